Background: an optimization exercise with open tools, aiming at small area. Do not read the settings as production practice.
The RTL was checked by simulation tests, not by an equivalence proof against the original design.
Runs are listed by start time; runs that overlapped did not see each other's results, and the first one shown may already differ from the original design.
Not every run is shown, and edits may drop behaviour that the tests do not exercise.
The clock port is modelled as an ideal driver; clocking choices that lean on that would not hold on a real chip.
Power figures rest on the tool's default switching activity, not on a simulated workload.

==> flow/design.v <==
module boron_gate (x3, x2, x1, x0, y3, y2, y1, y0);
input x3, x2, x1, x0;
output y3, y2, y1, y0;
reg [3:0] y;
always @(*)
  case ({x3, x2, x1, x0})
    4'h0: y = 4'he; 4'h1: y = 4'h4; 4'h2: y = 4'hb; 4'h3: y = 4'h1;
    4'h4: y = 4'h7; 4'h5: y = 4'h9; 4'h6: y = 4'hc; 4'h7: y = 4'ha;
    4'h8: y = 4'hd; 4'h9: y = 4'h2; 4'ha: y = 4'h0; 4'hb: y = 4'hf;
    4'hc: y = 4'h8; 4'hd: y = 4'h5; 4'he: y = 4'h3; default: y = 4'h6;
  endcase
assign {y3, y2, y1, y0} = y;
endmodule
module block_shuffle (so, bso);
input [15:0] so;
output [15:0] bso;
assign bso[3:0] = so[11:8];
assign bso[7:4] = so[15:12];
assign bso[11:8] = so[3:0];
assign bso[15:12] = so[7:4];
endmodule
module round_p (bso, rpo);
input [63:0] bso;
output [63:0] rpo;
wire [15:0] a,b,c,d;
assign d ={bso[54:48],bso[63:55]};
assign c ={bso[40:32],bso[47:41]};
assign b ={bso[27:16],bso[31:28]};
assign a ={bso[14:0],bso[15]};
assign rpo = {d, c, b, a};
endmodule
module boron_xor (rpo, xor_op);
input [63:0] rpo;
output [63:0] xor_op;
wire [15:0] t1 = rpo[47:32] ^ rpo[15:0];
wire [15:0] t2 = rpo[63:48] ^ rpo[31:16];
assign xor_op[63:48] = rpo[63:48] ^ t1;
assign xor_op[47:32] = t1;
assign xor_op[31:16] = t2;
assign xor_op[15:0] = t2 ^ rpo[15:0];
endmodule
module counter (clk,reset,count);
  input clk;
  input reset;
  output reg [4:0]count;
  always @(posedge clk)
    begin
      if(reset)
        count<=5'b00000;
      else
        count<=count+5'b00001;
    end
endmodule
module key_boron (key_in, count, clk, select, RKi);
  input [127:0] key_in;
  input clk, select;
  input [4:0] count;
  output [63:0] RKi;
  reg [127:0] key;
  wire [127:0] s = {key[114:0], key[127:115]};
  wire [3:0] n1, n2;
  boron_gate sbox1 (s[3], s[2], s[1], s[0], n1[3], n1[2], n1[1], n1[0]);
  boron_gate sbox2 (s[7], s[6], s[5], s[4], n2[3], n2[2], n2[1], n2[0]);
  wire [127:0] next_key = {s[127:64], s[63:59] ^ count, s[58:8], n2, n1};
  always @(posedge clk)
    key <= select ? key_in : next_key;
  assign RKi = key[63:0];
endmodule
module boron_top (clk, plain_txt, key_in, cipher_txt, select, count1, reset);
input [63:0] plain_txt;
input [127:0] key_in;
input clk, select, reset;
output [63:0] cipher_txt;
output [4:0] count1;
wire [63:0] so, xor_op, rpo, bso, si, RKi;
wire [4:0] count;
reg [63:0] state;
assign count1 = count;
always @(posedge clk)
  state <= select ? plain_txt : xor_op;
assign si = state ^ RKi;
assign cipher_txt = si;
counter c2 (clk, reset, count);
key_boron k1 (key_in, count, clk, select, RKi);
genvar i;
generate for (i = 0; i < 16; i = i + 1) begin : sb
  boron_gate s (si[4*i+3], si[4*i+2], si[4*i+1], si[4*i], so[4*i+3], so[4*i+2], so[4*i+1], so[4*i]);
end endgenerate
block_shuffle b1 (so[15:0], bso[15:0]);
block_shuffle b2 (so[31:16], bso[31:16]);
block_shuffle b3 (so[47:32], bso[47:32]);
block_shuffle b4 (so[63:48], bso[63:48]);
round_p r1 (bso, rpo);
boron_xor r2 (rpo, xor_op);
endmodule
==> flow/run.sh <==
#!/bin/bash
# synth_recipe.tcl (not shown) runs the flow's synth.tcl, then flattens the netlist and writes it again
# the make line also repeats each setting of config.mk as NAME=value (left out here)
make -C /OpenROAD-flow-scripts/flow DESIGN_CONFIG=/design/flow/config.mk WORK_HOME=/design/flow/orfs CLKGATE_MAP_FILE= SYNTH_SCRIPT=/design/flow/synth_recipe.tcl finish
==> flow/config.mk <==
export PLATFORM = sky130hd
export DESIGN_NAME = boron_top
export DESIGN_NICKNAME = boron_top
export VERILOG_FILES = /design/flow/design.v
export SDC_FILE = /design/flow/constraint.sdc
export NUM_CORES = 4
export LEC_CHECK = 0
export ABC_AREA = 1
export CAP_MARGIN = 20
export CORE_MARGIN = 2
export CORE_UTILIZATION = 40
export SLEW_MARGIN = 20
==> flow/constraint.sdc <==
create_clock -name core_clock -period 5.0 [get_ports {clk}]
set_input_delay 1.0000 -clock core_clock [delete_from_list [all_inputs] [get_ports {clk}]]
set_output_delay 1.0000 -clock core_clock [all_outputs]
set_load 0.01 [all_outputs]
==> flow_summary.json, run 1 <==
{
  "avgSynthCellArea_sq_um": 6.04,
  "hold_buffers": 0,
  "cts_tree": "done",
  "synth_ff_type": "dfxtp_1",
  "fillers": 2967,
  "die_y_microns": 175,
  "synth_edf_count": 0,
  "num_rows": 62,
  "setup_violations": 0,
  "clk_latency_ns": 0.45,
  "vias": 12100,
  "finalHoldViolCount": 0,
  "antenna_found_initial": 1,
  "grt_max_degree": 110,
  "cp-start-kind": "input pin",
  "drt_iter0_drc": 700,
  "power.total_mw": 9.18,
  "cts.sinks": 197,
  "syn_area_sq_um": 11700,
  "cts_root_buffer": "clkbuf_16",
  "crit_path_frequent_cell": "inv_1",
  "clockBufferDepth": 2,
  "drive_gt1_share_pct": 3.23,
  "grt_pass1_vias": 11200,
  "wl_mm": 39.1,
  "maxCapViolCount": 0,
  "ir_drop_mv": 0.270,
  "timing.slew.headroom_pct": 46.8,
  "synth_seq_cells": 197,
  "finalNetCount": 2340,
  "yosysTopAreaCell": "dfxtp_1",
  "ctsResizeCount": 0,
  "grtUsageTotal_pct": 25.1,
  "clk_pin_slew_worst_paths_ns": 0.07,
  "finalCritPeriodShare_pct": 60.9,
  "power_density_nw_per_um2": 620,
  "fin_skew_ns": 0.0207,
  "grt_pass1_wl_mm": 59.4,
  "path_class": "input pin to register",
  "synth_top_area_share_pct": 33.6,
  "tightest_slew_ns": 0.799,
  "synth_most_common_cell": "nand2_1",
  "synth_commonest_cells": "nand2_1, inv_1, dfxtp_1",
  "async_reset_ff_share_pct": 0,
  "rsz0062_at_grt": "false",
  "cp_max_fo": 109,
  "dp_hpwl_mm": 31.8,
  "antenna_left": 0,
  "fin_area_sq_um": 14800,
  "min_period_ns": 3.04,
  "worstSetupEndpointType": "register",
  "synthTopCellsByArea": "dfxtp_1, nand2_1, nand3_1",
  "yosysSeqAreaShare_pct": 33.6,
  "routedWlPerCell_microns": 15.5,
  "final.setup.tns_ns": 0,
  "die_area_sq_um": 30800,
  "port-buffer-count": 263,
  "status": "timing/DRC/antenna clean",
  "postCtsSetupBuffers": 0,
  "p_leak_nw": 7.87,
  "area_growth_pct": 26.0,
  "slowest_delay_ns": 0.55,
  "synth.distinct_cells": 33,
  "gp_congestion": 0.878,
  "initial_core_util_pct": 40.8,
  "drc_errors": 0,
  "worstPathCellList": "buf_6 > inv_4 > or2_2 > o21a_1 > inv_1 > ha_1 > inv_1 > nand2_1 > a21oi_1 > a21o_1",
  "core_sq_um": 28800,
  "cp.required_ns": 5.38,
  "syn_inst": 1946,
  "path_delay_family": "buffers and inverters",
  "clock.fmax_mhz": 329,
  "viasPerCell": 4.78,
  "worst_path_max_delay_cell": "buf_6",
  "h-tree-depth": 4,
  "path_buf_inv": 4,
  "arrival_ns": 3.42,
  "hp-class": "register to register",
  "diodes": 0,
  "drtPass1Iterations": 5,
  "yosys_warnings": 4,
  "io_pins": 264,
  "die_width_microns": 175,
  "grt-ovfl-total": 0,
  "dpl_cell_area_sq_um": 14200,
  "cts_made_buffers": 17,
  "finalMaxSlewViolations": 0
}
==> worst paths after layout <==
path	start	to	slack [ns]	depth (start not counted)
max	select	k1.n1[3]	1.96	10
min	k1.key[114]	k1.key[127]	0.42	2
max reg2reg	k1.key[49]	state[4]	2.84	13
min reg2reg	k1.key[114]	k1.key[127]	0.42	2
==> cell families after synthesis <==
| kind of cell | count (synthesis) | share of synthesized area, % |
|---|---|---|
| DFF | 197 | 33.6 |
| xor gates and xnor gates | 30 | 2.94 |
| adders and majority gates | 21 | 2.24 |
| AOI/OAI and AO/OA | 123 | 5.69 |
| and+or+nand+nor | 1264 | 43.2 |
| buffers and inverters | 311 | 12.4 |
==> layout by cell type, fill, tap and decap left out, types with 5 or more instances in the layout <==
| cell | synthesis | final |
|---|---|---|
| nand2_1 | 1016 | 1016 |
| clkdlybuf4s50_1 | 0 | 262 |
| inv_1 | 200 | 200 |
| dfxtp_1 | 197 | 197 |
| nand3_1 | 191 | 191 |
| o21ai_0 | 80 | 80 |
| nor2_1 | 26 | 26 |
| ha_1 | 21 | 21 |
| xnor2_1 | 17 | 17 |
| clkbuf_16 | 0 | 17 |
| a31oi_1 | 16 | 16 |
| a21oi_1 | 13 | 13 |
| nand2_2 | 10 | 10 |
| xor2_2 | 10 | 10 |
| nand4_1 | 8 | 8 |
| clkinv_8 | 0 | 5 |
| inv_8 | 0 | 5 |
==> where the power goes <==
group | switching [mW] | internal (mW) | leakage (nW)
clock | 0.740 | 0.679 | 0.287
sequential | 0.349 | 1.97 | 1.66
combinational | 3.46 | 1.98 | 5.92
total | 4.55 | 4.63 | 7.87
==> flip-flops by register name, indices dropped and copies added (netlist names) <==
signal and cells:
k1.key 120, c2.count 5, state 64, k1.n1 4, k1.n2 4
==> area by class of cell <==
cell class | count | area (sq um) | share of cell area, %
Timing Repair Buffer | 266 | 2660 | 17.9
Clock inverter | 15 | 179 | 1.21
Inverter | 204 | 768 | 5.19
Multi-Input combinational cell | 1438 | 6350 | 42.9
Clock buffer | 17 | 425 | 2.87
Tap cell | 384 | 480 | 3.25
Sequential cell | 197 | 3940 | 26.6
==> stage by stage <==
step	hold WS, ns	setup WS (ns)	std cells	util [%]
after floorplan	0.396	2.57	1946	-
after global placement	0.403	1.59	2489	49.3
after detailed placement	0.406	1.50	2489	49.3
after CTS	0.423	1.95	2521	51.4
after global routing	0.433	1.75	2521	51.4
final	0.422	1.96	2521	51.4
==> metal layers <==
layer / global-route usage, % / part of all wire (%) / up-vias
met5: 0 / 0.041 / -
met4: 5.94 / 1.9 / 2
met2: 43.6 / 47 / 349
met3: 4.72 / 6.5 / 32
met1: 32.2 / 44 / 5387
li1: - / - / 6282
==> worst register-to-register path, stage by stage, from the launching register on <==
cell and delay, ns:
dfxtp_1 0.49, inv_1 0.10, nand2_1 0.07, nand2_1 0.09, ha_1 0.31, inv_1 0.06
nand2_1 0.10, nand3_1 0.08, nand2_1 0.15, nand3_1 0.11, nand2_1 0.15, nand2_1 0.13
nand3_1 0.15, nand2_1 0.07
==> run 2: changes to the inputs <==
--- a/flow/config.mk
+++ b/flow/config.mk
@@ -7,3 +7,2 @@
 export LEC_CHECK = 0
-export ABC_AREA = 1
 export CAP_MARGIN = 20
==> run 2 against run 1 <==
Compared with the run above: setup slack lost 0.16 ns; highest routed layer unchanged; synthesized area shrank 12%; routed wire length shrank 30%; still clean on timing, DRC and antenna; largest cell class unchanged.
==> flow_summary.json, run 2 <==
{
  "wl_mm": 27.4,
  "synth_xor_area_share_pct": 17.0,
  "port-buffer-count": 263,
  "core_sq_um": 25300,
  "cts_made_buffers": 17,
  "cp.required_ns": 4.00,
  "dp_hpwl_mm": 22.0,
  "rrSetupSlack_ns": 2.49,
  "syn_inst": 986,
  "path_class": "register to primary output",
  "die_area_sq_um": 27300,
  "cts_tree": "done",
  "hold_buffers": 0,
  "regMostFlops": "k1.key",
  "grt_max_degree": 94,
  "finalCritPeriodShare_pct": 64.0,
  "rsz0062_at_grt": "false",
  "yosysSeqAreaShare_pct": 38.0,
  "cp-start-kind": "register",
  "min_from": "k1.key[99]",
  "final.setup.tns_ns": 0,
  "postCtsSetupBuffers": 0,
  "synthSimpleGateAreaFrac_pct": 4.81,
  "min_period_ns": 3.20,
  "die_width_microns": 165,
  "synth_top_family_by_area": "multiplexers",
  "drt_iter0_drc": 415,
  "grtUsageTotal_pct": 20.1,
  "worst_path_max_delay_cell": "xor2_1",
  "antenna_left": 0,
  "synth.distinct_cells": 43,
  "area_growth_pct": 29.8,
  "setup_violations": 0,
  "hold_path_depth": 1,
  "largestRegisters": "k1.key: 120 flops, state: 64 flops, c2.count: 5 flops",
  "tightest_slew_ns": 1.04,
  "diodes": 0,
  "finalMaxSlewViolations": 0,
  "holdPathEnd": "k1.key[112]",
  "path_buf_inv": 1,
  "drive_gt1_share_pct": 17.6,
  "r2r-end": "state[2]",
  "arrival_ns": 2.20,
  "synth_commonest_cells": "dfxtp_1, mux2_2, xnor2_1",
  "synthAdderAreaFrac_pct": 2.53,
  "maxCapViolCount": 0,
  "grt_pass1_vias": 7081,
  "drc_errors": 0,
  "path_delay_family": "XOR/XNOR gates",
  "h-tree-depth": 4,
  "grt-ovfl-total": 0,
  "final_cell_mix": "clkdlybuf4s50_1, dfxtp_1, mux2_2",
  "gp_congestion": 0.828,
  "reg2reg_from": "k1.key[49]",
  "synth_top_area_share_pct": 38.0,
  "synth_most_common_cell": "dfxtp_1",
  "timing.slew.headroom_pct": 30.7,
  "viasPerCell": 4.73,
  "drtPass1Iterations": 4,
  "post-route-util_pct": 53.2,
  "num_rows": 58,
  "avgSynthCellArea_sq_um": 10.5,
  "slowest_delay_ns": 0.71,
  "initial_core_util_pct": 41.0,
  "io_pins": 264,
  "synth_edf_count": 0,
  "finalNetCount": 1393,
  "hp-class": "register to register",
  "syn_area_sq_um": 10400,
  "status": "timing/DRC/antenna clean",
  "routedWlPerCell_microns": 18.1,
  "vias": 7189,
  "synthTopCellsByArea": "dfxtp_1, mux2_2, xnor2_1",
  "clockBufferDepth": 2,
  "finalHoldViolCount": 0,
  "yosys_warnings": 4,
  "synth_ff_type": "dfxtp_1",
  "clk_pin_slew_worst_paths_ns": 0.08,
  "largest_reg_flops": 120,
  "r2r_cells": 6,
  "final_common_cell": "clkdlybuf4s50_1",
  "yosysTopAreaCell": "dfxtp_1",
  "cts.sinks": 197,
  "cp_max_fo": 11,
  "grt_pass1_wl_mm": 40.3,
  "antenna_found_initial": 3,
  "worstSetupEndpointType": "primary output",
  "fin_skew_ns": 0.0117,
  "clock.fmax_mhz": 312,
  "clk_latency_ns": 0.44,
  "async_reset_ff_share_pct": 0,
  "die_y_microns": 165,
  "synth_seq_cells": 197,
  "synth_compound_area_share_pct": 6.48,
  "ctsResizeCount": 0,
  "synthMuxAreaShare_pct": 22.8,
  "worstPathCellList": "xor2_1 > clkdlybuf4s50_1",
  "cts_root_buffer": "clkbuf_16"
}
-- run 2: cell count changes after synthesis, sizes merged, moves of 13 or more --
cell	delta
mux2i	+74
nand2	-963
a211oi	+21
nor3	+13
buf	-24
nand3	-187
mux2	+125
a31oi	-14
xor2	+22
o21ai	-30
xnor2	+120
inv	-130
-- run 2: stage by stage --
| step | std cells | instance area (sq um) | setup WS (ns) | hold WS (ns) |
|---|---|---|---|---|
| final | 1520 | 13500 | 1.80 | 0.458 |
| after global routing | 1520 | 13500 | 1.70 | 0.471 |
| after CTS | 1520 | 13500 | 1.80 | 0.463 |
| after detailed placement | 1488 | 12900 | 2.12 | 0.443 |
| after global placement | 1488 | 12900 | 2.12 | 0.436 |
| after floorplan | 986 | 10400 | 2.36 | 0.434 |
-- run 2: how the worst max path moves through the flow --
stage,from,to,cells after the start
finish,k1.key[2],cipher_txt[2],2
global route,k1.key[6],cipher_txt[6],2
CTS,k1.key[6],cipher_txt[6],2
detailed placement,select,state[6],3
global placement,select,state[6],3
floorplan,select,k1.n1[3],6
-- run 2: cell type report --
| cell class | instances | area [sq um] |
|---|---|---|
| Sequential cell | 197 | 3940 |
| Multi-Input combinational cell | 623 | 5580 |
| Fill cell | 2270 | 11800 |
| Clock buffer | 18 | 439 |
| Tap cell | 330 | 413 |
| Timing Repair Buffer | 265 | 2650 |
| Clock inverter | 14 | 180 |
| Inverter | 73 | 274 |
-- run 2: cells by family (layout without fill, tap and decap cells) --
| group | count (synthesis) | after routing |
|---|---|---|
| AO/OA/AOI/OAI | 105 | 105 |
| XOR/XNOR | 173 | 173 |
| adder cells (fa/ha/maj) | 21 | 21 |
| buffers and inverters | 166 | 370 |
| flip-flops | 197 | 197 |
| multiplexers | 209 | 209 |
| AND/OR/NAND/NOR | 115 | 115 |
-- run 2: routing by layer --
| metal | global-route usage [%] | vias up | routed length, microns |
|---|---|---|---|
| met3 | 6.89 | 13 | 2220 |
| met4 | 3.83 | 4 | 187 |
| met2 | 32.3 | 196 | 12500 |
| met1 | 26.4 | 3333 | 12500 |
| met5 | 0 | - | 24 |
| li1 | - | 3643 | - |
Power of run 2 is not shown: the default activity estimate is doubtful for this run.
==> run 3: changes to the inputs <==
==> flow/flow/run.sh (new file) <==
#!/bin/bash
# Own layout flow: the standard synthesis, then the standard ORFS steps with
# smaller port buffers, synthesis buffers removed, every cell first downsized to
# its smallest drive strength, and power (area) recovery after global routing.
set -euo pipefail
cd "$(dirname "$0")/.."
F=$PWD/flow
bash standard.sh synth > synth.log 2>&1
bash standard.sh \
  REMOVE_ABC_BUFFERS=1 \
  POST_FLOORPLAN_TCL=$F/post_floorplan.tcl \
  BUFFER_PORTS_ARGS="-buffer_cell sky130_fd_sc_hd__buf_1" \
  RECOVER_POWER=100 \
  finish > layout.log 2>&1
==> flow/flow/downsize.tcl (new file) <==
proc my_downsize_all {} {
  set dont_use {}
  if { [info exists ::env(DONT_USE_CELLS)] } { set dont_use $::env(DONT_USE_CELLS) }
  set best [dict create]
  set n 0
  set saved 0.0
  foreach inst [get_cells *] {
    set lc [get_lib_cells -of_objects $inst]
    set name [get_name $lc]
    if { ![regexp {^(sky130_fd_sc_hd__[a-z0-9]+)_[0-9]+$} $name -> fam] } { continue }
    if { [string match "*df*" $fam] || [string match "*tap*" $fam] || [string match "*conb*" $fam] } { continue }
    if { ![dict exists $best $fam] } {
      set bc ""
      set ba 1e9
      foreach c [get_lib_cells ${fam}_*] {
        set cn [get_name $c]
        if { ![regexp "^${fam}_\[0-9\]+\$" $cn] } { continue }
        if { [lsearch -exact $dont_use $cn] >= 0 } { continue }
        set a [get_property $c area]
        if { $a < $ba } { set ba $a; set bc $cn }
      }
      dict set best $fam [list $bc $ba]
    }
    lassign [dict get $best $fam] bc ba
    if { $bc ne "" && $bc ne $name } {
      set a0 [get_property $lc area]
      if { $ba < $a0 } {
        replace_cell $inst $bc
        incr n
        set saved [expr { $saved + $a0 - $ba }]
      }
    }
  }
  puts "my_downsize_all: resized $n cells, saved $saved um^2"
}
my_downsize_all
==> flow/flow/post_floorplan.tcl (new file) <==
source [file join [file dirname [info script]] downsize.tcl]
==> flow/standard.sh (new file) <==
#!/bin/bash
# synth_recipe.tcl (not shown) runs the flow's synth.tcl, then flattens the netlist and writes it again
# the make line also repeats each setting of config.mk as NAME=value (left out here)
make -C /OpenROAD-flow-scripts/flow DESIGN_CONFIG=/design/flow/config.mk WORK_HOME=/design/flow/orfs CLKGATE_MAP_FILE= SYNTH_SCRIPT=/design/flow/synth_recipe.tcl "${@:-finish}"
removed: flow/run.sh
==> run 3 against run 2 <==
Compared with the run above: the layout now fails its checks (max-capacitance violations, max-slew violations); routed wire length decreased by 4.5%; clock skew is 0.0015 ns higher; sequential share of layout area increased by 4.9 points; die area stayed put; synthesized area unchanged; global-route usage shrank 0.87 points; register-to-register slack got worse by 0.02 ns; sequential cell count stayed put; critical endpoint is now k1.key[85].
==> flow_summary.json, run 3 <==
{
  "drt_iter0_drc": 261,
  "cts_tree": "done",
  "min_period_ns": 3.70,
  "clk_pin_slew_worst_paths_ns": 0.08,
  "initial_core_util_pct": 41.0,
  "area_growth_pct": 11.1,
  "synth_ff_type": "dfxtp_1",
  "worstPathCellList": "clkbuf_1 > clkbuf_2 > mux2_2",
  "rsz0062_at_grt": "false",
  "grtUsageTotal_pct": 19.3,
  "syn_area_sq_um": 10400,
  "yosys_warnings": 4,
  "postCtsSetupBuffers": 0,
  "dp_hpwl_mm": 21.0,
  "largestRegisters": "k1.key: 120 flops, state: 64 flops, c2.count: 5 flops",
  "worst_path_max_delay_cell": "clkbuf_1",
  "antenna_left": 0,
  "hp-class": "register to register",
  "finalMaxSlewViolations": 34,
  "hold_path_depth": 1,
  "finalCritPeriodShare_pct": 74.0,
  "wl_met1_mm": 11.7,
  "die_width_microns": 165,
  "synth_edf_count": 0,
  "cp-start-kind": "input pin",
  "clock.fmax_mhz": 270,
  "tightest_slew_ns": 2.14,
  "finalHoldViolCount": 0,
  "antenna_found_initial": 1,
  "cp_max_fo": 51,
  "grt_max_degree": 117,
  "post-route-util_pct": 45.6,
  "syn_inst": 986,
  "core_sq_um": 25300,
  "so_faults": "max-capacitance violations, max-slew violations",
  "drc_errors": 0,
  "grt_pass1_wl_mm": 38.7,
  "min_from": "k1.key[85]",
  "die_area_sq_um": 27300,
  "port-buffer-count": 263,
  "vias": 7182,
  "final_cell_mix": "buf_1, dfxtp_1, xnor2_1",
  "worstSetupEndpointType": "register",
  "reg2reg_from": "k1.key[31]",
  "final_common_cell": "buf_1",
  "timing.slew.headroom_pct": -42.4,
  "regMostFlops": "k1.key",
  "largest_reg_flops": 120,
  "synth_commonest_cells": "dfxtp_1, mux2_2, xnor2_1",
  "io_pins": 264,
  "yosysSeqAreaShare_pct": 38.0,
  "synth_top_area_share_pct": 38.0,
  "drive_gt1_share_pct": 14.1,
  "synth.distinct_cells": 43,
  "r2r_cells": 7,
  "top_layer_used": "met4",
  "synth_seq_cells": 197,
  "num_rows": 58,
  "startpoint": "select",
  "grt_pass1_vias": 7100,
  "yosysTopAreaCell": "dfxtp_1",
  "viasPerCell": 4.72,
  "final.setup.tns_ns": 0,
  "holdPathEnd": "k1.key[98]",
  "grt-ovfl-total": 0,
  "synthTopCellsByArea": "dfxtp_1, mux2_2, xnor2_1",
  "die_y_microns": 165,
  "avgSynthCellArea_sq_um": 10.5,
  "setup_violations": 0,
  "slowest_delay_ns": 1.49,
  "async_reset_ff_share_pct": 0,
  "dr_wl_met3_mm": 2.01,
  "arrival_ns": 4.02,
  "finalNetCount": 1394,
  "gp_congestion": 0.855,
  "h-tree-depth": 4,
  "cp.required_ns": 5.32,
  "r2r-end": "state[10]",
  "ctsResizeCount": 0,
  "path_class": "input pin to register",
  "synth_most_common_cell": "dfxtp_1",
  "clk_latency_ns": 0.44,
  "wl_mm": 26.2,
  "fin_skew_ns": 0.0133,
  "cts.sinks": 197,
  "rrSetupSlack_ns": 2.47,
  "clockBufferDepth": 2,
  "status": "failed layout checks",
  "cts_root_buffer": "clkbuf_16",
  "drtPass1Iterations": 4,
  "cts_made_buffers": 17,
  "hold_buffers": 0,
  "maxCapViolCount": 1,
  "dr_wl_met2_mm": 12.1,
  "routedWlPerCell_microns": 17.2
}
[run 3: cell types whose count changed in the layout (fill, tap and decap cells not counted), sizes merged]
| cell | before | now |
|---|---|---|
| clkdlybuf4s50 | 262 | 0 |
| buf | 3 | 263 |
| clkbuf | 18 | 22 |
| clkinv | 8 | 6 |
| clkinvlp | 0 | 2 |
| diode | 0 | 2 |
| inv | 79 | 77 |
| bufinv | 0 | 1 |
[run 3: how the worst max path moves through the flow]
stage	end	slack [ns]	cells after the start
2_1_floorplan	k1.n2[3]	2.85	2
3_3_place_gp	k1.n2[3]	2.23	3
3_5_place_dp	k1.n2[3]	2.17	5
4_1_cts	cipher_txt[2]	2.12	2
5_1_grt	state[4]	1.02	3
6_report	k1.key[85]	1.30	3
[run 3: worst max-delay path: cells and delay by family]
kind                   cells  cell delay, ns
buffers and inverters      2            2.54
muxes                      1            0.42
[run 3: cell families (layout without fill, tap and decap cells)]
kind of cell / Yosys count / in the layout / synth area share [%]
multiplexers: 209 / 209 / 22.8
flip-flops: 197 / 197 / 38.0
XOR/XNOR: 173 / 173 / 17.0
buffers and inverters: 166 / 371 / 8.35
AND/OR/NAND/NOR: 115 / 115 / 4.81
AO/OA/AOI/OAI: 105 / 105 / 6.48
adder cells (fa/ha/maj): 21 / 21 / 2.53
other: 0 / 2 / 0
[run 3: layout make-up]
class	instances	area [sq um]
Antenna cell	2	5.00
Clock buffer	19	443
Clock inverter	13	140
Fill cell	2534	13800
Inverter	73	274
Multi-Input combinational cell	623	5310
Sequential cell	197	3940
Tap cell	330	413
Timing Repair Buffer	266	1020
[run 3: through the flow]
step	instances	area, sq um	hold WS (ns)	setup slack (ns)
2_1_floorplan	893	9800	0.434	2.85
3_3_place_gp	1489	11000	0.436	2.23
3_5_place_dp	1489	11000	0.442	2.17
4_1_cts	1521	11500	0.455	2.12
5_1_grt	1521	11500	0.454	1.02
6_report	1523	11500	0.454	1.30
[run 3: metal layers]
layer	global-route usage [%]	up-vias
li1	-	3663
met1	24.6	3305
met4	5.10	0
met2	31.9	194
met3	5.52	20
met5	0	-
Power of run 3 is not shown: the default activity estimate is doubtful for this run.
==> run 4: changes to the inputs <==
--- a/flow/flow/run.sh
+++ b/flow/flow/run.sh
@@ -3,3 +3,3 @@
 # smaller port buffers, synthesis buffers removed, every cell first downsized to
-# its smallest drive strength, and power (area) recovery after global routing.
+# its smallest drive strength, and a clock tree of small buffers.
 set -euo pipefail
@@ -12,3 +12,3 @@
   BUFFER_PORTS_ARGS="-buffer_cell sky130_fd_sc_hd__buf_1" \
-  RECOVER_POWER=100 \
+  CTS_ARGS="-sink_clustering_enable -repair_clock_nets -dont_use_dummy_load -buf_list sky130_fd_sc_hd__clkbuf_8" \
   finish > layout.log 2>&1
==> run 4 against run 3 <==
Compared with the run above: now clean on timing, DRC and antenna; worst hold slack worse by 0.016 ns; sequential share of layout area up 1.1 points; clock skew up 0.029 ns; setup slack better by 0.80 ns; synthesized cell count unchanged; fmax up 28%; final cell count down 1.1%; synthesized area unchanged; sequential cell count unchanged; critical path type is now register to primary output; critical endpoint is now cipher_txt[2].
==> flow_summary.json, run 4 <==
{
  "status": "timing/DRC/antenna clean",
  "antenna_found_initial": 1,
  "core_sq_um": 25300,
  "finalNetCount": 1394,
  "drtPass1Iterations": 4,
  "clk_pin_slew_worst_paths_ns": 0.10,
  "drc_errors": 0,
  "rrSetupSlack_ns": 2.47,
  "wl_mm": 26.0,
  "cts_made_buffers": 17,
  "r2r_cells": 7,
  "dp_cells": 1489,
  "synth_ff_type": "dfxtp_1",
  "gp_congestion": 0.855,
  "final.setup.tns_ns": 0,
  "regMostFlops": "k1.key",
  "setup_violations": 0,
  "syn_area_sq_um": 10400,
  "largest_reg_flops": 120,
  "worstSetupEndpointType": "primary output",
  "die_area_sq_um": 27300,
  "hold_buffers": 0,
  "synth.distinct_cells": 43,
  "postCtsSetupBuffers": 0,
  "timing.slew.headroom_pct": 38.1,
  "maxCapViolCount": 0,
  "initial_core_util_pct": 41.0,
  "path_class": "register to primary output",
  "startpoint": "k1.key[2]",
  "holdWs_ns": 0.438,
  "crit_end": "cipher_txt[2]",
  "synth_top_area_share_pct": 38.0,
  "vias": 7125,
  "die_y_microns": 165,
  "cts.sinks": 197,
  "cp-start-kind": "register",
  "yosysSeqAreaShare_pct": 38.0,
  "num_rows": 58,
  "final_cell_mix": "buf_1, dfxtp_1, xnor2_1",
  "synth_seq_cells": 197,
  "cp_max_fo": 11,
  "antenna_left": 0,
  "clockBufferDepth": 2,
  "diodes": 0,
  "finalMaxSlewViolations": 0,
  "tightest_slew_ns": 0.925,
  "r2r-end": "state[10]",
  "busiest_layer": "met2",
  "drt_iter0_drc": 265,
  "cts_tree": "done",
  "grt_pass1_vias": 7059,
  "avgSynthCellArea_sq_um": 10.5,
  "fin_skew_ns": 0.0425,
  "routedWlPerCell_microns": 17.3,
  "dpl_cell_area_sq_um": 11000,
  "largestRegisters": "k1.key: 120 flops, state: 64 flops, c2.count: 5 flops",
  "min_period_ns": 2.90,
  "grt-ovfl-total": 0,
  "io_pins": 264,
  "die_width_microns": 165,
  "reg2reg_from": "k1.key[31]",
  "synth_most_common_cell": "dfxtp_1",
  "grt_pass1_wl_mm": 38.4,
  "hp-class": "register to register",
  "cp.required_ns": 4.00,
  "synth_commonest_cells": "dfxtp_1, mux2_2, xnor2_1",
  "port-buffer-count": 263,
  "rsz0062_at_grt": "false",
  "final_common_cell": "buf_1",
  "clock.fmax_mhz": 345,
  "yosys_warnings": 4,
  "syn_inst": 986,
  "fillers": 2551,
  "async_reset_ff_share_pct": 0,
  "grt_max_degree": 117,
  "grt_use_met2_pct": 31.3,
  "synth_edf_count": 0,
  "grt_use_met3_pct": 5.49,
  "h-tree-depth": 4,
  "fin_area_sq_um": 11200,
  "clk_latency_ns": 0.47,
  "dp_hpwl_mm": 21.0,
  "yosysTopAreaCell": "dfxtp_1",
  "finalCritPeriodShare_pct": 57.9,
  "cts_root_buffer": "clkbuf_8",
  "grtUsageTotal_pct": 19.0,
  "drive_gt1_share_pct": 13.7,
  "area_growth_pct": 7.77,
  "fin_cells": 1506,
  "synthTopCellsByArea": "dfxtp_1, mux2_2, xnor2_1",
  "viasPerCell": 4.73,
  "finalHoldViolCount": 0,
  "arrival_ns": 1.90,
  "ctsResizeCount": 0,
  "use_met1_pct": 24.4
}
## run 4: cell counts after synthesis
No cell type changed its count.
## run 4: per-layer routing
metal	vias up	share of wire [%]
met3	20	7.0
met5	-	0
met1	3287	45
met2	185	46
met4	0	1.6
li1	3633	-
## run 4: cells by family (layout without fill, tap and decap cells)
logic type                 after synthesis  count (layout)  share of synthesized area [%]
muxes                                  209             209                           22.8
xor gates and xnor gates               173             173                           17.0
adders and majority gates               21              21                           2.53
buffers and inverters                  166             356                           8.35
and+or+nand+nor                        115             115                           4.81
AOI/OAI and AO/OA                      105             105                           6.48
DFF                                    197             197                           38.0
## run 4: final cells by class
| class | count | area (sq um) | area share, % |
|---|---|---|---|
| repair buffers | 266 | 1030 | 9.16 |
| multi-input cells | 623 | 5310 | 47.4 |
| well taps | 330 | 413 | 3.69 |
| flip-flops and latches | 197 | 3940 | 35.2 |
| inverters | 73 | 274 | 2.45 |
| clock buffers | 17 | 234 | 2.09 |
## run 4: per-stage QoR
stage                     setup slack (ns)  util, %
after global placement                2.23     43.3
after detailed placement              2.17     43.3
after CTS                             2.07     44.2
after global routing                  1.94     44.2
after floorplan                       2.85        -
final                                 2.10     44.2
## run 4: worst min path at each step
stage                             to  cells past startpoint  slack (ns)        start
final                      k1.key[9]                      1        0.44  k1.key[124]
after global routing       k1.key[9]                      1        0.44  k1.key[124]
after CTS                  k1.key[9]                      1        0.43  k1.key[124]
after detailed placement   k1.key[9]                      1        0.44  k1.key[124]
after global placement    k1.key[85]                      1        0.44   k1.key[72]
after floorplan            k1.key[0]                      1        0.43     k1.n1[0]
## run 4: critical path: stages (launching register included)
cell and delay (ns):
dfxtp_1 0.44, xor2_1 0.74, buf_1 0.26
Power of run 4 is not shown: the default activity estimate is doubtful for this run.
==> run 5: changes to the inputs <==
==> flow/design.v (replaced) <==
module sbox_s (x, y);
  input [3:0] x;
  output [3:0] y;
  wire n10, n11, n12, n13, n14, n15, n16, n17, n18, n19, n20, n21, n22, n23, n24, n25, n6, n7, n8, n9;
  c_clkinv g0 (.A(x[1]), .Y(n10));
  c_clkinv g1 (.A(x[2]), .Y(n11));
  c_clkinv g2 (.A(x[3]), .Y(n12));
  c_nand2 g3 (.A(x[0]), .B(x[3]), .Y(n13));
  c_nor2 g4 (.A(x[2]), .B(n13), .Y(n14));
  c_nor2 g5 (.A(x[1]), .B(x[2]), .Y(n15));
  c_nand2b g6 (.A_N(x[0]), .B(n12), .Y(n16));
  c_o21ai g7 (.A1(n11), .A2(n16), .B1(n13), .Y(n17));
  c_nor2 g8 (.A(n15), .B(n17), .Y(n18));
  c_a21oi g9 (.A1(n10), .A2(n14), .B1(n18), .Y(n8));
  c_nor2 g10 (.A(n10), .B(n11), .Y(n19));
  c_o21ai g11 (.A1(n14), .A2(n19), .B1(n16), .Y(n20));
  c_o21ai g12 (.A1(n16), .A2(n19), .B1(n20), .Y(n7));
  c_nor2 g13 (.A(x[0]), .B(n12), .Y(n21));
  c_nor2 g14 (.A(n15), .B(n19), .Y(n22));
  c_nor2 g15 (.A(n21), .B(n22), .Y(n23));
  c_a21oi g16 (.A1(n21), .A2(n22), .B1(n23), .Y(n6));
  c_a22oi g17 (.A1(n11), .A2(x[0]), .B1(x[1]), .B2(x[3]), .Y(n24));
  c_nor2 g18 (.A(n14), .B(n24), .Y(n25));
  c_a21oi g19 (.A1(n10), .A2(n17), .B1(n25), .Y(n9));
  assign y[0] = n6;
  assign y[1] = n7;
  assign y[2] = n8;
  assign y[3] = n9;
endmodule
module sbox_k (x, y);
  input [3:0] x;
  output [3:0] y;
  wire n10, n11, n12, n13, n14, n15, n16, n17, n18, n19, n20, n21, n22, n23, n24, n25, n6, n7, n8, n9;
  c_clkinv g0 (.A(x[1]), .Y(n10));
  c_clkinv g1 (.A(x[2]), .Y(n11));
  c_clkinv g2 (.A(x[3]), .Y(n12));
  c_nand2 g3 (.A(x[0]), .B(x[3]), .Y(n13));
  c_nor2 g4 (.A(x[2]), .B(n13), .Y(n14));
  c_nor2 g5 (.A(x[1]), .B(x[2]), .Y(n15));
  c_nand2b g6 (.A_N(x[0]), .B(n12), .Y(n16));
  c_o21ai g7 (.A1(n11), .A2(n16), .B1(n13), .Y(n17));
  c_nor2 g8 (.A(n15), .B(n17), .Y(n18));
  c_a21oi g9 (.A1(n10), .A2(n14), .B1(n18), .Y(n8));
  c_nor2 g10 (.A(n10), .B(n11), .Y(n19));
  c_o21ai g11 (.A1(n14), .A2(n19), .B1(n16), .Y(n20));
  c_o21ai g12 (.A1(n16), .A2(n19), .B1(n20), .Y(n7));
  c_nor2 g13 (.A(x[0]), .B(n12), .Y(n21));
  c_nor2 g14 (.A(n15), .B(n19), .Y(n22));
  c_nor2 g15 (.A(n21), .B(n22), .Y(n23));
  c_a21oi g16 (.A1(n21), .A2(n22), .B1(n23), .Y(n6));
  c_a22oi g17 (.A1(n11), .A2(x[0]), .B1(x[1]), .B2(x[3]), .Y(n24));
  c_nor2 g18 (.A(n14), .B(n24), .Y(n25));
  c_a21oi g19 (.A1(n10), .A2(n17), .B1(n25), .Y(n9));
  assign y[0] = n6;
  assign y[1] = n7;
  assign y[2] = n8;
  assign y[3] = n9;
endmodule
module c_a21oi (A1, A2, B1, Y);
input A1;
input A2;
input B1;
output Y;
assign Y = (~A1&~B1) | (~A2&~B1);
endmodule
module c_a22oi (A1, A2, B1, B2, Y);
input A1;
input A2;
input B1;
input B2;
output Y;
assign Y = (~A1&~B1) | (~A1&~B2) | (~A2&~B1) | (~A2&~B2);
endmodule
module c_clkinv (A, Y);
input A;
output Y;
assign Y = (~A);
endmodule
module c_nand2 (A, B, Y);
input A;
input B;
output Y;
assign Y = (~A) | (~B);
endmodule
module c_nand2b (A_N, B, Y);
input A_N;
input B;
output Y;
assign Y = (A_N) | (~B);
endmodule
module c_nor2 (A, B, Y);
input A;
input B;
output Y;
assign Y = (~A&~B);
endmodule
module c_o21ai (A1, A2, B1, Y);
input A1;
input A2;
input B1;
output Y;
assign Y = (~A1&~A2) | (~B1);
endmodule
module c_o22a (A1, A2, B1, B2, X);
input A1;
input A2;
input B1;
input B2;
output X;
assign X = (A1&B1) | (A2&B1) | (A1&B2) | (A2&B2);
endmodule
module c_o22ai (A1, A2, B1, B2, Y);
input A1;
input A2;
input B1;
input B2;
output Y;
assign Y = (~B1&~B2) | (~A1&~A2);
endmodule
module c_xnor2 (A, B, Y);
input A;
input B;
output Y;
assign Y = (~A&~B) | (A&B);
endmodule
module c_xor2 (A, B, X);
input A;
input B;
output X;
assign X = (A&~B) | (~A&B);
endmodule
module counter (clk,reset,count);
  input clk;
  input reset;
  output reg [4:0]count;
  always @(posedge clk)
    begin
      if(reset)
        count<=5'b00000;
      else
        count<=count+5'b00001;
    end
endmodule
module boron_top (clk, plain_txt, key_in, cipher_txt, select, count1, reset);
input [63:0] plain_txt;
input [127:0] key_in;
input clk, select, reset;
output [63:0] cipher_txt;
output [4:0] count1;
reg [63:0] state_n;
reg [127:0] key;
wire [4:0] count;
wire ns;
wire [63:0] si, so, x;
wire [63:0] nstate_n;
wire [127:0] s, nkey;
wire [15:0] t1, t2;
assign count1 = count;
counter c2 (clk, reset, count);
c_clkinv u_ns (.A(select), .Y(ns));
always @(posedge clk) begin
  state_n <= nstate_n;
  key <= nkey;
end
c_xnor2 u_si0 (.A(state_n[0]), .B(key[0]), .Y(si[0]));
c_xnor2 u_si1 (.A(state_n[1]), .B(key[1]), .Y(si[1]));
c_xnor2 u_si2 (.A(state_n[2]), .B(key[2]), .Y(si[2]));
c_xnor2 u_si3 (.A(state_n[3]), .B(key[3]), .Y(si[3]));
c_xnor2 u_si4 (.A(state_n[4]), .B(key[4]), .Y(si[4]));
c_xnor2 u_si5 (.A(state_n[5]), .B(key[5]), .Y(si[5]));
c_xnor2 u_si6 (.A(state_n[6]), .B(key[6]), .Y(si[6]));
c_xnor2 u_si7 (.A(state_n[7]), .B(key[7]), .Y(si[7]));
c_xnor2 u_si8 (.A(state_n[8]), .B(key[8]), .Y(si[8]));
c_xnor2 u_si9 (.A(state_n[9]), .B(key[9]), .Y(si[9]));
c_xnor2 u_si10 (.A(state_n[10]), .B(key[10]), .Y(si[10]));
c_xnor2 u_si11 (.A(state_n[11]), .B(key[11]), .Y(si[11]));
c_xnor2 u_si12 (.A(state_n[12]), .B(key[12]), .Y(si[12]));
c_xnor2 u_si13 (.A(state_n[13]), .B(key[13]), .Y(si[13]));
c_xnor2 u_si14 (.A(state_n[14]), .B(key[14]), .Y(si[14]));
c_xnor2 u_si15 (.A(state_n[15]), .B(key[15]), .Y(si[15]));
c_xnor2 u_si16 (.A(state_n[16]), .B(key[16]), .Y(si[16]));
c_xnor2 u_si17 (.A(state_n[17]), .B(key[17]), .Y(si[17]));
c_xnor2 u_si18 (.A(state_n[18]), .B(key[18]), .Y(si[18]));
c_xnor2 u_si19 (.A(state_n[19]), .B(key[19]), .Y(si[19]));
c_xnor2 u_si20 (.A(state_n[20]), .B(key[20]), .Y(si[20]));
c_xnor2 u_si21 (.A(state_n[21]), .B(key[21]), .Y(si[21]));
c_xnor2 u_si22 (.A(state_n[22]), .B(key[22]), .Y(si[22]));
c_xnor2 u_si23 (.A(state_n[23]), .B(key[23]), .Y(si[23]));
c_xnor2 u_si24 (.A(state_n[24]), .B(key[24]), .Y(si[24]));
c_xnor2 u_si25 (.A(state_n[25]), .B(key[25]), .Y(si[25]));
c_xnor2 u_si26 (.A(state_n[26]), .B(key[26]), .Y(si[26]));
c_xnor2 u_si27 (.A(state_n[27]), .B(key[27]), .Y(si[27]));
c_xnor2 u_si28 (.A(state_n[28]), .B(key[28]), .Y(si[28]));
c_xnor2 u_si29 (.A(state_n[29]), .B(key[29]), .Y(si[29]));
c_xnor2 u_si30 (.A(state_n[30]), .B(key[30]), .Y(si[30]));
c_xnor2 u_si31 (.A(state_n[31]), .B(key[31]), .Y(si[31]));
c_xnor2 u_si32 (.A(state_n[32]), .B(key[32]), .Y(si[32]));
c_xnor2 u_si33 (.A(state_n[33]), .B(key[33]), .Y(si[33]));
c_xnor2 u_si34 (.A(state_n[34]), .B(key[34]), .Y(si[34]));
c_xnor2 u_si35 (.A(state_n[35]), .B(key[35]), .Y(si[35]));
c_xnor2 u_si36 (.A(state_n[36]), .B(key[36]), .Y(si[36]));
c_xnor2 u_si37 (.A(state_n[37]), .B(key[37]), .Y(si[37]));
c_xnor2 u_si38 (.A(state_n[38]), .B(key[38]), .Y(si[38]));
c_xnor2 u_si39 (.A(state_n[39]), .B(key[39]), .Y(si[39]));
c_xnor2 u_si40 (.A(state_n[40]), .B(key[40]), .Y(si[40]));
c_xnor2 u_si41 (.A(state_n[41]), .B(key[41]), .Y(si[41]));
c_xnor2 u_si42 (.A(state_n[42]), .B(key[42]), .Y(si[42]));
c_xnor2 u_si43 (.A(state_n[43]), .B(key[43]), .Y(si[43]));
c_xnor2 u_si44 (.A(state_n[44]), .B(key[44]), .Y(si[44]));
c_xnor2 u_si45 (.A(state_n[45]), .B(key[45]), .Y(si[45]));
c_xnor2 u_si46 (.A(state_n[46]), .B(key[46]), .Y(si[46]));
c_xnor2 u_si47 (.A(state_n[47]), .B(key[47]), .Y(si[47]));
c_xnor2 u_si48 (.A(state_n[48]), .B(key[48]), .Y(si[48]));
c_xnor2 u_si49 (.A(state_n[49]), .B(key[49]), .Y(si[49]));
c_xnor2 u_si50 (.A(state_n[50]), .B(key[50]), .Y(si[50]));
c_xnor2 u_si51 (.A(state_n[51]), .B(key[51]), .Y(si[51]));
c_xnor2 u_si52 (.A(state_n[52]), .B(key[52]), .Y(si[52]));
c_xnor2 u_si53 (.A(state_n[53]), .B(key[53]), .Y(si[53]));
c_xnor2 u_si54 (.A(state_n[54]), .B(key[54]), .Y(si[54]));
c_xnor2 u_si55 (.A(state_n[55]), .B(key[55]), .Y(si[55]));
c_xnor2 u_si56 (.A(state_n[56]), .B(key[56]), .Y(si[56]));
c_xnor2 u_si57 (.A(state_n[57]), .B(key[57]), .Y(si[57]));
c_xnor2 u_si58 (.A(state_n[58]), .B(key[58]), .Y(si[58]));
c_xnor2 u_si59 (.A(state_n[59]), .B(key[59]), .Y(si[59]));
c_xnor2 u_si60 (.A(state_n[60]), .B(key[60]), .Y(si[60]));
c_xnor2 u_si61 (.A(state_n[61]), .B(key[61]), .Y(si[61]));
c_xnor2 u_si62 (.A(state_n[62]), .B(key[62]), .Y(si[62]));
c_xnor2 u_si63 (.A(state_n[63]), .B(key[63]), .Y(si[63]));
assign cipher_txt = si;
sbox_s u_sb0 (.x(si[3:0]), .y(so[3:0]));
sbox_s u_sb1 (.x(si[7:4]), .y(so[7:4]));
sbox_s u_sb2 (.x(si[11:8]), .y(so[11:8]));
sbox_s u_sb3 (.x(si[15:12]), .y(so[15:12]));
sbox_s u_sb4 (.x(si[19:16]), .y(so[19:16]));
sbox_s u_sb5 (.x(si[23:20]), .y(so[23:20]));
sbox_s u_sb6 (.x(si[27:24]), .y(so[27:24]));
sbox_s u_sb7 (.x(si[31:28]), .y(so[31:28]));
sbox_s u_sb8 (.x(si[35:32]), .y(so[35:32]));
sbox_s u_sb9 (.x(si[39:36]), .y(so[39:36]));
sbox_s u_sb10 (.x(si[43:40]), .y(so[43:40]));
sbox_s u_sb11 (.x(si[47:44]), .y(so[47:44]));
sbox_s u_sb12 (.x(si[51:48]), .y(so[51:48]));
sbox_s u_sb13 (.x(si[55:52]), .y(so[55:52]));
sbox_s u_sb14 (.x(si[59:56]), .y(so[59:56]));
sbox_s u_sb15 (.x(si[63:60]), .y(so[63:60]));
c_xor2 u_t1_0 (.A(so[33]), .B(so[7]), .X(t1[0]));
c_xor2 u_t2_0 (.A(so[63]), .B(so[20]), .X(t2[0]));
c_xor2 u_x63_0 (.A(so[63]), .B(t1[0]), .X(x[48]));
assign x[32] = t1[0];
assign x[16] = t2[0];
c_xor2 u_x15_0 (.A(t2[0]), .B(so[7]), .X(x[0]));
c_xor2 u_t1_1 (.A(so[34]), .B(so[8]), .X(t1[1]));
c_xor2 u_t2_1 (.A(so[48]), .B(so[21]), .X(t2[1]));
c_xor2 u_x63_1 (.A(so[48]), .B(t1[1]), .X(x[49]));
assign x[33] = t1[1];
assign x[17] = t2[1];
c_xor2 u_x15_1 (.A(t2[1]), .B(so[8]), .X(x[1]));
c_xor2 u_t1_2 (.A(so[35]), .B(so[9]), .X(t1[2]));
c_xor2 u_t2_2 (.A(so[49]), .B(so[22]), .X(t2[2]));
c_xor2 u_x63_2 (.A(so[49]), .B(t1[2]), .X(x[50]));
assign x[34] = t1[2];
assign x[18] = t2[2];
c_xor2 u_x15_2 (.A(t2[2]), .B(so[9]), .X(x[2]));
c_xor2 u_t1_3 (.A(so[36]), .B(so[10]), .X(t1[3]));
c_xor2 u_t2_3 (.A(so[50]), .B(so[23]), .X(t2[3]));
c_xor2 u_x63_3 (.A(so[50]), .B(t1[3]), .X(x[51]));
assign x[35] = t1[3];
assign x[19] = t2[3];
c_xor2 u_x15_3 (.A(t2[3]), .B(so[10]), .X(x[3]));
c_xor2 u_t1_4 (.A(so[37]), .B(so[11]), .X(t1[4]));
c_xor2 u_t2_4 (.A(so[51]), .B(so[24]), .X(t2[4]));
c_xor2 u_x63_4 (.A(so[51]), .B(t1[4]), .X(x[52]));
assign x[36] = t1[4];
assign x[20] = t2[4];
c_xor2 u_x15_4 (.A(t2[4]), .B(so[11]), .X(x[4]));
c_xor2 u_t1_5 (.A(so[38]), .B(so[12]), .X(t1[5]));
c_xor2 u_t2_5 (.A(so[52]), .B(so[25]), .X(t2[5]));
c_xor2 u_x63_5 (.A(so[52]), .B(t1[5]), .X(x[53]));
assign x[37] = t1[5];
assign x[21] = t2[5];
c_xor2 u_x15_5 (.A(t2[5]), .B(so[12]), .X(x[5]));
c_xor2 u_t1_6 (.A(so[39]), .B(so[13]), .X(t1[6]));
c_xor2 u_t2_6 (.A(so[53]), .B(so[26]), .X(t2[6]));
c_xor2 u_x63_6 (.A(so[53]), .B(t1[6]), .X(x[54]));
assign x[38] = t1[6];
assign x[22] = t2[6];
c_xor2 u_x15_6 (.A(t2[6]), .B(so[13]), .X(x[6]));
c_xor2 u_t1_7 (.A(so[40]), .B(so[14]), .X(t1[7]));
c_xor2 u_t2_7 (.A(so[54]), .B(so[27]), .X(t2[7]));
c_xor2 u_x63_7 (.A(so[54]), .B(t1[7]), .X(x[55]));
assign x[39] = t1[7];
assign x[23] = t2[7];
c_xor2 u_x15_7 (.A(t2[7]), .B(so[14]), .X(x[7]));
c_xor2 u_t1_8 (.A(so[41]), .B(so[15]), .X(t1[8]));
c_xor2 u_t2_8 (.A(so[55]), .B(so[28]), .X(t2[8]));
c_xor2 u_x63_8 (.A(so[55]), .B(t1[8]), .X(x[56]));
assign x[40] = t1[8];
assign x[24] = t2[8];
c_xor2 u_x15_8 (.A(t2[8]), .B(so[15]), .X(x[8]));
c_xor2 u_t1_9 (.A(so[42]), .B(so[0]), .X(t1[9]));
c_xor2 u_t2_9 (.A(so[56]), .B(so[29]), .X(t2[9]));
c_xor2 u_x63_9 (.A(so[56]), .B(t1[9]), .X(x[57]));
assign x[41] = t1[9];
assign x[25] = t2[9];
c_xor2 u_x15_9 (.A(t2[9]), .B(so[0]), .X(x[9]));
c_xor2 u_t1_10 (.A(so[43]), .B(so[1]), .X(t1[10]));
c_xor2 u_t2_10 (.A(so[57]), .B(so[30]), .X(t2[10]));
c_xor2 u_x63_10 (.A(so[57]), .B(t1[10]), .X(x[58]));
assign x[42] = t1[10];
assign x[26] = t2[10];
c_xor2 u_x15_10 (.A(t2[10]), .B(so[1]), .X(x[10]));
c_xor2 u_t1_11 (.A(so[44]), .B(so[2]), .X(t1[11]));
c_xor2 u_t2_11 (.A(so[58]), .B(so[31]), .X(t2[11]));
c_xor2 u_x63_11 (.A(so[58]), .B(t1[11]), .X(x[59]));
assign x[43] = t1[11];
assign x[27] = t2[11];
c_xor2 u_x15_11 (.A(t2[11]), .B(so[2]), .X(x[11]));
c_xor2 u_t1_12 (.A(so[45]), .B(so[3]), .X(t1[12]));
c_xor2 u_t2_12 (.A(so[59]), .B(so[16]), .X(t2[12]));
c_xor2 u_x63_12 (.A(so[59]), .B(t1[12]), .X(x[60]));
assign x[44] = t1[12];
assign x[28] = t2[12];
c_xor2 u_x15_12 (.A(t2[12]), .B(so[3]), .X(x[12]));
c_xor2 u_t1_13 (.A(so[46]), .B(so[4]), .X(t1[13]));
c_xor2 u_t2_13 (.A(so[60]), .B(so[17]), .X(t2[13]));
c_xor2 u_x63_13 (.A(so[60]), .B(t1[13]), .X(x[61]));
assign x[45] = t1[13];
assign x[29] = t2[13];
c_xor2 u_x15_13 (.A(t2[13]), .B(so[4]), .X(x[13]));
c_xor2 u_t1_14 (.A(so[47]), .B(so[5]), .X(t1[14]));
c_xor2 u_t2_14 (.A(so[61]), .B(so[18]), .X(t2[14]));
c_xor2 u_x63_14 (.A(so[61]), .B(t1[14]), .X(x[62]));
assign x[46] = t1[14];
assign x[30] = t2[14];
c_xor2 u_x15_14 (.A(t2[14]), .B(so[5]), .X(x[14]));
c_xor2 u_t1_15 (.A(so[32]), .B(so[6]), .X(t1[15]));
c_xor2 u_t2_15 (.A(so[62]), .B(so[19]), .X(t2[15]));
c_xor2 u_x63_15 (.A(so[62]), .B(t1[15]), .X(x[63]));
assign x[47] = t1[15];
assign x[31] = t2[15];
c_xor2 u_x15_15 (.A(t2[15]), .B(so[6]), .X(x[15]));
c_o22ai u_ms0 (.A1(select), .A2(x[0]), .B1(ns), .B2(plain_txt[0]), .Y(nstate_n[0]));
c_o22ai u_ms1 (.A1(select), .A2(x[1]), .B1(ns), .B2(plain_txt[1]), .Y(nstate_n[1]));
c_o22ai u_ms2 (.A1(select), .A2(x[2]), .B1(ns), .B2(plain_txt[2]), .Y(nstate_n[2]));
c_o22ai u_ms3 (.A1(select), .A2(x[3]), .B1(ns), .B2(plain_txt[3]), .Y(nstate_n[3]));
c_o22ai u_ms4 (.A1(select), .A2(x[4]), .B1(ns), .B2(plain_txt[4]), .Y(nstate_n[4]));
c_o22ai u_ms5 (.A1(select), .A2(x[5]), .B1(ns), .B2(plain_txt[5]), .Y(nstate_n[5]));
c_o22ai u_ms6 (.A1(select), .A2(x[6]), .B1(ns), .B2(plain_txt[6]), .Y(nstate_n[6]));
c_o22ai u_ms7 (.A1(select), .A2(x[7]), .B1(ns), .B2(plain_txt[7]), .Y(nstate_n[7]));
c_o22ai u_ms8 (.A1(select), .A2(x[8]), .B1(ns), .B2(plain_txt[8]), .Y(nstate_n[8]));
c_o22ai u_ms9 (.A1(select), .A2(x[9]), .B1(ns), .B2(plain_txt[9]), .Y(nstate_n[9]));
c_o22ai u_ms10 (.A1(select), .A2(x[10]), .B1(ns), .B2(plain_txt[10]), .Y(nstate_n[10]));
c_o22ai u_ms11 (.A1(select), .A2(x[11]), .B1(ns), .B2(plain_txt[11]), .Y(nstate_n[11]));
c_o22ai u_ms12 (.A1(select), .A2(x[12]), .B1(ns), .B2(plain_txt[12]), .Y(nstate_n[12]));
c_o22ai u_ms13 (.A1(select), .A2(x[13]), .B1(ns), .B2(plain_txt[13]), .Y(nstate_n[13]));
c_o22ai u_ms14 (.A1(select), .A2(x[14]), .B1(ns), .B2(plain_txt[14]), .Y(nstate_n[14]));
c_o22ai u_ms15 (.A1(select), .A2(x[15]), .B1(ns), .B2(plain_txt[15]), .Y(nstate_n[15]));
c_o22ai u_ms16 (.A1(select), .A2(x[16]), .B1(ns), .B2(plain_txt[16]), .Y(nstate_n[16]));
c_o22ai u_ms17 (.A1(select), .A2(x[17]), .B1(ns), .B2(plain_txt[17]), .Y(nstate_n[17]));
c_o22ai u_ms18 (.A1(select), .A2(x[18]), .B1(ns), .B2(plain_txt[18]), .Y(nstate_n[18]));
c_o22ai u_ms19 (.A1(select), .A2(x[19]), .B1(ns), .B2(plain_txt[19]), .Y(nstate_n[19]));
c_o22ai u_ms20 (.A1(select), .A2(x[20]), .B1(ns), .B2(plain_txt[20]), .Y(nstate_n[20]));
c_o22ai u_ms21 (.A1(select), .A2(x[21]), .B1(ns), .B2(plain_txt[21]), .Y(nstate_n[21]));
c_o22ai u_ms22 (.A1(select), .A2(x[22]), .B1(ns), .B2(plain_txt[22]), .Y(nstate_n[22]));
c_o22ai u_ms23 (.A1(select), .A2(x[23]), .B1(ns), .B2(plain_txt[23]), .Y(nstate_n[23]));
c_o22ai u_ms24 (.A1(select), .A2(x[24]), .B1(ns), .B2(plain_txt[24]), .Y(nstate_n[24]));
c_o22ai u_ms25 (.A1(select), .A2(x[25]), .B1(ns), .B2(plain_txt[25]), .Y(nstate_n[25]));
c_o22ai u_ms26 (.A1(select), .A2(x[26]), .B1(ns), .B2(plain_txt[26]), .Y(nstate_n[26]));
c_o22ai u_ms27 (.A1(select), .A2(x[27]), .B1(ns), .B2(plain_txt[27]), .Y(nstate_n[27]));
c_o22ai u_ms28 (.A1(select), .A2(x[28]), .B1(ns), .B2(plain_txt[28]), .Y(nstate_n[28]));
c_o22ai u_ms29 (.A1(select), .A2(x[29]), .B1(ns), .B2(plain_txt[29]), .Y(nstate_n[29]));
c_o22ai u_ms30 (.A1(select), .A2(x[30]), .B1(ns), .B2(plain_txt[30]), .Y(nstate_n[30]));
c_o22ai u_ms31 (.A1(select), .A2(x[31]), .B1(ns), .B2(plain_txt[31]), .Y(nstate_n[31]));
c_o22ai u_ms32 (.A1(select), .A2(x[32]), .B1(ns), .B2(plain_txt[32]), .Y(nstate_n[32]));
c_o22ai u_ms33 (.A1(select), .A2(x[33]), .B1(ns), .B2(plain_txt[33]), .Y(nstate_n[33]));
c_o22ai u_ms34 (.A1(select), .A2(x[34]), .B1(ns), .B2(plain_txt[34]), .Y(nstate_n[34]));
c_o22ai u_ms35 (.A1(select), .A2(x[35]), .B1(ns), .B2(plain_txt[35]), .Y(nstate_n[35]));
c_o22ai u_ms36 (.A1(select), .A2(x[36]), .B1(ns), .B2(plain_txt[36]), .Y(nstate_n[36]));
c_o22ai u_ms37 (.A1(select), .A2(x[37]), .B1(ns), .B2(plain_txt[37]), .Y(nstate_n[37]));
c_o22ai u_ms38 (.A1(select), .A2(x[38]), .B1(ns), .B2(plain_txt[38]), .Y(nstate_n[38]));
c_o22ai u_ms39 (.A1(select), .A2(x[39]), .B1(ns), .B2(plain_txt[39]), .Y(nstate_n[39]));
c_o22ai u_ms40 (.A1(select), .A2(x[40]), .B1(ns), .B2(plain_txt[40]), .Y(nstate_n[40]));
c_o22ai u_ms41 (.A1(select), .A2(x[41]), .B1(ns), .B2(plain_txt[41]), .Y(nstate_n[41]));
c_o22ai u_ms42 (.A1(select), .A2(x[42]), .B1(ns), .B2(plain_txt[42]), .Y(nstate_n[42]));
c_o22ai u_ms43 (.A1(select), .A2(x[43]), .B1(ns), .B2(plain_txt[43]), .Y(nstate_n[43]));
c_o22ai u_ms44 (.A1(select), .A2(x[44]), .B1(ns), .B2(plain_txt[44]), .Y(nstate_n[44]));
c_o22ai u_ms45 (.A1(select), .A2(x[45]), .B1(ns), .B2(plain_txt[45]), .Y(nstate_n[45]));
c_o22ai u_ms46 (.A1(select), .A2(x[46]), .B1(ns), .B2(plain_txt[46]), .Y(nstate_n[46]));
c_o22ai u_ms47 (.A1(select), .A2(x[47]), .B1(ns), .B2(plain_txt[47]), .Y(nstate_n[47]));
c_o22ai u_ms48 (.A1(select), .A2(x[48]), .B1(ns), .B2(plain_txt[48]), .Y(nstate_n[48]));
c_o22ai u_ms49 (.A1(select), .A2(x[49]), .B1(ns), .B2(plain_txt[49]), .Y(nstate_n[49]));
c_o22ai u_ms50 (.A1(select), .A2(x[50]), .B1(ns), .B2(plain_txt[50]), .Y(nstate_n[50]));
c_o22ai u_ms51 (.A1(select), .A2(x[51]), .B1(ns), .B2(plain_txt[51]), .Y(nstate_n[51]));
c_o22ai u_ms52 (.A1(select), .A2(x[52]), .B1(ns), .B2(plain_txt[52]), .Y(nstate_n[52]));
c_o22ai u_ms53 (.A1(select), .A2(x[53]), .B1(ns), .B2(plain_txt[53]), .Y(nstate_n[53]));
c_o22ai u_ms54 (.A1(select), .A2(x[54]), .B1(ns), .B2(plain_txt[54]), .Y(nstate_n[54]));
c_o22ai u_ms55 (.A1(select), .A2(x[55]), .B1(ns), .B2(plain_txt[55]), .Y(nstate_n[55]));
c_o22ai u_ms56 (.A1(select), .A2(x[56]), .B1(ns), .B2(plain_txt[56]), .Y(nstate_n[56]));
c_o22ai u_ms57 (.A1(select), .A2(x[57]), .B1(ns), .B2(plain_txt[57]), .Y(nstate_n[57]));
c_o22ai u_ms58 (.A1(select), .A2(x[58]), .B1(ns), .B2(plain_txt[58]), .Y(nstate_n[58]));
c_o22ai u_ms59 (.A1(select), .A2(x[59]), .B1(ns), .B2(plain_txt[59]), .Y(nstate_n[59]));
c_o22ai u_ms60 (.A1(select), .A2(x[60]), .B1(ns), .B2(plain_txt[60]), .Y(nstate_n[60]));
c_o22ai u_ms61 (.A1(select), .A2(x[61]), .B1(ns), .B2(plain_txt[61]), .Y(nstate_n[61]));
c_o22ai u_ms62 (.A1(select), .A2(x[62]), .B1(ns), .B2(plain_txt[62]), .Y(nstate_n[62]));
c_o22ai u_ms63 (.A1(select), .A2(x[63]), .B1(ns), .B2(plain_txt[63]), .Y(nstate_n[63]));
assign s = {key[114:0], key[127:115]};
wire [127:0] ks;
sbox_k u_ks0 (.x(s[3:0]), .y(ks[3:0]));
sbox_k u_ks1 (.x(s[7:4]), .y(ks[7:4]));
assign ks[58:8] = s[58:8];
c_xor2 u_kc0 (.A(s[59]), .B(count[0]), .X(ks[59]));
c_xor2 u_kc1 (.A(s[60]), .B(count[1]), .X(ks[60]));
c_xor2 u_kc2 (.A(s[61]), .B(count[2]), .X(ks[61]));
c_xor2 u_kc3 (.A(s[62]), .B(count[3]), .X(ks[62]));
c_xor2 u_kc4 (.A(s[63]), .B(count[4]), .X(ks[63]));
assign ks[127:64] = s[127:64];
c_o22a u_mk0 (.A1(select), .A2(ks[0]), .B1(ns), .B2(key_in[0]), .X(nkey[0]));
c_o22a u_mk1 (.A1(select), .A2(ks[1]), .B1(ns), .B2(key_in[1]), .X(nkey[1]));
c_o22a u_mk2 (.A1(select), .A2(ks[2]), .B1(ns), .B2(key_in[2]), .X(nkey[2]));
c_o22a u_mk3 (.A1(select), .A2(ks[3]), .B1(ns), .B2(key_in[3]), .X(nkey[3]));
c_o22a u_mk4 (.A1(select), .A2(ks[4]), .B1(ns), .B2(key_in[4]), .X(nkey[4]));
c_o22a u_mk5 (.A1(select), .A2(ks[5]), .B1(ns), .B2(key_in[5]), .X(nkey[5]));
c_o22a u_mk6 (.A1(select), .A2(ks[6]), .B1(ns), .B2(key_in[6]), .X(nkey[6]));
c_o22a u_mk7 (.A1(select), .A2(ks[7]), .B1(ns), .B2(key_in[7]), .X(nkey[7]));
c_o22a u_mk8 (.A1(select), .A2(ks[8]), .B1(ns), .B2(key_in[8]), .X(nkey[8]));
c_o22a u_mk9 (.A1(select), .A2(ks[9]), .B1(ns), .B2(key_in[9]), .X(nkey[9]));
c_o22a u_mk10 (.A1(select), .A2(ks[10]), .B1(ns), .B2(key_in[10]), .X(nkey[10]));
c_o22a u_mk11 (.A1(select), .A2(ks[11]), .B1(ns), .B2(key_in[11]), .X(nkey[11]));
c_o22a u_mk12 (.A1(select), .A2(ks[12]), .B1(ns), .B2(key_in[12]), .X(nkey[12]));
c_o22a u_mk13 (.A1(select), .A2(ks[13]), .B1(ns), .B2(key_in[13]), .X(nkey[13]));
c_o22a u_mk14 (.A1(select), .A2(ks[14]), .B1(ns), .B2(key_in[14]), .X(nkey[14]));
c_o22a u_mk15 (.A1(select), .A2(ks[15]), .B1(ns), .B2(key_in[15]), .X(nkey[15]));
c_o22a u_mk16 (.A1(select), .A2(ks[16]), .B1(ns), .B2(key_in[16]), .X(nkey[16]));
c_o22a u_mk17 (.A1(select), .A2(ks[17]), .B1(ns), .B2(key_in[17]), .X(nkey[17]));
c_o22a u_mk18 (.A1(select), .A2(ks[18]), .B1(ns), .B2(key_in[18]), .X(nkey[18]));
c_o22a u_mk19 (.A1(select), .A2(ks[19]), .B1(ns), .B2(key_in[19]), .X(nkey[19]));
c_o22a u_mk20 (.A1(select), .A2(ks[20]), .B1(ns), .B2(key_in[20]), .X(nkey[20]));
c_o22a u_mk21 (.A1(select), .A2(ks[21]), .B1(ns), .B2(key_in[21]), .X(nkey[21]));
c_o22a u_mk22 (.A1(select), .A2(ks[22]), .B1(ns), .B2(key_in[22]), .X(nkey[22]));
c_o22a u_mk23 (.A1(select), .A2(ks[23]), .B1(ns), .B2(key_in[23]), .X(nkey[23]));
c_o22a u_mk24 (.A1(select), .A2(ks[24]), .B1(ns), .B2(key_in[24]), .X(nkey[24]));
c_o22a u_mk25 (.A1(select), .A2(ks[25]), .B1(ns), .B2(key_in[25]), .X(nkey[25]));
c_o22a u_mk26 (.A1(select), .A2(ks[26]), .B1(ns), .B2(key_in[26]), .X(nkey[26]));
c_o22a u_mk27 (.A1(select), .A2(ks[27]), .B1(ns), .B2(key_in[27]), .X(nkey[27]));
c_o22a u_mk28 (.A1(select), .A2(ks[28]), .B1(ns), .B2(key_in[28]), .X(nkey[28]));
c_o22a u_mk29 (.A1(select), .A2(ks[29]), .B1(ns), .B2(key_in[29]), .X(nkey[29]));
c_o22a u_mk30 (.A1(select), .A2(ks[30]), .B1(ns), .B2(key_in[30]), .X(nkey[30]));
c_o22a u_mk31 (.A1(select), .A2(ks[31]), .B1(ns), .B2(key_in[31]), .X(nkey[31]));
c_o22a u_mk32 (.A1(select), .A2(ks[32]), .B1(ns), .B2(key_in[32]), .X(nkey[32]));
c_o22a u_mk33 (.A1(select), .A2(ks[33]), .B1(ns), .B2(key_in[33]), .X(nkey[33]));
c_o22a u_mk34 (.A1(select), .A2(ks[34]), .B1(ns), .B2(key_in[34]), .X(nkey[34]));
c_o22a u_mk35 (.A1(select), .A2(ks[35]), .B1(ns), .B2(key_in[35]), .X(nkey[35]));
c_o22a u_mk36 (.A1(select), .A2(ks[36]), .B1(ns), .B2(key_in[36]), .X(nkey[36]));
c_o22a u_mk37 (.A1(select), .A2(ks[37]), .B1(ns), .B2(key_in[37]), .X(nkey[37]));
c_o22a u_mk38 (.A1(select), .A2(ks[38]), .B1(ns), .B2(key_in[38]), .X(nkey[38]));
c_o22a u_mk39 (.A1(select), .A2(ks[39]), .B1(ns), .B2(key_in[39]), .X(nkey[39]));
c_o22a u_mk40 (.A1(select), .A2(ks[40]), .B1(ns), .B2(key_in[40]), .X(nkey[40]));
c_o22a u_mk41 (.A1(select), .A2(ks[41]), .B1(ns), .B2(key_in[41]), .X(nkey[41]));
c_o22a u_mk42 (.A1(select), .A2(ks[42]), .B1(ns), .B2(key_in[42]), .X(nkey[42]));
c_o22a u_mk43 (.A1(select), .A2(ks[43]), .B1(ns), .B2(key_in[43]), .X(nkey[43]));
c_o22a u_mk44 (.A1(select), .A2(ks[44]), .B1(ns), .B2(key_in[44]), .X(nkey[44]));
c_o22a u_mk45 (.A1(select), .A2(ks[45]), .B1(ns), .B2(key_in[45]), .X(nkey[45]));
c_o22a u_mk46 (.A1(select), .A2(ks[46]), .B1(ns), .B2(key_in[46]), .X(nkey[46]));
c_o22a u_mk47 (.A1(select), .A2(ks[47]), .B1(ns), .B2(key_in[47]), .X(nkey[47]));
c_o22a u_mk48 (.A1(select), .A2(ks[48]), .B1(ns), .B2(key_in[48]), .X(nkey[48]));
c_o22a u_mk49 (.A1(select), .A2(ks[49]), .B1(ns), .B2(key_in[49]), .X(nkey[49]));
c_o22a u_mk50 (.A1(select), .A2(ks[50]), .B1(ns), .B2(key_in[50]), .X(nkey[50]));
c_o22a u_mk51 (.A1(select), .A2(ks[51]), .B1(ns), .B2(key_in[51]), .X(nkey[51]));
c_o22a u_mk52 (.A1(select), .A2(ks[52]), .B1(ns), .B2(key_in[52]), .X(nkey[52]));
c_o22a u_mk53 (.A1(select), .A2(ks[53]), .B1(ns), .B2(key_in[53]), .X(nkey[53]));
c_o22a u_mk54 (.A1(select), .A2(ks[54]), .B1(ns), .B2(key_in[54]), .X(nkey[54]));
c_o22a u_mk55 (.A1(select), .A2(ks[55]), .B1(ns), .B2(key_in[55]), .X(nkey[55]));
c_o22a u_mk56 (.A1(select), .A2(ks[56]), .B1(ns), .B2(key_in[56]), .X(nkey[56]));
c_o22a u_mk57 (.A1(select), .A2(ks[57]), .B1(ns), .B2(key_in[57]), .X(nkey[57]));
c_o22a u_mk58 (.A1(select), .A2(ks[58]), .B1(ns), .B2(key_in[58]), .X(nkey[58]));
c_o22a u_mk59 (.A1(select), .A2(ks[59]), .B1(ns), .B2(key_in[59]), .X(nkey[59]));
c_o22a u_mk60 (.A1(select), .A2(ks[60]), .B1(ns), .B2(key_in[60]), .X(nkey[60]));
c_o22a u_mk61 (.A1(select), .A2(ks[61]), .B1(ns), .B2(key_in[61]), .X(nkey[61]));
c_o22a u_mk62 (.A1(select), .A2(ks[62]), .B1(ns), .B2(key_in[62]), .X(nkey[62]));
c_o22a u_mk63 (.A1(select), .A2(ks[63]), .B1(ns), .B2(key_in[63]), .X(nkey[63]));
c_o22a u_mk64 (.A1(select), .A2(ks[64]), .B1(ns), .B2(key_in[64]), .X(nkey[64]));
c_o22a u_mk65 (.A1(select), .A2(ks[65]), .B1(ns), .B2(key_in[65]), .X(nkey[65]));
c_o22a u_mk66 (.A1(select), .A2(ks[66]), .B1(ns), .B2(key_in[66]), .X(nkey[66]));
c_o22a u_mk67 (.A1(select), .A2(ks[67]), .B1(ns), .B2(key_in[67]), .X(nkey[67]));
c_o22a u_mk68 (.A1(select), .A2(ks[68]), .B1(ns), .B2(key_in[68]), .X(nkey[68]));
c_o22a u_mk69 (.A1(select), .A2(ks[69]), .B1(ns), .B2(key_in[69]), .X(nkey[69]));
c_o22a u_mk70 (.A1(select), .A2(ks[70]), .B1(ns), .B2(key_in[70]), .X(nkey[70]));
c_o22a u_mk71 (.A1(select), .A2(ks[71]), .B1(ns), .B2(key_in[71]), .X(nkey[71]));
c_o22a u_mk72 (.A1(select), .A2(ks[72]), .B1(ns), .B2(key_in[72]), .X(nkey[72]));
c_o22a u_mk73 (.A1(select), .A2(ks[73]), .B1(ns), .B2(key_in[73]), .X(nkey[73]));
c_o22a u_mk74 (.A1(select), .A2(ks[74]), .B1(ns), .B2(key_in[74]), .X(nkey[74]));
c_o22a u_mk75 (.A1(select), .A2(ks[75]), .B1(ns), .B2(key_in[75]), .X(nkey[75]));
c_o22a u_mk76 (.A1(select), .A2(ks[76]), .B1(ns), .B2(key_in[76]), .X(nkey[76]));
c_o22a u_mk77 (.A1(select), .A2(ks[77]), .B1(ns), .B2(key_in[77]), .X(nkey[77]));
c_o22a u_mk78 (.A1(select), .A2(ks[78]), .B1(ns), .B2(key_in[78]), .X(nkey[78]));
c_o22a u_mk79 (.A1(select), .A2(ks[79]), .B1(ns), .B2(key_in[79]), .X(nkey[79]));
c_o22a u_mk80 (.A1(select), .A2(ks[80]), .B1(ns), .B2(key_in[80]), .X(nkey[80]));
c_o22a u_mk81 (.A1(select), .A2(ks[81]), .B1(ns), .B2(key_in[81]), .X(nkey[81]));
c_o22a u_mk82 (.A1(select), .A2(ks[82]), .B1(ns), .B2(key_in[82]), .X(nkey[82]));
c_o22a u_mk83 (.A1(select), .A2(ks[83]), .B1(ns), .B2(key_in[83]), .X(nkey[83]));
c_o22a u_mk84 (.A1(select), .A2(ks[84]), .B1(ns), .B2(key_in[84]), .X(nkey[84]));
c_o22a u_mk85 (.A1(select), .A2(ks[85]), .B1(ns), .B2(key_in[85]), .X(nkey[85]));
c_o22a u_mk86 (.A1(select), .A2(ks[86]), .B1(ns), .B2(key_in[86]), .X(nkey[86]));
c_o22a u_mk87 (.A1(select), .A2(ks[87]), .B1(ns), .B2(key_in[87]), .X(nkey[87]));
c_o22a u_mk88 (.A1(select), .A2(ks[88]), .B1(ns), .B2(key_in[88]), .X(nkey[88]));
c_o22a u_mk89 (.A1(select), .A2(ks[89]), .B1(ns), .B2(key_in[89]), .X(nkey[89]));
c_o22a u_mk90 (.A1(select), .A2(ks[90]), .B1(ns), .B2(key_in[90]), .X(nkey[90]));
c_o22a u_mk91 (.A1(select), .A2(ks[91]), .B1(ns), .B2(key_in[91]), .X(nkey[91]));
c_o22a u_mk92 (.A1(select), .A2(ks[92]), .B1(ns), .B2(key_in[92]), .X(nkey[92]));
c_o22a u_mk93 (.A1(select), .A2(ks[93]), .B1(ns), .B2(key_in[93]), .X(nkey[93]));
c_o22a u_mk94 (.A1(select), .A2(ks[94]), .B1(ns), .B2(key_in[94]), .X(nkey[94]));
c_o22a u_mk95 (.A1(select), .A2(ks[95]), .B1(ns), .B2(key_in[95]), .X(nkey[95]));
c_o22a u_mk96 (.A1(select), .A2(ks[96]), .B1(ns), .B2(key_in[96]), .X(nkey[96]));
c_o22a u_mk97 (.A1(select), .A2(ks[97]), .B1(ns), .B2(key_in[97]), .X(nkey[97]));
c_o22a u_mk98 (.A1(select), .A2(ks[98]), .B1(ns), .B2(key_in[98]), .X(nkey[98]));
c_o22a u_mk99 (.A1(select), .A2(ks[99]), .B1(ns), .B2(key_in[99]), .X(nkey[99]));
c_o22a u_mk100 (.A1(select), .A2(ks[100]), .B1(ns), .B2(key_in[100]), .X(nkey[100]));
c_o22a u_mk101 (.A1(select), .A2(ks[101]), .B1(ns), .B2(key_in[101]), .X(nkey[101]));
c_o22a u_mk102 (.A1(select), .A2(ks[102]), .B1(ns), .B2(key_in[102]), .X(nkey[102]));
c_o22a u_mk103 (.A1(select), .A2(ks[103]), .B1(ns), .B2(key_in[103]), .X(nkey[103]));
c_o22a u_mk104 (.A1(select), .A2(ks[104]), .B1(ns), .B2(key_in[104]), .X(nkey[104]));
c_o22a u_mk105 (.A1(select), .A2(ks[105]), .B1(ns), .B2(key_in[105]), .X(nkey[105]));
c_o22a u_mk106 (.A1(select), .A2(ks[106]), .B1(ns), .B2(key_in[106]), .X(nkey[106]));
c_o22a u_mk107 (.A1(select), .A2(ks[107]), .B1(ns), .B2(key_in[107]), .X(nkey[107]));
c_o22a u_mk108 (.A1(select), .A2(ks[108]), .B1(ns), .B2(key_in[108]), .X(nkey[108]));
c_o22a u_mk109 (.A1(select), .A2(ks[109]), .B1(ns), .B2(key_in[109]), .X(nkey[109]));
c_o22a u_mk110 (.A1(select), .A2(ks[110]), .B1(ns), .B2(key_in[110]), .X(nkey[110]));
c_o22a u_mk111 (.A1(select), .A2(ks[111]), .B1(ns), .B2(key_in[111]), .X(nkey[111]));
c_o22a u_mk112 (.A1(select), .A2(ks[112]), .B1(ns), .B2(key_in[112]), .X(nkey[112]));
c_o22a u_mk113 (.A1(select), .A2(ks[113]), .B1(ns), .B2(key_in[113]), .X(nkey[113]));
c_o22a u_mk114 (.A1(select), .A2(ks[114]), .B1(ns), .B2(key_in[114]), .X(nkey[114]));
c_o22a u_mk115 (.A1(select), .A2(ks[115]), .B1(ns), .B2(key_in[115]), .X(nkey[115]));
c_o22a u_mk116 (.A1(select), .A2(ks[116]), .B1(ns), .B2(key_in[116]), .X(nkey[116]));
c_o22a u_mk117 (.A1(select), .A2(ks[117]), .B1(ns), .B2(key_in[117]), .X(nkey[117]));
c_o22a u_mk118 (.A1(select), .A2(ks[118]), .B1(ns), .B2(key_in[118]), .X(nkey[118]));
c_o22a u_mk119 (.A1(select), .A2(ks[119]), .B1(ns), .B2(key_in[119]), .X(nkey[119]));
c_o22a u_mk120 (.A1(select), .A2(ks[120]), .B1(ns), .B2(key_in[120]), .X(nkey[120]));
c_o22a u_mk121 (.A1(select), .A2(ks[121]), .B1(ns), .B2(key_in[121]), .X(nkey[121]));
c_o22a u_mk122 (.A1(select), .A2(ks[122]), .B1(ns), .B2(key_in[122]), .X(nkey[122]));
c_o22a u_mk123 (.A1(select), .A2(ks[123]), .B1(ns), .B2(key_in[123]), .X(nkey[123]));
c_o22a u_mk124 (.A1(select), .A2(ks[124]), .B1(ns), .B2(key_in[124]), .X(nkey[124]));
c_o22a u_mk125 (.A1(select), .A2(ks[125]), .B1(ns), .B2(key_in[125]), .X(nkey[125]));
c_o22a u_mk126 (.A1(select), .A2(ks[126]), .B1(ns), .B2(key_in[126]), .X(nkey[126]));
c_o22a u_mk127 (.A1(select), .A2(ks[127]), .B1(ns), .B2(key_in[127]), .X(nkey[127]));
endmodule
--- a/flow/config.mk
+++ b/flow/config.mk
@@ -9,3 +9,4 @@
 export CORE_MARGIN = 2
-export CORE_UTILIZATION = 40
+export CORE_UTILIZATION = 70
 export SLEW_MARGIN = 20
+export SYNTH_HIERARCHICAL = 1
==> run 5 against run 4 <==
Compared with the run above: final cell count is 10% lower; sequential cell count stayed put; clock skew is 0.012 ns lower; synthesized cell count is 1.8% lower; critical path depth stayed put; register-to-register slack better by 0.14 ns; die area is 49% lower; count of clock-buffer cells in the layout stayed put; critical endpoint is now cipher_txt[32]; sequential share of layout area is 5.0 points higher; still clean; synthesized area is 12% lower; design area is 12% lower.
==> flow_summary.json, run 5 <==
{
  "status": "timing/DRC/antenna clean",
  "io_pins": 264,
  "cp_max_fo": 5,
  "final_common_cell": "buf_1",
  "min_period_ns": 2.46,
  "grt_pass1_wl_mm": 34.7,
  "finalHoldViolCount": 0,
  "clk_pin_slew_worst_paths_ns": 0.09,
  "hp-class": "register to register",
  "regMostFlops": "key",
  "grt-ovfl-total": 0,
  "grt_max_degree": 163,
  "routedWlPerCell_microns": 16.7,
  "timing.slew.headroom_pct": 39.4,
  "setup_violations": 0,
  "cts_made_buffers": 17,
  "rrSetupSlack_ns": 2.61,
  "die_width_microns": 118,
  "min_from": "key[77]",
  "core_sq_um": 12700,
  "area_growth_pct": 6.95,
  "cts_root_buffer": "clkbuf_8",
  "port-buffer-count": 263,
  "r2r_cells": 8,
  "largestRegisters": "key: 128 flops, state_n: 64 flops, c2.count: 5 flops",
  "die_y_microns": 118,
  "final.setup.tns_ns": 0,
  "synth_top_area_share_pct": 43.0,
  "dr_wl_met3_mm": 2.05,
  "cts_tree": "done",
  "diodes": 0,
  "maxCapViolCount": 0,
  "viasPerCell": 5.61,
  "h-tree-depth": 4,
  "yosysSeqAreaShare_pct": 43.0,
  "dpl_cell_area_sq_um": 9560,
  "rsz0062_at_grt": "false",
  "holdWs_ns": 0.452,
  "finalMaxSlewViolations": 0,
  "startpoint": "key[32]",
  "final_cell_mix": "buf_1, dfxtp_1, nor2_1",
  "synthTopCellsByArea": "dfxtp_1, o22a_1, xor2_1",
  "dr_wl_met2_mm": 10.4,
  "top_layer_used": "met4",
  "syn_area_sq_um": 9160,
  "synth_seq_cells": 197,
  "fin_area_sq_um": 9800,
  "synth.distinct_cells": 17,
  "antenna_left": 0,
  "antenna_found_initial": 0,
  "holdPathEnd": "key[90]",
  "fin_skew_ns": 0.0309,
  "arrival_ns": 1.46,
  "worstSetupEndpointType": "primary output",
  "syn_inst": 968,
  "grtUsageTotal_pct": 31.6,
  "postCtsSetupBuffers": 0,
  "r2r-end": "state_n[11]",
  "synth_edf_count": 0,
  "die_area_sq_um": 14000,
  "drt_iter0_drc": 620,
  "finalNetCount": 1378,
  "async_reset_ff_share_pct": 0,
  "clk_latency_ns": 0.46,
  "ctsResizeCount": 0,
  "synth_commonest_cells": "dfxtp_1, nor2_1, o22a_1",
  "largest_reg_flops": 128,
  "hold_path_depth": 1,
  "synth_most_common_cell": "dfxtp_1",
  "path_class": "register to primary output",
  "tightest_slew_ns": 0.908,
  "drive_gt1_share_pct": 1.95,
  "finalCritPeriodShare_pct": 49.1,
  "clockBufferDepth": 2,
  "hold_buffers": 0,
  "dp_hpwl_mm": 17.0,
  "drc_errors": 0,
  "cp.required_ns": 4.00,
  "wl_mm": 22.6,
  "yosysTopAreaCell": "dfxtp_1",
  "num_rows": 41,
  "cts.sinks": 197,
  "drtPass1Iterations": 5,
  "yosys_warnings": 8,
  "cp-start-kind": "register",
  "grt_pass1_vias": 7064,
  "initial_core_util_pct": 72.0,
  "vias": 7585,
  "gp_congestion": 0.969,
  "synth_ff_type": "dfxtp_1",
  "clock.fmax_mhz": 407,
  "wl_met1_mm": 9.36,
  "avgSynthCellArea_sq_um": 9.46,
  "reg2reg_from": "key[58]"
}
==> run 5: cell count changes in the layout (fill, tap and decap cells not counted), sizes merged, moves of 20 or more <==
| cell | delta |
|---|---|
| xor2 | +35 |
| o22a | +128 |
| mux2 | -123 |
| nor2 | +128 |
| ha | -20 |
| a21oi | +46 |
| xnor2 | -73 |
| mux2i | -74 |
| a211oi | -21 |
| o22ai | +64 |
| nand2 | -45 |
==> run 5: how the worst max path moves through the flow <==
stage                          end  cells after the start
floorplan                   key[0]                      2
global placement       state_n[57]                      4
detailed placement     state_n[57]                      4
CTS                    state_n[43]                      4
global route        cipher_txt[36]                      2
finish              cipher_txt[32]                      2
==> run 5: layout make-up <==
class,count,area (sq um)
Tap cell,172,215
Multi-Input combinational cell,644,4170
Sequential cell,197,3940
Fill cell,1038,2920
Inverter,55,214
Timing Repair Buffer,267,1020
Clock buffer,17,234
==> run 5: modules after synthesis, one instance, submodules excluded, a selection <==
module / times used / cell area (sq um) / cells inside
sbox_k: 2 / 30.0 / 4
sbox_s: 16 / 30.0 / 4
boron_top: 1 / 3840 / 192
c_clkinv: 55 / 3.75 / 1
c_xnor2: 64 / 8.76 / 1
c_o22a: 128 / 8.76 / 1
==> run 5: cell families (layout without fill, tap and decap cells) <==
| group | count (synthesis) | count (layout) | synth area share, % |
|---|---|---|---|
| compound gates | 318 | 318 | 27.2 |
| buf+inv | 127 | 339 | 8.15 |
| mux | 2 | 2 | 0.328 |
| xor+xnor | 134 | 134 | 12.8 |
| simple gates | 189 | 189 | 8.34 |
| flops | 197 | 197 | 43.0 |
| fa+ha+maj | 1 | 1 | 0.137 |
==> run 5: critical path: stages (launching register included) <==
cell and delay (ns):
dfxtp_1 0.33, xnor2_1 0.47, buf_1 0.21
==> run 5: through the flow <==
step	setup WS (ns)	utilization [%]	cells
2_1_floorplan	0.806	-	896
3_3_place_gp	1.96	75.2	1335
3_5_place_dp	1.97	75.2	1335
4_1_cts	2.45	77.0	1352
5_1_grt	2.46	77.0	1352
6_report	2.54	77.0	1352
==> run 5: per-layer routing <==
| layer | global-route usage [%] | vias to the layer above |
|---|---|---|
| met2 | 51.6 | 326 |
| met3 | 9.46 | 47 |
| met5 | 0 | - |
| met1 | 38.9 | 3441 |
| met4 | 13.5 | 0 |
| li1 | - | 3771 |
Power of run 5 is not shown: the default activity estimate is doubtful for this run.
==> run 6: changes to the inputs <==
--- a/flow/config.mk
+++ b/flow/config.mk
@@ -9,3 +9,3 @@
 export CORE_MARGIN = 2
-export CORE_UTILIZATION = 70
+export CORE_UTILIZATION = 55
 export SLEW_MARGIN = 20
==> run 6 against run 5 <==
Compared with the run above: setup slack worse by 0.17 ns; global-route usage down 5.4 points; core utilization down 17 points; worst hold slack worse by 0.0068 ns; clock skew up 0.0011 ns; count of clock-buffer cells in the layout unchanged; fmax down 6.6%; critical path type is now input pin to register; sequential cell count unchanged; critical endpoint is now state_n[6].
==> flow_summary.json, run 6 <==
{
  "p_leak_nw": 3.84,
  "timing.final.ws_setup_ns": 2.37,
  "area_growth_pct": 7.58,
  "async_reset_ff_share_pct": 0,
  "clk_pin_slew_worst_paths_ns": 0.09,
  "rsz0062_at_grt": "false",
  "diodes": 0,
  "dp_hpwl_mm": 18.0,
  "antenna_left": 0,
  "h-tree-depth": 4,
  "port-buffer-count": 263,
  "synth_ff_type": "dfxtp_1",
  "synthTopCellsByArea": "dfxtp_1, o22a_1, xor2_1",
  "final_cell_mix": "buf_1, dfxtp_1, nor2_1",
  "antenna_found_initial": 0,
  "path_class": "input pin to register",
  "cts_made_buffers": 17,
  "clockBufferDepth": 2,
  "io_pins": 264,
  "tightest_slew_ns": 0.883,
  "yosysTopAreaCell": "dfxtp_1",
  "die_area_sq_um": 17700,
  "timing.slew.headroom_pct": 41.1,
  "drc_errors": 0,
  "grt_pass1_wl_mm": 35.8,
  "final_common_cell": "buf_1",
  "cts_root_buffer": "clkbuf_8",
  "initial_core_util_pct": 55.8,
  "gp_congestion": 0.918,
  "postCtsSetupBuffers": 0,
  "drive_gt1_share_pct": 1.95,
  "synth_seq_cells": 197,
  "cts_tree": "done",
  "finalCritPeriodShare_pct": 52.6,
  "vias": 7361,
  "hold_buffers": 0,
  "dp_slack_ns": 1.93,
  "synth_top_area_share_pct": 43.0,
  "finalHoldViolCount": 0,
  "ir_drop_mv": 0.356,
  "finalMaxSlewViolations": 0,
  "clock.fmax_mhz": 380,
  "arrival_ns": 2.92,
  "cp-start-kind": "input pin",
  "cp.required_ns": 5.29,
  "synth_commonest_cells": "dfxtp_1, nor2_1, o22a_1",
  "die_y_microns": 133,
  "synth_most_common_cell": "dfxtp_1",
  "r2r-end": "state_n[5]",
  "final.setup.tns_ns": 0,
  "power_density_nw_per_um2": 794,
  "num_rows": 47,
  "largestRegisters": "key: 128 flops, state_n: 64 flops, c2.count: 5 flops",
  "crit_end": "state_n[6]",
  "synth_edf_count": 0,
  "grtUsageTotal_pct": 26.3,
  "syn_area_sq_um": 9160,
  "ctsResizeCount": 0,
  "reg2reg_from": "key[53]",
  "grt_max_degree": 116,
  "hp-class": "register to register",
  "routedWlPerCell_microns": 17.0,
  "avgSynthCellArea_sq_um": 9.46,
  "status": "timing/DRC/antenna clean",
  "fin_skew_ns": 0.0319,
  "wl_mm": 23.8,
  "cp_max_fo": 115,
  "startpoint": "select",
  "min_period_ns": 2.63,
  "finalNetCount": 1378,
  "grt-ovfl-total": 0,
  "yosysSeqAreaShare_pct": 43.0,
  "die_width_microns": 133,
  "drtPass1Iterations": 6,
  "largest_reg_flops": 128,
  "cts.sinks": 197,
  "regMostFlops": "key",
  "core_sq_um": 16400,
  "syn_inst": 968,
  "r2r_cells": 8,
  "worstSetupEndpointType": "register",
  "yosys_warnings": 8,
  "drt_iter0_drc": 441,
  "grt_pass1_vias": 6873,
  "clk_latency_ns": 0.46,
  "setup_violations": 0,
  "rrSetupSlack_ns": 2.67,
  "synth.distinct_cells": 17,
  "viasPerCell": 5.26,
  "maxCapViolCount": 0
}
## run 6: cell types whose count changed in the layout (fill, tap and decap cells not counted)
cell   previous run  this run
inv_8             1         0
inv_6             0         1
## run 6: layout make-up
type	instances	area, sq um
flip-flops and latches	197	3940
repair buffers	267	1020
well taps	220	275
clock buffers	17	234
fillers	1556	6550
inverters	55	211
multi-input cells	644	4170
## run 6: worst max-delay path, cell delays in order
cell and delay (ns):
clkbuf_4 0.40, inv_6 0.76, buf_4 0.54, o22ai_1 0.15
## run 6: worst min-delay path by stage
stage	startpoint	end	depth (start not counted)	slack [ns]
4_1_cts	key[101]	key[114]	1	0.44
3_5_place_dp	key[125]	key[10]	1	0.43
3_3_place_gp	key[96]	key[109]	1	0.43
2_1_floorplan	key[87]	key[100]	1	0.43
6_report	key[101]	key[114]	1	0.44
5_1_grt	key[102]	key[115]	1	0.46
## run 6: per-module statistics from Yosys, one instance, submodules excluded, a selection
module	copies in the design	cell area [sq um]
boron_top	1	3840
sbox_s	16	30.0
sbox_k	2	30.0
c_a22oi	18	12.5
c_a21oi	54	8.76
c_xor2	69	8.76
c_xnor2	64	8.76
c_o22a	128	8.76
c_nand2b	18	6.26
c_o22ai	64	6.26
c_o21ai	54	5.00
c_nand2	18	3.75
c_nor2	144	3.75
c_clkinv	55	3.75
## run 6: logic make-up after synthesis
logic type / share of synthesized area, %
buffers and inverters: 8.15
AO/OA/AOI/OAI: 27.2
AND/OR/NAND/NOR: 8.34
multiplexers: 0.328
XOR/XNOR: 12.8
adder cells (fa/ha/maj): 0.137
flip-flops: 43.0
## run 6: stage by stage
stage | hold WS [ns] | cell area [sq um] | cells | util, % | power, mW
after floorplan | 0.426 | 8620 | 896 | - | 6.13
after global placement | 0.429 | 9620 | 1383 | 58.6 | 7.01
after detailed placement | 0.433 | 9620 | 1383 | 58.6 | 7.01
after CTS | 0.441 | 9860 | 1400 | 60.1 | 7.82
after global routing | 0.464 | 9860 | 1400 | 60.1 | 8.46
final | 0.445 | 9860 | 1400 | 60.1 | 7.82
## run 6: layer usage
layer	vias to the layer above	GRT usage, %	share of wire [%]
li1	3763	-	-
met1	3339	34.1	44
met2	226	43.1	47
met3	33	6.02	6.4
met4	0	9.14	2.4
met5	-	0	0
## run 6: power breakdown
part	internal [mW]	switching (mW)
combinational	1.84	3.01
clock	0.302	0.475
sequential	1.99	0.203
==> run 7: changes to the inputs <==
--- a/flow/flow/run.sh
+++ b/flow/flow/run.sh
@@ -12,3 +12,3 @@
   BUFFER_PORTS_ARGS="-buffer_cell sky130_fd_sc_hd__buf_1" \
-  CTS_ARGS="-sink_clustering_enable -repair_clock_nets -dont_use_dummy_load -buf_list sky130_fd_sc_hd__clkbuf_8" \
+  CTS_ARGS="-sink_clustering_enable -repair_clock_nets -dont_use_dummy_load -buf_list {sky130_fd_sc_hd__clkbuf_4 sky130_fd_sc_hd__clkbuf_8}" \
   finish > layout.log 2>&1
--- a/flow/config.mk
+++ b/flow/config.mk
@@ -9,3 +9,3 @@
 export CORE_MARGIN = 2
-export CORE_UTILIZATION = 55
+export CORE_UTILIZATION = 70
 export SLEW_MARGIN = 20
==> run 7 against run 6 <==
Compared with the run above: routed wire length shrank 5.0%; final cell count fell by 3.4%; global-route usage rose by 5.4 points; design area fell by 0.58%; non-clock buffer count stayed put; sequential share of layout area is 0.24 points higher; first-iteration DRC count grew 41%; setup slack better by 0.17 ns; critical path type is now register to primary output; sequential cell count unchanged; fmax is 7.0% higher; still clean on timing, DRC and antenna; die area fell by 21%; register-to-register slack lost 0.06 ns.
==> flow_summary.json, run 7 <==
{
  "status": "timing/DRC/antenna clean",
  "grt_max_degree": 163,
  "cts.sinks": 197,
  "postCtsSetupBuffers": 0,
  "finalCritPeriodShare_pct": 49.1,
  "startpoint": "key[32]",
  "cts_tree": "done",
  "final_cell_mix": "buf_1, dfxtp_1, nor2_1",
  "rsz0062_at_grt": "false",
  "largestRegisters": "key: 128 flops, state_n: 64 flops, c2.count: 5 flops",
  "diodes": 0,
  "arrival_ns": 1.46,
  "finalMaxSlewViolations": 0,
  "drt_iter0_drc": 620,
  "regMostFlops": "key",
  "clk_pin_slew_worst_paths_ns": 0.09,
  "routedWlPerCell_microns": 16.7,
  "worstPathCellList": "xnor2_1 > buf_1",
  "cp_max_fo": 5,
  "yosysTopAreaCell": "dfxtp_1",
  "async_reset_ff_share_pct": 0,
  "hp-class": "register to register",
  "synth_seq_cells": 197,
  "port-buffer-count": 263,
  "grt_pass1_vias": 7064,
  "dp_hpwl_mm": 17.0,
  "final_common_cell": "buf_1",
  "final.setup.tns_ns": 0,
  "tightest_slew_ns": 0.908,
  "antenna_found_initial": 0,
  "synth_ff_type": "dfxtp_1",
  "worstSetupEndpointType": "primary output",
  "fin_skew_ns": 0.0309,
  "antenna_left": 0,
  "grt_use_met2_pct": 51.6,
  "h-tree-depth": 4,
  "finalNetCount": 1378,
  "viasPerCell": 5.61,
  "r2r_cells": 8,
  "drc_errors": 0,
  "maxCapViolCount": 0,
  "num_rows": 41,
  "io_pins": 264,
  "use_met1_pct": 38.9,
  "gp_congestion": 0.969,
  "cp-start-kind": "register",
  "cp.required_ns": 4.00,
  "drtPass1Iterations": 5,
  "hold_path_depth": 1,
  "finalHoldViolCount": 0,
  "cts_root_buffer": "clkbuf_8",
  "synth.distinct_cells": 17,
  "area_growth_pct": 6.95,
  "slowest_delay_ns": 0.47,
  "grtUsageTotal_pct": 31.6,
  "vias": 7585,
  "cts_made_buffers": 17,
  "wl_mm": 22.6,
  "die_width_microns": 118,
  "synth_commonest_cells": "dfxtp_1, nor2_1, o22a_1",
  "min_from": "key[77]",
  "clk_latency_ns": 0.46,
  "syn_area_sq_um": 9160,
  "fillers": 1038,
  "core_sq_um": 12700,
  "multi_input_area_sq_um": 4170,
  "ctsResizeCount": 0,
  "yosys_warnings": 8,
  "busiest_layer": "met2",
  "initial_core_util_pct": 72.0,
  "clockBufferDepth": 2,
  "synth_edf_count": 0,
  "reg2reg_from": "key[58]",
  "path_class": "register to primary output",
  "drive_gt1_share_pct": 1.95,
  "largest_reg_flops": 128,
  "die_area_sq_um": 14000,
  "yosysSeqAreaShare_pct": 43.0,
  "grt_use_met3_pct": 9.46,
  "seqCellArea_sq_um": 3940,
  "setup_violations": 0,
  "synthTopCellsByArea": "dfxtp_1, o22a_1, xor2_1",
  "r2r-end": "state_n[11]",
  "syn_inst": 968,
  "timing.slew.headroom_pct": 39.4,
  "worst_path_max_delay_cell": "xnor2_1",
  "avgSynthCellArea_sq_um": 9.46,
  "grt-ovfl-total": 0,
  "min_period_ns": 2.46,
  "synth_most_common_cell": "dfxtp_1",
  "hold_buffers": 0,
  "die_y_microns": 118,
  "rrSetupSlack_ns": 2.61,
  "synth_top_area_share_pct": 43.0,
  "clock.fmax_mhz": 407,
  "holdPathEnd": "key[90]",
  "grt_pass1_wl_mm": 34.7
}
==> run 7: cell counts after synthesis <==
Identical to the previous run, type by type.
==> run 7: critical path, delay by kind of cell (launching register included) <==
kind	cells	cell delay [ns]
xor gates and xnor gates	1	0.47
DFF	1	0.33
buffers and inverters	1	0.21
==> run 7: area by class of cell <==
type                       count  area share, %
clock buffer                  17           2.39
inverter                      55           2.18
multi-input combinational    644           42.6
sequential                   197           40.3
tap                          172           2.20
timing repair buffer         267           10.4
==> run 7: cells by family (layout without fill, tap and decap cells) <==
kind of cell    count (synthesis)  in the layout  share of synthesized area (%)
compound gates                318            318                           27.2
simple gates                  189            189                           8.34
buf+inv                       127            339                           8.15
xor+xnor                      134            134                           12.8
fa+ha+maj                       1              1                          0.137
mux                             2              2                          0.328
flops                         197            197                           43.0
==> run 7: per-stage QoR <==
| step | worst slack, ns | std cells | area (sq um) | utilization (%) | hold WS, ns |
|---|---|---|---|---|---|
| floorplan | 0.806 | 896 | 8620 | - | 0.426 |
| global placement | 1.96 | 1335 | 9560 | 75.2 | 0.427 |
| detailed placement | 1.97 | 1335 | 9560 | 75.2 | 0.433 |
| CTS | 2.45 | 1352 | 9800 | 77.0 | 0.455 |
| global route | 2.46 | 1352 | 9800 | 77.0 | 0.461 |
| finish | 2.54 | 1352 | 9800 | 77.0 | 0.452 |
==> run 7: how the worst max path moves through the flow <==
stage	cells after the start	slack, ns	to
6_report	2	2.54	cipher_txt[32]
3_3_place_gp	4	1.96	state_n[57]
5_1_grt	2	2.46	cipher_txt[36]
2_1_floorplan	2	0.81	key[0]
4_1_cts	4	2.45	state_n[43]
3_5_place_dp	4	1.97	state_n[57]
==> run 7: modules after synthesis, one instance, submodules excluded, a selection <==
module	cells inside	flops+latches	cell area (sq um)	copies in the design
c_nand2	1	0	3.75	18
c_nor2	1	0	3.75	144
c_o22a	1	0	8.76	128
c_o21ai	1	0	5.00	54
c_o22ai	1	0	6.26	64
boron_top	192	192	3840	1
c_a21oi	1	0	8.76	54
sbox_s	4	0	30.0	16
c_xor2	1	0	8.76	69
==> run 7: layer usage <==
layer  part of all wire, %  wire length [microns]  vias to the layer above
li1                      -                      -                     3771
met1                    41                   9360                     3441
met5                     0                      0                        -
met4                   3.5                    799                        0
met2                    46                  10400                      326
met3                   9.1                   2050                       47
Power of run 7 is not shown: the default activity estimate is doubtful for this run.
==> run 8: changes to the inputs <==
--- a/flow/design.v
+++ b/flow/design.v
@@ -3,23 +3,20 @@
   output [3:0] y;
-  wire n10, n11, n12, n13, n14, n15, n16, n17, n18, n19, n20, n21, n22, n23, n24, n25, n6, n7, n8, n9;
-  c_clkinv g0 (.A(x[1]), .Y(n10));
-  c_clkinv g1 (.A(x[2]), .Y(n11));
-  c_clkinv g2 (.A(x[3]), .Y(n12));
-  c_nand2 g3 (.A(x[0]), .B(x[3]), .Y(n13));
-  c_nor2 g4 (.A(x[2]), .B(n13), .Y(n14));
-  c_nor2 g5 (.A(x[1]), .B(x[2]), .Y(n15));
-  c_nand2b g6 (.A_N(x[0]), .B(n12), .Y(n16));
-  c_o21ai g7 (.A1(n11), .A2(n16), .B1(n13), .Y(n17));
-  c_nor2 g8 (.A(n15), .B(n17), .Y(n18));
-  c_a21oi g9 (.A1(n10), .A2(n14), .B1(n18), .Y(n8));
-  c_nor2 g10 (.A(n10), .B(n11), .Y(n19));
-  c_o21ai g11 (.A1(n14), .A2(n19), .B1(n16), .Y(n20));
-  c_o21ai g12 (.A1(n16), .A2(n19), .B1(n20), .Y(n7));
-  c_nor2 g13 (.A(x[0]), .B(n12), .Y(n21));
-  c_nor2 g14 (.A(n15), .B(n19), .Y(n22));
-  c_nor2 g15 (.A(n21), .B(n22), .Y(n23));
-  c_a21oi g16 (.A1(n21), .A2(n22), .B1(n23), .Y(n6));
-  c_a22oi g17 (.A1(n11), .A2(x[0]), .B1(x[1]), .B2(x[3]), .Y(n24));
-  c_nor2 g18 (.A(n14), .B(n24), .Y(n25));
-  c_a21oi g19 (.A1(n10), .A2(n17), .B1(n25), .Y(n9));
+  wire n10, n11, n12, n13, n14, n15, n16, n17, n18, n19, n20, n21, n22, n6, n7, n8, n9;
+  c_clkinv g0 (.A(x[2]), .Y(n10));
+  c_nor2 g1 (.A(x[1]), .B(x[2]), .Y(n11));
+  c_nand2b g2 (.A_N(x[0]), .B(x[3]), .Y(n12));
+  c_nor2 g3 (.A(n10), .B(x[0]), .Y(n13));
+  c_o21ai g4 (.A1(x[3]), .A2(n13), .B1(n12), .Y(n14));
+  c_and3 g5 (.A(n10), .B(x[0]), .C(x[3]), .X(n15));
+  c_nand2 g6 (.A(n11), .B(n14), .Y(n16));
+  c_o21ai g7 (.A1(n11), .A2(n14), .B1(n16), .Y(n8));
+  c_nor2 g8 (.A(x[0]), .B(x[3]), .Y(n17));
+  c_nor2b g9 (.A(n10), .B_N(x[1]), .Y(n18));
+  c_nor3 g10 (.A(n17), .B(n18), .C(n15), .Y(n19));
+  c_a21oi g11 (.A1(n17), .A2(n18), .B1(n19), .Y(n7));
+  c_nor2 g12 (.A(n11), .B(n18), .Y(n20));
+  c_nor2 g13 (.A(n12), .B(n20), .Y(n21));
+  c_a21oi g14 (.A1(n12), .A2(n20), .B1(n21), .Y(n6));
+  c_a22oi g15 (.A1(n10), .A2(x[0]), .B1(x[1]), .B2(x[3]), .Y(n22));
+  c_o22ai g16 (.A1(x[1]), .A2(n14), .B1(n15), .B2(n22), .Y(n9));
   assign y[0] = n6;
@@ -73,2 +70,9 @@
 endmodule
+module c_and3 (A, B, C, X);
+input A;
+input B;
+input C;
+output X;
+assign X = (A&B&C);
+endmodule
 module c_clkinv (A, Y);
@@ -96,2 +100,15 @@
 endmodule
+module c_nor2b (A, B_N, Y);
+input A;
+input B_N;
+output Y;
+assign Y = (~A&B_N);
+endmodule
+module c_nor3 (A, B, C, Y);
+input A;
+input B;
+input C;
+output Y;
+assign Y = (~A&~B&~C);
+endmodule
 module c_o21ai (A1, A2, B1, Y);
@@ -245,15 +262,15 @@
 sbox_s u_sb15 (.x(si[63:60]), .y(so[63:60]));
-c_xor2 u_t1_0 (.A(so[33]), .B(so[7]), .X(t1[0]));
+c_xnor2 u_t1_0 (.A(so[33]), .B(so[7]), .Y(t1[0]));
 c_xor2 u_t2_0 (.A(so[63]), .B(so[20]), .X(t2[0]));
-c_xor2 u_x63_0 (.A(so[63]), .B(t1[0]), .X(x[48]));
+c_xnor2 u_x63_0 (.A(so[63]), .B(t1[0]), .Y(x[48]));
 assign x[32] = t1[0];
 assign x[16] = t2[0];
-c_xor2 u_x15_0 (.A(t2[0]), .B(so[7]), .X(x[0]));
-c_xor2 u_t1_1 (.A(so[34]), .B(so[8]), .X(t1[1]));
-c_xor2 u_t2_1 (.A(so[48]), .B(so[21]), .X(t2[1]));
-c_xor2 u_x63_1 (.A(so[48]), .B(t1[1]), .X(x[49]));
+c_xnor2 u_x15_0 (.A(t2[0]), .B(so[7]), .Y(x[0]));
+c_xnor2 u_t1_1 (.A(so[34]), .B(so[8]), .Y(t1[1]));
+c_xnor2 u_t2_1 (.A(so[48]), .B(so[21]), .Y(t2[1]));
+c_xnor2 u_x63_1 (.A(so[48]), .B(t1[1]), .Y(x[49]));
 assign x[33] = t1[1];
 assign x[17] = t2[1];
-c_xor2 u_x15_1 (.A(t2[1]), .B(so[8]), .X(x[1]));
-c_xor2 u_t1_2 (.A(so[35]), .B(so[9]), .X(t1[2]));
+c_xnor2 u_x15_1 (.A(t2[1]), .B(so[8]), .Y(x[1]));
+c_xnor2 u_t1_2 (.A(so[35]), .B(so[9]), .Y(t1[2]));
 c_xor2 u_t2_2 (.A(so[49]), .B(so[22]), .X(t2[2]));
@@ -263,4 +280,4 @@
 c_xor2 u_x15_2 (.A(t2[2]), .B(so[9]), .X(x[2]));
-c_xor2 u_t1_3 (.A(so[36]), .B(so[10]), .X(t1[3]));
-c_xor2 u_t2_3 (.A(so[50]), .B(so[23]), .X(t2[3]));
+c_xnor2 u_t1_3 (.A(so[36]), .B(so[10]), .Y(t1[3]));
+c_xnor2 u_t2_3 (.A(so[50]), .B(so[23]), .Y(t2[3]));
 c_xor2 u_x63_3 (.A(so[50]), .B(t1[3]), .X(x[51]));
@@ -269,15 +286,15 @@
 c_xor2 u_x15_3 (.A(t2[3]), .B(so[10]), .X(x[3]));
-c_xor2 u_t1_4 (.A(so[37]), .B(so[11]), .X(t1[4]));
+c_xnor2 u_t1_4 (.A(so[37]), .B(so[11]), .Y(t1[4]));
 c_xor2 u_t2_4 (.A(so[51]), .B(so[24]), .X(t2[4]));
-c_xor2 u_x63_4 (.A(so[51]), .B(t1[4]), .X(x[52]));
+c_xnor2 u_x63_4 (.A(so[51]), .B(t1[4]), .Y(x[52]));
 assign x[36] = t1[4];
 assign x[20] = t2[4];
-c_xor2 u_x15_4 (.A(t2[4]), .B(so[11]), .X(x[4]));
-c_xor2 u_t1_5 (.A(so[38]), .B(so[12]), .X(t1[5]));
-c_xor2 u_t2_5 (.A(so[52]), .B(so[25]), .X(t2[5]));
-c_xor2 u_x63_5 (.A(so[52]), .B(t1[5]), .X(x[53]));
+c_xnor2 u_x15_4 (.A(t2[4]), .B(so[11]), .Y(x[4]));
+c_xnor2 u_t1_5 (.A(so[38]), .B(so[12]), .Y(t1[5]));
+c_xnor2 u_t2_5 (.A(so[52]), .B(so[25]), .Y(t2[5]));
+c_xnor2 u_x63_5 (.A(so[52]), .B(t1[5]), .Y(x[53]));
 assign x[37] = t1[5];
 assign x[21] = t2[5];
-c_xor2 u_x15_5 (.A(t2[5]), .B(so[12]), .X(x[5]));
-c_xor2 u_t1_6 (.A(so[39]), .B(so[13]), .X(t1[6]));
+c_xnor2 u_x15_5 (.A(t2[5]), .B(so[12]), .Y(x[5]));
+c_xnor2 u_t1_6 (.A(so[39]), .B(so[13]), .Y(t1[6]));
 c_xor2 u_t2_6 (.A(so[53]), .B(so[26]), .X(t2[6]));
@@ -287,4 +304,4 @@
 c_xor2 u_x15_6 (.A(t2[6]), .B(so[13]), .X(x[6]));
-c_xor2 u_t1_7 (.A(so[40]), .B(so[14]), .X(t1[7]));
-c_xor2 u_t2_7 (.A(so[54]), .B(so[27]), .X(t2[7]));
+c_xnor2 u_t1_7 (.A(so[40]), .B(so[14]), .Y(t1[7]));
+c_xnor2 u_t2_7 (.A(so[54]), .B(so[27]), .Y(t2[7]));
 c_xor2 u_x63_7 (.A(so[54]), .B(t1[7]), .X(x[55]));
@@ -293,15 +310,15 @@
 c_xor2 u_x15_7 (.A(t2[7]), .B(so[14]), .X(x[7]));
-c_xor2 u_t1_8 (.A(so[41]), .B(so[15]), .X(t1[8]));
+c_xnor2 u_t1_8 (.A(so[41]), .B(so[15]), .Y(t1[8]));
 c_xor2 u_t2_8 (.A(so[55]), .B(so[28]), .X(t2[8]));
-c_xor2 u_x63_8 (.A(so[55]), .B(t1[8]), .X(x[56]));
+c_xnor2 u_x63_8 (.A(so[55]), .B(t1[8]), .Y(x[56]));
 assign x[40] = t1[8];
 assign x[24] = t2[8];
-c_xor2 u_x15_8 (.A(t2[8]), .B(so[15]), .X(x[8]));
-c_xor2 u_t1_9 (.A(so[42]), .B(so[0]), .X(t1[9]));
-c_xor2 u_t2_9 (.A(so[56]), .B(so[29]), .X(t2[9]));
-c_xor2 u_x63_9 (.A(so[56]), .B(t1[9]), .X(x[57]));
+c_xnor2 u_x15_8 (.A(t2[8]), .B(so[15]), .Y(x[8]));
+c_xnor2 u_t1_9 (.A(so[42]), .B(so[0]), .Y(t1[9]));
+c_xnor2 u_t2_9 (.A(so[56]), .B(so[29]), .Y(t2[9]));
+c_xnor2 u_x63_9 (.A(so[56]), .B(t1[9]), .Y(x[57]));
 assign x[41] = t1[9];
 assign x[25] = t2[9];
-c_xor2 u_x15_9 (.A(t2[9]), .B(so[0]), .X(x[9]));
-c_xor2 u_t1_10 (.A(so[43]), .B(so[1]), .X(t1[10]));
+c_xnor2 u_x15_9 (.A(t2[9]), .B(so[0]), .Y(x[9]));
+c_xnor2 u_t1_10 (.A(so[43]), .B(so[1]), .Y(t1[10]));
 c_xor2 u_t2_10 (.A(so[57]), .B(so[30]), .X(t2[10]));
@@ -311,4 +328,4 @@
 c_xor2 u_x15_10 (.A(t2[10]), .B(so[1]), .X(x[10]));
-c_xor2 u_t1_11 (.A(so[44]), .B(so[2]), .X(t1[11]));
-c_xor2 u_t2_11 (.A(so[58]), .B(so[31]), .X(t2[11]));
+c_xnor2 u_t1_11 (.A(so[44]), .B(so[2]), .Y(t1[11]));
+c_xnor2 u_t2_11 (.A(so[58]), .B(so[31]), .Y(t2[11]));
 c_xor2 u_x63_11 (.A(so[58]), .B(t1[11]), .X(x[59]));
@@ -317,15 +334,15 @@
 c_xor2 u_x15_11 (.A(t2[11]), .B(so[2]), .X(x[11]));
-c_xor2 u_t1_12 (.A(so[45]), .B(so[3]), .X(t1[12]));
+c_xnor2 u_t1_12 (.A(so[45]), .B(so[3]), .Y(t1[12]));
 c_xor2 u_t2_12 (.A(so[59]), .B(so[16]), .X(t2[12]));
-c_xor2 u_x63_12 (.A(so[59]), .B(t1[12]), .X(x[60]));
+c_xnor2 u_x63_12 (.A(so[59]), .B(t1[12]), .Y(x[60]));
 assign x[44] = t1[12];
 assign x[28] = t2[12];
-c_xor2 u_x15_12 (.A(t2[12]), .B(so[3]), .X(x[12]));
-c_xor2 u_t1_13 (.A(so[46]), .B(so[4]), .X(t1[13]));
-c_xor2 u_t2_13 (.A(so[60]), .B(so[17]), .X(t2[13]));
-c_xor2 u_x63_13 (.A(so[60]), .B(t1[13]), .X(x[61]));
+c_xnor2 u_x15_12 (.A(t2[12]), .B(so[3]), .Y(x[12]));
+c_xnor2 u_t1_13 (.A(so[46]), .B(so[4]), .Y(t1[13]));
+c_xnor2 u_t2_13 (.A(so[60]), .B(so[17]), .Y(t2[13]));
+c_xnor2 u_x63_13 (.A(so[60]), .B(t1[13]), .Y(x[61]));
 assign x[45] = t1[13];
 assign x[29] = t2[13];
-c_xor2 u_x15_13 (.A(t2[13]), .B(so[4]), .X(x[13]));
-c_xor2 u_t1_14 (.A(so[47]), .B(so[5]), .X(t1[14]));
+c_xnor2 u_x15_13 (.A(t2[13]), .B(so[4]), .Y(x[13]));
+c_xnor2 u_t1_14 (.A(so[47]), .B(so[5]), .Y(t1[14]));
 c_xor2 u_t2_14 (.A(so[61]), .B(so[18]), .X(t2[14]));
@@ -335,4 +352,4 @@
 c_xor2 u_x15_14 (.A(t2[14]), .B(so[5]), .X(x[14]));
-c_xor2 u_t1_15 (.A(so[32]), .B(so[6]), .X(t1[15]));
-c_xor2 u_t2_15 (.A(so[62]), .B(so[19]), .X(t2[15]));
+c_xnor2 u_t1_15 (.A(so[32]), .B(so[6]), .Y(t1[15]));
+c_xnor2 u_t2_15 (.A(so[62]), .B(so[19]), .Y(t2[15]));
 c_xor2 u_x63_15 (.A(so[62]), .B(t1[15]), .X(x[63]));
==> flow/flow/run.sh (replaced) <==
#!/bin/bash
# Own layout flow: the standard synthesis, then the standard ORFS steps with
# smaller port buffers, synthesis buffers removed, every cell first downsized to
# its smallest drive strength, and a clock tree of small buffers,
# shrunk after CTS while the flip-flop clock slew stays low.
set -euo pipefail
cd "$(dirname "$0")/.."
F=$PWD/flow
bash standard.sh synth > synth.log 2>&1
bash standard.sh \
  REMOVE_ABC_BUFFERS=1 \
  POST_FLOORPLAN_TCL=$F/post_floorplan.tcl \
  POST_CTS_TCL=$F/post_cts.tcl \
  BUFFER_PORTS_ARGS="-buffer_cell sky130_fd_sc_hd__buf_1" \
  CTS_ARGS="-sink_clustering_enable -repair_clock_nets -dont_use_dummy_load -buf_list sky130_fd_sc_hd__clkbuf_8" \
  finish > layout.log 2>&1
==> flow/flow/post_cts.tcl (new file) <==
proc my_max_clk_slew {} {
  set m 0.0
  foreach p [get_pins -hierarchical */CLK] {
    set s [get_property $p slew_max]
    if { $s > $m } { set m $s }
  }
  return $m
}
proc my_shrink_clock_buffers { limit } {
  estimate_parasitics -placement
  puts "my_shrink_clock_buffers: start max clk slew [my_max_clk_slew]"
  foreach to {sky130_fd_sc_hd__clkbuf_4 sky130_fd_sc_hd__clkbuf_2} {
    foreach inst [get_cells *] {
      set from [get_name [get_lib_cells -of_objects $inst]]
      if { ![string match sky130_fd_sc_hd__clkbuf_* $from] } { continue }
      if { $from eq $to } { continue }
      if { [get_property [get_lib_cells */$from] area] <= [get_property [get_lib_cells */$to] area] } { continue }
      replace_cell $inst $to
      estimate_parasitics -placement
      if { [my_max_clk_slew] > $limit } {
        replace_cell $inst $from
        estimate_parasitics -placement
      } else {
        puts "my_shrink_clock_buffers: [get_name $inst] $from -> $to"
      }
    }
  }
  puts "my_shrink_clock_buffers: end max clk slew [my_max_clk_slew]"
}
my_shrink_clock_buffers 0.105
==> run 8 against run 7 <==
Compared with the run above: synthesized area grew 0.66%; synthesized cell count shrank 5.0%; the run now fails in clock tree synthesis (4_1_cts).
==> flow_summary.json, run 8 <==
{
  "synth_seq_cells": 197,
  "yosysSeqAreaShare_pct": 42.8,
  "initial_core_util_pct": 72.5,
  "synthTopCellsByArea": "dfxtp_1, o22a_1, xnor2_1",
  "dp_slack_ns": 2.03,
  "synth_commonest_cells": "dfxtp_1, o22a_1, xnor2_1",
  "synth_edf_count": 0,
  "io_pins": 264,
  "firstError": "[ERROR STA-2204] get_property NULL is not an object.",
  "port-buffer-count": 263,
  "die_width_microns": 119,
  "synth_ff_type": "dfxtp_1",
  "dp_hpwl_mm": 16.7,
  "die_y_microns": 119,
  "yosys_warnings": 8,
  "gp_congestion": 0.924,
  "async_reset_ff_share_pct": 0,
  "syn_area_sq_um": 9220,
  "synth.distinct_cells": 20,
  "syn_inst": 920,
  "stop_stage": "clock tree synthesis (4_1_cts)",
  "synth_most_common_cell": "dfxtp_1",
  "num_rows": 41,
  "avgSynthCellArea_sq_um": 10.0,
  "yosysTopAreaCell": "dfxtp_1",
  "synth_top_area_share_pct": 42.8,
  "status": "stopped before the end",
  "cts.sinks": 197
}
==> run 8: how the worst min path moves through the flow <==
| stage | end | slack [ns] | depth (start not counted) |
|---|---|---|---|
| 3_5_place_dp | key[113] | 0.43 | 1 |
| 3_3_place_gp | key[8] | 0.43 | 1 |
| 2_1_floorplan | key[100] | 0.43 | 1 |
==> run 8: kinds of logic after synthesis <==
logic type                 after synthesis  share of synthesized area (%)
buffers and inverters                   95                           6.80
and+or+nand+nor                        189                           11.5
xor gates and xnor gates               134                           12.7
adders and majority gates                1                          0.136
DFF                                    197                           42.8
muxes                                    2                          0.326
AOI/OAI and AO/OA                      302                           25.7
==> run 8: Yosys stat by module (local to each module, per instance), excerpt <==
module | copies in the design | cells inside
c_xor2 | 29 | 1
counter | 1 | 18
c_nor3 | 16 | 1
c_nor2 | 96 | 1
c_clkinv | 23 | 1
c_o21ai | 38 | 1
c_and3 | 16 | 1
sbox_k | 2 | 4
c_a22oi | 18 | 1
==> run 8: stage by stage <==
step,instance area [sq um],std cells,util [%]
after floorplan,8680,848,-
after detailed placement,9480,1287,74.5
after global placement,9480,1287,74.5
==> run 9: changes to the inputs <==
--- a/flow/flow/run.sh
+++ b/flow/flow/run.sh
@@ -3,4 +3,3 @@
 # smaller port buffers, synthesis buffers removed, every cell first downsized to
-# its smallest drive strength, and a clock tree of small buffers,
-# shrunk after CTS while the flip-flop clock slew stays low.
+# its smallest drive strength, and a clock tree of small buffers.
 set -euo pipefail
@@ -12,3 +11,2 @@
   POST_FLOORPLAN_TCL=$F/post_floorplan.tcl \
-  POST_CTS_TCL=$F/post_cts.tcl \
   BUFFER_PORTS_ARGS="-buffer_cell sky130_fd_sc_hd__buf_1" \
removed: flow/flow/post_cts.tcl
==> run 9 against run 8 <==
Compared with the run above: now clean on timing, DRC and antenna; synthesized cell count is the same; synthesized area is the same.
==> flow_summary.json, run 9 <==
{
  "cp_max_fo": 135,
  "maxCapViolCount": 0,
  "yosysTopAreaCell": "dfxtp_1",
  "largest_reg_flops": 128,
  "initial_core_util_pct": 72.5,
  "synth_most_common_cell": "dfxtp_1",
  "path_class": "input pin to register",
  "hold_path_depth": 1,
  "synth_compound_area_share_pct": 25.7,
  "reg2reg_from": "key[2]",
  "wl_mm": 22.6,
  "arrival_ns": 2.90,
  "port-buffer-count": 263,
  "cp.required_ns": 5.30,
  "grt-ovfl-total": 0,
  "die_width_microns": 119,
  "grtUsageTotal_pct": 31.4,
  "syn_inst": 920,
  "synthTopCellsByArea": "dfxtp_1, o22a_1, xnor2_1",
  "grt_pass1_wl_mm": 34.2,
  "regMostFlops": "key",
  "hold_buffers": 0,
  "diodes": 0,
  "die_area_sq_um": 14100,
  "finalHoldViolCount": 0,
  "multi_input_area_sq_um": 4210,
  "synth_edf_count": 0,
  "synth_commonest_cells": "dfxtp_1, o22a_1, xnor2_1",
  "drt_iter0_drc": 677,
  "clockBufferDepth": 2,
  "antenna_left": 0,
  "fin_skew_ns": 0.0315,
  "timing.slew.headroom_pct": 33.2,
  "postCtsSetupBuffers": 0,
  "grt_pass1_vias": 6818,
  "final_cell_mix": "buf_1, dfxtp_1, o22a_1",
  "die_y_microns": 119,
  "dp_hpwl_mm": 16.7,
  "largestRegisters": "key: 128 flops, state_n: 64 flops, c2.count: 5 flops",
  "synthSimpleGateAreaFrac_pct": 11.5,
  "worstSetupEndpointType": "register",
  "min_from": "key[100]",
  "yosysSeqAreaShare_pct": 42.8,
  "viasPerCell": 5.77,
  "finalMaxSlewViolations": 0,
  "antenna_found_initial": 0,
  "avgSynthCellArea_sq_um": 10.0,
  "ctsResizeCount": 0,
  "cts_root_buffer": "clkbuf_8",
  "seqCellArea_sq_um": 3940,
  "grt_max_degree": 136,
  "core_sq_um": 12700,
  "gp_congestion": 0.924,
  "synth_xor_area_share_pct": 12.7,
  "finalCritPeriodShare_pct": 51.9,
  "area_growth_pct": 5.36,
  "min_period_ns": 2.59,
  "cts.sinks": 197,
  "holdPathEnd": "key[113]",
  "async_reset_ff_share_pct": 0,
  "routedWlPerCell_microns": 17.3,
  "synth_top_area_share_pct": 42.8,
  "final_common_cell": "buf_1",
  "syn_area_sq_um": 9220,
  "rrSetupSlack_ns": 2.74,
  "vias": 7530,
  "synth_ff_type": "dfxtp_1",
  "cts_made_buffers": 17,
  "clk_latency_ns": 0.47,
  "r2r-end": "state_n[60]",
  "synthMuxAreaShare_pct": 0.326,
  "drive_gt1_share_pct": 2.03,
  "drtPass1Iterations": 8,
  "rsz0062_at_grt": "false",
  "h-tree-depth": 4,
  "cts_tree": "done",
  "drc_errors": 0,
  "hp-class": "register to register",
  "yosys_warnings": 8,
  "final.setup.tns_ns": 0,
  "num_rows": 41,
  "synth_seq_cells": 197,
  "cp-start-kind": "input pin",
  "r2r_cells": 8,
  "status": "timing/DRC/antenna clean",
  "fillers": 1000,
  "clock.fmax_mhz": 386,
  "setup_violations": 0,
  "io_pins": 264,
  "synth_top_family_by_area": "compound AO/OA/AOI/OAI gates",
  "clk_pin_slew_worst_paths_ns": 0.08,
  "tightest_slew_ns": 1.00,
  "finalNetCount": 1330,
  "synth.distinct_cells": 20,
  "synthAdderAreaFrac_pct": 0.136
}
-- run 9: cell counts after synthesis --
No cell type changed its count.
-- run 9: cells by family (layout without fill, tap and decap cells) --
group,after synthesis,in the layout
buf+inv,95,307
flops,197,197
simple gates,189,189
mux,2,2
xor+xnor,134,134
compound gates,302,302
fa+ha+maj,1,1
-- run 9: cell type report --
class	instances	area share, %
clock buffers	17	2.41
repair buffers	267	10.5
multi-input cells	628	43.3
inverters	23	0.940
well taps	172	2.22
flip-flops and latches	197	40.6
-- run 9: worst max path at each step --
stage	start	end	slack [ns]	cells past startpoint
3_3_place_gp	select	state_n[39]	2.05	4
3_5_place_dp	select	state_n[54]	2.03	4
6_report	select	state_n[53]	2.41	4
2_1_floorplan	select	key[0]	0.81	2
4_1_cts	key[47]	cipher_txt[47]	2.47	2
5_1_grt	select	state_n[53]	2.28	4
-- run 9: modules after synthesis, one instance, submodules excluded, a selection --
module     times used  flops+latches
boron_top           1            192
c_a21oi            38              0
c_a22oi            18              0
c_and3             16              0
c_clkinv           23              0
c_nand2            18              0
c_nor2             96              0
c_nor3             16              0
c_o21ai            38              0
c_o22a            128              0
c_o22ai            80              0
c_xnor2           104              0
c_xor2             29              0
counter             1              5
-- run 9: critical path, stage by stage --
cell      delay [ns]
clkbuf_4        0.36
inv_6           0.78
buf_4           0.48
o22ai_1         0.14
-- run 9: metal layers --
metal	part of all wire (%)	track usage, %	vias up	routed length [microns]
li1	-	-	3696	-
met1	42	40.0	3430	9400
met2	47	51.0	372	10600
met3	9.2	8.78	32	2080
met4	2.3	10.9	0	525
met5	0	0	-	0
-- run 9: through the flow --
stage | cell area [sq um] | hold slack [ns] | setup WS, ns | utilization (%) | std cells
3_3_place_gp | 9480 | 0.428 | 2.05 | 74.5 | 1287
2_1_floorplan | 8680 | 0.426 | 0.806 | - | 848
6_report | 9720 | 0.452 | 2.41 | 76.4 | 1304
5_1_grt | 9720 | 0.458 | 2.28 | 76.4 | 1304
3_5_place_dp | 9480 | 0.433 | 2.03 | 74.5 | 1287
4_1_cts | 9720 | 0.450 | 2.47 | 76.4 | 1304
Power of run 9 is not shown: the default activity estimate is doubtful for this run.
==> run 10: changes to the inputs <==
--- a/flow/flow/run.sh
+++ b/flow/flow/run.sh
@@ -3,3 +3,4 @@
 # smaller port buffers, synthesis buffers removed, every cell first downsized to
-# its smallest drive strength, and a clock tree of small buffers.
+# its smallest drive strength, and a clock tree of small buffers,
+# shrunk after CTS while the flip-flop clock slew stays low.
 set -euo pipefail
@@ -11,2 +12,3 @@
   POST_FLOORPLAN_TCL=$F/post_floorplan.tcl \
+  POST_CTS_TCL=$F/post_cts.tcl \
   BUFFER_PORTS_ARGS="-buffer_cell sky130_fd_sc_hd__buf_1" \
==> flow/flow/post_cts.tcl (new file) <==
proc my_max_clk_slew {} {
  set m 0.0
  foreach p [get_pins -hierarchical */CLK] {
    set s [get_property $p slew_max]
    if { $s > $m } { set m $s }
  }
  return $m
}
proc my_shrink_clock_buffers { limit } {
  estimate_parasitics -placement
  puts "my_shrink_clock_buffers: start max clk slew [my_max_clk_slew]"
  foreach to {sky130_fd_sc_hd__clkbuf_4 sky130_fd_sc_hd__clkbuf_2} {
    foreach inst [get_cells *] {
      set from [get_name [get_lib_cells -of_objects $inst]]
      if { ![string match sky130_fd_sc_hd__clkbuf_* $from] } { continue }
      if { $from eq $to } { continue }
      if { [get_property [get_lib_cells $from] area] <= [get_property [get_lib_cells $to] area] } { continue }
      replace_cell $inst $to
      estimate_parasitics -placement
      if { [my_max_clk_slew] > $limit } {
        replace_cell $inst $from
        estimate_parasitics -placement
      } else {
        puts "my_shrink_clock_buffers: [get_name $inst] $from -> $to"
      }
    }
  }
  puts "my_shrink_clock_buffers: end max clk slew [my_max_clk_slew]"
}
my_shrink_clock_buffers 0.105
==> run 10 against run 9 <==
Compared with the run above: synthesized area is the same; synthesized cell count is the same; the flow now stops in clock tree synthesis (4_1_cts).
==> flow_summary.json, run 10 <==
{
  "initial_core_util_pct": 72.5,
  "syn_area_sq_um": 9220,
  "port-buffer-count": 263,
  "syn_inst": 920,
  "synth_seq_cells": 197,
  "avgSynthCellArea_sq_um": 10.0,
  "status": "stopped before the end",
  "synth_ff_type": "dfxtp_1",
  "cts.sinks": 197,
  "synthTopCellsByArea": "dfxtp_1, o22a_1, xnor2_1",
  "yosysSeqAreaShare_pct": 42.8,
  "io_pins": 264,
  "synth_commonest_cells": "dfxtp_1, o22a_1, xnor2_1",
  "die_width_microns": 119,
  "firstError": "[ERROR STA-2204] get_property NULL is not an object.",
  "gp_congestion": 0.924,
  "synth_top_area_share_pct": 42.8,
  "stop_stage": "clock tree synthesis (4_1_cts)",
  "dp_hpwl_mm": 16.7,
  "yosys_warnings": 8,
  "synth_edf_count": 0,
  "async_reset_ff_share_pct": 0,
  "synth_most_common_cell": "dfxtp_1",
  "yosysTopAreaCell": "dfxtp_1",
  "die_y_microns": 119,
  "num_rows": 41,
  "synth.distinct_cells": 20
}
run 10: cell counts after synthesis:
Identical to the previous run, type by type.
run 10: kinds of logic after synthesis:
logic type      Yosys count  share of synthesized area (%)
flops                   197                           42.8
buf+inv                  95                           6.80
fa+ha+maj                 1                          0.136
xor+xnor                134                           12.7
simple gates            189                           11.5
compound gates          302                           25.7
mux                       2                          0.326
run 10: worst max-delay path by stage:
stage                              to  slack (ns)  depth (start not counted)
after floorplan                key[0]        0.81                          2
after global placement    state_n[39]        2.05                          4
after detailed placement  state_n[54]        2.03                          4
run 10: modules after synthesis (local to each module, per instance), a selection:
module     area (sq um)  flops+latches  cells inside
boron_top          3840            192           192
counter             195              5            18
sbox_k             30.0              0             4
sbox_s             30.0              0             4
c_nor2b            13.8              0             1
c_a22oi            12.5              0             1
c_xor2             8.76              0             1
c_a21oi            8.76              0             1
c_o22a             8.76              0             1
c_xnor2            8.76              0             1
c_nand2b           6.26              0             1
c_and3             6.26              0             1
c_o21ai            5.00              0             1
c_clkinv           3.75              0             1
c_nand2            3.75              0             1
run 10: metrics by stage:
stage	hold slack (ns)	cells	setup WS, ns	area, sq um
3_5_place_dp	0.433	1287	2.03	9480
3_3_place_gp	0.428	1287	2.05	9480
2_1_floorplan	0.426	848	0.806	8680
==> run 11: changes to the inputs <==
--- a/flow/flow/post_cts.tcl
+++ b/flow/flow/post_cts.tcl
@@ -13,3 +13,5 @@
     foreach inst [get_cells *] {
-      set from [get_name [get_lib_cells -of_objects $inst]]
+      # only the buffers CTS made (named clkbuf_*), not port or repair buffers
+      if { ![string match clkbuf_* [get_name $inst]] } { continue }
+      set from [get_property $inst ref_name]
       if { ![string match sky130_fd_sc_hd__clkbuf_* $from] } { continue }
@@ -29,2 +31,2 @@
 }
-my_shrink_clock_buffers 0.105
+my_shrink_clock_buffers 0.118
==> run 11 against run 10 <==
Compared with the run above: the run now finishes clean; synthesized cell count unchanged; synthesized area is the same.
==> flow_summary.json, run 11 <==
{
  "initial_core_util_pct": 72.5,
  "timing.slew.headroom_pct": 34.7,
  "rsz0062_at_grt": "false",
  "worstSetupEndpointType": "primary output",
  "path_class": "register to primary output",
  "antenna_left": 0,
  "finalNetCount": 1330,
  "drtPass1Iterations": 5,
  "syn_inst": 920,
  "wl_mm": 22.5,
  "cp.required_ns": 4.00,
  "final_cell_mix": "buf_1, dfxtp_1, o22a_1",
  "yosysSeqAreaShare_pct": 42.8,
  "drc_errors": 0,
  "port-buffer-count": 263,
  "gp_congestion": 0.924,
  "synthTopCellsByArea": "dfxtp_1, o22a_1, xnor2_1",
  "largest_reg_flops": 128,
  "busiest_layer": "met2",
  "routedWlPerCell_microns": 17.3,
  "grt-ovfl-total": 0,
  "synth_top_area_share_pct": 42.8,
  "cts_tree": "done",
  "finalMaxSlewViolations": 0,
  "final_common_cell": "buf_1",
  "async_reset_ff_share_pct": 0,
  "cts.sinks": 197,
  "status": "timing/DRC/antenna clean",
  "die_area_sq_um": 14100,
  "grt_max_degree": 136,
  "cp_max_fo": 6,
  "num_rows": 41,
  "tightest_slew_ns": 0.980,
  "drt_iter0_drc": 639,
  "largestRegisters": "key: 128 flops, state_n: 64 flops, c2.count: 5 flops",
  "die_y_microns": 119,
  "multi_input_area_sq_um": 4210,
  "grt_use_met2_pct": 51.1,
  "finalHoldViolCount": 0,
  "maxCapViolCount": 0,
  "fillers": 1005,
  "core_sq_um": 12700,
  "synth_commonest_cells": "dfxtp_1, o22a_1, xnor2_1",
  "setup_violations": 0,
  "syn_area_sq_um": 9220,
  "synth.distinct_cells": 20,
  "avgSynthCellArea_sq_um": 10.0,
  "io_pins": 264,
  "yosysTopAreaCell": "dfxtp_1",
  "final.setup.tns_ns": 0,
  "finalCritPeriodShare_pct": 54.4,
  "viasPerCell": 5.76,
  "diodes": 0,
  "arrival_ns": 1.72,
  "seqCellArea_sq_um": 3940,
  "min_period_ns": 2.72,
  "post-route-util_pct": 76.0,
  "clk_pin_slew_worst_paths_ns": 0.11,
  "regMostFlops": "key",
  "synth_edf_count": 0,
  "fin_area_sq_um": 9670,
  "yosys_warnings": 8,
  "clk_latency_ns": 0.61,
  "grt_pass1_wl_mm": 34.2,
  "grt_pass1_vias": 6809,
  "synth_ff_type": "dfxtp_1",
  "synth_seq_cells": 197,
  "clock.fmax_mhz": 368,
  "dp_hpwl_mm": 16.7,
  "drive_gt1_share_pct": 2.03,
  "synth_most_common_cell": "dfxtp_1",
  "area_growth_pct": 4.88,
  "cp-start-kind": "register",
  "grt_use_met3_pct": 9.36,
  "fin_skew_ns": 0.0391,
  "vias": 7513,
  "holdWs_ns": 0.430,
  "use_met1_pct": 39.9,
  "dpl_cell_area_sq_um": 9480,
  "die_width_microns": 119,
  "antenna_found_initial": 0,
  "hp-class": "register to register",
  "grtUsageTotal_pct": 31.4
}
-- run 11: cell counts after synthesis --
Identical to the previous run, type by type.
-- run 11: routing by layer --
layer	wire length, microns	share of wire [%]
met5	0	0
met4	535	2.4
met3	2010	8.9
met2	10500	47
met1	9430	42
-- run 11: path summary, 6_finish.rpt --
kind / start / to / slack (ns) / cells past startpoint
min reg2reg: key[87] / key[100] / 0.43 / 1
max: key[31] / cipher_txt[31] / 2.28 / 2
min: key[87] / key[100] / 0.43 / 1
max reg2reg: key[31] / state_n[11] / 2.66 / 7
-- run 11: through the flow --
stage,cells,setup slack [ns]
finish,1304,2.28
global route,1304,2.21
detailed placement,1287,2.03
global placement,1287,2.05
floorplan,848,0.806
-- run 11: per-module statistics from Yosys (local to each module, per instance), a selection --
module,copies in the design,flip-flops and latches,cells inside
c_nand2,18,0,1
c_xnor2,104,0,1
c_nand2b,18,0,1
sbox_k,2,0,4
c_nor2b,16,0,1
boron_top,1,192,192
-- run 11: logic make-up (layout without fill, tap and decap cells) --
logic type / count (synthesis) / after routing / share of synthesized area [%]
AOI/OAI and AO/OA: 302 / 302 / 25.7
xor gates and xnor gates: 134 / 134 / 12.7
adders and majority gates: 1 / 1 / 0.136
buffers and inverters: 95 / 307 / 6.80
DFF: 197 / 197 / 42.8
muxes: 2 / 2 / 0.326
and+or+nand+nor: 189 / 189 / 11.5
-- run 11: final cells by class --
class	count	area share, %
clock buffers	17	1.97
inverters	23	0.944
multi-input cells	628	43.5
flip-flops and latches	197	40.8
well taps	172	2.23
repair buffers	267	10.6
-- run 11: worst max-delay path, stage by stage (launching register included) --
cell and delay [ns]:
dfxtp_1 0.35, xnor2_1 0.55, buf_1 0.21
Power of run 11 is not shown: the default activity estimate is doubtful for this run.
==> run 12: changes to the inputs <==
--- a/flow/design.v
+++ b/flow/design.v
@@ -94,2 +94,17 @@
 endmodule
+module c_nand3 (A, B, C, Y);
+input A;
+input B;
+input C;
+output Y;
+assign Y = (~A) | (~B) | (~C);
+endmodule
+module c_nand4 (A, B, C, D, Y);
+input A;
+input B;
+input C;
+input D;
+output Y;
+assign Y = (~A) | (~B) | (~C) | (~D);
+endmodule
 module c_nor2 (A, B, Y);
@@ -148,13 +163,22 @@
 endmodule
-module counter (clk,reset,count);
+module counter (clk, reset, count);
   input clk;
   input reset;
-  output reg [4:0]count;
+  output reg [4:0] count;
+  wire [4:0] n;
+  wire e1, a2, e2, a3, e3, a4, e4;
+  c_nor2 u_n0 (.A(reset), .B(count[0]), .Y(n[0]));
+  c_xnor2 u_e1 (.A(count[1]), .B(count[0]), .Y(e1));
+  c_nor2 u_n1 (.A(reset), .B(e1), .Y(n[1]));
+  c_nand2 u_a2 (.A(count[1]), .B(count[0]), .Y(a2));
+  c_xor2 u_e2 (.A(count[2]), .B(a2), .X(e2));
+  c_nor2 u_n2 (.A(reset), .B(e2), .Y(n[2]));
+  c_nand3 u_a3 (.A(count[2]), .B(count[1]), .C(count[0]), .Y(a3));
+  c_xor2 u_e3 (.A(count[3]), .B(a3), .X(e3));
+  c_nor2 u_n3 (.A(reset), .B(e3), .Y(n[3]));
+  c_nand4 u_a4 (.A(count[3]), .B(count[2]), .C(count[1]), .D(count[0]), .Y(a4));
+  c_xor2 u_e4 (.A(count[4]), .B(a4), .X(e4));
+  c_nor2 u_n4 (.A(reset), .B(e4), .Y(n[4]));
   always @(posedge clk)
-    begin
-      if(reset)
-        count<=5'b00000;
-      else
-        count<=count+5'b00001;
-    end
+    count <= n;
 endmodule
==> run 12 against run 11 <==
Compared with the run above: still clean on timing, DRC and antenna; design area down 0.12%; setup slack better by 0.041 ns; fmax up 1.5%; register-to-register slack better by 0.03 ns; die area down 0.28%; count of clock-buffer cells in the layout unchanged; final cell count up 0.15%; global-route usage down 0.37 points; highest routed layer unchanged.
==> flow_summary.json, run 12 <==
{
  "core_sq_um": 12700,
  "die_area_sq_um": 14100,
  "fin_cells": 1306,
  "final.setup.tns_ns": 0,
  "num_rows": 41,
  "min_period_ns": 2.68,
  "worstPathCellList": "xnor2_1 > buf_1",
  "antenna_found_initial": 1,
  "synthTopCellsByArea": "dfxtp_1, o22a_1, xnor2_1",
  "grt_max_degree": 103,
  "drive_gt1_share_pct": 2.03,
  "synth_most_common_cell": "dfxtp_1",
  "largestRegisters": "key: 128 flops, state_n: 64 flops, c2.count: 5 flops",
  "finalMaxSlewViolations": 0,
  "synth.distinct_cells": 18,
  "yosysSeqAreaShare_pct": 42.9,
  "timing.slew.headroom_pct": 44.4,
  "synth_seq_cells": 197,
  "die_width_microns": 119,
  "grtUsageTotal_pct": 31.1,
  "drtPass1Iterations": 7,
  "area_growth_pct": 5.06,
  "routedWlPerCell_microns": 17.0,
  "yosys_warnings": 8,
  "worstSetupEndpointType": "primary output",
  "finalCritPeriodShare_pct": 53.6,
  "maxCapViolCount": 0,
  "regMostFlops": "key",
  "async_reset_ff_share_pct": 0,
  "worst_path_max_delay_cell": "xnor2_1",
  "dp_cells": 1286,
  "drc_errors": 0,
  "antenna_left": 0,
  "fillers": 1026,
  "grt_pass1_vias": 6703,
  "synth_edf_count": 0,
  "die_y_microns": 119,
  "yosysTopAreaCell": "dfxtp_1",
  "fin_skew_ns": 0.0328,
  "arrival_ns": 1.68,
  "tightest_slew_ns": 0.833,
  "avgSynthCellArea_sq_um": 10.0,
  "clock.fmax_mhz": 373,
  "drt_iter0_drc": 765,
  "wl_mm": 22.2,
  "multi_input_area_sq_um": 4190,
  "cp.required_ns": 4.00,
  "cts_tree": "done",
  "largest_reg_flops": 128,
  "grt_pass1_wl_mm": 33.9,
  "io_pins": 264,
  "status": "timing/DRC/antenna clean",
  "cp-start-kind": "register",
  "path_class": "register to primary output",
  "synth_commonest_cells": "dfxtp_1, o22a_1, xnor2_1",
  "hp-class": "register to register",
  "rsz0062_at_grt": "false",
  "gp_congestion": 0.938,
  "grt-ovfl-total": 0,
  "timing.final.ws_setup_ns": 2.32,
  "dp_slack_ns": 2.04,
  "synth_ff_type": "dfxtp_1",
  "clk_pin_slew_worst_paths_ns": 0.10,
  "initial_core_util_pct": 72.3,
  "seqCellArea_sq_um": 3940,
  "setup_violations": 0,
  "clk_latency_ns": 0.61,
  "port-buffer-count": 263,
  "viasPerCell": 5.76,
  "dp_hpwl_mm": 16.7,
  "finalNetCount": 1328,
  "slowest_delay_ns": 0.45,
  "final_cell_mix": "buf_1, dfxtp_1, o22a_1",
  "cts.sinks": 197,
  "vias": 7524,
  "finalHoldViolCount": 0,
  "final_common_cell": "buf_1",
  "synth_top_area_share_pct": 42.9,
  "cp_max_fo": 6,
  "syn_area_sq_um": 9200,
  "syn_inst": 919
}
==> run 12: cell families (layout without fill, tap and decap cells) <==
family	Yosys count	after routing	share of synthesized area (%)
compound gates	302	302	25.8
flops	197	197	42.9
xor+xnor	137	137	13.0
simple gates	188	188	11.5
other cells	0	3	0
buf+inv	95	307	6.82
==> run 12: metal layers <==
layer	share of wire (%)	GRT usage, %	up-vias	wire [microns]
met5	0	0	-	0
met4	2.0	10.3	0	435
met3	9.1	8.11	37	2030
met2	47	49.8	352	10500
met1	42	40.8	3453	9300
li1	-	-	3682	-
==> run 12: area by class of cell <==
class,count,area share [%]
antenna,3,0.0777
tap,172,2.23
clock buffer,17,1.97
multi-input combinational,627,43.4
sequential,197,40.8
inverter,23,0.945
timing repair buffer,267,10.6
==> run 12: modules after synthesis (local to each module, per instance), excerpt <==
| module | copies in the design | flip-flops and latches |
|---|---|---|
| boron_top | 1 | 192 |
| c_a21oi | 38 | 0 |
| c_clkinv | 23 | 0 |
| c_nand4 | 1 | 0 |
| c_nor2b | 16 | 0 |
| c_o21ai | 38 | 0 |
| c_xnor2 | 105 | 0 |
| c_xor2 | 32 | 0 |
| counter | 1 | 5 |
| sbox_s | 16 | 0 |
==> run 12: worst max-delay path, delay by kind of cell, from the launching register on <==
kind / cells / cell delay [ns]
XOR/XNOR: 1 / 0.45
buffers and inverters: 1 / 0.23
flip-flops: 1 / 0.40
==> run 12: final timing paths <==
path / depth (start not counted) / slack (ns) / startpoint / to
hold reg to reg: 1 / 0.45 / key[100] / key[113]
setup reg to reg: 7 / 2.69 / key[53] / state_n[6]
hold / removal: 1 / 0.45 / key[100] / key[113]
setup / recovery: 2 / 2.32 / key[7] / cipher_txt[7]
==> run 12: per-stage QoR <==
step	hold WS, ns	area [sq um]	util (%)
2_1_floorplan	0.426	8650	-
3_3_place_gp	0.428	9460	74.4
3_5_place_dp	0.433	9460	74.4
5_1_grt	0.453	9660	75.9
6_report	0.446	9660	75.9
Power of run 12 is not shown: the default activity estimate is doubtful for this run.
==> run 13: changes to the inputs <==
--- a/flow/design.v
+++ b/flow/design.v
@@ -3,24 +3,18 @@
   output [3:0] y;
-  wire n10, n11, n12, n13, n14, n15, n16, n17, n18, n19, n20, n21, n22, n6, n7, n8, n9;
-  c_clkinv g0 (.A(x[2]), .Y(n10));
-  c_nor2 g1 (.A(x[1]), .B(x[2]), .Y(n11));
-  c_nand2b g2 (.A_N(x[0]), .B(x[3]), .Y(n12));
-  c_nor2 g3 (.A(n10), .B(x[0]), .Y(n13));
-  c_o21ai g4 (.A1(x[3]), .A2(n13), .B1(n12), .Y(n14));
-  c_and3 g5 (.A(n10), .B(x[0]), .C(x[3]), .X(n15));
-  c_nand2 g6 (.A(n11), .B(n14), .Y(n16));
-  c_o21ai g7 (.A1(n11), .A2(n14), .B1(n16), .Y(n8));
-  c_nor2 g8 (.A(x[0]), .B(x[3]), .Y(n17));
-  c_nor2b g9 (.A(n10), .B_N(x[1]), .Y(n18));
-  c_nor3 g10 (.A(n17), .B(n18), .C(n15), .Y(n19));
-  c_a21oi g11 (.A1(n17), .A2(n18), .B1(n19), .Y(n7));
-  c_nor2 g12 (.A(n11), .B(n18), .Y(n20));
-  c_nor2 g13 (.A(n12), .B(n20), .Y(n21));
-  c_a21oi g14 (.A1(n12), .A2(n20), .B1(n21), .Y(n6));
-  c_a22oi g15 (.A1(n10), .A2(x[0]), .B1(x[1]), .B2(x[3]), .Y(n22));
-  c_o22ai g16 (.A1(x[1]), .A2(n14), .B1(n15), .B2(n22), .Y(n9));
-  assign y[0] = n6;
-  assign y[1] = n7;
-  assign y[2] = n8;
-  assign y[3] = n9;
+  wire n4, n5, n7, n9, n13, n17, n19, n24, n29, n31, n33;
+  c_nor2 g4 (.A(x[3]), .B(x[0]), .Y(n4));
+  c_a21oi g5 (.A1(x[3]), .A2(x[0]), .B1(n4), .Y(n5));
+  c_o22ai g7 (.A1(n5), .A2(n5), .B1(x[1]), .B2(x[2]), .Y(n7));
+  c_xnor2 g9 (.A(x[1]), .B(x[2]), .Y(n9));
+  c_nand2 g13 (.A(x[3]), .B(n5), .Y(n13));
+  c_xor2 g17 (.A(n9), .B(n13), .X(n17));
+  c_a2bb2oi g19 (.A1_N(n9), .A2_N(x[1]), .B1(x[0]), .B2(n9), .Y(n19));
+  c_xor2 g24 (.A(n4), .B(x[1]), .X(n24));
+  c_o31ai g29 (.A1(x[2]), .A2(n5), .A3(n24), .B1(n7), .Y(n29));
+  c_o22ai g31 (.A1(n29), .A2(n24), .B1(n9), .B2(n7), .Y(n31));
+  c_xor2 g33 (.A(n19), .B(n7), .X(n33));
+  assign y[0] = n17;
+  assign y[1] = n31;
+  assign y[2] = n29;
+  assign y[3] = n33;
 endmodule
@@ -70,8 +64,9 @@
 endmodule
-module c_and3 (A, B, C, X);
-input A;
-input B;
-input C;
-output X;
-assign X = (A&B&C);
+module c_a2bb2oi (A1_N, A2_N, B1, B2, Y);
+input A1_N;
+input A2_N;
+input B1;
+input B2;
+output Y;
+assign Y = (A1_N&~B1) | (A1_N&~B2) | (A2_N&~B1) | (A2_N&~B2);
 endmodule
@@ -115,15 +110,2 @@
 endmodule
-module c_nor2b (A, B_N, Y);
-input A;
-input B_N;
-output Y;
-assign Y = (~A&B_N);
-endmodule
-module c_nor3 (A, B, C, Y);
-input A;
-input B;
-input C;
-output Y;
-assign Y = (~A&~B&~C);
-endmodule
 module c_o21ai (A1, A2, B1, Y);
@@ -151,2 +133,10 @@
 endmodule
+module c_o31ai (A1, A2, A3, B1, Y);
+input A1;
+input A2;
+input A3;
+input B1;
+output Y;
+assign Y = (~A1&~A2&~A3) | (~B1);
+endmodule
 module c_xnor2 (A, B, Y);
@@ -286,4 +276,4 @@
 sbox_s u_sb15 (.x(si[63:60]), .y(so[63:60]));
-c_xnor2 u_t1_0 (.A(so[33]), .B(so[7]), .Y(t1[0]));
-c_xor2 u_t2_0 (.A(so[63]), .B(so[20]), .X(t2[0]));
+c_xor2 u_t1_0 (.A(so[33]), .B(so[7]), .X(t1[0]));
+c_xnor2 u_t2_0 (.A(so[63]), .B(so[20]), .Y(t2[0]));
 c_xnor2 u_x63_0 (.A(so[63]), .B(t1[0]), .Y(x[48]));
@@ -294,20 +284,20 @@
 c_xnor2 u_t2_1 (.A(so[48]), .B(so[21]), .Y(t2[1]));
-c_xnor2 u_x63_1 (.A(so[48]), .B(t1[1]), .Y(x[49]));
+c_xor2 u_x63_1 (.A(so[48]), .B(t1[1]), .X(x[49]));
 assign x[33] = t1[1];
 assign x[17] = t2[1];
-c_xnor2 u_x15_1 (.A(t2[1]), .B(so[8]), .Y(x[1]));
-c_xnor2 u_t1_2 (.A(so[35]), .B(so[9]), .Y(t1[2]));
+c_xor2 u_x15_1 (.A(t2[1]), .B(so[8]), .X(x[1]));
+c_xor2 u_t1_2 (.A(so[35]), .B(so[9]), .X(t1[2]));
 c_xor2 u_t2_2 (.A(so[49]), .B(so[22]), .X(t2[2]));
-c_xor2 u_x63_2 (.A(so[49]), .B(t1[2]), .X(x[50]));
+c_xnor2 u_x63_2 (.A(so[49]), .B(t1[2]), .Y(x[50]));
 assign x[34] = t1[2];
 assign x[18] = t2[2];
-c_xor2 u_x15_2 (.A(t2[2]), .B(so[9]), .X(x[2]));
+c_xnor2 u_x15_2 (.A(t2[2]), .B(so[9]), .Y(x[2]));
 c_xnor2 u_t1_3 (.A(so[36]), .B(so[10]), .Y(t1[3]));
-c_xnor2 u_t2_3 (.A(so[50]), .B(so[23]), .Y(t2[3]));
-c_xor2 u_x63_3 (.A(so[50]), .B(t1[3]), .X(x[51]));
+c_xor2 u_t2_3 (.A(so[50]), .B(so[23]), .X(t2[3]));
+c_xnor2 u_x63_3 (.A(so[50]), .B(t1[3]), .Y(x[51]));
 assign x[35] = t1[3];
 assign x[19] = t2[3];
-c_xor2 u_x15_3 (.A(t2[3]), .B(so[10]), .X(x[3]));
-c_xnor2 u_t1_4 (.A(so[37]), .B(so[11]), .Y(t1[4]));
-c_xor2 u_t2_4 (.A(so[51]), .B(so[24]), .X(t2[4]));
+c_xnor2 u_x15_3 (.A(t2[3]), .B(so[10]), .Y(x[3]));
+c_xor2 u_t1_4 (.A(so[37]), .B(so[11]), .X(t1[4]));
+c_xnor2 u_t2_4 (.A(so[51]), .B(so[24]), .Y(t2[4]));
 c_xnor2 u_x63_4 (.A(so[51]), .B(t1[4]), .Y(x[52]));
@@ -318,20 +308,20 @@
 c_xnor2 u_t2_5 (.A(so[52]), .B(so[25]), .Y(t2[5]));
-c_xnor2 u_x63_5 (.A(so[52]), .B(t1[5]), .Y(x[53]));
+c_xor2 u_x63_5 (.A(so[52]), .B(t1[5]), .X(x[53]));
 assign x[37] = t1[5];
 assign x[21] = t2[5];
-c_xnor2 u_x15_5 (.A(t2[5]), .B(so[12]), .Y(x[5]));
-c_xnor2 u_t1_6 (.A(so[39]), .B(so[13]), .Y(t1[6]));
+c_xor2 u_x15_5 (.A(t2[5]), .B(so[12]), .X(x[5]));
+c_xor2 u_t1_6 (.A(so[39]), .B(so[13]), .X(t1[6]));
 c_xor2 u_t2_6 (.A(so[53]), .B(so[26]), .X(t2[6]));
-c_xor2 u_x63_6 (.A(so[53]), .B(t1[6]), .X(x[54]));
+c_xnor2 u_x63_6 (.A(so[53]), .B(t1[6]), .Y(x[54]));
 assign x[38] = t1[6];
 assign x[22] = t2[6];
-c_xor2 u_x15_6 (.A(t2[6]), .B(so[13]), .X(x[6]));
+c_xnor2 u_x15_6 (.A(t2[6]), .B(so[13]), .Y(x[6]));
 c_xnor2 u_t1_7 (.A(so[40]), .B(so[14]), .Y(t1[7]));
-c_xnor2 u_t2_7 (.A(so[54]), .B(so[27]), .Y(t2[7]));
-c_xor2 u_x63_7 (.A(so[54]), .B(t1[7]), .X(x[55]));
+c_xor2 u_t2_7 (.A(so[54]), .B(so[27]), .X(t2[7]));
+c_xnor2 u_x63_7 (.A(so[54]), .B(t1[7]), .Y(x[55]));
 assign x[39] = t1[7];
 assign x[23] = t2[7];
-c_xor2 u_x15_7 (.A(t2[7]), .B(so[14]), .X(x[7]));
-c_xnor2 u_t1_8 (.A(so[41]), .B(so[15]), .Y(t1[8]));
-c_xor2 u_t2_8 (.A(so[55]), .B(so[28]), .X(t2[8]));
+c_xnor2 u_x15_7 (.A(t2[7]), .B(so[14]), .Y(x[7]));
+c_xor2 u_t1_8 (.A(so[41]), .B(so[15]), .X(t1[8]));
+c_xnor2 u_t2_8 (.A(so[55]), .B(so[28]), .Y(t2[8]));
 c_xnor2 u_x63_8 (.A(so[55]), .B(t1[8]), .Y(x[56]));
@@ -342,20 +332,20 @@
 c_xnor2 u_t2_9 (.A(so[56]), .B(so[29]), .Y(t2[9]));
-c_xnor2 u_x63_9 (.A(so[56]), .B(t1[9]), .Y(x[57]));
+c_xor2 u_x63_9 (.A(so[56]), .B(t1[9]), .X(x[57]));
 assign x[41] = t1[9];
 assign x[25] = t2[9];
-c_xnor2 u_x15_9 (.A(t2[9]), .B(so[0]), .Y(x[9]));
-c_xnor2 u_t1_10 (.A(so[43]), .B(so[1]), .Y(t1[10]));
+c_xor2 u_x15_9 (.A(t2[9]), .B(so[0]), .X(x[9]));
+c_xor2 u_t1_10 (.A(so[43]), .B(so[1]), .X(t1[10]));
 c_xor2 u_t2_10 (.A(so[57]), .B(so[30]), .X(t2[10]));
-c_xor2 u_x63_10 (.A(so[57]), .B(t1[10]), .X(x[58]));
+c_xnor2 u_x63_10 (.A(so[57]), .B(t1[10]), .Y(x[58]));
 assign x[42] = t1[10];
 assign x[26] = t2[10];
-c_xor2 u_x15_10 (.A(t2[10]), .B(so[1]), .X(x[10]));
+c_xnor2 u_x15_10 (.A(t2[10]), .B(so[1]), .Y(x[10]));
 c_xnor2 u_t1_11 (.A(so[44]), .B(so[2]), .Y(t1[11]));
-c_xnor2 u_t2_11 (.A(so[58]), .B(so[31]), .Y(t2[11]));
-c_xor2 u_x63_11 (.A(so[58]), .B(t1[11]), .X(x[59]));
+c_xor2 u_t2_11 (.A(so[58]), .B(so[31]), .X(t2[11]));
+c_xnor2 u_x63_11 (.A(so[58]), .B(t1[11]), .Y(x[59]));
 assign x[43] = t1[11];
 assign x[27] = t2[11];
-c_xor2 u_x15_11 (.A(t2[11]), .B(so[2]), .X(x[11]));
-c_xnor2 u_t1_12 (.A(so[45]), .B(so[3]), .Y(t1[12]));
-c_xor2 u_t2_12 (.A(so[59]), .B(so[16]), .X(t2[12]));
+c_xnor2 u_x15_11 (.A(t2[11]), .B(so[2]), .Y(x[11]));
+c_xor2 u_t1_12 (.A(so[45]), .B(so[3]), .X(t1[12]));
+c_xnor2 u_t2_12 (.A(so[59]), .B(so[16]), .Y(t2[12]));
 c_xnor2 u_x63_12 (.A(so[59]), .B(t1[12]), .Y(x[60]));
@@ -366,18 +356,18 @@
 c_xnor2 u_t2_13 (.A(so[60]), .B(so[17]), .Y(t2[13]));
-c_xnor2 u_x63_13 (.A(so[60]), .B(t1[13]), .Y(x[61]));
+c_xor2 u_x63_13 (.A(so[60]), .B(t1[13]), .X(x[61]));
 assign x[45] = t1[13];
 assign x[29] = t2[13];
-c_xnor2 u_x15_13 (.A(t2[13]), .B(so[4]), .Y(x[13]));
-c_xnor2 u_t1_14 (.A(so[47]), .B(so[5]), .Y(t1[14]));
+c_xor2 u_x15_13 (.A(t2[13]), .B(so[4]), .X(x[13]));
+c_xor2 u_t1_14 (.A(so[47]), .B(so[5]), .X(t1[14]));
 c_xor2 u_t2_14 (.A(so[61]), .B(so[18]), .X(t2[14]));
-c_xor2 u_x63_14 (.A(so[61]), .B(t1[14]), .X(x[62]));
+c_xnor2 u_x63_14 (.A(so[61]), .B(t1[14]), .Y(x[62]));
 assign x[46] = t1[14];
 assign x[30] = t2[14];
-c_xor2 u_x15_14 (.A(t2[14]), .B(so[5]), .X(x[14]));
+c_xnor2 u_x15_14 (.A(t2[14]), .B(so[5]), .Y(x[14]));
 c_xnor2 u_t1_15 (.A(so[32]), .B(so[6]), .Y(t1[15]));
-c_xnor2 u_t2_15 (.A(so[62]), .B(so[19]), .Y(t2[15]));
-c_xor2 u_x63_15 (.A(so[62]), .B(t1[15]), .X(x[63]));
+c_xor2 u_t2_15 (.A(so[62]), .B(so[19]), .X(t2[15]));
+c_xnor2 u_x63_15 (.A(so[62]), .B(t1[15]), .Y(x[63]));
 assign x[47] = t1[15];
 assign x[31] = t2[15];
-c_xor2 u_x15_15 (.A(t2[15]), .B(so[6]), .X(x[15]));
+c_xnor2 u_x15_15 (.A(t2[15]), .B(so[6]), .Y(x[15]));
 c_o22ai u_ms0 (.A1(select), .A2(x[0]), .B1(ns), .B2(plain_txt[0]), .Y(nstate_n[0]));
==> run 13 against run 12 <==
Compared with the run above: still clean; design area decreased by 1.3%; global-route usage decreased by 0.69 points; clock skew increased by 0.0055 ns; routed wire length decreased by 3.2%; worst hold slack lost 0.016 ns; core utilization increased by 0.28 points; first-iteration DRC count is 27% lower; final cell count shrank 7.6%; via count fell by 7.7%; critical path type is now register to register.
==> flow_summary.json, run 13 <==
{
  "drt_iter0_drc": 557,
  "vias": 6948,
  "drive_gt1_share_pct": 2.22,
  "avgSynthCellArea_sq_um": 10.8,
  "syn_inst": 823,
  "finalCritPeriodShare_pct": 52.7,
  "rsz0062_at_grt": "false",
  "path_buf_inv": 0,
  "worst_path_max_delay_cell": "o31ai_1",
  "hp-class": "register to register",
  "cp_max_fo": 4,
  "io_pins": 264,
  "largest_reg_flops": 128,
  "initial_core_util_pct": 71.2,
  "synth.distinct_cells": 17,
  "grt_pass1_vias": 6217,
  "drc_errors": 0,
  "largestRegisters": "key: 128 flops, state_n: 64 flops, c2.count: 5 flops",
  "fillers": 985,
  "worstPathCellList": "xnor2_1 > nor2_1 > xor2_1 > o31ai_1 > o22ai_1 > xor2_1 > xnor2_1 > o22ai_1",
  "die_y_microns": 117,
  "fin_skew_ns": 0.0383,
  "die_width_microns": 117,
  "grt_max_degree": 104,
  "grtUsageTotal_pct": 30.4,
  "min_period_ns": 2.64,
  "num_rows": 41,
  "path_class": "register to register",
  "yosysSeqAreaShare_pct": 44.2,
  "regMostFlops": "key",
  "cts_tree": "done",
  "arrival_ns": 3.08,
  "async_reset_ff_share_pct": 0,
  "dp_hpwl_mm": 16.3,
  "cts.sinks": 197,
  "routedWlPerCell_microns": 17.8,
  "clk_pin_slew_worst_paths_ns": 0.11,
  "synth_seq_cells": 197,
  "finalNetCount": 1232,
  "status": "timing/DRC/antenna clean",
  "synth_top_area_share_pct": 44.2,
  "synth_most_common_cell": "dfxtp_1",
  "synth_commonest_cells": "dfxtp_1, o22a_1, xnor2_1",
  "grt-ovfl-total": 0,
  "cp.required_ns": 5.44,
  "worstSetupEndpointType": "register",
  "cp-start-kind": "register",
  "final_common_cell": "buf_1",
  "grt_pass1_wl_mm": 31.0,
  "synth_edf_count": 0,
  "path_delay_family": "XOR/XNOR gates",
  "antenna_found_initial": 0,
  "gp_congestion": 0.905,
  "core_sq_um": 12500,
  "timing.final.ws_setup_ns": 2.36,
  "yosys_warnings": 8,
  "synthTopCellsByArea": "dfxtp_1, o22a_1, xnor2_1",
  "final.setup.tns_ns": 0,
  "viasPerCell": 5.76,
  "synth_ff_type": "dfxtp_1",
  "slowest_delay_ns": 0.51,
  "dp_slack_ns": 2.38,
  "syn_area_sq_um": 8910,
  "die_area_sq_um": 13700,
  "clk_latency_ns": 0.60,
  "finalMaxSlewViolations": 0,
  "wl_mm": 21.5,
  "diodes": 0,
  "clock.fmax_mhz": 379,
  "setup_violations": 0,
  "drtPass1Iterations": 4,
  "antenna_left": 0,
  "tightest_slew_ns": 1.02,
  "maxCapViolCount": 0,
  "port-buffer-count": 263,
  "final_cell_mix": "buf_1, dfxtp_1, o22a_1",
  "area_growth_pct": 7.00,
  "yosysTopAreaCell": "dfxtp_1",
  "finalHoldViolCount": 0,
  "timing.slew.headroom_pct": 31.7
}
## run 13: worst register-to-register path, cell delays in order, from the launching register on
cell and delay [ns]:
dfxtp_1 0.35, xnor2_1 0.43, nor2_1 0.14, xor2_1 0.19, o31ai_1 0.51, o22ai_1 0.25, xor2_1 0.35, xnor2_1 0.16
o22ai_1 0.09
## run 13: final timing paths
| check | startpoint | to | slack, ns | cells past startpoint |
|---|---|---|---|---|
| max | key[15] | state_n[54] | 2.36 | 8 |
| min | key[76] | key[89] | 0.43 | 1 |
| max reg2reg | key[15] | state_n[54] | 2.36 | 8 |
| min reg2reg | key[76] | key[89] | 0.43 | 1 |
## run 13: per-stage QoR
step	utilization, %	area [sq um]	std cells	hold WS (ns)
6_report	76.2	9540	1207	0.430
5_1_grt	76.2	9540	1207	0.439
3_5_place_dp	74.6	9340	1190	0.433
3_3_place_gp	74.6	9340	1190	0.430
2_1_floorplan	-	8370	751	0.426
## run 13: area by class of cell
| type | count | area (sq um) | area share [%] |
|---|---|---|---|
| Clock buffer | 17 | 196 | 2.06 |
| Inverter | 7 | 31.3 | 0.328 |
| Multi-Input combinational cell | 547 | 4130 | 43.3 |
| Sequential cell | 197 | 3940 | 41.3 |
| Tap cell | 172 | 215 | 2.26 |
| Timing Repair Buffer | 267 | 1020 | 10.7 |
## run 13: modules after synthesis, one instance, submodules excluded, a selection
module | cells | cell area [sq um] | copies in the design
c_nor2 | 1 | 3.75 | 37
c_xor2 | 1 | 8.76 | 80
c_clkinv | 1 | 3.75 | 7
counter | 5 | 100 | 1
c_nand2b | 1 | 6.26 | 2
boron_top | 192 | 3840 | 1
c_a2bb2oi | 1 | 15.0 | 16
c_o21ai | 1 | 5.00 | 6
c_xnor2 | 1 | 8.76 | 121
sbox_s | 4 | 30.0 | 16
sbox_k | 4 | 30.0 | 2
## run 13: layer usage
| metal | global-route usage (%) | part of all wire [%] | vias to the layer above | wire length [microns] |
|---|---|---|---|---|
| met5 | 0 | 0 | - | 0 |
| met4 | 14.1 | 3.5 | 0 | 745 |
| met3 | 8.34 | 7.9 | 49 | 1710 |
| met2 | 49.6 | 47 | 268 | 10200 |
| met1 | 37.5 | 41 | 3234 | 8880 |
| li1 | - | - | 3397 | - |
## run 13: kinds of logic (layout without fill, tap and decap cells)
family,count (synthesis),in the layout,share of synthesized area (%)
flip-flops,197,197,44.2
AO/OA/AOI/OAI,286,286,27.0
buffers and inverters,79,291,6.36
AND/OR/NAND/NOR,60,60,2.62
XOR/XNOR,201,201,19.7
Power of run 13 is not shown: the default activity estimate is doubtful for this run.
==> run 14: changes to the inputs <==
--- a/flow/design.v
+++ b/flow/design.v
@@ -3,18 +3,18 @@
   output [3:0] y;
-  wire n4, n5, n7, n9, n13, n17, n19, n24, n29, n31, n33;
-  c_nor2 g4 (.A(x[3]), .B(x[0]), .Y(n4));
-  c_a21oi g5 (.A1(x[3]), .A2(x[0]), .B1(n4), .Y(n5));
-  c_o22ai g7 (.A1(n5), .A2(n5), .B1(x[1]), .B2(x[2]), .Y(n7));
-  c_xnor2 g9 (.A(x[1]), .B(x[2]), .Y(n9));
-  c_nand2 g13 (.A(x[3]), .B(n5), .Y(n13));
-  c_xor2 g17 (.A(n9), .B(n13), .X(n17));
-  c_a2bb2oi g19 (.A1_N(n9), .A2_N(x[1]), .B1(x[0]), .B2(n9), .Y(n19));
-  c_xor2 g24 (.A(n4), .B(x[1]), .X(n24));
-  c_o31ai g29 (.A1(x[2]), .A2(n5), .A3(n24), .B1(n7), .Y(n29));
-  c_o22ai g31 (.A1(n29), .A2(n24), .B1(n9), .B2(n7), .Y(n31));
-  c_xor2 g33 (.A(n19), .B(n7), .X(n33));
+  wire n4, n5, n7, n15, n17, n23, n24, n25, n29, n32, n33;
+  c_xnor2 g4 (.A(x[0]), .B(x[2]), .Y(n4));
+  c_o2bb2ai g5 (.A1_N(x[0]), .A2_N(n4), .B1(x[1]), .B2(n4), .Y(n5));
+  c_nor2 g7 (.A(x[3]), .B(x[0]), .Y(n7));
+  c_xor2 g15 (.A(n7), .B(x[1]), .X(n15));
+  c_xnor2 g17 (.A(n4), .B(n15), .Y(n17));
+  c_a21oi g23 (.A1(x[3]), .A2(x[0]), .B1(n7), .Y(n23));
+  c_nand2 g24 (.A(x[2]), .B(n15), .Y(n24));
+  c_o21ai g25 (.A1(n15), .A2(x[2]), .B1(n23), .Y(n25));
+  c_xnor2 g29 (.A(n25), .B(n5), .Y(n29));
+  c_o31ai g32 (.A1(x[2]), .A2(n15), .A3(n23), .B1(n25), .Y(n32));
+  c_o21ai g33 (.A1(n23), .A2(x[2]), .B1(n24), .Y(n33));
   assign y[0] = n17;
-  assign y[1] = n31;
-  assign y[2] = n29;
-  assign y[3] = n33;
+  assign y[1] = n33;
+  assign y[2] = n32;
+  assign y[3] = n29;
 endmodule
@@ -23,27 +23,19 @@
   output [3:0] y;
-  wire n10, n11, n12, n13, n14, n15, n16, n17, n18, n19, n20, n21, n22, n23, n24, n25, n6, n7, n8, n9;
-  c_clkinv g0 (.A(x[1]), .Y(n10));
-  c_clkinv g1 (.A(x[2]), .Y(n11));
-  c_clkinv g2 (.A(x[3]), .Y(n12));
-  c_nand2 g3 (.A(x[0]), .B(x[3]), .Y(n13));
-  c_nor2 g4 (.A(x[2]), .B(n13), .Y(n14));
-  c_nor2 g5 (.A(x[1]), .B(x[2]), .Y(n15));
-  c_nand2b g6 (.A_N(x[0]), .B(n12), .Y(n16));
-  c_o21ai g7 (.A1(n11), .A2(n16), .B1(n13), .Y(n17));
-  c_nor2 g8 (.A(n15), .B(n17), .Y(n18));
-  c_a21oi g9 (.A1(n10), .A2(n14), .B1(n18), .Y(n8));
-  c_nor2 g10 (.A(n10), .B(n11), .Y(n19));
-  c_o21ai g11 (.A1(n14), .A2(n19), .B1(n16), .Y(n20));
-  c_o21ai g12 (.A1(n16), .A2(n19), .B1(n20), .Y(n7));
-  c_nor2 g13 (.A(x[0]), .B(n12), .Y(n21));
-  c_nor2 g14 (.A(n15), .B(n19), .Y(n22));
-  c_nor2 g15 (.A(n21), .B(n22), .Y(n23));
-  c_a21oi g16 (.A1(n21), .A2(n22), .B1(n23), .Y(n6));
-  c_a22oi g17 (.A1(n11), .A2(x[0]), .B1(x[1]), .B2(x[3]), .Y(n24));
-  c_nor2 g18 (.A(n14), .B(n24), .Y(n25));
-  c_a21oi g19 (.A1(n10), .A2(n17), .B1(n25), .Y(n9));
-  assign y[0] = n6;
-  assign y[1] = n7;
-  assign y[2] = n8;
-  assign y[3] = n9;
+  wire n4, n5, n6, n7, n8, n12, n13, n14, n16, n19, n22, n30;
+  c_xor2 g4 (.A(x[0]), .B(x[3]), .X(n4));
+  c_nand2 g5 (.A(x[3]), .B(n4), .Y(n5));
+  c_xnor2 g6 (.A(n5), .B(x[2]), .Y(n6));
+  c_o21a g7 (.A1(x[0]), .A2(x[1]), .B1(x[2]), .X(n7));
+  c_xor2 g8 (.A(x[1]), .B(n6), .X(n8));
+  c_a21oi g12 (.A1(x[3]), .A2(n8), .B1(n7), .Y(n12));
+  c_a22o g13 (.A1(n4), .A2(x[2]), .B1(x[3]), .B2(n5), .X(n13));
+  c_o21a g14 (.A1(n6), .A2(x[0]), .B1(n12), .X(n14));
+  c_nand2 g16 (.A(x[1]), .B(n13), .Y(n16));
+  c_o21ai g19 (.A1(n7), .A2(n4), .B1(n16), .Y(n19));
+  c_o22ai g22 (.A1(x[3]), .A2(n12), .B1(n7), .B2(n14), .Y(n22));
+  c_o22ai g30 (.A1(n13), .A2(x[1]), .B1(n12), .B2(n4), .Y(n30));
+  assign y[0] = n8;
+  assign y[1] = n19;
+  assign y[2] = n30;
+  assign y[3] = n22;
 endmodule
@@ -56,3 +48,3 @@
 endmodule
-module c_a22oi (A1, A2, B1, B2, Y);
+module c_a22o (A1, A2, B1, B2, X);
 input A1;
@@ -61,12 +53,4 @@
 input B2;
-output Y;
-assign Y = (~A1&~B1) | (~A1&~B2) | (~A2&~B1) | (~A2&~B2);
-endmodule
-module c_a2bb2oi (A1_N, A2_N, B1, B2, Y);
-input A1_N;
-input A2_N;
-input B1;
-input B2;
-output Y;
-assign Y = (A1_N&~B1) | (A1_N&~B2) | (A2_N&~B1) | (A2_N&~B2);
+output X;
+assign X = (B1&B2) | (A1&A2);
 endmodule
@@ -83,8 +67,2 @@
 endmodule
-module c_nand2b (A_N, B, Y);
-input A_N;
-input B;
-output Y;
-assign Y = (A_N) | (~B);
-endmodule
 module c_nand3 (A, B, C, Y);
@@ -110,2 +88,9 @@
 endmodule
+module c_o21a (A1, A2, B1, X);
+input A1;
+input A2;
+input B1;
+output X;
+assign X = (A1&B1) | (A2&B1);
+endmodule
 module c_o21ai (A1, A2, B1, Y);
@@ -133,2 +118,10 @@
 endmodule
+module c_o2bb2ai (A1_N, A2_N, B1, B2, Y);
+input A1_N;
+input A2_N;
+input B1;
+input B2;
+output Y;
+assign Y = (~B1&~B2) | (A1_N&A2_N);
+endmodule
 module c_o31ai (A1, A2, A3, B1, Y);
@@ -276,4 +269,4 @@
 sbox_s u_sb15 (.x(si[63:60]), .y(so[63:60]));
-c_xor2 u_t1_0 (.A(so[33]), .B(so[7]), .X(t1[0]));
-c_xnor2 u_t2_0 (.A(so[63]), .B(so[20]), .Y(t2[0]));
+c_xnor2 u_t1_0 (.A(so[33]), .B(so[7]), .Y(t1[0]));
+c_xor2 u_t2_0 (.A(so[63]), .B(so[20]), .X(t2[0]));
 c_xnor2 u_x63_0 (.A(so[63]), .B(t1[0]), .Y(x[48]));
@@ -282,15 +275,15 @@
 c_xnor2 u_x15_0 (.A(t2[0]), .B(so[7]), .Y(x[0]));
-c_xnor2 u_t1_1 (.A(so[34]), .B(so[8]), .Y(t1[1]));
+c_xor2 u_t1_1 (.A(so[34]), .B(so[8]), .X(t1[1]));
 c_xnor2 u_t2_1 (.A(so[48]), .B(so[21]), .Y(t2[1]));
-c_xor2 u_x63_1 (.A(so[48]), .B(t1[1]), .X(x[49]));
+c_xnor2 u_x63_1 (.A(so[48]), .B(t1[1]), .Y(x[49]));
 assign x[33] = t1[1];
 assign x[17] = t2[1];
-c_xor2 u_x15_1 (.A(t2[1]), .B(so[8]), .X(x[1]));
-c_xor2 u_t1_2 (.A(so[35]), .B(so[9]), .X(t1[2]));
-c_xor2 u_t2_2 (.A(so[49]), .B(so[22]), .X(t2[2]));
-c_xnor2 u_x63_2 (.A(so[49]), .B(t1[2]), .Y(x[50]));
+c_xnor2 u_x15_1 (.A(t2[1]), .B(so[8]), .Y(x[1]));
+c_xnor2 u_t1_2 (.A(so[35]), .B(so[9]), .Y(t1[2]));
+c_xnor2 u_t2_2 (.A(so[49]), .B(so[22]), .Y(t2[2]));
+c_xor2 u_x63_2 (.A(so[49]), .B(t1[2]), .X(x[50]));
 assign x[34] = t1[2];
 assign x[18] = t2[2];
-c_xnor2 u_x15_2 (.A(t2[2]), .B(so[9]), .Y(x[2]));
-c_xnor2 u_t1_3 (.A(so[36]), .B(so[10]), .Y(t1[3]));
+c_xor2 u_x15_2 (.A(t2[2]), .B(so[9]), .X(x[2]));
+c_xor2 u_t1_3 (.A(so[36]), .B(so[10]), .X(t1[3]));
 c_xor2 u_t2_3 (.A(so[50]), .B(so[23]), .X(t2[3]));
@@ -300,4 +293,4 @@
 c_xnor2 u_x15_3 (.A(t2[3]), .B(so[10]), .Y(x[3]));
-c_xor2 u_t1_4 (.A(so[37]), .B(so[11]), .X(t1[4]));
-c_xnor2 u_t2_4 (.A(so[51]), .B(so[24]), .Y(t2[4]));
+c_xnor2 u_t1_4 (.A(so[37]), .B(so[11]), .Y(t1[4]));
+c_xor2 u_t2_4 (.A(so[51]), .B(so[24]), .X(t2[4]));
 c_xnor2 u_x63_4 (.A(so[51]), .B(t1[4]), .Y(x[52]));
@@ -306,15 +299,15 @@
 c_xnor2 u_x15_4 (.A(t2[4]), .B(so[11]), .Y(x[4]));
-c_xnor2 u_t1_5 (.A(so[38]), .B(so[12]), .Y(t1[5]));
+c_xor2 u_t1_5 (.A(so[38]), .B(so[12]), .X(t1[5]));
 c_xnor2 u_t2_5 (.A(so[52]), .B(so[25]), .Y(t2[5]));
-c_xor2 u_x63_5 (.A(so[52]), .B(t1[5]), .X(x[53]));
+c_xnor2 u_x63_5 (.A(so[52]), .B(t1[5]), .Y(x[53]));
 assign x[37] = t1[5];
 assign x[21] = t2[5];
-c_xor2 u_x15_5 (.A(t2[5]), .B(so[12]), .X(x[5]));
-c_xor2 u_t1_6 (.A(so[39]), .B(so[13]), .X(t1[6]));
-c_xor2 u_t2_6 (.A(so[53]), .B(so[26]), .X(t2[6]));
-c_xnor2 u_x63_6 (.A(so[53]), .B(t1[6]), .Y(x[54]));
+c_xnor2 u_x15_5 (.A(t2[5]), .B(so[12]), .Y(x[5]));
+c_xnor2 u_t1_6 (.A(so[39]), .B(so[13]), .Y(t1[6]));
+c_xnor2 u_t2_6 (.A(so[53]), .B(so[26]), .Y(t2[6]));
+c_xor2 u_x63_6 (.A(so[53]), .B(t1[6]), .X(x[54]));
 assign x[38] = t1[6];
 assign x[22] = t2[6];
-c_xnor2 u_x15_6 (.A(t2[6]), .B(so[13]), .Y(x[6]));
-c_xnor2 u_t1_7 (.A(so[40]), .B(so[14]), .Y(t1[7]));
+c_xor2 u_x15_6 (.A(t2[6]), .B(so[13]), .X(x[6]));
+c_xor2 u_t1_7 (.A(so[40]), .B(so[14]), .X(t1[7]));
 c_xor2 u_t2_7 (.A(so[54]), .B(so[27]), .X(t2[7]));
@@ -324,4 +317,4 @@
 c_xnor2 u_x15_7 (.A(t2[7]), .B(so[14]), .Y(x[7]));
-c_xor2 u_t1_8 (.A(so[41]), .B(so[15]), .X(t1[8]));
-c_xnor2 u_t2_8 (.A(so[55]), .B(so[28]), .Y(t2[8]));
+c_xnor2 u_t1_8 (.A(so[41]), .B(so[15]), .Y(t1[8]));
+c_xor2 u_t2_8 (.A(so[55]), .B(so[28]), .X(t2[8]));
 c_xnor2 u_x63_8 (.A(so[55]), .B(t1[8]), .Y(x[56]));
@@ -330,15 +323,15 @@
 c_xnor2 u_x15_8 (.A(t2[8]), .B(so[15]), .Y(x[8]));
-c_xnor2 u_t1_9 (.A(so[42]), .B(so[0]), .Y(t1[9]));
+c_xor2 u_t1_9 (.A(so[42]), .B(so[0]), .X(t1[9]));
 c_xnor2 u_t2_9 (.A(so[56]), .B(so[29]), .Y(t2[9]));
-c_xor2 u_x63_9 (.A(so[56]), .B(t1[9]), .X(x[57]));
+c_xnor2 u_x63_9 (.A(so[56]), .B(t1[9]), .Y(x[57]));
 assign x[41] = t1[9];
 assign x[25] = t2[9];
-c_xor2 u_x15_9 (.A(t2[9]), .B(so[0]), .X(x[9]));
-c_xor2 u_t1_10 (.A(so[43]), .B(so[1]), .X(t1[10]));
-c_xor2 u_t2_10 (.A(so[57]), .B(so[30]), .X(t2[10]));
-c_xnor2 u_x63_10 (.A(so[57]), .B(t1[10]), .Y(x[58]));
+c_xnor2 u_x15_9 (.A(t2[9]), .B(so[0]), .Y(x[9]));
+c_xnor2 u_t1_10 (.A(so[43]), .B(so[1]), .Y(t1[10]));
+c_xnor2 u_t2_10 (.A(so[57]), .B(so[30]), .Y(t2[10]));
+c_xor2 u_x63_10 (.A(so[57]), .B(t1[10]), .X(x[58]));
 assign x[42] = t1[10];
 assign x[26] = t2[10];
-c_xnor2 u_x15_10 (.A(t2[10]), .B(so[1]), .Y(x[10]));
-c_xnor2 u_t1_11 (.A(so[44]), .B(so[2]), .Y(t1[11]));
+c_xor2 u_x15_10 (.A(t2[10]), .B(so[1]), .X(x[10]));
+c_xor2 u_t1_11 (.A(so[44]), .B(so[2]), .X(t1[11]));
 c_xor2 u_t2_11 (.A(so[58]), .B(so[31]), .X(t2[11]));
@@ -348,4 +341,4 @@
 c_xnor2 u_x15_11 (.A(t2[11]), .B(so[2]), .Y(x[11]));
-c_xor2 u_t1_12 (.A(so[45]), .B(so[3]), .X(t1[12]));
-c_xnor2 u_t2_12 (.A(so[59]), .B(so[16]), .Y(t2[12]));
+c_xnor2 u_t1_12 (.A(so[45]), .B(so[3]), .Y(t1[12]));
+c_xor2 u_t2_12 (.A(so[59]), .B(so[16]), .X(t2[12]));
 c_xnor2 u_x63_12 (.A(so[59]), .B(t1[12]), .Y(x[60]));
@@ -354,15 +347,15 @@
 c_xnor2 u_x15_12 (.A(t2[12]), .B(so[3]), .Y(x[12]));
-c_xnor2 u_t1_13 (.A(so[46]), .B(so[4]), .Y(t1[13]));
+c_xor2 u_t1_13 (.A(so[46]), .B(so[4]), .X(t1[13]));
 c_xnor2 u_t2_13 (.A(so[60]), .B(so[17]), .Y(t2[13]));
-c_xor2 u_x63_13 (.A(so[60]), .B(t1[13]), .X(x[61]));
+c_xnor2 u_x63_13 (.A(so[60]), .B(t1[13]), .Y(x[61]));
 assign x[45] = t1[13];
 assign x[29] = t2[13];
-c_xor2 u_x15_13 (.A(t2[13]), .B(so[4]), .X(x[13]));
-c_xor2 u_t1_14 (.A(so[47]), .B(so[5]), .X(t1[14]));
-c_xor2 u_t2_14 (.A(so[61]), .B(so[18]), .X(t2[14]));
-c_xnor2 u_x63_14 (.A(so[61]), .B(t1[14]), .Y(x[62]));
+c_xnor2 u_x15_13 (.A(t2[13]), .B(so[4]), .Y(x[13]));
+c_xnor2 u_t1_14 (.A(so[47]), .B(so[5]), .Y(t1[14]));
+c_xnor2 u_t2_14 (.A(so[61]), .B(so[18]), .Y(t2[14]));
+c_xor2 u_x63_14 (.A(so[61]), .B(t1[14]), .X(x[62]));
 assign x[46] = t1[14];
 assign x[30] = t2[14];
-c_xnor2 u_x15_14 (.A(t2[14]), .B(so[5]), .Y(x[14]));
-c_xnor2 u_t1_15 (.A(so[32]), .B(so[6]), .Y(t1[15]));
+c_xor2 u_x15_14 (.A(t2[14]), .B(so[5]), .X(x[14]));
+c_xor2 u_t1_15 (.A(so[32]), .B(so[6]), .X(t1[15]));
 c_xor2 u_t2_15 (.A(so[62]), .B(so[19]), .X(t2[15]));
==> run 14 against run 13 <==
Compared with the run above: critical endpoint is now cipher_txt[58]; critical path depth decreased by 6; final cell count fell by 1.2%; synthesized area fell by 0.93%; worst hold slack got worse by 0.064 ns; clock skew hardly changed; synthesized cell count decreased by 1.9%; largest cell class unchanged; register-to-register slack gained 0.097 ns; still clean; fmax fell by 8.8%; sequential cell count is the same.
==> flow_summary.json, run 14 <==
{
  "cts_tree": "done",
  "die_width_microns": 116,
  "min_from": "plain_txt[28]",
  "hp-class": "input pin to register",
  "setup_violations": 0,
  "routedWlPerCell_microns": 17.7,
  "fin_skew_ns": 0.0388,
  "path_class": "register to primary output",
  "path_delay_family": "XOR/XNOR gates",
  "syn_area_sq_um": 8830,
  "final.setup.tns_ns": 0,
  "rrSetupSlack_ns": 2.46,
  "seqCellArea_sq_um": 3940,
  "tightest_slew_ns": 0.875,
  "port-buffer-count": 263,
  "die_y_microns": 116,
  "arrival_ns": 1.89,
  "grt_pass1_vias": 6159,
  "grtUsageTotal_pct": 30.4,
  "largestRegisters": "key: 128 flops, state_n: 64 flops, c2.count: 5 flops",
  "final_cell_mix": "buf_1, dfxtp_1, xnor2_1",
  "synth_edf_count": 0,
  "yosysTopAreaCell": "dfxtp_1",
  "multi_input_area_sq_um": 4100,
  "r2r-end": "state_n[12]",
  "maxCapViolCount": 0,
  "drive_gt1_share_pct": 2.26,
  "holdPathEnd": "state_n[28]",
  "clk_pin_slew_worst_paths_ns": 0.11,
  "io_pins": 264,
  "worstSetupEndpointType": "primary output",
  "finalMaxSlewViolations": 0,
  "cp.required_ns": 4.00,
  "timing.slew.headroom_pct": 41.7,
  "worstPathCellList": "xnor2_1 > buf_1",
  "yosysSeqAreaShare_pct": 44.7,
  "antenna_left": 0,
  "slowest_delay_ns": 0.49,
  "r2r_cells": 8,
  "viasPerCell": 5.69,
  "fillers": 994,
  "synthTopCellsByArea": "dfxtp_1, xnor2_1, o22a_1",
  "initial_core_util_pct": 70.9,
  "grt_pass1_wl_mm": 30.8,
  "worst_path_max_delay_cell": "xnor2_1",
  "path_buf_inv": 1,
  "status": "timing/DRC/antenna clean",
  "hold_path_depth": 2,
  "async_reset_ff_share_pct": 0,
  "synth_ff_type": "dfxtp_1",
  "antenna_found_initial": 1,
  "dp_hpwl_mm": 15.9,
  "synth_top_area_share_pct": 44.7,
  "syn_inst": 807,
  "clock.fmax_mhz": 346,
  "gp_congestion": 0.918,
  "wl_mm": 21.1,
  "synth_most_common_cell": "dfxtp_1",
  "clk_latency_ns": 0.81,
  "core_sq_um": 12500,
  "drc_errors": 0,
  "drtPass1Iterations": 7,
  "final_common_cell": "buf_1",
  "rsz0062_at_grt": "false",
  "synth_seq_cells": 197,
  "drt_iter0_drc": 571,
  "cp_max_fo": 6,
  "cp-start-kind": "register",
  "grt_max_degree": 121,
  "reg2reg_from": "key[56]",
  "synth.distinct_cells": 17,
  "avgSynthCellArea_sq_um": 10.9,
  "min_period_ns": 2.89,
  "area_growth_pct": 7.42,
  "synth_commonest_cells": "dfxtp_1, xnor2_1, o22a_1",
  "finalHoldViolCount": 0,
  "yosys_warnings": 8,
  "finalNetCount": 1216,
  "num_rows": 41,
  "finalCritPeriodShare_pct": 57.8,
  "die_area_sq_um": 13500,
  "largest_reg_flops": 128,
  "vias": 6788,
  "cts.sinks": 197,
  "grt-ovfl-total": 0,
  "regMostFlops": "key"
}
## run 14: cell count changes in the layout (fill, tap and decap cells not counted), sizes merged, moves of 6 or more
cell,before,now
o22ai,96,68
xor2,80,52
xnor2,121,155
a2bb2oi,16,0
o21ai,6,34
o2bb2ai,0,16
nor2,37,21
inv,7,1
## run 14: how the worst max path moves through the flow
stage | from | endpoint | slack, ns | depth (start not counted)
2_1_floorplan | select | key[0] | 0.81 | 2
3_3_place_gp | select | state_n[55] | 2.10 | 4
3_5_place_dp | select | state_n[58] | 2.08 | 4
5_1_grt | key[58] | cipher_txt[58] | 1.96 | 2
6_report | key[58] | cipher_txt[58] | 2.11 | 2
## run 14: worst reg2reg max path, stage by stage (launching register included)
cell,delay (ns)
dfxtp_1,0.34
xnor2_1,0.40
nor2_1,0.15
xor2_1,0.32
o21ai_1,0.14
xnor2_1,0.40
xor2_1,0.28
xnor2_1,0.22
o22ai_1,0.13
## run 14: through the flow
stage | area, sq um | util (%) | setup WS (ns) | cells | hold WS, ns
floorplan | 8290 | - | 0.806 | 735 | 0.426
global placement | 9290 | 74.5 | 2.10 | 1174 | 0.428
detailed placement | 9290 | 74.5 | 2.08 | 1174 | 0.433
global route | 9490 | 76.1 | 1.96 | 1192 | 0.294
finish | 9490 | 76.1 | 2.11 | 1192 | 0.366
## run 14: layer usage
metal  vias up  part of all wire [%]  GRT usage, %
li1       3320                     -             -
met1      3135                    42          38.2
met2       291                    47          48.6
met3        42                   8.5          9.39
met4         0                   3.0          13.0
met5         -                     0             0
## run 14: modules after synthesis (local to each module, per instance), a selection
module / copies in the design / cell area [sq um] / flops+latches / cells
sbox_k: 2 / 30.0 / 0 / 4
c_nand3: 1 / 5.00 / 0 / 1
sbox_s: 16 / 30.0 / 0 / 4
boron_top: 1 / 3840 / 192 / 192
c_a22o: 2 / 8.76 / 0 / 1
c_nand2: 21 / 3.75 / 0 / 1
c_nor2: 21 / 3.75 / 0 / 1
c_clkinv: 1 / 3.75 / 0 / 1
## run 14: area by class of cell
class                      instances  share of cell area, %
timing repair buffer             267                   10.8
multi-input combinational        537                   43.2
antenna                            1                 0.0264
tap                              172                   2.27
clock buffer                      17                   2.11
sequential                       197                   41.6
inverter                           1                 0.0923
## run 14: logic make-up after synthesis
family	share of synthesized area (%)
buf+inv	6.16
xor+xnor	20.5
flops	44.7
simple gates	1.91
compound gates	26.7
Power of run 14 is not shown: the default activity estimate is doubtful for this run.
==> run 15: changes to the inputs <==
--- a/flow/flow/post_cts.tcl
+++ b/flow/flow/post_cts.tcl
@@ -31,2 +31,2 @@
 }
-my_shrink_clock_buffers 0.118
+my_shrink_clock_buffers 0.125
==> run 15 against run 14 <==
Compared with the run above: design area decreased by 0.37%; global-route usage hardly changed; critical path type unchanged; fmax is 8.6% higher; routed wire length decreased by 0.28%; via count is essentially flat; synthesized cell count unchanged; sequential cell count is the same; setup slack better by 0.23 ns; clock skew rose by 0.0041 ns; synthesized area unchanged; final cell count unchanged; core utilization is 0.28 points lower.
==> flow_summary.json, run 15 <==
{
  "fin_area_sq_um": 9450,
  "core_sq_um": 12500,
  "gp_congestion": 0.918,
  "routedWlPerCell_microns": 17.7,
  "worst_path_max_delay_cell": "xnor2_1",
  "synthMuxAreaShare_pct": 0,
  "yosysTopAreaCell": "dfxtp_1",
  "fin_skew_ns": 0.0429,
  "final.setup.tns_ns": 0,
  "maxCapViolCount": 0,
  "wl_mm": 21.0,
  "largestRegisters": "key: 128 flops, state_n: 64 flops, c2.count: 5 flops",
  "cp_max_fo": 6,
  "drive_gt1_share_pct": 2.26,
  "grtUsageTotal_pct": 30.4,
  "num_rows": 41,
  "final_common_cell": "buf_1",
  "syn_area_sq_um": 8830,
  "antenna_found_initial": 1,
  "worstPathCellList": "xnor2_1 > buf_1",
  "die_width_microns": 116,
  "finalCritPeriodShare_pct": 53.3,
  "status": "timing/DRC/antenna clean",
  "grt-ovfl-total": 0,
  "arrival_ns": 1.66,
  "die_area_sq_um": 13500,
  "yosys_warnings": 8,
  "setup_violations": 0,
  "synth_top_area_share_pct": 44.7,
  "drt_iter0_drc": 599,
  "yosysSeqAreaShare_pct": 44.7,
  "dpl_cell_area_sq_um": 9290,
  "path_delay_family": "XOR/XNOR gates",
  "io_pins": 264,
  "hp-class": "register to register",
  "rrSetupSlack_ns": 2.48,
  "drtPass1Iterations": 5,
  "synth_most_common_cell": "dfxtp_1",
  "clk_latency_ns": 0.59,
  "initial_core_util_pct": 70.9,
  "cp.required_ns": 4.00,
  "grt_max_degree": 121,
  "clk_pin_slew_worst_paths_ns": 0.12,
  "synth_ff_type": "dfxtp_1",
  "dp_cells": 1174,
  "synth_commonest_cells": "dfxtp_1, xnor2_1, o22a_1",
  "drc_errors": 0,
  "port-buffer-count": 263,
  "path_class": "register to primary output",
  "area_growth_pct": 7.03,
  "die_y_microns": 116,
  "dp_hpwl_mm": 15.9,
  "grt_pass1_wl_mm": 30.8,
  "largest_reg_flops": 128,
  "avgSynthCellArea_sq_um": 10.9,
  "cts.sinks": 197,
  "synth_edf_count": 0,
  "grt_pass1_vias": 6159,
  "synthSimpleGateAreaFrac_pct": 1.91,
  "tightest_slew_ns": 0.882,
  "finalMaxSlewViolations": 0,
  "viasPerCell": 5.70,
  "slowest_delay_ns": 0.46,
  "holdWs_ns": 0.424,
  "final_cell_mix": "buf_1, dfxtp_1, xnor2_1",
  "finalHoldViolCount": 0,
  "cts_tree": "done",
  "synthTopCellsByArea": "dfxtp_1, xnor2_1, o22a_1",
  "fin_cells": 1192,
  "regMostFlops": "key",
  "antenna_left": 0,
  "path_buf_inv": 1,
  "synthAdderAreaFrac_pct": 0,
  "rsz0062_at_grt": "false",
  "clock.fmax_mhz": 376,
  "synth_seq_cells": 197,
  "finalNetCount": 1216,
  "synth_xor_area_share_pct": 20.5,
  "synth.distinct_cells": 17,
  "synth_compound_area_share_pct": 26.7,
  "synth_top_family_by_area": "compound AO/OA/AOI/OAI gates",
  "fillers": 1002,
  "timing.slew.headroom_pct": 41.2,
  "min_period_ns": 2.66,
  "worstSetupEndpointType": "primary output",
  "syn_inst": 807,
  "cp-start-kind": "register",
  "vias": 6789,
  "async_reset_ff_share_pct": 0
}
## run 15: cell counts after synthesis
Identical to the previous run, type by type.
## run 15: per-module statistics from Yosys (local to each module, per instance), excerpt
module	area, sq um	flops+latches	copies in the design	cells
c_o21a	7.51	0	4	1
c_nand3	5.00	0	1	1
c_o22a	8.76	0	128	1
c_o22ai	6.26	0	68	1
c_a21oi	8.76	0	18	1
c_clkinv	3.75	0	1	1
c_nor2	3.75	0	21	1
counter	100	5	1	5
c_nand2	3.75	0	21	1
sbox_s	30.0	0	16	4
## run 15: metal layers
| metal | routed length [microns] | up-vias | GRT usage (%) |
|---|---|---|---|
| met5 | 0 | - | 0 |
| met4 | 706 | 0 | 13.2 |
| met3 | 1830 | 49 | 9.39 |
| met2 | 9810 | 286 | 48.5 |
| met1 | 8700 | 3130 | 38.2 |
| li1 | - | 3324 | - |
## run 15: kinds of logic after synthesis
family | Yosys count
DFF | 197
xor gates and xnor gates | 207
buffers and inverters | 73
and+or+nand+nor | 44
AOI/OAI and AO/OA | 286
## run 15: final timing paths
check / startpoint / endpoint / cells after the start
min: key[80] / key[93] / 1
max reg2reg: key[24] / state_n[6] / 8
max: state_n[14] / cipher_txt[14] / 2
min reg2reg: key[80] / key[93] / 1
## run 15: layout make-up
class	count	area, sq um	area share (%)
Multi-Input combinational cell	537	4100	43.3
Sequential cell	197	3940	41.7
Timing Repair Buffer	267	1020	10.8
Tap cell	172	215	2.28
Clock buffer	17	165	1.75
Inverter	1	8.76	0.0927
Antenna cell	1	2.50	0.0265
## run 15: metrics by stage
step                      setup slack, ns  utilization, %
after global placement               2.10            74.5
final                                2.34            75.8
after detailed placement             2.08            74.5
after global routing                 2.21            75.8
after floorplan                     0.806               -
## run 15: worst reg2reg max path, cell delays in order (launching register included)
cell	delay, ns
dfxtp_1	0.36
xnor2_1	0.45
nor2_1	0.15
xor2_1	0.22
o21ai_1	0.23
o31ai_1	0.12
xnor2_1	0.48
xor2_1	0.21
o22ai_1	0.11
Power of run 15 is not shown: the default activity estimate is doubtful for this run.
==> run 16: changes to the inputs <==
--- a/flow/flow/post_cts.tcl
+++ b/flow/flow/post_cts.tcl
@@ -31,2 +31,2 @@
 }
-my_shrink_clock_buffers 0.125
+my_shrink_clock_buffers 0.121
==> run 16 against run 15 <==
Compared with the run above: sequential cell count unchanged; first-iteration DRC count down 20%; die area stayed put; routed wire length down 0.14%; design area up 0.26%; still clean on timing, DRC and antenna.
==> flow_summary.json, run 16 <==
{
  "grtUsageTotal_pct": 30.4,
  "reg2reg_from": "key[56]",
  "fillers": 997,
  "gp_congestion": 0.918,
  "grt-ovfl-total": 0,
  "grt_pass1_wl_mm": 30.8,
  "drtPass1Iterations": 5,
  "synth_most_common_cell": "dfxtp_1",
  "clk_latency_ns": 0.60,
  "rsz0062_at_grt": "false",
  "post-route-util_pct": 76.0,
  "core_sq_um": 12500,
  "drc_errors": 0,
  "syn_area_sq_um": 8830,
  "num_rows": 41,
  "regMostFlops": "key",
  "finalCritPeriodShare_pct": 53.6,
  "cp-start-kind": "register",
  "die_area_sq_um": 13500,
  "area_growth_pct": 7.31,
  "status": "timing/DRC/antenna clean",
  "min_period_ns": 2.68,
  "seqCellArea_sq_um": 3940,
  "worstSetupEndpointType": "primary output",
  "viasPerCell": 5.70,
  "grt_max_degree": 121,
  "io_pins": 264,
  "final_common_cell": "buf_1",
  "clk_pin_slew_worst_paths_ns": 0.12,
  "final.setup.tns_ns": 0,
  "synth_edf_count": 0,
  "yosys_warnings": 8,
  "die_width_microns": 116,
  "dpl_cell_area_sq_um": 9290,
  "vias": 6789,
  "synth_ff_type": "dfxtp_1",
  "path_class": "register to primary output",
  "crit_end": "cipher_txt[58]",
  "synth_top_area_share_pct": 44.7,
  "yosysTopAreaCell": "dfxtp_1",
  "synth.distinct_cells": 17,
  "arrival_ns": 1.68,
  "synth_commonest_cells": "dfxtp_1, xnor2_1, o22a_1",
  "cp_max_fo": 6,
  "cts_tree": "done",
  "drive_gt1_share_pct": 2.26,
  "synth_seq_cells": 197,
  "maxCapViolCount": 0,
  "synthTopCellsByArea": "dfxtp_1, xnor2_1, o22a_1",
  "r2r_cells": 8,
  "drt_iter0_drc": 482,
  "rrSetupSlack_ns": 2.48,
  "hp-class": "register to register",
  "setup_violations": 0,
  "initial_core_util_pct": 70.9,
  "antenna_left": 0,
  "yosysSeqAreaShare_pct": 44.7,
  "finalHoldViolCount": 0,
  "largestRegisters": "key: 128 flops, state_n: 64 flops, c2.count: 5 flops",
  "async_reset_ff_share_pct": 0,
  "die_y_microns": 116,
  "final_cell_mix": "buf_1, dfxtp_1, xnor2_1",
  "largest_reg_flops": 128,
  "dp_hpwl_mm": 15.9,
  "port-buffer-count": 263,
  "wl_mm": 21.0,
  "routedWlPerCell_microns": 17.6,
  "syn_inst": 807,
  "avgSynthCellArea_sq_um": 10.9,
  "cp.required_ns": 4.00,
  "clock.fmax_mhz": 373,
  "finalNetCount": 1216,
  "tightest_slew_ns": 0.878,
  "antenna_found_initial": 1,
  "finalMaxSlewViolations": 0,
  "grt_pass1_vias": 6166,
  "fin_skew_ns": 0.0375,
  "timing.slew.headroom_pct": 41.5,
  "r2r-end": "state_n[12]",
  "fin_area_sq_um": 9480,
  "startpoint": "key[58]",
  "cts.sinks": 197,
  "multi_input_area_sq_um": 4100
}
run 16: cell types whose count changed in the layout (fill, tap and decap cells not counted):
cell      before  now
clkbuf_4      12    8
clkbuf_8       6   10
run 16: cell type report:
| cell class | instances | area share, % |
|---|---|---|
| inverter | 1 | 0.0924 |
| tap | 172 | 2.27 |
| clock buffer | 17 | 2.01 |
| timing repair buffer | 267 | 10.8 |
| sequential | 197 | 41.6 |
| multi-input combinational | 537 | 43.2 |
| antenna | 1 | 0.0264 |
run 16: metal layers:
layer / part of all wire [%] / track usage, %
met1: 42 / 38.2
met2: 46 / 48.6
met3: 8.4 / 9.39
met4: 3.2 / 13.2
met5: 0 / 0
run 16: per-module statistics from Yosys, one instance, submodules excluded, excerpt:
module     cells inside  area [sq um]  flip-flops and latches  copies in the design
sbox_s                4          30.0                       0                    16
c_nand2               1          3.75                       0                    21
c_o22ai               1          6.26                       0                    68
counter               5           100                       5                     1
c_o22a                1          8.76                       0                   128
c_a21oi               1          8.76                       0                    18
boron_top           192          3840                     192                     1
c_nand4               1          6.26                       0                     1
sbox_k                4          30.0                       0                     2
c_clkinv              1          3.75                       0                     1
c_nand3               1          5.00                       0                     1
c_o31ai               1          12.5                       0                    16
run 16: metrics by stage:
step	cells	hold WS (ns)	worst slack, ns
2_1_floorplan	735	0.426	0.806
5_1_grt	1192	0.432	2.19
6_report	1192	0.431	2.32
3_5_place_dp	1174	0.433	2.08
3_3_place_gp	1174	0.428	2.10
run 16: cells by family (layout without fill, tap and decap cells):
group | count (synthesis) | count (layout) | share of synthesized area, %
compound gates | 286 | 286 | 26.7
buf+inv | 73 | 285 | 6.16
simple gates | 44 | 44 | 1.91
xor+xnor | 207 | 207 | 20.5
other cells | 0 | 1 | 0
flops | 197 | 197 | 44.7
run 16: worst min-delay path by stage:
stage               depth (start not counted)  startpoint  slack, ns       end
floorplan                                   1     key[87]       0.43  key[100]
detailed placement                          1     key[70]       0.43   key[83]
global route                                1    key[101]       0.43  key[114]
global placement                            1     key[66]       0.43   key[79]
finish                                      1    key[101]       0.43  key[114]
run 16: critical path, stage by stage, from the launching register on:
cell and delay [ns]:
dfxtp_1 0.38, xnor2_1 0.49, buf_1 0.24
Power of run 16 is not shown: the default activity estimate is doubtful for this run.
==> run 17: changes to the inputs <==
--- a/flow/design.v
+++ b/flow/design.v
@@ -3,18 +3,19 @@
   output [3:0] y;
-  wire n4, n5, n7, n15, n17, n23, n24, n25, n29, n32, n33;
-  c_xnor2 g4 (.A(x[0]), .B(x[2]), .Y(n4));
-  c_o2bb2ai g5 (.A1_N(x[0]), .A2_N(n4), .B1(x[1]), .B2(n4), .Y(n5));
-  c_nor2 g7 (.A(x[3]), .B(x[0]), .Y(n7));
-  c_xor2 g15 (.A(n7), .B(x[1]), .X(n15));
-  c_xnor2 g17 (.A(n4), .B(n15), .Y(n17));
-  c_a21oi g23 (.A1(x[3]), .A2(x[0]), .B1(n7), .Y(n23));
-  c_nand2 g24 (.A(x[2]), .B(n15), .Y(n24));
-  c_o21ai g25 (.A1(n15), .A2(x[2]), .B1(n23), .Y(n25));
-  c_xnor2 g29 (.A(n25), .B(n5), .Y(n29));
-  c_o31ai g32 (.A1(x[2]), .A2(n15), .A3(n23), .B1(n25), .Y(n32));
-  c_o21ai g33 (.A1(n23), .A2(x[2]), .B1(n24), .Y(n33));
-  assign y[0] = n17;
-  assign y[1] = n33;
-  assign y[2] = n32;
-  assign y[3] = n29;
+  wire n4, n5, n6, n8, n9, n10, n13, n14, n17, n20, n22, n30;
+  c_nand2 g4 (.A(x[3]), .B(x[3]), .Y(n4));
+  c_nand2 g5 (.A(x[0]), .B(x[3]), .Y(n5));
+  c_nor2 g6 (.A(x[2]), .B(x[2]), .Y(n6));
+  c_xor2 g8 (.A(x[1]), .B(n5), .X(n8));
+  c_o21ai g9 (.A1(x[0]), .A2(x[3]), .B1(n5), .Y(n9));
+  c_o22ai g10 (.A1(n6), .A2(n9), .B1(n8), .B2(x[2]), .Y(n10));
+  c_a22oi g13 (.A1(x[2]), .A2(n4), .B1(x[3]), .B2(n6), .Y(n13));
+  c_nor2 g14 (.A(n8), .B(n6), .Y(n14));
+  c_a22oi g17 (.A1(n13), .A2(x[0]), .B1(x[2]), .B2(n9), .Y(n17));
+  c_xor2 g20 (.A(n13), .B(n8), .X(n20));
+  c_o22ai g22 (.A1(n4), .A2(n8), .B1(n17), .B2(n14), .Y(n22));
+  c_o22ai g30 (.A1(n14), .A2(n9), .B1(n17), .B2(n8), .Y(n30));
+  assign y[0] = n20;
+  assign y[1] = n30;
+  assign y[2] = n10;
+  assign y[3] = n22;
 endmodule
@@ -56,2 +57,10 @@
 endmodule
+module c_a22oi (A1, A2, B1, B2, Y);
+input A1;
+input A2;
+input B1;
+input B2;
+output Y;
+assign Y = (~A1&~B1) | (~A1&~B2) | (~A2&~B1) | (~A2&~B2);
+endmodule
 module c_clkinv (A, Y);
@@ -118,18 +127,2 @@
 endmodule
-module c_o2bb2ai (A1_N, A2_N, B1, B2, Y);
-input A1_N;
-input A2_N;
-input B1;
-input B2;
-output Y;
-assign Y = (~B1&~B2) | (A1_N&A2_N);
-endmodule
-module c_o31ai (A1, A2, A3, B1, Y);
-input A1;
-input A2;
-input A3;
-input B1;
-output Y;
-assign Y = (~A1&~A2&~A3) | (~B1);
-endmodule
 module c_xnor2 (A, B, Y);
@@ -269,4 +262,4 @@
 sbox_s u_sb15 (.x(si[63:60]), .y(so[63:60]));
-c_xnor2 u_t1_0 (.A(so[33]), .B(so[7]), .Y(t1[0]));
-c_xor2 u_t2_0 (.A(so[63]), .B(so[20]), .X(t2[0]));
+c_xor2 u_t1_0 (.A(so[33]), .B(so[7]), .X(t1[0]));
+c_xnor2 u_t2_0 (.A(so[63]), .B(so[20]), .Y(t2[0]));
 c_xnor2 u_x63_0 (.A(so[63]), .B(t1[0]), .Y(x[48]));
@@ -275,15 +268,15 @@
 c_xnor2 u_x15_0 (.A(t2[0]), .B(so[7]), .Y(x[0]));
-c_xor2 u_t1_1 (.A(so[34]), .B(so[8]), .X(t1[1]));
+c_xnor2 u_t1_1 (.A(so[34]), .B(so[8]), .Y(t1[1]));
 c_xnor2 u_t2_1 (.A(so[48]), .B(so[21]), .Y(t2[1]));
-c_xnor2 u_x63_1 (.A(so[48]), .B(t1[1]), .Y(x[49]));
+c_xor2 u_x63_1 (.A(so[48]), .B(t1[1]), .X(x[49]));
 assign x[33] = t1[1];
 assign x[17] = t2[1];
-c_xnor2 u_x15_1 (.A(t2[1]), .B(so[8]), .Y(x[1]));
-c_xnor2 u_t1_2 (.A(so[35]), .B(so[9]), .Y(t1[2]));
-c_xnor2 u_t2_2 (.A(so[49]), .B(so[22]), .Y(t2[2]));
-c_xor2 u_x63_2 (.A(so[49]), .B(t1[2]), .X(x[50]));
+c_xor2 u_x15_1 (.A(t2[1]), .B(so[8]), .X(x[1]));
+c_xor2 u_t1_2 (.A(so[35]), .B(so[9]), .X(t1[2]));
+c_xor2 u_t2_2 (.A(so[49]), .B(so[22]), .X(t2[2]));
+c_xnor2 u_x63_2 (.A(so[49]), .B(t1[2]), .Y(x[50]));
 assign x[34] = t1[2];
 assign x[18] = t2[2];
-c_xor2 u_x15_2 (.A(t2[2]), .B(so[9]), .X(x[2]));
-c_xor2 u_t1_3 (.A(so[36]), .B(so[10]), .X(t1[3]));
+c_xnor2 u_x15_2 (.A(t2[2]), .B(so[9]), .Y(x[2]));
+c_xnor2 u_t1_3 (.A(so[36]), .B(so[10]), .Y(t1[3]));
 c_xor2 u_t2_3 (.A(so[50]), .B(so[23]), .X(t2[3]));
@@ -293,4 +286,4 @@
 c_xnor2 u_x15_3 (.A(t2[3]), .B(so[10]), .Y(x[3]));
-c_xnor2 u_t1_4 (.A(so[37]), .B(so[11]), .Y(t1[4]));
-c_xor2 u_t2_4 (.A(so[51]), .B(so[24]), .X(t2[4]));
+c_xor2 u_t1_4 (.A(so[37]), .B(so[11]), .X(t1[4]));
+c_xnor2 u_t2_4 (.A(so[51]), .B(so[24]), .Y(t2[4]));
 c_xnor2 u_x63_4 (.A(so[51]), .B(t1[4]), .Y(x[52]));
@@ -299,15 +292,15 @@
 c_xnor2 u_x15_4 (.A(t2[4]), .B(so[11]), .Y(x[4]));
-c_xor2 u_t1_5 (.A(so[38]), .B(so[12]), .X(t1[5]));
+c_xnor2 u_t1_5 (.A(so[38]), .B(so[12]), .Y(t1[5]));
 c_xnor2 u_t2_5 (.A(so[52]), .B(so[25]), .Y(t2[5]));
-c_xnor2 u_x63_5 (.A(so[52]), .B(t1[5]), .Y(x[53]));
+c_xor2 u_x63_5 (.A(so[52]), .B(t1[5]), .X(x[53]));
 assign x[37] = t1[5];
 assign x[21] = t2[5];
-c_xnor2 u_x15_5 (.A(t2[5]), .B(so[12]), .Y(x[5]));
-c_xnor2 u_t1_6 (.A(so[39]), .B(so[13]), .Y(t1[6]));
-c_xnor2 u_t2_6 (.A(so[53]), .B(so[26]), .Y(t2[6]));
-c_xor2 u_x63_6 (.A(so[53]), .B(t1[6]), .X(x[54]));
+c_xor2 u_x15_5 (.A(t2[5]), .B(so[12]), .X(x[5]));
+c_xor2 u_t1_6 (.A(so[39]), .B(so[13]), .X(t1[6]));
+c_xor2 u_t2_6 (.A(so[53]), .B(so[26]), .X(t2[6]));
+c_xnor2 u_x63_6 (.A(so[53]), .B(t1[6]), .Y(x[54]));
 assign x[38] = t1[6];
 assign x[22] = t2[6];
-c_xor2 u_x15_6 (.A(t2[6]), .B(so[13]), .X(x[6]));
-c_xor2 u_t1_7 (.A(so[40]), .B(so[14]), .X(t1[7]));
+c_xnor2 u_x15_6 (.A(t2[6]), .B(so[13]), .Y(x[6]));
+c_xnor2 u_t1_7 (.A(so[40]), .B(so[14]), .Y(t1[7]));
 c_xor2 u_t2_7 (.A(so[54]), .B(so[27]), .X(t2[7]));
@@ -317,4 +310,4 @@
 c_xnor2 u_x15_7 (.A(t2[7]), .B(so[14]), .Y(x[7]));
-c_xnor2 u_t1_8 (.A(so[41]), .B(so[15]), .Y(t1[8]));
-c_xor2 u_t2_8 (.A(so[55]), .B(so[28]), .X(t2[8]));
+c_xor2 u_t1_8 (.A(so[41]), .B(so[15]), .X(t1[8]));
+c_xnor2 u_t2_8 (.A(so[55]), .B(so[28]), .Y(t2[8]));
 c_xnor2 u_x63_8 (.A(so[55]), .B(t1[8]), .Y(x[56]));
@@ -323,15 +316,15 @@
 c_xnor2 u_x15_8 (.A(t2[8]), .B(so[15]), .Y(x[8]));
-c_xor2 u_t1_9 (.A(so[42]), .B(so[0]), .X(t1[9]));
+c_xnor2 u_t1_9 (.A(so[42]), .B(so[0]), .Y(t1[9]));
 c_xnor2 u_t2_9 (.A(so[56]), .B(so[29]), .Y(t2[9]));
-c_xnor2 u_x63_9 (.A(so[56]), .B(t1[9]), .Y(x[57]));
+c_xor2 u_x63_9 (.A(so[56]), .B(t1[9]), .X(x[57]));
 assign x[41] = t1[9];
 assign x[25] = t2[9];
-c_xnor2 u_x15_9 (.A(t2[9]), .B(so[0]), .Y(x[9]));
-c_xnor2 u_t1_10 (.A(so[43]), .B(so[1]), .Y(t1[10]));
-c_xnor2 u_t2_10 (.A(so[57]), .B(so[30]), .Y(t2[10]));
-c_xor2 u_x63_10 (.A(so[57]), .B(t1[10]), .X(x[58]));
+c_xor2 u_x15_9 (.A(t2[9]), .B(so[0]), .X(x[9]));
+c_xor2 u_t1_10 (.A(so[43]), .B(so[1]), .X(t1[10]));
+c_xor2 u_t2_10 (.A(so[57]), .B(so[30]), .X(t2[10]));
+c_xnor2 u_x63_10 (.A(so[57]), .B(t1[10]), .Y(x[58]));
 assign x[42] = t1[10];
 assign x[26] = t2[10];
-c_xor2 u_x15_10 (.A(t2[10]), .B(so[1]), .X(x[10]));
-c_xor2 u_t1_11 (.A(so[44]), .B(so[2]), .X(t1[11]));
+c_xnor2 u_x15_10 (.A(t2[10]), .B(so[1]), .Y(x[10]));
+c_xnor2 u_t1_11 (.A(so[44]), .B(so[2]), .Y(t1[11]));
 c_xor2 u_t2_11 (.A(so[58]), .B(so[31]), .X(t2[11]));
@@ -341,4 +334,4 @@
 c_xnor2 u_x15_11 (.A(t2[11]), .B(so[2]), .Y(x[11]));
-c_xnor2 u_t1_12 (.A(so[45]), .B(so[3]), .Y(t1[12]));
-c_xor2 u_t2_12 (.A(so[59]), .B(so[16]), .X(t2[12]));
+c_xor2 u_t1_12 (.A(so[45]), .B(so[3]), .X(t1[12]));
+c_xnor2 u_t2_12 (.A(so[59]), .B(so[16]), .Y(t2[12]));
 c_xnor2 u_x63_12 (.A(so[59]), .B(t1[12]), .Y(x[60]));
@@ -347,15 +340,15 @@
 c_xnor2 u_x15_12 (.A(t2[12]), .B(so[3]), .Y(x[12]));
-c_xor2 u_t1_13 (.A(so[46]), .B(so[4]), .X(t1[13]));
+c_xnor2 u_t1_13 (.A(so[46]), .B(so[4]), .Y(t1[13]));
 c_xnor2 u_t2_13 (.A(so[60]), .B(so[17]), .Y(t2[13]));
-c_xnor2 u_x63_13 (.A(so[60]), .B(t1[13]), .Y(x[61]));
+c_xor2 u_x63_13 (.A(so[60]), .B(t1[13]), .X(x[61]));
 assign x[45] = t1[13];
 assign x[29] = t2[13];
-c_xnor2 u_x15_13 (.A(t2[13]), .B(so[4]), .Y(x[13]));
-c_xnor2 u_t1_14 (.A(so[47]), .B(so[5]), .Y(t1[14]));
-c_xnor2 u_t2_14 (.A(so[61]), .B(so[18]), .Y(t2[14]));
-c_xor2 u_x63_14 (.A(so[61]), .B(t1[14]), .X(x[62]));
+c_xor2 u_x15_13 (.A(t2[13]), .B(so[4]), .X(x[13]));
+c_xor2 u_t1_14 (.A(so[47]), .B(so[5]), .X(t1[14]));
+c_xor2 u_t2_14 (.A(so[61]), .B(so[18]), .X(t2[14]));
+c_xnor2 u_x63_14 (.A(so[61]), .B(t1[14]), .Y(x[62]));
 assign x[46] = t1[14];
 assign x[30] = t2[14];
-c_xor2 u_x15_14 (.A(t2[14]), .B(so[5]), .X(x[14]));
-c_xor2 u_t1_15 (.A(so[32]), .B(so[6]), .X(t1[15]));
+c_xnor2 u_x15_14 (.A(t2[14]), .B(so[5]), .Y(x[14]));
+c_xnor2 u_t1_15 (.A(so[32]), .B(so[6]), .Y(t1[15]));
 c_xor2 u_t2_15 (.A(so[62]), .B(so[19]), .X(t2[15]));
==> run 17 against run 16 <==
Compared with the run above: still clean; routed wire length rose by 4.8%; register-to-register slack worse by 0.17 ns; sequential share of layout area up 0.25 points; fmax shrank 0.50%; non-clock buffer count did not move; worst hold slack gained 0.021 ns; critical endpoint is now state_n[12].
==> flow_summary.json, run 17 <==
{
  "core_sq_um": 12100,
  "largest_reg_flops": 128,
  "synth_compound_area_share_pct": 27.6,
  "tightest_slew_ns": 1.02,
  "async_reset_ff_share_pct": 0,
  "cts_tree": "done",
  "drtPass1Iterations": 6,
  "grt_max_degree": 143,
  "grtUsageTotal_pct": 32.8,
  "drc_errors": 0,
  "regMostFlops": "key",
  "finalCritPeriodShare_pct": 53.8,
  "initial_core_util_pct": 72.2,
  "cp_max_fo": 6,
  "num_rows": 40,
  "cp-start-kind": "register",
  "die_area_sq_um": 13400,
  "hp-class": "register to register",
  "synth_xor_area_share_pct": 17.6,
  "slowest_delay_ns": 0.45,
  "finalNetCount": 1232,
  "synth_ff_type": "dfxtp_1",
  "avgSynthCellArea_sq_um": 10.6,
  "yosysSeqAreaShare_pct": 45.3,
  "antenna_found_initial": 1,
  "cts.sinks": 197,
  "min_period_ns": 2.69,
  "synth_most_common_cell": "dfxtp_1",
  "finalMaxSlewViolations": 0,
  "rsz0062_at_grt": "false",
  "port-buffer-count": 263,
  "worstSetupEndpointType": "register",
  "yosysTopAreaCell": "dfxtp_1",
  "viasPerCell": 5.92,
  "vias": 7127,
  "die_y_microns": 116,
  "fin_cells": 1204,
  "drt_iter0_drc": 606,
  "routedWlPerCell_microns": 18.3,
  "clock.fmax_mhz": 372,
  "finalHoldViolCount": 0,
  "arrival_ns": 3.12,
  "clk_latency_ns": 0.58,
  "grt_pass1_vias": 6576,
  "synth_edf_count": 0,
  "syn_area_sq_um": 8710,
  "maxCapViolCount": 0,
  "synthMuxAreaShare_pct": 0,
  "synthTopCellsByArea": "dfxtp_1, o22a_1, xnor2_1",
  "status": "timing/DRC/antenna clean",
  "grt-ovfl-total": 0,
  "die_width_microns": 116,
  "fin_skew_ns": 0.0340,
  "synth_commonest_cells": "dfxtp_1, o22a_1, o22ai_1",
  "io_pins": 264,
  "drive_gt1_share_pct": 2.22,
  "synth_top_area_share_pct": 45.3,
  "worst_path_max_delay_cell": "xnor2_1",
  "wl_mm": 22.0,
  "synth.distinct_cells": 16,
  "timing.slew.headroom_pct": 32.3,
  "synth_top_family_by_area": "compound AO/OA/AOI/OAI gates",
  "largestRegisters": "key: 128 flops, state_n: 64 flops, c2.count: 5 flops",
  "area_growth_pct": 8.13,
  "yosys_warnings": 8,
  "clk_pin_slew_worst_paths_ns": 0.10,
  "final_common_cell": "buf_1",
  "dp_hpwl_mm": 16.5,
  "syn_inst": 823,
  "cp.required_ns": 5.43,
  "fillers": 904,
  "synth_seq_cells": 197,
  "synthAdderAreaFrac_pct": 0,
  "final.setup.tns_ns": 0,
  "gp_congestion": 0.966,
  "final_cell_mix": "buf_1, dfxtp_1, o22a_1",
  "grt_pass1_wl_mm": 33.3,
  "rrSetupSlack_ns": 2.31,
  "worstPathCellList": "xnor2_1 > nand2_1 > xor2_1 > nor2_1 > o22ai_1 > xnor2_1 > xnor2_1 > o22ai_1",
  "synthSimpleGateAreaFrac_pct": 3.32,
  "antenna_left": 0,
  "dp_cells": 1186,
  "path_class": "register to register",
  "crit_path_frequent_cell": "xnor2_1",
  "setup_violations": 0
}
## run 17: worst paths after layout
kind           start          end  cells past startpoint
max reg2reg  key[59]  state_n[12]                      8
min          key[88]     key[101]                      1
max          key[59]  state_n[12]                      8
min reg2reg  key[88]     key[101]                      1
## run 17: Yosys stat by module, one instance, submodules excluded, a selection
module | flip-flops and latches | cells inside | times used
c_a22o | 0 | 1 | 2
c_nor2 | 0 | 1 | 37
c_nand2 | 0 | 1 | 37
c_o22ai | 0 | 1 | 116
counter | 5 | 5 | 1
c_xnor2 | 0 | 1 | 107
c_o21ai | 0 | 1 | 18
sbox_s | 0 | 4 | 16
boron_top | 192 | 192 | 1
c_o21a | 0 | 1 | 4
c_nand4 | 0 | 1 | 1
c_o22a | 0 | 1 | 128
c_a21oi | 0 | 1 | 2
c_a22oi | 0 | 1 | 32
c_nand3 | 0 | 1 | 1
c_xor2 | 0 | 1 | 68
## run 17: layer usage
metal,track usage (%),share of wire [%],vias to the layer above
met3,10.8,9.1,47
li1,-,-,3447
met2,54.4,48,293
met4,13.2,2.9,0
met5,0,0,-
met1,39.4,40,3340
## run 17: kinds of logic (layout without fill, tap and decap cells)
group | Yosys count | after routing
buffers and inverters | 73 | 285
DFF | 197 | 197
AOI/OAI and AO/OA | 302 | 302
and+or+nand+nor | 76 | 76
xor gates and xnor gates | 175 | 175
other | 0 | 1
## run 17: critical path: cells and delay by family, from the launching register on
family | cells | cell delay, ns
compound gates | 2 | 0.51
xor+xnor | 4 | 1.37
flops | 1 | 0.39
simple gates | 2 | 0.28
## run 17: layout make-up
cell class | instances | area (sq um) | area share, %
antenna | 1 | 2.50 | 0.0266
clock buffer | 17 | 178 | 1.89
inverter | 1 | 8.76 | 0.0930
multi-input combinational | 553 | 4060 | 43.1
sequential | 197 | 3940 | 41.9
tap | 168 | 210 | 2.23
timing repair buffer | 267 | 1020 | 10.8
## run 17: stage by stage
stage                     hold slack [ns]  utilization [%]  worst slack (ns)  cell area (sq um)
after floorplan                     0.426                -             0.806               8170
after global placement              0.428             76.6              1.78               9240
after detailed placement            0.434             76.6              1.78               9240
after global routing                0.464             78.1              2.11               9420
final                               0.451             78.1              2.31               9420
Power of run 17 is not shown: the default activity estimate is doubtful for this run.
==> run 18: changes to the inputs <==
--- a/flow/design.v
+++ b/flow/design.v
@@ -3,16 +3,16 @@
   output [3:0] y;
-  wire n4, n5, n6, n8, n9, n10, n13, n14, n17, n20, n22, n30;
-  c_nand2 g4 (.A(x[3]), .B(x[3]), .Y(n4));
+  wire n4, n5, n6, n8, n9, n10, n13, n14, n17, n21, n22, n30;
+  c_clkinv g4 (.A(x[3]), .Y(n4));
   c_nand2 g5 (.A(x[0]), .B(x[3]), .Y(n5));
-  c_nor2 g6 (.A(x[2]), .B(x[2]), .Y(n6));
-  c_xor2 g8 (.A(x[1]), .B(n5), .X(n8));
-  c_o21ai g9 (.A1(x[0]), .A2(x[3]), .B1(n5), .Y(n9));
-  c_o22ai g10 (.A1(n6), .A2(n9), .B1(n8), .B2(x[2]), .Y(n10));
-  c_a22oi g13 (.A1(x[2]), .A2(n4), .B1(x[3]), .B2(n6), .Y(n13));
+  c_clkinv g6 (.A(x[2]), .Y(n6));
+  c_xor2 g8 (.A(n5), .B(x[1]), .X(n8));
+  c_o21ai g9 (.A1(x[3]), .A2(x[0]), .B1(n5), .Y(n9));
+  c_o22ai g10 (.A1(n9), .A2(n6), .B1(x[2]), .B2(n8), .Y(n10));
+  c_o22ai g13 (.A1(n6), .A2(n4), .B1(x[2]), .B2(x[3]), .Y(n13));
   c_nor2 g14 (.A(n8), .B(n6), .Y(n14));
-  c_a22oi g17 (.A1(n13), .A2(x[0]), .B1(x[2]), .B2(n9), .Y(n17));
-  c_xor2 g20 (.A(n13), .B(n8), .X(n20));
-  c_o22ai g22 (.A1(n4), .A2(n8), .B1(n17), .B2(n14), .Y(n22));
-  c_o22ai g30 (.A1(n14), .A2(n9), .B1(n17), .B2(n8), .Y(n30));
-  assign y[0] = n20;
+  c_a22oi g17 (.A1(x[0]), .A2(n13), .B1(n9), .B2(x[2]), .Y(n17));
+  c_xor2 g21 (.A(n8), .B(n13), .X(n21));
+  c_o22ai g22 (.A1(n8), .A2(n4), .B1(n14), .B2(n17), .Y(n22));
+  c_o22ai g30 (.A1(n14), .A2(n9), .B1(n8), .B2(n10), .Y(n30));
+  assign y[0] = n21;
   assign y[1] = n30;
==> run 18 against run 17 <==
Compared with the run above: clock skew increased by 0.011 ns; die area decreased by 1.1%; fmax increased by 1.8%; global-route usage decreased by 0.74 points; worst hold slack got worse by 0.031 ns; highest routed layer unchanged.
==> flow_summary.json, run 18 <==
{
  "largest_reg_flops": 128,
  "antenna_found_initial": 1,
  "drtPass1Iterations": 6,
  "arrival_ns": 3.08,
  "regMostFlops": "key",
  "largestRegisters": "key: 128 flops, state_n: 64 flops, c2.count: 5 flops",
  "dpl_cell_area_sq_um": 9190,
  "rrSetupSlack_ns": 2.36,
  "startpoint": "key[3]",
  "fillers": 910,
  "timing.slew.headroom_pct": 37.2,
  "final_cell_mix": "buf_1, dfxtp_1, o22ai_1",
  "synth_ff_type": "dfxtp_1",
  "avgSynthCellArea_sq_um": 10.5,
  "yosys_warnings": 8,
  "synth_commonest_cells": "dfxtp_1, o22ai_1, o22a_1",
  "cp-start-kind": "register",
  "synthTopCellsByArea": "dfxtp_1, o22a_1, xnor2_1",
  "min_period_ns": 2.64,
  "gp_congestion": 0.923,
  "grt_pass1_wl_mm": 32.2,
  "synth_seq_cells": 197,
  "final_common_cell": "buf_1",
  "reg2reg_from": "key[3]",
  "r2r-end": "state_n[58]",
  "synth_most_common_cell": "dfxtp_1",
  "yosysSeqAreaShare_pct": 45.8,
  "cp.required_ns": 5.43,
  "die_y_microns": 115,
  "wl_mm": 21.3,
  "grt_pass1_vias": 6444,
  "port-buffer-count": 263,
  "yosysTopAreaCell": "dfxtp_1",
  "worstSetupEndpointType": "register",
  "finalMaxSlewViolations": 0,
  "fin_area_sq_um": 9390,
  "drt_iter0_drc": 793,
  "holdWs_ns": 0.420,
  "holdPathEnd": "key[116]",
  "synth_edf_count": 0,
  "area_growth_pct": 9.07,
  "clock.fmax_mhz": 378,
  "viasPerCell": 5.98,
  "initial_core_util_pct": 71.7,
  "hold_path_depth": 1,
  "die_width_microns": 115,
  "cts.sinks": 197,
  "die_area_sq_um": 13200,
  "io_pins": 264,
  "async_reset_ff_share_pct": 0,
  "vias": 7077,
  "status": "timing/DRC/antenna clean",
  "routedWlPerCell_microns": 18.0,
  "setup_violations": 0,
  "final.setup.tns_ns": 0,
  "rsz0062_at_grt": "false",
  "syn_area_sq_um": 8610,
  "grt_max_degree": 130,
  "cts_tree": "done",
  "maxCapViolCount": 0,
  "antenna_left": 0,
  "drive_gt1_share_pct": 2.22,
  "dp_hpwl_mm": 16.1,
  "finalNetCount": 1232,
  "drc_errors": 0,
  "finalCritPeriodShare_pct": 52.9,
  "hp-class": "register to register",
  "grtUsageTotal_pct": 32.0,
  "clk_latency_ns": 0.62,
  "num_rows": 40,
  "cp_max_fo": 5,
  "tightest_slew_ns": 0.942,
  "clk_pin_slew_worst_paths_ns": 0.11,
  "fin_skew_ns": 0.0452,
  "path_class": "register to register",
  "synth_top_area_share_pct": 45.8,
  "r2r_cells": 8,
  "synth.distinct_cells": 16,
  "finalHoldViolCount": 0,
  "syn_inst": 823,
  "grt-ovfl-total": 0,
  "core_sq_um": 12000,
  "min_from": "key[103]"
}
## run 18: changes by cell type after synthesis
cell and change:
inv_1 +32, a22oi_2 -16, nand2_1 -16, nor2_1 -16, o22ai_1 +16
## run 18: through the flow
| step | cells | util [%] | setup WS (ns) |
|---|---|---|---|
| after global placement | 1165 | 76.5 | 2.09 |
| after global routing | 1183 | 78.2 | 2.19 |
| after floorplan | 751 | - | 0.806 |
| after detailed placement | 1165 | 76.5 | 2.09 |
| final | 1183 | 78.2 | 2.36 |
## run 18: cells by family (layout without fill, tap and decap cells)
kind of cell	Yosys count	count (layout)	synth area share, %
AO/OA/AOI/OAI	302	302	26.7
flip-flops	197	197	45.8
XOR/XNOR	175	175	17.8
buffers and inverters	105	317	7.71
AND/OR/NAND/NOR	44	44	1.96
other	0	1	0
## run 18: worst max-delay path by stage
stage / end / slack [ns]
after floorplan: key[0] / 0.81
after global placement: state_n[61] / 2.09
after detailed placement: key[125] / 2.09
after global routing: state_n[10] / 2.19
final: state_n[58] / 2.36
## run 18: per-module statistics from Yosys, one instance, submodules excluded, a selection
module    cells inside  flops+latches
c_nor2               1              0
sbox_k               4              0
c_a22o               1              0
c_xor2               1              0
c_o21a               1              0
counter              5              5
c_a21oi              1              0
c_nand3              1              0
c_o22a               1              0
c_nand2              1              0
c_clkinv             1              0
c_o21ai              1              0
c_a22oi              1              0
c_o22ai              1              0
c_nand4              1              0
sbox_s               4              0
## run 18: cell type report
cell class	instances	area, sq um	share of cell area, %
Antenna cell	1	2.50	0.0266
Clock buffer	17	196	2.09
Inverter	33	129	1.37
Multi-Input combinational cell	521	3920	41.7
Sequential cell	197	3940	42.0
Tap cell	147	184	1.96
Timing Repair Buffer	267	1020	10.9
## run 18: worst max-delay path, stage by stage (launching register included)
cell and delay, ns:
dfxtp_1 0.35, xnor2_1 0.40, nand2_1 0.14, xor2_1 0.39, o22ai_1 0.26, o22ai_1 0.39
xor2_1 0.31, xnor2_1 0.16, o22ai_1 0.09
## run 18: routing by layer
metal	share of wire [%]	vias up	GRT usage, %
met1	41	3296	41.9
met4	3.8	0	15.5
met2	45	331	49.0
met3	9.5	46	9.23
met5	0	-	0
li1	-	3404	-
Power of run 18 is not shown: the default activity estimate is doubtful for this run.
==> run 19: changes to the inputs <==
--- a/flow/flow/post_cts.tcl
+++ b/flow/flow/post_cts.tcl
@@ -31,2 +31,2 @@
 }
-my_shrink_clock_buffers 0.121
+my_shrink_clock_buffers 0.116
==> run 19 against run 18 <==
Compared with the run above: sequential cell count stayed put; sequential share of layout area hardly changed; via count hardly changed; setup slack hardly changed; first-iteration DRC count is 3.3% lower; die area stayed put; clock skew is 0.0093 ns lower; synthesized area stayed put; global-route usage stayed put; largest cell class unchanged; fmax hardly changed; register-to-register slack hardly changed; final cell count stayed put.
==> flow_summary.json, run 19 <==
{
  "status": "timing/DRC/antenna clean",
  "finalHoldViolCount": 0,
  "cp-start-kind": "register",
  "async_reset_ff_share_pct": 0,
  "num_rows": 40,
  "maxCapViolCount": 0,
  "yosysSeqAreaShare_pct": 45.8,
  "grt_pass1_vias": 6444,
  "syn_inst": 823,
  "cp_max_fo": 5,
  "final_cell_mix": "buf_1, dfxtp_1, o22ai_1",
  "io_pins": 264,
  "worstSetupEndpointType": "primary output",
  "finalMaxSlewViolations": 0,
  "cts_tree": "done",
  "synth.distinct_cells": 16,
  "fin_area_sq_um": 9400,
  "arrival_ns": 1.64,
  "die_area_sq_um": 13200,
  "viasPerCell": 5.98,
  "gp_congestion": 0.923,
  "synth_top_area_share_pct": 45.8,
  "cp.required_ns": 4.00,
  "grt_max_degree": 130,
  "hp-class": "register to register",
  "drt_iter0_drc": 767,
  "clk_pin_slew_worst_paths_ns": 0.11,
  "clock.fmax_mhz": 378,
  "drc_errors": 0,
  "dpl_cell_area_sq_um": 9190,
  "port-buffer-count": 263,
  "dp_hpwl_mm": 16.1,
  "avgSynthCellArea_sq_um": 10.5,
  "setup_violations": 0,
  "finalNetCount": 1232,
  "antenna_left": 0,
  "routedWlPerCell_microns": 18.1,
  "synth_ff_type": "dfxtp_1",
  "synth_edf_count": 0,
  "synthTopCellsByArea": "dfxtp_1, o22a_1, xnor2_1",
  "largestRegisters": "key: 128 flops, state_n: 64 flops, c2.count: 5 flops",
  "timing.slew.headroom_pct": 38.0,
  "worst_path_max_delay_cell": "xnor2_1",
  "path_class": "register to primary output",
  "syn_area_sq_um": 8610,
  "yosysTopAreaCell": "dfxtp_1",
  "fin_skew_ns": 0.0358,
  "slowest_delay_ns": 0.45,
  "drtPass1Iterations": 5,
  "area_growth_pct": 9.14,
  "initial_core_util_pct": 71.7,
  "final_common_cell": "buf_1",
  "die_y_microns": 115,
  "worstPathCellList": "xnor2_1 > buf_1",
  "antenna_found_initial": 1,
  "vias": 7073,
  "finalCritPeriodShare_pct": 52.9,
  "reg2reg_from": "key[56]",
  "wl_mm": 21.4,
  "clk_latency_ns": 0.61,
  "final.setup.tns_ns": 0,
  "synth_commonest_cells": "dfxtp_1, o22ai_1, o22a_1",
  "die_width_microns": 115,
  "grt_pass1_wl_mm": 32.2,
  "min_period_ns": 2.64,
  "drive_gt1_share_pct": 2.22,
  "regMostFlops": "key",
  "yosys_warnings": 8,
  "grt-ovfl-total": 0,
  "core_sq_um": 12000,
  "synth_most_common_cell": "dfxtp_1",
  "cts.sinks": 197,
  "grtUsageTotal_pct": 32.0,
  "largest_reg_flops": 128,
  "min_from": "key[103]",
  "synth_seq_cells": 197,
  "tightest_slew_ns": 0.930,
  "startpoint": "key[39]",
  "rsz0062_at_grt": "false",
  "holdWs_ns": 0.421
}
[run 19: path summary, 6_finish.rpt]
kind / to / slack [ns] / cells after the start
setup / recovery: cipher_txt[39] / 2.36 / 2
hold / removal: key[116] / 0.42 / 1
setup reg to reg: state_n[10] / 2.36 / 8
hold reg to reg: key[116] / 0.42 / 1
[run 19: kinds of logic (layout without fill, tap and decap cells)]
| group | count (synthesis) | in the layout | synth area share [%] |
|---|---|---|---|
| AND/OR/NAND/NOR | 44 | 44 | 1.96 |
| buffers and inverters | 105 | 317 | 7.71 |
| other | 0 | 1 | 0 |
| flip-flops | 197 | 197 | 45.8 |
| AO/OA/AOI/OAI | 302 | 302 | 26.7 |
| XOR/XNOR | 175 | 175 | 17.8 |
[run 19: layer usage]
layer	share of wire (%)	up-vias	GRT usage (%)
met3	9.0	41	9.23
met5	0	-	0
met1	42	3310	41.9
met2	45	316	49.0
met4	3.6	0	15.5
li1	-	3406	-
[run 19: modules after synthesis (local to each module, per instance), a selection]
module,flops+latches,area [sq um],times used
c_xor2,0,8.76,68
c_xnor2,0,8.76,107
c_clkinv,0,3.75,33
c_o21a,0,7.51,4
c_o22a,0,8.76,128
counter,5,100,1
boron_top,192,3840,1
sbox_s,0,30.0,16
c_o22ai,0,6.26,132
c_a22o,0,8.76,2
c_o21ai,0,5.00,18
sbox_k,0,30.0,2
c_nand2,0,3.75,21
c_nand3,0,5.00,1
[run 19: through the flow]
| step | setup slack (ns) | utilization, % | std cells |
|---|---|---|---|
| after global placement | 2.09 | 76.5 | 1165 |
| after floorplan | 0.806 | - | 751 |
| after global routing | 2.19 | 78.3 | 1183 |
| after detailed placement | 2.09 | 76.5 | 1165 |
| final | 2.36 | 78.3 | 1183 |
[run 19: area by class of cell]
class / count / area [sq um]
Antenna cell: 1 / 2.50
Inverter: 33 / 129
Timing Repair Buffer: 267 / 1020
Multi-Input combinational cell: 521 / 3920
Sequential cell: 197 / 3940
Clock buffer: 17 / 203
Tap cell: 147 / 184
Fill cell: 908 / 2610
[run 19: critical path: cells and delay by family, from the launching register on]
family | cells | cell delay [ns]
xor+xnor | 1 | 0.45
flops | 1 | 0.34
buf+inv | 1 | 0.24
Power of run 19 is not shown: the default activity estimate is doubtful for this run.

-- static timing again, ports no longer ideal --
In the flow no input, the clock included, has a driving cell. The finished layouts below were timed again as built, in two steps. Step 1 sets driving cells, clkbuf_16 on the clock port and buf_2 on the other inputs (assumed; they add their load-dependent delay and slew). Step 2 also shifts input and output timing later by t, the mid clock arrival at the registers, as if the neighbouring blocks saw the same clock. Slacks: ideal / step 1 / step 2; pairs: ideal / step 1.
| run | t, ns | slack for setup (ns) | hold WS [ns] | worst register clock-pin slew, ns |
|---|---|---|---|---|
| run 1 | 0.492 | 1.957 / 1.968 / 1.476 | 0.422 / 0.422 / 0.422 | 0.09 / 0.09 |
| run 2 | 0.481 | 1.798 / 1.752 / 2.040 | 0.458 / 0.458 / 0.458 | 0.08 / 0.08 |
| run 3 | 0.476 | 1.300 / 1.307 / 0.830 | 0.454 / 0.454 / 0.454 | 0.08 / 0.08 |
| run 4 | 0.485 | 2.103 / 2.063 / 2.183 | 0.438 / 0.438 / 0.438 | 0.11 / 0.11 |
| run 5 | 0.482 | 2.543 / 2.505 / 2.109 | 0.452 / 0.452 / 0.452 | 0.10 / 0.10 |
| run 6 | 0.485 | 2.370 / 2.391 / 1.906 | 0.445 / 0.445 / 0.445 | 0.10 / 0.10 |
| run 7 | 0.482 | 2.543 / 2.505 / 2.109 | 0.452 / 0.452 / 0.452 | 0.10 / 0.10 |
| run 9 | 0.491 | 2.407 / 2.426 / 1.934 | 0.452 / 0.452 / 0.452 | 0.10 / 0.10 |
| run 11 | 0.625 | 2.281 / 2.243 / 1.957 | 0.430 / 0.429 / 0.429 | 0.12 / 0.12 |
| run 12 | 0.634 | 2.322 / 2.280 / 2.028 | 0.446 / 0.446 / 0.446 | 0.11 / 0.11 |
| run 13 | 0.622 | 2.363 / 2.336 / 2.361 | 0.430 / 0.430 / 0.430 | 0.11 / 0.11 |
| run 14 | 0.833 | 2.108 / 2.068 / 2.021 | 0.366 / 0.366 / 0.449 | 0.11 / 0.11 |
| run 15 | 0.613 | 2.337 / 2.295 / 2.035 | 0.424 / 0.424 / 0.424 | 0.12 / 0.12 |
| run 16 | 0.620 | 2.322 / 2.279 / 2.012 | 0.431 / 0.431 / 0.431 | 0.12 / 0.12 |
| run 17 | 0.605 | 2.308 / 2.288 / 1.744 | 0.451 / 0.451 / 0.451 | 0.12 / 0.12 |
| run 18 | 0.640 | 2.355 / 2.319 / 2.020 | 0.420 / 0.420 / 0.420 | 0.12 / 0.12 |
| run 19 | 0.635 | 2.355 / 2.317 / 2.042 | 0.421 / 0.421 / 0.421 | 0.11 / 0.11 |
The setup slack of run 17, which loses most, moves by -0.020 ns with the drivers and by -0.564 ns with both steps.
